This design comes from an exercise in tuning for small area on the open sky130 flow, not from production work.
Where RTL was checked, it was by simulation tests only, not by an equivalence proof against the original.
Runs are listed by start time; runs that overlapped did not see each other's results, and the first one shown may already differ from the original design.
The series may have gaps, and a smaller design here may also do less where the tests do not look.
Only the layout flow was run in runs 3 to 7; the RTL was not checked for function there.
The clock cells of runs 9 to 16 come from the design's own scripts or RTL, not from TritonCTS.
The flow treats the clock pin as an ideal source. Dropping or thinning the clock tree relies on that and would not hold on a real chip.
Power figures rest on the tool's default switching activity, not on a simulated workload.

<file path="flow/config.mk">
export PLATFORM = sky130hd
export DESIGN_NAME = collision_avoidance_car
export DESIGN_NICKNAME = collision_avoidance_car
export VERILOG_FILES = /design/flow/design.v
export SDC_FILE = /design/flow/constraint.sdc
export NUM_CORES = 4
export LEC_CHECK = 0
export CAP_MARGIN = 20
export CORE_MARGIN = 2
export CORE_UTILIZATION = 40
export SLEW_MARGIN = 20
</file>
<file path="flow/constraint.sdc">
create_clock -name core_clock -period 9.0 [get_ports {clk}]
set_input_delay 1.8000 -clock core_clock [delete_from_list [all_inputs] [get_ports {clk}]]
set_output_delay 1.8000 -clock core_clock [all_outputs]
set_load 0.01 [all_outputs]
</file>
<file path="flow/design.v">
module collision_avoidance_car (
    input wire clk,
    input wire rst,
    input wire front_obstacle_detected,
    input wire left_obstacle_detected,
    input wire right_obstacle_detected,
    input wire front_obstacle_slow,
    input wire lane_clear_left,
    input wire lane_clear_right,
    input wire destination_reached,
    input wire [1:0] speed_limit_zone,
    output reg [1:0] acceleration,
    output reg [1:0] steering,
    output reg [1:0] indicators,
    output reg [7:0] current_speed_out,
    output reg [31:0] distance_travelled_out,
    output reg [31:0] total_power_consumed_out
);
    reg [1:0] next_acceleration;
    reg [1:0] next_steering;
    reg [1:0] next_indicators;
    reg front_obstacle_slow_reg;
    reg lane_clear_left_reg;
    reg lane_clear_right_reg;
    reg destination_reached_reg;
    reg [1:0] speed_limit_zone_reg;
    always @(posedge clk or posedge rst) begin
        if (rst) begin
            front_obstacle_slow_reg <= 1'b0;
            lane_clear_left_reg     <= 1'b0;
            lane_clear_right_reg    <= 1'b0;
            destination_reached_reg <= 1'b0;
            speed_limit_zone_reg    <= 2'b0;
        end else begin
            front_obstacle_slow_reg <= front_obstacle_slow;
            lane_clear_left_reg     <= lane_clear_left;
            lane_clear_right_reg    <= lane_clear_right;
            destination_reached_reg <= destination_reached;
            speed_limit_zone_reg    <= speed_limit_zone;
        end
    end
    parameter STATE_WIDTH = 11;
    parameter IDLE                      = 11'b00000000001;
    parameter ACCELERATE_FWD            = 11'b00000000010;
    parameter CRUISE                    = 11'b00000000100;
    parameter DECELERATE                = 11'b00000001000;
    parameter PREPARE_LANE_CHANGE_LEFT  = 11'b00000010000;
    parameter LANE_CHANGE_LEFT          = 11'b00000100000;
    parameter PREPARE_LANE_CHANGE_RIGHT = 11'b00001000000;
    parameter LANE_CHANGE_RIGHT         = 11'b00010000000;
    parameter AVOID_OBSTACLE_STOP       = 11'b00100000000;
    parameter REVERSE                   = 11'b01000000000;
    parameter STOPPED                   = 11'b10000000000;
    reg [STATE_WIDTH-1:0] current_state, next_state;
    reg [2:0] front_obstacle_history, left_obstacle_history, right_obstacle_history;
    wire persistent_front_obstacle, persistent_left_obstacle, persistent_right_obstacle;
    always @(posedge clk or posedge rst) begin
        if (rst) begin
            front_obstacle_history <= 3'b0;
            left_obstacle_history  <= 3'b0;
            right_obstacle_history <= 3'b0;
        end else begin
            front_obstacle_history <= {front_obstacle_history[1:0], front_obstacle_detected};
            left_obstacle_history  <= {left_obstacle_history[1:0], left_obstacle_detected};
            right_obstacle_history <= {right_obstacle_history[1:0], right_obstacle_detected};
        end
    end
    assign persistent_front_obstacle = &front_obstacle_history;
    assign persistent_left_obstacle  = &left_obstacle_history;
    assign persistent_right_obstacle = &right_obstacle_history;
    reg [7:0] current_speed;
    wire [7:0] target_speed;
    reg [31:0] distance_travelled;
    wire [7:0] speed_limit;
    wire [7:0] speed_error;
    wire signed [8:0] signed_speed_error;
    wire [7:0] throttle_value;
    wire speed_is_zero;
    wire target_speed_reached;
    reg signed [15:0] integral_error_accumulator;
    wire [15:0] instantaneous_power;
    reg [31:0] total_power_consumed;
    assign speed_limit = (speed_limit_zone_reg == 2'b00) ? 8'd30 :
                         (speed_limit_zone_reg == 2'b01) ? 8'd60 :
                         (speed_limit_zone_reg == 2'b10) ? 8'd100:
                         8'd0;
    assign speed_error = (target_speed > current_speed) ? (target_speed - current_speed) : 8'd0;
    assign signed_speed_error = target_speed - current_speed;
    assign throttle_value = (acceleration == 2'b10 && speed_error > 20) ? 8'd150:
                            (acceleration == 2'b10 && speed_error > 5)  ? 8'd100:
                            (acceleration == 2'b10)                     ? 8'd50 :
                            8'd0;
    assign instantaneous_power = current_speed * throttle_value;
    always @(posedge clk or posedge rst) begin
        if (rst) begin
            current_speed <= 8'd0;
            distance_travelled <= 32'd0;
            total_power_consumed <= 32'd0;
            integral_error_accumulator <= 16'd0;
        end else begin
            if (acceleration[1]) begin
                current_speed <= current_speed + (throttle_value >> 4) + (integral_error_accumulator >> 8);
            end else if (!acceleration[1] && !acceleration[0] && current_speed > 0) begin
                current_speed <= (current_speed > 8'd1) ? current_speed - 8'd2 : 8'd0;
            end
            distance_travelled <= distance_travelled + current_speed;
            total_power_consumed <= total_power_consumed + instantaneous_power;
            if (current_state == CRUISE) begin
                integral_error_accumulator <= integral_error_accumulator + signed_speed_error;
            end else begin
                integral_error_accumulator <= 16'd0;
            end
        end
    end
    assign speed_is_zero = (current_speed == 8'd0);
    assign target_speed_reached = (current_speed >= target_speed);
    always @(posedge clk or posedge rst) begin
        if (rst) current_state <= IDLE;
        else     current_state <= next_state;
    end
    always @(*) begin
        next_state = current_state;
        case (current_state)
            IDLE:           if (destination_reached_reg) next_state = STOPPED; else if (!persistent_front_obstacle) next_state = ACCELERATE_FWD;
            ACCELERATE_FWD: if (persistent_front_obstacle) next_state = AVOID_OBSTACLE_STOP; else if (front_obstacle_slow_reg) next_state = DECELERATE; else if (destination_reached_reg) next_state = STOPPED; else if (target_speed_reached) next_state = CRUISE;
            CRUISE:         if (persistent_front_obstacle) next_state = AVOID_OBSTACLE_STOP; else if (front_obstacle_slow_reg) next_state = DECELERATE; else if (destination_reached_reg) next_state = STOPPED; else if (!target_speed_reached) next_state = ACCELERATE_FWD;
            DECELERATE:     if (persistent_front_obstacle) next_state = AVOID_OBSTACLE_STOP; else if (lane_clear_left_reg && !persistent_left_obstacle) next_state = PREPARE_LANE_CHANGE_LEFT; else if (lane_clear_right_reg && !persistent_right_obstacle) next_state = PREPARE_LANE_CHANGE_RIGHT; else if (!front_obstacle_slow_reg) next_state = ACCELERATE_FWD;
            PREPARE_LANE_CHANGE_LEFT:  next_state = LANE_CHANGE_LEFT;
            LANE_CHANGE_LEFT:          next_state = ACCELERATE_FWD;
            PREPARE_LANE_CHANGE_RIGHT: next_state = LANE_CHANGE_RIGHT;
            LANE_CHANGE_RIGHT:         next_state = ACCELERATE_FWD;
            AVOID_OBSTACLE_STOP:       if (speed_is_zero && !persistent_front_obstacle) next_state = IDLE;
            STOPPED:                   next_state = STOPPED;
            default: next_state = IDLE;
        endcase
    end
    assign target_speed = 
        (current_state == ACCELERATE_FWD || current_state == LANE_CHANGE_LEFT || current_state == LANE_CHANGE_RIGHT) ? speed_limit :
        (current_state == PREPARE_LANE_CHANGE_LEFT || current_state == PREPARE_LANE_CHANGE_RIGHT) ? current_speed :
        8'd0;
    always @(*) begin
        next_acceleration = 2'b01;
        next_steering = 2'b00;
        next_indicators = 2'b00;
        case (current_state)
            ACCELERATE_FWD: next_acceleration = 2'b10;
            CRUISE:         next_acceleration = 2'b01;
            DECELERATE:     next_acceleration = 2'b00;
            PREPARE_LANE_CHANGE_LEFT:  next_indicators = 2'b01;
            LANE_CHANGE_LEFT:          begin next_acceleration = 2'b10; next_steering = 2'b01; next_indicators = 2'b01; end
            PREPARE_LANE_CHANGE_RIGHT: next_indicators = 2'b10;
            LANE_CHANGE_RIGHT:         begin next_acceleration = 2'b10; next_steering = 2'b10; next_indicators = 2'b10; end
            AVOID_OBSTACLE_STOP:       next_acceleration = 2'b00;
            STOPPED:                   next_acceleration = 2'b00;
        endcase
    end
    always @(posedge clk or posedge rst) begin
        if (rst) begin
            acceleration <= 2'b01;
            steering     <= 2'b00;
            indicators   <= 2'b00;
            current_speed_out <= 8'd0;
            distance_travelled_out <= 32'd0;
            total_power_consumed_out <= 32'd0;
        end else begin
            acceleration <= next_acceleration;
            steering     <= next_steering;
            indicators   <= next_indicators;
            current_speed_out <= current_speed;
            distance_travelled_out <= distance_travelled;
            total_power_consumed_out <= total_power_consumed;
        end
    end
endmodule
</file>
<file path="flow/run.sh">
#!/bin/bash
# synth_recipe.tcl (not shown) runs the flow's synth.tcl, then flattens the netlist and writes it again
# the make line also repeats each setting of config.mk as NAME=value (left out here)
make -C /OpenROAD-flow-scripts/flow DESIGN_CONFIG=/design/flow/config.mk WORK_HOME=/design/flow/orfs CLKGATE_MAP_FILE= SYNTH_SCRIPT=/design/flow/synth_recipe.tcl finish
</file>
==> PnR_summary.wiki, run 1 <==
{| class="wikitable"
! Metric !! Value
|-
| Setup repair after global routing missed its margin || no
|-
| Buffers on Ports || 87
|-
| Net count reported at finish || 1243
|-
| Total via count in the routed design || 7293
|-
| Detailed-placement wirelength estimate || 15.5 mm
|-
| Die X || 167 µm
|-
| Number of buffers created by CTS || 17
|-
| Register bit total from synthesis || 189
|-
| Max-cap check violation count || 0
|-
| Combined flip-flop and latch cell area || 4730 µm²
|-
| Pre-antenna DRT Iters || 18
|-
| Total global routing overflow || 0
|-
| Final routed DRC violation total || 0
|-
| Share of post-route cells with drive strength above 1 || 5.62%
|-
| Post-CTS setup buffers || 0
|-
| Routability-driven placement congestion ratio || 0.821
|-
| Worst slew pin tran || 922 ps
|-
| Global-route wire length before repair || 36.6 mm
|-
| Final critical delay including setup and external delays || 8380 ps
|-
| Antenna Diode Count || 0
|-
| Critical-path top delay cell || or4_4
|-
| Vias in the first global route || 7270
|-
| Layout-stage area growth over the synthesis result || 17.8%
|-
| Final antenna-violating net count || 0
|-
| Clock tree root driver cell || clkbuf_16
|-
| Net count after synthesis || 1154
|-
| Core box area || 26100 µm²
|-
| Netlist cell types || 74
|-
| Mean number of vias per cell || 5.07
|-
| Count of clock tree sinks || 189
|-
| Req. time, crit path || 9300 ps
|-
| CTS clk-pin slew, worst paths || 80 ps
|-
| Type of element launching the critical path || register
|-
| Synthesized instance count || 1002
|-
| Max stage delay on crit path || 600 ps
|-
| Minimum setup slack in the final design || 617 ps
|-
| Dominant cell type by count on the critical path || fa_1
|-
| Minimum setup slack after placement || 331 ps
|-
| Leakage Power || 6.29 nW
|-
| Kind of end point of the critical path || register
|-
| Number of antenna violations at the first check in global routing || 0
|-
| Status || timing/DRC/antenna clean
|-
| CP arrival || 8690 ps
|-
| Buffers from clock root to sink, at most || 2
|-
| Starting density of the core || 40.8%
|-
| Die footprint || 28000 µm²
|-
| Commonest non-fill, non-tap cell in the layout || dfrtp_1
|-
| Most frequent cells in the layout || 187 x dfrtp_1, 108 x inv_1, 98 x ha_1, 87 x clkdlybuf4s50_1, 84 x nor2_1
|-
| Number of flops mapped to enable cells by yosys || 0
|-
| Dominant delay contributor by cell family on the critical path || simple AND/OR/NAND/NOR gates
|-
| Path category of the worst min-delay check || reg -> reg
|-
| Count of cells resized by post-cts repair || 0
|-
| Die height || 167 µm
|-
| Number of setup violations in the final report || 0
|-
| Std-Cell Rows || 59
|-
| Buffer and inverter count on the worst path || 4
|-
| Most instantiated flip-flop cell in the synthesis netlist || dfrtp_1
|-
| Max Freq || 119 MHz
|-
| Register area share after synthesis || 44.3%
|-
| Clock skew || 11.1 ps
|-
| Count of hold-fix buffers inserted at cts || 0
|-
| Clock tree from TritonCTS || yes
|-
| DRC violation total after the first TritonRoute iteration || 539
|-
| Area of combinational cells with multiple inputs || 5460 µm²
|-
| Source-to-sink clock delay at the later pin of the worst-skew pair || 430 ps
|-
| Wirelength, routed || 21.0 mm
|-
| Cell Pwr Density || 254 nW/µm²
|-
| Deepest level of the CTS H-tree || 4
|-
| Post-route fraction of the period consumed by the critical path || 93.1%
|-
| Number of top-level pins || 89
|-
| Total number of yosys warnings || 1
|-
| Final Hold Viols || 0
|-
| Largest registers || distance_travelled (32), distance_travelled_out (32)
|-
| Share of synthesized registers carrying an async set or reset || 100%
|-
| Total global routing track utilization || 16.0%
|-
| Fillers || 2428
|-
| Tot Pwr || 0.00320 W
|-
| Critical setup path kind || reg -> reg
|-
| Post-Route Setup TNS || 0 ps
|-
| Wire per inst || 14.6 µm
|-
| Relative slew slack || 38.6%
|-
| Syn_area_per_cell || 10.7 µm²
|-
| Number of slew-limit violations in the final report || 0
|-
| Maximum number of pins on one net before global-route repair || 117
|-
| Maximum net fanout on the critical path || 10
|-
| Synth Cell Area || 10700 µm²
|-
| Worst IR drop on VDD || 0.000120 V
|}
-- routing by layer --
layer	up-vias	track usage, %	wire length (µm)
met2	134	26.1	9930
met4	0	3.36	157
li1	3596	-	-
met3	12	2.74	904
met5	-	0	0
met1	3551	22.7	10000
-- power by group --
| part | internal [W] | switching (W) |
|---|---|---|
| clock network | 0.000386 | 0.000397 |
| registers | 0.00101 | 0.000167 |
| logic | 0.000571 | 0.000673 |
| total | 0.00196 | 0.00124 |
-- cell usage after synthesis (4+ instances only) --
library cell / instances / area, µm²
o2111ai_1: 4 / 35.0
xnor2_1: 51 / 447
nor2_1: 85 / 319
ha_1: 98 / 1230
fa_1: 43 / 861
nor2b_1: 16 / 100
and2_1: 9 / 56.3
a21oi_1: 36 / 180
nand4_1: 7 / 43.8
a22o_1: 4 / 35.0
o21bai_1: 6 / 45.0
nand2b_1: 16 / 100
xor2_1: 29 / 254
o21a_1: 7 / 52.6
a21o_1: 17 / 128
or2_2: 4 / 25.0
o21ai_1: 5 / 25.0
a31oi_1: 6 / 37.5
nand3_1: 38 / 190
nor4_1: 9 / 56.3
a211oi_1: 9 / 67.6
inv_1: 109 / 409
clkbuf_1: 17 / 63.8
dfrtp_1: 187 / 4680
and3_1: 19 / 119
or3_1: 5 / 31.3
nor3_1: 19 / 95.1
and4_1: 5 / 43.8
nand2_1: 51 / 191
o21ai_0: 26 / 130
-- through the flow --
step	instances	util, %	hold slack [ps]	area [µm²]
2_1_floorplan	1002	-	346	10700
3_3_place_gp	1407	45.6	352	11900
3_5_place_dp	1407	45.6	362	11900
4_1_cts	1439	48.0	379	12500
5_1_grt	1439	48.1	392	12600
6_report	1439	48.1	380	12600
-- logic make-up after synthesis --
kind of cell / Yosys count / share of synthesized area (%)
simple gates: 299 / 14.3
flops: 189 / 44.3
compound gates: 159 / 10.3
fa+ha+maj: 141 / 19.6
buf+inv: 132 / 4.82
xor+xnor: 80 / 6.56
other cells: 1 / 0.0351
mux: 1 / 0.0938
-- area by class of cell --
cell class	instances	area share, %
clock buffer	17	3.38
clock inverter	15	1.64
inverter	109	3.31
multi-input combinational	681	43.4
sequential	189	37.6
tap	335	3.33
timing repair buffer	93	7.28
-- path summary, 6_finish.rpt --
path,startpoint,end,slack (ps),depth (start not counted)
min in group asynchronous,rst,total_power_consumed_out[23],1920,2
max in group asynchronous,rst,speed_limit_zone_reg[0],5660,3
min,front_obstacle_history[0],front_obstacle_history[1],380,0
max,current_state[5],total_power_consumed[29],620,28
max reg2reg,current_state[5],total_power_consumed[29],620,28
min reg2reg,front_obstacle_history[0],front_obstacle_history[1],380,0
==> inputs of run 2 (changes only) <==
==> flow/design.v (replaced) <==
module collision_avoidance_car (
    input wire clk,
    input wire rst,
    input wire front_obstacle_detected,
    input wire left_obstacle_detected,
    input wire right_obstacle_detected,
    input wire front_obstacle_slow,
    input wire lane_clear_left,
    input wire lane_clear_right,
    input wire destination_reached,
    input wire [1:0] speed_limit_zone,
    output wire [1:0] acceleration,
    output wire [1:0] steering,
    output wire [1:0] indicators,
    output reg  [7:0] current_speed_out,
    output reg  [31:0] distance_travelled_out,
    output wire [31:0] total_power_consumed_out
);
    reg [1:0] front_cnt;
    reg       left_h1, left_h2;      
    reg       right_h1, right_h2;
    reg       lcl_ok, lcr_ok;
    reg       slow_r, dest_r;
    reg [1:0] zone_r;
    always @(posedge clk or posedge rst) begin
        if (rst) begin
            front_cnt <= 2'd0;
            left_h1   <= 1'b0;
            left_h2   <= 1'b0;
            right_h1  <= 1'b0;
            right_h2  <= 1'b0;
            lcl_ok    <= 1'b0;
            lcr_ok    <= 1'b0;
            slow_r    <= 1'b0;
            dest_r    <= 1'b0;
            zone_r    <= 2'd0;
        end else begin
            front_cnt[1] <= front_obstacle_detected & (front_cnt[1] | front_cnt[0]);
            front_cnt[0] <= front_obstacle_detected & (front_cnt[1] | ~front_cnt[0]);
            left_h1   <= left_obstacle_detected;
            left_h2   <= left_obstacle_detected & left_h1;
            right_h1  <= right_obstacle_detected;
            right_h2  <= right_obstacle_detected & right_h1;
            lcl_ok    <= lane_clear_left  & ~(left_obstacle_detected  & left_h2);
            lcr_ok    <= lane_clear_right & ~(right_obstacle_detected & right_h2);
            slow_r    <= front_obstacle_slow;
            dest_r    <= destination_reached;
            zone_r    <= speed_limit_zone;
        end
    end
    wire pf = front_cnt[1] & front_cnt[0];
    localparam [3:0] S_IDLE  = 4'd0,
                     S_ACC   = 4'd1,
                     S_CRU   = 4'd2,
                     S_DEC   = 4'd3,
                     S_PLL   = 4'd4,
                     S_LL    = 4'd5,
                     S_PLR   = 4'd6,
                     S_LR    = 4'd7,
                     S_AVOID = 4'd8,
                     S_STOP  = 4'd9;
    reg [3:0] st, st_n;
    reg a1, a0, s1, s0;
    assign acceleration = {a1, a0};
    assign indicators   = {s1, s0};
    assign steering     = {s1 & a1, s0 & a1};
    reg [1:0] k_d;       
    reg       brake_d;   
    wire [7:0] S = current_speed_out;
    wire [7:0] sp_b = {{4{brake_d}},
                       brake_d | (k_d[1] & k_d[0]),
                       brake_d | (k_d[1] & ~k_d[0]),
                       brake_d | (k_d[1] ^ k_d[0]),
                       k_d[0]};
    wire [7:0] sp_sum;
    cac_rca #(8) u_sp (.a(S), .b(sp_b), .s(sp_sum));
    wire [7:0] speed = (brake_d & (S[7:1] == 7'd0)) ? 8'd0 : sp_sum;
    reg hi, mid, reached;
    always @(*) begin
        case (zone_r)
            2'd0: begin hi = speed < 8'd10; mid = speed < 8'd25; reached = speed >= 8'd30;  end
            2'd1: begin hi = speed < 8'd40; mid = speed < 8'd55; reached = speed >= 8'd60;  end
            2'd2: begin hi = speed < 8'd80; mid = speed < 8'd95; reached = speed >= 8'd100; end
            default: begin hi = 1'b0; mid = 1'b0; reached = 1'b1; end
        endcase
    end
    wire in_acc = (st == S_ACC);
    wire [1:0] k = !a1 ? 2'd0 :
                   (in_acc & hi)  ? 2'd3 :
                   (in_acc & mid) ? 2'd2 : 2'd1;
    always @(*) begin
        st_n = st;
        case (st)
            S_IDLE:  if (dest_r) st_n = S_STOP; else if (!pf) st_n = S_ACC;
            S_ACC:   if (pf) st_n = S_AVOID; else if (slow_r) st_n = S_DEC; else if (dest_r) st_n = S_STOP; else if (reached) st_n = S_CRU;
            S_CRU:   if (pf) st_n = S_AVOID; else if (slow_r) st_n = S_DEC; else if (dest_r) st_n = S_STOP;
            S_DEC:   if (pf) st_n = S_AVOID; else if (lcl_ok) st_n = S_PLL; else if (lcr_ok) st_n = S_PLR; else if (!slow_r) st_n = S_ACC;
            S_PLL:   st_n = S_LL;
            S_LL:    st_n = S_ACC;
            S_PLR:   st_n = S_LR;
            S_LR:    st_n = S_ACC;
            S_AVOID: if (speed == 8'd0 && !pf) st_n = S_IDLE;
            S_STOP:  st_n = S_STOP;
            default: st_n = S_IDLE;
        endcase
    end
    wire a1_n = (st == S_ACC) | (st == S_LL) | (st == S_LR);
    wire a0_n = (st == S_IDLE) | (st == S_CRU) | (st == S_PLL) | (st == S_PLR);
    wire s0_n = (st == S_PLL) | (st == S_LL);
    wire s1_n = (st == S_PLR) | (st == S_LR);
    reg [30:0] pw;
    assign total_power_consumed_out = {pw, 1'b0};
    wire [9:0] m;
    cac_rca #(10) u_m (.a({2'b00, S & {8{k_d[0]}}}), .b({1'b0, S & {8{k_d[1]}}, 1'b0}), .s(m));
    wire [30:0] c1s, c1c, c2s, c2c, pw_n;
    cac_csa #(31) u_c1 (.a({21'd0, m}), .b({18'd0, m, 3'd0}), .c({17'd0, m, 4'd0}), .s(c1s), .co(c1c));
    cac_csa #(31) u_c2 (.a(c1s), .b(c1c), .c(pw), .s(c2s), .co(c2c));
    cac_rca #(31) u_pw (.a(c2s), .b(c2c), .s(pw_n));
    wire [31:0] dist_n;
    cac_rca #(32) u_d (.a(distance_travelled_out), .b({24'd0, S}), .s(dist_n));
    always @(posedge clk or posedge rst) begin
        if (rst) begin
            st <= S_IDLE;
            a1 <= 1'b0; a0 <= 1'b1; s1 <= 1'b0; s0 <= 1'b0;
            k_d <= 2'd0;
            brake_d <= 1'b0;
            current_speed_out <= 8'd0;
            distance_travelled_out <= 32'd0;
            pw <= 31'd0;
        end else begin
            st <= st_n;
            a1 <= a1_n; a0 <= a0_n; s1 <= s1_n; s0 <= s0_n;
            k_d <= k;
            brake_d <= ~a1 & ~a0;
            current_speed_out <= speed;
            distance_travelled_out <= dist_n;
            pw <= pw_n;
        end
    end
endmodule
module cac_rca #(parameter W = 8) (
    input  wire [W-1:0] a,
    input  wire [W-1:0] b,
    output wire [W-1:0] s
);
    wire [W:0] c;
    assign c[0] = 1'b0;
    genvar i;
    generate for (i = 0; i < W; i = i + 1) begin : g
        assign s[i]   = a[i] ^ b[i] ^ c[i];
        assign c[i+1] = (a[i] & b[i]) | (c[i] & (a[i] ^ b[i]));
    end endgenerate
endmodule
module cac_csa #(parameter W = 8) (
    input  wire [W-1:0] a,
    input  wire [W-1:0] b,
    input  wire [W-1:0] c,
    output wire [W-1:0] s,
    output wire [W-1:0] co
);
    wire [W-1:0] mj = (a & b) | (c & (a ^ b));
    assign s  = a ^ b ^ c;
    assign co = {mj[W-2:0], 1'b0};
endmodule
==> run 2 against run 1 <==
  * Now fails the layout checks on negative setup slack
  * Total power decreased by 27%
  * Critical endpoint is now pw[30]
  * Highest routed layer unchanged
  * First-iteration DRC count decreased by 77%
  * Synthesized area decreased by 51%
  * Non-clock buffer count is 14 higher
  * Global-route usage decreased by 1.1 points
  * Sequential cell count shrank 95
  * Clock skew fell by 6.5 ps
  * Synthesized cell count down 59%
  * Worst hold slack improved by 41 ps
==> PnR_summary.wiki, run 2 <==
{| class="wikitable"
! Metric !! Value
|-
| Critical-path top delay cell || fa_2
|-
| Clock tree root driver cell || clkbuf_16
|-
| Combined flip-flop and latch cell area || 2350 µm² (-50%)
|-
| Buffers from clock root to sink, at most || 2 (unchanged)
|-
| Count of placed standard cells in the final layout, fillers left out || 682 (-53%)
|-
| Count of hold-fix buffers inserted at cts || 0 (unchanged)
|-
| Post-route fraction of the period consumed by the critical path || 103% (+9.8 points)
|-
| Cell Pwr Density || 344 nW/µm² (+35%)
|-
| Clock skew || 4.52 ps (-6.54 ps)
|-
| Maximum net fanout on the critical path || 2 (-8)
|-
| Total global routing overflow || 0 (unchanged)
|-
| Max stage delay on crit path || 550 ps (-50 ps)
|-
| Status || complete, but fails checks
|-
| Max Freq || 108 MHz (-9.6%)
|-
| Antenna Diode Count || 0 (unchanged)
|-
| Worst slew pin tran || 693 ps (-228 ps)
|-
| Maximum number of pins on one net before global-route repair || 56 (-52%)
|-
| Largest registers || distance_travelled_out (32), pw (31), current_speed_out (8)
|-
| Final critical delay including setup and external delays || 9270 ps (+885 ps)
|-
| Die footprint || 13900 µm² (-50%)
|-
| Type of element launching the critical path || register
|-
| Path category of the worst min-delay check || reg -> reg
|-
| Count of clock tree sinks || 94 (-50%)
|-
| Total global routing track utilization || 15.0% (-1.1 points)
|-
| Syn_area_per_cell || 12.5 µm² (+18%)
|-
| Clock tree from TritonCTS || yes
|-
| Fillers || 1129 (-54%)
|-
| Detailed route wirelength on metal2 || 4.65 mm (-53%)
|-
| Final core area utilization || 53.4% (+5.3 points)
|-
| Pre-antenna DRT Iters || 4 (-14)
|-
| Deepest level of the CTS H-tree || 3 (-1)
|-
| Leading cell types by total area after synthesis || dfrtp_1 45%, fa_1 18%, ha_1 13%
|-
| Post-synth top area cell || dfrtp_1
|-
| Failed Checks || negative setup slack
|-
| Total met3 wirelength after detailed routing || 588 µm (-35%)
|-
| Number of antenna violations at the first check in global routing || 0 (unchanged)
|-
| Final antenna-violating net count || 0 (unchanged)
|-
| Vias in the first global route || 3475 (-52%)
|-
| Most instantiated flip-flop cell in the synthesis netlist || dfrtp_1
|-
| Buffers on Ports || 87 (unchanged)
|-
| Relative slew slack || 53.8% (+15 points)
|-
| Netlist cell types || 49 (-34%)
|-
| Detailed-placement wirelength estimate || 7.41 mm (-52%)
|-
| Std-Cell Rows || 41 (-31%)
|-
| CP arrival || 9500 ps (+810 ps)
|-
| Final routed DRC violation total || 0 (unchanged)
|-
| Share of post-route cells with drive strength above 1 || 17.8% (+12 points)
|-
| Kind of end point of the critical path || register
|-
| Number of slew-limit violations in the final report || 0 (unchanged)
|-
| Core box area || 12700 µm² (-52%)
|-
| Share of synthesized registers carrying an async set or reset || 100% (unchanged)
|-
| Proportion of netlist area held by the largest area contributor || 44.7% (+0.88 points)
|-
| Global-route wire length before repair || 16.5 mm (-55%)
|-
| Mean number of vias per cell || 4.69 (-7.4%)
|-
| Net count after synthesis || 529 (-54%)
|-
| Max-cap check violation count || 0 (unchanged)
|-
| Register area share after synthesis || 45.2% (+0.89 points)
|-
| Die X || 118 µm (-29%)
|-
| DRC violation total after the first TritonRoute iteration || 123 (-77%)
|-
| Number of top-level pins || 89 (unchanged)
|-
| Total via count in the routed design || 3201 (-56%)
|-
| Max reg flops || 32
|-
| Dominant cell type by count on the critical path || ha_4
|-
| Req. time, crit path || 9230 ps (-70 ps)
|-
| Layout-stage area growth over the synthesis result || 30.0%
|-
| Top-count cell post-synth || dfrtp_1
|-
| WL met1 || 3.89 mm (-61%)
|-
| Critical setup path kind || reg -> reg
|-
| Most numerous cell types in the synthesized netlist || 93 x dfrtp_1, 61 x inv_1, 55 x ha_1
|-
| Wire per inst || 13.7 µm (-6.4%)
|-
| Number of setup violations in the final report || 3 (+3)
|-
| Routability-driven placement congestion ratio || 0.852 (+3.8%)
|-
| Source-to-sink clock delay at the later pin of the worst-skew pair || 350 ps (-80 ps)
|-
| Minimum setup slack after placement || -423 ps (-754 ps)
|-
| Die height || 118 µm (-29%)
|-
| Total number of yosys warnings || 1 (unchanged)
|-
| CTS clk-pin slew, worst paths || 60 ps (-20 ps)
|-
| Synth Cell Area || 5200 µm² (-51%)
|-
| Total placed cells including tap cells || 664 (-53%)
|-
| Setup repair after global routing missed its margin || yes
|-
| Final Hold Viols || 0 (unchanged)
|-
| Largest reg by FF count || distance_travelled_out
|-
| Synthesized instance count || 415 (-59%)
|-
| Top sig layer || met4
|-
| Net count reported at finish || 619 (-50%)
|-
| Worst IR drop on VDD || 0.000161 V (+35%)
|-
| Number of flops mapped to enable cells by yosys || 0 (unchanged)
|-
| Number of buffers created by CTS || 9 (-8)
|-
| Minimum setup slack in the final design || -268 ps (-885 ps)
|-
| Commonest non-fill, non-tap cell in the layout || dfrtp_1
|-
| Most frequent cells in the layout || 92 x dfrtp_1, 87 x clkdlybuf4s50_1, 51 x inv_1, 39 x ha_1, 32 x fa_1
|-
| Wirelength, routed || 9.32 mm (-56%)
|-
| Register bit total from synthesis || 94 (-50%)
|-
| Starting density of the core || 41.1% (+0.22 points)
|-
| Leakage Power || 3.19 nW (-49%)
|-
| Area of combinational cells with multiple inputs || 2660 µm² (-51%)
|}
-- run 2: kinds of logic (layout without fill, tap and decap cells) --
| group | after synthesis | count (layout) | synth area share [%] |
|---|---|---|---|
| fa+ha+maj | 103 | 103 | 31.7 |
| flops | 94 | 94 | 45.2 |
| buf+inv | 89 | 184 | 8.15 |
| simple gates | 78 | 78 | 7.91 |
| compound gates | 47 | 47 | 6.08 |
| xor+xnor | 3 | 3 | 0.866 |
| other cells | 1 | 1 | 0.0721 |
-- run 2: power breakdown --
part / internal (W) / switching (W)
clock: 0.000202 / 0.000158
combinational: 0.000640 / 0.000655
sequential: 0.000560 / 0.000111
total: 0.00140 / 0.000924
-- run 2: per-layer routing --
layer,vias up,GRT usage (%)
li1,1500,-
met1,1593,17.8
met2,94,24.8
met3,14,5.72
met4,0,5.27
met5,-,0
-- run 2: path summary, 6_finish.rpt --
check                                              to  startpoint  cells past startpoint  slack [ps]
min in group asynchronous  distance_travelled_out[19]         rst                      2        1820
hold reg to reg                                lcl_ok     left_h2                      1         420
setup reg to reg                               pw[30]      k_d[0]                     39        -270
max in group asynchronous                      k_d[0]         rst                      3        6070
setup / recovery                               pw[30]      k_d[0]                     39        -270
hold / removal                                 lcl_ok     left_h2                      1         420
-- run 2: area by class of cell --
cell class	count	share of cell area (%)
sequential	94	34.8
timing repair buffer	107	15.1
clock buffer	11	3.74
tap	172	3.18
multi-input combinational	232	39.3
inverter	61	3.42
clock inverter	5	0.462
-- run 2: through the flow --
step | power [W] | setup TNS [ps] | instance area (µm²) | hold WS, ps
2_1_floorplan | 0.00151 | -522 | 5410 | 404
3_3_place_gp | 0.00193 | -592 | 6440 | 417
3_5_place_dp | 0.00199 | -915 | 6440 | 425
4_1_cts | 0.00237 | -599 | 6770 | 428
5_1_grt | 0.00257 | -1360 | 6770 | 444
6_report | 0.00233 | -433 | 6770 | 421
-- run 2: what timing repair did --
item | 4_1_cts | 5_1_grt
endpoints found under the setup margin | 3 | 4
buffers inserted | 2 | 0
resized for setup | 5 | 0
pin swaps | 3 | 0
-- run 2: critical path, delay by kind of cell, from the launching register on --
| family | cells | cell delay, ps |
|---|---|---|
| buf+inv | 5 | 230 |
| xor+xnor | 1 | 150 |
| simple gates | 1 | 90 |
| fa+ha+maj | 32 | 8260 |
| flops | 1 | 370 |
==> inputs of run 3 (changes only) <==
==> flow/design.v (replaced) <==
module collision_avoidance_car (
    input wire clk,
    input wire rst,
    input wire front_obstacle_detected,
    input wire left_obstacle_detected,
    input wire right_obstacle_detected,
    input wire front_obstacle_slow,
    input wire lane_clear_left,
    input wire lane_clear_right,
    input wire destination_reached,
    input wire [1:0] speed_limit_zone,
    output wire [1:0] acceleration,
    output wire [1:0] steering,
    output wire [1:0] indicators,
    output reg  [7:0] current_speed_out,
    output reg  [31:0] distance_travelled_out,
    output wire [31:0] total_power_consumed_out
);
    reg [1:0] front_cnt;
    reg       left_h1, left_h2;      
    reg       right_h1, right_h2;
    reg       lcl_ok, lcr_ok;
    reg       slow_r, dest_r;
    reg [1:0] zone_r;
    always @(posedge clk or posedge rst) begin
        if (rst) begin
            front_cnt <= 2'd0;
            left_h1   <= 1'b0;
            left_h2   <= 1'b0;
            right_h1  <= 1'b0;
            right_h2  <= 1'b0;
            lcl_ok    <= 1'b0;
            lcr_ok    <= 1'b0;
            slow_r    <= 1'b0;
            dest_r    <= 1'b0;
            zone_r    <= 2'd0;
        end else begin
            front_cnt[1] <= front_obstacle_detected & (front_cnt[1] | front_cnt[0]);
            front_cnt[0] <= front_obstacle_detected & (front_cnt[1] | ~front_cnt[0]);
            left_h1   <= left_obstacle_detected;
            left_h2   <= left_obstacle_detected & left_h1;
            right_h1  <= right_obstacle_detected;
            right_h2  <= right_obstacle_detected & right_h1;
            lcl_ok    <= lane_clear_left  & ~(left_obstacle_detected  & left_h2);
            lcr_ok    <= lane_clear_right & ~(right_obstacle_detected & right_h2);
            slow_r    <= front_obstacle_slow;
            dest_r    <= destination_reached;
            zone_r    <= speed_limit_zone;
        end
    end
    wire pf = front_cnt[1] & front_cnt[0];
    localparam [2:0] X_IDLE  = 3'd0,
                     X_ACC   = 3'd1,
                     X_CRU   = 3'd2,
                     X_DEC   = 3'd3,
                     X_AVOID = 3'd4,
                     X_STOP  = 3'd5,
                     X_LEFT  = 3'd6,
                     X_RIGHT = 3'd7;
    reg a1, a0;
    reg [2:0] x;
    assign acceleration = {a1, a0};
    wire sd      = x[2] & x[1];
    wire ind_on  = sd & (a1 | a0);
    assign indicators = {ind_on & x[0], ind_on & ~x[0]};
    assign steering   = {sd & a1 & x[0], sd & a1 & ~x[0]};
    wire in_idle  = (x == X_IDLE);
    wire in_acc   = (x == X_ACC) | (sd & a1);
    wire in_cru   = (x == X_CRU);
    wire in_dec   = (x == X_DEC);
    wire in_avoid = (x == X_AVOID);
    wire in_prep  = sd & ~a1 & ~a0;
    wire in_lane  = sd & a0;
    reg [1:0] k_d;       
    reg       brake_d;   
    wire [7:0] S = current_speed_out;
    wire spb1 = brake_d | (k_d[1] ^ k_d[0]);
    wire spb2 = brake_d | (k_d[1] & ~k_d[0]);
    wire spb3 = brake_d | (k_d[1] & k_d[0]);
    wire [7:0] sp_sum;
    wire [7:0] speed = (brake_d & (S[7:1] == 7'd0)) ? 8'd0 : sp_sum;
    reg hi, mid, reached;
    always @(*) begin
        case (zone_r)
            2'd0: begin hi = speed < 8'd10; mid = speed < 8'd25; reached = speed >= 8'd30;  end
            2'd1: begin hi = speed < 8'd40; mid = speed < 8'd55; reached = speed >= 8'd60;  end
            2'd2: begin hi = speed < 8'd80; mid = speed < 8'd95; reached = speed >= 8'd100; end
            default: begin hi = 1'b0; mid = 1'b0; reached = 1'b1; end
        endcase
    end
    wire [1:0] k = !a1 ? 2'd0 :
                   (in_acc & hi)  ? 2'd3 :
                   (in_acc & mid) ? 2'd2 : 2'd1;
    reg [2:0] x_n;
    always @(*) begin
        x_n = x;
        if (in_idle) begin
            if (dest_r) x_n = X_STOP; else if (!pf) x_n = X_ACC;
        end else if (in_acc) begin
            if (pf) x_n = X_AVOID; else if (slow_r) x_n = X_DEC; else if (dest_r) x_n = X_STOP;
            else if (reached) x_n = X_CRU; else x_n = X_ACC;
        end else if (in_cru) begin
            if (pf) x_n = X_AVOID; else if (slow_r) x_n = X_DEC; else if (dest_r) x_n = X_STOP;
        end else if (in_dec) begin
            if (pf) x_n = X_AVOID; else if (lcl_ok) x_n = X_LEFT; else if (lcr_ok) x_n = X_RIGHT;
            else if (!slow_r) x_n = X_ACC;
        end else if (in_avoid) begin
            if (speed == 8'd0 && !pf) x_n = X_IDLE;
        end
    end
    wire a1_n = in_acc | in_lane;
    wire a0_n = in_idle | in_cru | in_prep;
    reg [30:0] pw;
    assign total_power_consumed_out = {pw, 1'b0};
    wire [7:0] ma = S & {8{k_d[0]}};
    wire [7:0] mb = S & {8{k_d[1]}};
    wire [30:0] pw_n;
    wire [31:0] dist_n;
    wire hs1, hc2, fs3, fc4, fs5, fc6, fs7, fc8, fs9, fc10, fs11, fc12, fs13, fc14, w15, hs16, hc17, fs18, fc19, fs20, fc21, fs22, fc23, fs24, fc25, fs26, fc27, fs28, fc29, hs30, hc31, fs32, fc33, fs34, fc35, fs36, fc37, fs38, fc39, fs40, fc41, fs42, fc43, fs44, fc45, fs46, fc47, fs48, fc49, fs50, fc51, fs52, fc53, fs54, fc55, fs56, fc57, fs58, fc59, fs60, fc61, fs62, fc63, fs64, fc65, fs66, fc67, fs68, fc69, fs70, fc71, hs72, hc73, fs74, fc75, fs76, fc77, hs78, hc79, hs80, hc81, fs82, fc83, fs84, fc85, fs86, fc87, fs88, fc89, fs90, fc91, hs92, hc93, hs94, hc95, hs96, hc97, fs98, fc99, fs100, fc101, hs102, hc103, hs104, hc105, hs106, hc107, w108, cb109, hs110, hc111, hs112, hc113, hs114, hc115, w116, cb117, hs118, hc119, hs120, hc121, hs122, hc123, w124, cb125, hs126, hc127, hs128, hc129, hs130, hc131, w132, hs133, hc134, fs135, fc136, fs137, fc138, fs139, fc140, fs141, fc142, fs143, fc144, fs145, fc146, fs147, fc148, hs149, hc150, hs151, hc152, hs153, hc154, hs155, hc156, hs157, hc158, hs159, hc160, hs161, hc162, hs163, hc164, hs165, hc166, hs167, hc168, hs169, hc170, w171, cb172, hs173, hc174, hs175, hc176, hs177, hc178, hs179, hc180, hs181, hc182, hs183, hc184, hs185, hc186, hs187, hc188, hs189, hc190, hs191, hc192, hs193, hc194, w195;
    cac_ha u_hs1 (.a(S[0]), .b(k_d[0]), .s(hs1), .co(hc2));
    cac_fa u_fs3 (.a(S[1]), .b(spb1), .c(hc2), .s(fs3), .co(fc4));
    cac_fa u_fs5 (.a(S[2]), .b(spb2), .c(fc4), .s(fs5), .co(fc6));
    cac_fa u_fs7 (.a(S[3]), .b(spb3), .c(fc6), .s(fs7), .co(fc8));
    cac_fa u_fs9 (.a(S[4]), .b(brake_d), .c(fc8), .s(fs9), .co(fc10));
    cac_fa u_fs11 (.a(S[5]), .b(brake_d), .c(fc10), .s(fs11), .co(fc12));
    cac_fa u_fs13 (.a(S[6]), .b(brake_d), .c(fc12), .s(fs13), .co(fc14));
    assign w15 = S[7] ^ brake_d ^ fc14;
    assign sp_sum = {w15, fs13, fs11, fs9, fs7, fs5, fs3, hs1};
    cac_ha u_hs16 (.a(ma[1]), .b(mb[0]), .s(hs16), .co(hc17));
    cac_fa u_fs18 (.a(ma[2]), .b(mb[1]), .c(hc17), .s(fs18), .co(fc19));
    cac_fa u_fs20 (.a(ma[3]), .b(mb[2]), .c(fc19), .s(fs20), .co(fc21));
    cac_fa u_fs22 (.a(ma[4]), .b(mb[3]), .c(fc21), .s(fs22), .co(fc23));
    cac_fa u_fs24 (.a(ma[5]), .b(mb[4]), .c(fc23), .s(fs24), .co(fc25));
    cac_fa u_fs26 (.a(ma[6]), .b(mb[5]), .c(fc25), .s(fs26), .co(fc27));
    cac_fa u_fs28 (.a(ma[7]), .b(mb[6]), .c(fc27), .s(fs28), .co(fc29));
    cac_ha u_hs30 (.a(mb[7]), .b(fc29), .s(hs30), .co(hc31));
    cac_fa u_fs32 (.a(pw[3]), .b(fs20), .c(ma[0]), .s(fs32), .co(fc33));
    cac_fa u_fs34 (.a(pw[4]), .b(fs22), .c(hs16), .s(fs34), .co(fc35));
    cac_fa u_fs36 (.a(pw[5]), .b(fs24), .c(fs18), .s(fs36), .co(fc37));
    cac_fa u_fs38 (.a(pw[6]), .b(fs26), .c(fs20), .s(fs38), .co(fc39));
    cac_fa u_fs40 (.a(pw[7]), .b(fs28), .c(fs22), .s(fs40), .co(fc41));
    cac_fa u_fs42 (.a(pw[8]), .b(hs30), .c(fs24), .s(fs42), .co(fc43));
    cac_fa u_fs44 (.a(pw[9]), .b(hc31), .c(fs26), .s(fs44), .co(fc45));
    cac_fa u_fs46 (.a(pw[10]), .b(fs28), .c(fs26), .s(fs46), .co(fc47));
    cac_fa u_fs48 (.a(pw[11]), .b(hs30), .c(fs28), .s(fs48), .co(fc49));
    cac_fa u_fs50 (.a(pw[12]), .b(hc31), .c(hs30), .s(fs50), .co(fc51));
    cac_fa u_fs52 (.a(fc33), .b(fs34), .c(ma[0]), .s(fs52), .co(fc53));
    cac_fa u_fs54 (.a(fc35), .b(fs36), .c(hs16), .s(fs54), .co(fc55));
    cac_fa u_fs56 (.a(fc37), .b(fs38), .c(fs18), .s(fs56), .co(fc57));
    cac_fa u_fs58 (.a(fc39), .b(fs40), .c(fs20), .s(fs58), .co(fc59));
    cac_fa u_fs60 (.a(fc41), .b(fs42), .c(fs22), .s(fs60), .co(fc61));
    cac_fa u_fs62 (.a(fc43), .b(fs44), .c(fs24), .s(fs62), .co(fc63));
    cac_fa u_fs64 (.a(fc51), .b(pw[13]), .c(hc31), .s(fs64), .co(fc65));
    cac_fa u_fs66 (.a(fc63), .b(fc45), .c(fs46), .s(fs66), .co(fc67));
    cac_fa u_fs68 (.a(fc67), .b(fc47), .c(fs48), .s(fs68), .co(fc69));
    cac_fa u_fs70 (.a(fc69), .b(fc49), .c(fs50), .s(fs70), .co(fc71));
    cac_ha u_hs72 (.a(pw[0]), .b(ma[0]), .s(hs72), .co(hc73));
    cac_fa u_fs74 (.a(pw[1]), .b(hs16), .c(hc73), .s(fs74), .co(fc75));
    cac_fa u_fs76 (.a(pw[2]), .b(fs18), .c(fc75), .s(fs76), .co(fc77));
    cac_ha u_hs78 (.a(fs32), .b(fc77), .s(hs78), .co(hc79));
    cac_ha u_hs80 (.a(fs52), .b(hc79), .s(hs80), .co(hc81));
    cac_fa u_fs82 (.a(fc53), .b(fs54), .c(hc81), .s(fs82), .co(fc83));
    cac_fa u_fs84 (.a(fc55), .b(fs56), .c(fc83), .s(fs84), .co(fc85));
    cac_fa u_fs86 (.a(fc57), .b(fs58), .c(fc85), .s(fs86), .co(fc87));
    cac_fa u_fs88 (.a(fc59), .b(fs60), .c(fc87), .s(fs88), .co(fc89));
    cac_fa u_fs90 (.a(fc61), .b(fs62), .c(fc89), .s(fs90), .co(fc91));
    cac_ha u_hs92 (.a(fs66), .b(fc91), .s(hs92), .co(hc93));
    cac_ha u_hs94 (.a(fs68), .b(hc93), .s(hs94), .co(hc95));
    cac_ha u_hs96 (.a(fs70), .b(hc95), .s(hs96), .co(hc97));
    cac_fa u_fs98 (.a(fc71), .b(fs64), .c(hc97), .s(fs98), .co(fc99));
    cac_fa u_fs100 (.a(fc65), .b(pw[14]), .c(fc99), .s(fs100), .co(fc101));
    cac_ha u_hs102 (.a(pw[15]), .b(fc101), .s(hs102), .co(hc103));
    cac_ha u_hs104 (.a(pw[16]), .b(hc103), .s(hs104), .co(hc105));
    cac_ha u_hs106 (.a(pw[17]), .b(hc105), .s(hs106), .co(hc107));
    assign w108 = pw[18] ^ hc107;
    assign cb109 = fc101 & pw[15] & pw[16] & pw[17] & pw[18];
    cac_ha u_hs110 (.a(pw[19]), .b(cb109), .s(hs110), .co(hc111));
    cac_ha u_hs112 (.a(pw[20]), .b(hc111), .s(hs112), .co(hc113));
    cac_ha u_hs114 (.a(pw[21]), .b(hc113), .s(hs114), .co(hc115));
    assign w116 = pw[22] ^ hc115;
    assign cb117 = fc101 & pw[15] & pw[16] & pw[17] & pw[18] & pw[19] & pw[20] & pw[21] & pw[22];
    cac_ha u_hs118 (.a(pw[23]), .b(cb117), .s(hs118), .co(hc119));
    cac_ha u_hs120 (.a(pw[24]), .b(hc119), .s(hs120), .co(hc121));
    cac_ha u_hs122 (.a(pw[25]), .b(hc121), .s(hs122), .co(hc123));
    assign w124 = pw[26] ^ hc123;
    assign cb125 = fc101 & pw[15] & pw[16] & pw[17] & pw[18] & pw[19] & pw[20] & pw[21] & pw[22] & pw[23] & pw[24] & pw[25] & pw[26];
    cac_ha u_hs126 (.a(pw[27]), .b(cb125), .s(hs126), .co(hc127));
    cac_ha u_hs128 (.a(pw[28]), .b(hc127), .s(hs128), .co(hc129));
    cac_ha u_hs130 (.a(pw[29]), .b(hc129), .s(hs130), .co(hc131));
    assign w132 = pw[30] ^ hc131;
    assign pw_n = {w132, hs130, hs128, hs126, w124, hs122, hs120, hs118, w116, hs114, hs112, hs110, w108, hs106, hs104, hs102, fs100, fs98, hs96, hs94, hs92, fs90, fs88, fs86, fs84, fs82, hs80, hs78, fs76, fs74, hs72};
    cac_ha u_hs133 (.a(distance_travelled_out[0]), .b(S[0]), .s(hs133), .co(hc134));
    cac_fa u_fs135 (.a(distance_travelled_out[1]), .b(S[1]), .c(hc134), .s(fs135), .co(fc136));
    cac_fa u_fs137 (.a(distance_travelled_out[2]), .b(S[2]), .c(fc136), .s(fs137), .co(fc138));
    cac_fa u_fs139 (.a(distance_travelled_out[3]), .b(S[3]), .c(fc138), .s(fs139), .co(fc140));
    cac_fa u_fs141 (.a(distance_travelled_out[4]), .b(S[4]), .c(fc140), .s(fs141), .co(fc142));
    cac_fa u_fs143 (.a(distance_travelled_out[5]), .b(S[5]), .c(fc142), .s(fs143), .co(fc144));
    cac_fa u_fs145 (.a(distance_travelled_out[6]), .b(S[6]), .c(fc144), .s(fs145), .co(fc146));
    cac_fa u_fs147 (.a(distance_travelled_out[7]), .b(S[7]), .c(fc146), .s(fs147), .co(fc148));
    cac_ha u_hs149 (.a(distance_travelled_out[8]), .b(fc148), .s(hs149), .co(hc150));
    cac_ha u_hs151 (.a(distance_travelled_out[9]), .b(hc150), .s(hs151), .co(hc152));
    cac_ha u_hs153 (.a(distance_travelled_out[10]), .b(hc152), .s(hs153), .co(hc154));
    cac_ha u_hs155 (.a(distance_travelled_out[11]), .b(hc154), .s(hs155), .co(hc156));
    cac_ha u_hs157 (.a(distance_travelled_out[12]), .b(hc156), .s(hs157), .co(hc158));
    cac_ha u_hs159 (.a(distance_travelled_out[13]), .b(hc158), .s(hs159), .co(hc160));
    cac_ha u_hs161 (.a(distance_travelled_out[14]), .b(hc160), .s(hs161), .co(hc162));
    cac_ha u_hs163 (.a(distance_travelled_out[15]), .b(hc162), .s(hs163), .co(hc164));
    cac_ha u_hs165 (.a(distance_travelled_out[16]), .b(hc164), .s(hs165), .co(hc166));
    cac_ha u_hs167 (.a(distance_travelled_out[17]), .b(hc166), .s(hs167), .co(hc168));
    cac_ha u_hs169 (.a(distance_travelled_out[18]), .b(hc168), .s(hs169), .co(hc170));
    assign w171 = distance_travelled_out[19] ^ hc170;
    assign cb172 = fc148 & distance_travelled_out[8] & distance_travelled_out[9] & distance_travelled_out[10] & distance_travelled_out[11] & distance_travelled_out[12] & distance_travelled_out[13] & distance_travelled_out[14] & distance_travelled_out[15] & distance_travelled_out[16] & distance_travelled_out[17] & distance_travelled_out[18] & distance_travelled_out[19];
    cac_ha u_hs173 (.a(distance_travelled_out[20]), .b(cb172), .s(hs173), .co(hc174));
    cac_ha u_hs175 (.a(distance_travelled_out[21]), .b(hc174), .s(hs175), .co(hc176));
    cac_ha u_hs177 (.a(distance_travelled_out[22]), .b(hc176), .s(hs177), .co(hc178));
    cac_ha u_hs179 (.a(distance_travelled_out[23]), .b(hc178), .s(hs179), .co(hc180));
    cac_ha u_hs181 (.a(distance_travelled_out[24]), .b(hc180), .s(hs181), .co(hc182));
    cac_ha u_hs183 (.a(distance_travelled_out[25]), .b(hc182), .s(hs183), .co(hc184));
    cac_ha u_hs185 (.a(distance_travelled_out[26]), .b(hc184), .s(hs185), .co(hc186));
    cac_ha u_hs187 (.a(distance_travelled_out[27]), .b(hc186), .s(hs187), .co(hc188));
    cac_ha u_hs189 (.a(distance_travelled_out[28]), .b(hc188), .s(hs189), .co(hc190));
    cac_ha u_hs191 (.a(distance_travelled_out[29]), .b(hc190), .s(hs191), .co(hc192));
    cac_ha u_hs193 (.a(distance_travelled_out[30]), .b(hc192), .s(hs193), .co(hc194));
    assign w195 = distance_travelled_out[31] ^ hc194;
    assign dist_n = {w195, hs193, hs191, hs189, hs187, hs185, hs183, hs181, hs179, hs177, hs175, hs173, w171, hs169, hs167, hs165, hs163, hs161, hs159, hs157, hs155, hs153, hs151, hs149, fs147, fs145, fs143, fs141, fs139, fs137, fs135, hs133};
    always @(posedge clk or posedge rst) begin
        if (rst) begin
            x <= X_IDLE;
            a1 <= 1'b0; a0 <= 1'b1;
            k_d <= 2'd0;
            brake_d <= 1'b0;
            current_speed_out <= 8'd0;
            distance_travelled_out <= 32'd0;
            pw <= 31'd0;
        end else begin
            x <= x_n;
            a1 <= a1_n; a0 <= a0_n;
            k_d <= k;
            brake_d <= ~a1 & ~a0;
            current_speed_out <= speed;
            distance_travelled_out <= dist_n;
            pw <= pw_n;
        end
    end
endmodule
module cac_fa (input wire a, input wire b, input wire c, output wire s, output wire co);
    assign s  = a ^ b ^ c;
    assign co = (a & b) | (c & (a ^ b));
endmodule
module cac_ha (input wire a, input wire b, output wire s, output wire co);
    assign s  = a ^ b;
    assign co = a & b;
endmodule
--- a/flow/config.mk
+++ b/flow/config.mk
@@ -9,3 +9,4 @@
 export CORE_MARGIN = 2
 export CORE_UTILIZATION = 40
 export SLEW_MARGIN = 20
+export SYNTH_HIERARCHICAL = 1
==> run 3 against run 2 <==
  * The run now finishes clean
  * Utilization down 1.9 points
  * First-iteration DRC count decreased by 20%
  * Cell area fell by 9.3%
  * Non-clock buffer count fell by 19
  * Sequential cell count shrank 3
  * Global-route usage is 0.92 points higher
  * Via count decreased by 8.1%
  * Clock power rose by 14%
  * Combinational power shrank 3%
  * Register-to-register slack improved by 1200 ps
  * Critical endpoint unchanged
==> PnR_summary.wiki, run 3 <==
{| class="wikitable"
! Metric !! Value
|-
| Status || timing/DRC/antenna clean
|-
| Worst slew pin tran || 711 ps (+17.6 ps)
|-
| Count of cells along the worst register-to-register path || 25 (-36%)
|-
| Layout-stage area growth over the synthesis result || 27.1%
|-
| R2R Setup Slk || 930 ps (+1190 ps)
|-
| Maximum net fanout on the critical path || 11 (+9)
|-
| Cell Pwr Density || 385 nW/µm² (+12%)
|-
| Most numerous cell types in the synthesized netlist || 90 x dfrtp_1, 48 x fa_1, 46 x ha_1
|-
| Wirelength, routed || 9.08 mm (-2.7%)
|-
| Die height || 114 µm (-3.6%)
|-
| Hold Path Stages || 1 (unchanged)
|-
| Max reg flops || 32 (unchanged)
|-
| Critical setup path kind || reg -> reg
|-
| Antenna Diode Count || 0 (unchanged)
|-
| Buffers on Ports || 87 (unchanged)
|-
| Number of flops mapped to enable cells by yosys || 0 (unchanged)
|-
| Vias in the first global route || 3093 (-11%)
|-
| Maximum number of pins on one net before global-route repair || 57 (+1.8%)
|-
| CP arrival || 8300 ps (-1200 ps)
|-
| Pre-antenna DRT Iters || 4 (unchanged)
|-
| Clock tree root driver cell || clkbuf_16
|-
| Mean number of vias per cell || 5.08 (+8.3%)
|-
| Register area share after synthesis || 47.2% (+2.0 points)
|-
| Netlist cell types || 52 (+6.1%)
|-
| Routability-driven placement congestion ratio || 0.876 (+2.7%)
|-
| Leakage Power || 2.93 nW (-8.2%)
|-
| Setup repair after global routing missed its margin || no
|-
| Max Freq || 124 MHz (+15%)
|-
| Final critical delay including setup and external delays || 8070 ps (-1190 ps)
|-
| Deepest level of the CTS H-tree || 3 (unchanged)
|-
| Number of buffers created by CTS || 9 (unchanged)
|-
| Most frequent cells in the layout || 90 x dfrtp_1, 87 x clkdlybuf4s50_1, 48 x fa_1, 46 x ha_1, 24 x and2_1
|-
| Std-Cell Rows || 40 (-2.4%)
|-
| Count of clock tree sinks || 91 (-3.2%)
|-
| Path category of the worst min-delay check || reg -> reg
|-
| Count of hold-fix buffers inserted at cts || 0 (unchanged)
|-
| Total via count in the routed design || 2943 (-8.1%)
|-
| Clock tree from TritonCTS || yes
|-
| Net count after synthesis || 443 (-16%)
|-
| Total number of yosys warnings || 7 (+6)
|-
| Commonest non-fill, non-tap cell in the layout || dfrtp_1
|-
| Kind of end point of the critical path || register
|-
| RR Startpoint || k_d[0]
|-
| Top-count cell post-synth || dfrtp_1
|-
| CTS clk-pin slew, worst paths || 60 ps (about the same)
|-
| Proportion of netlist area held by the largest area contributor || 46.6% (+1.9 points)
|-
| Final Hold Viols || 0 (unchanged)
|-
| Source-to-sink clock delay at the later pin of the worst-skew pair || 340 ps (about the same)
|-
| Hold Crit Start || right_h2
|-
| Share of post-route cells with drive strength above 1 || 8.33% (-9.5 points)
|-
| Leading cell types by total area after synthesis || dfrtp_1 47%, fa_1 20%, ha_1 12%
|-
| Post-Route Setup TNS || 0 ps (+433 ps)
|-
| Req. time, crit path || 9230 ps (about the same)
|-
| Die footprint || 13000 µm² (-7.0%)
|-
| Number of slew-limit violations in the final report || 0 (unchanged)
|-
| Post-synth top area cell || dfrtp_1
|-
| Largest registers || distance_travelled_out (32), pw (31), current_speed_out (8)
|-
| Worst IR drop on VDD || 0.000124 V (-23%)
|-
| Fillers || 1067 (-5.5%)
|-
| Synthesized instance count || 338 (-19%)
|-
| Total global routing overflow || 0 (unchanged)
|-
| Syn_area_per_cell || 14.3 µm² (+14%)
|-
| Most instantiated flip-flop cell in the synthesis netlist || dfrtp_1
|-
| Clock skew || 7.41 ps (+2.89 ps)
|-
| Max-cap check violation count || 0 (unchanged)
|-
| Type of element launching the critical path || register
|-
| Net count reported at finish || 533 (-14%)
|-
| Hold Path End || lcr_ok
|-
| Number of top-level pins || 89 (unchanged)
|-
| Detailed-placement wirelength estimate || 7.05 mm (-5.0%)
|-
| Number of antenna violations at the first check in global routing || 0 (unchanged)
|-
| Post-CTS setup buffers || 0 (-2)
|-
| Buffers from clock root to sink, at most || 2 (unchanged)
|-
| Largest reg by FF count || distance_travelled_out
|-
| Share of synthesized registers carrying an async set or reset || 100% (unchanged)
|-
| DRC violation total after the first TritonRoute iteration || 98 (-20%)
|-
| Final routed DRC violation total || 0 (unchanged)
|-
| Count of cells resized by post-cts repair || 0 (-5)
|-
| Relative slew slack || 52.6% (-1.2 points)
|-
| Number of setup violations in the final report || 0 (-3)
|-
| Synth Cell Area || 4830 µm² (-7.2%)
|-
| Post-route fraction of the period consumed by the critical path || 89.7% (-13 points)
|-
| Core box area || 11900 µm² (-6.0%)
|-
| Wire per inst || 15.7 µm (+15%)
|-
| Die X || 114 µm (-3.6%)
|-
| Final antenna-violating net count || 0 (unchanged)
|-
| Global-route wire length before repair || 15.8 mm (-4.2%)
|-
| Total global routing track utilization || 15.9% (+0.92 points)
|-
| Starting density of the core || 40.5% (-0.53 points)
|-
| Capturing point of the worst reg2reg path || pw[30]
|-
| Register bit total from synthesis || 91 (-3.2%)
|-
| Minimum hold slack || 427 ps (+5.35 ps)
|}
## run 3: cell families after synthesis
group	share of synthesized area, %
buf+inv	2.12
mux	0.233
simple gates	9.95
xor+xnor	1.76
flops	47.2
fa+ha+maj	31.8
compound gates	6.84
other cells	0.0777
## run 3: worst max-delay path: stages, from the launching register on
cell     delay [ps]
dfrtp_1         470
and2_1          210
ha_1            200
fa_1            370
fa_1            380
fa_1            390
fa_1            390
fa_1            380
fa_1            610
fa_1            480
fa_1            500
fa_1            420
fa_1            380
fa_1            370
ha_1            190
ha_1            190
ha_1            190
fa_1            370
fa_1            400
and3_1          180
nand3_1         120
nor3_1           70
ha_1            180
ha_1            180
ha_1            180
xor2_1          150
## run 3: power breakdown
part | switching [W] | internal (W) | leakage [nW]
clock | 0.000152 | 0.000257 | 0.162
combinational | 0.000616 | 0.000634 | 1.62
sequential | 0.000155 | 0.000551 | 1.15
## run 3: worst max path at each step
stage                    startpoint     end
3_3_place_gp   current_speed_out[1]  pw[30]
5_1_grt        current_speed_out[1]  pw[30]
3_5_place_dp   current_speed_out[1]  pw[30]
4_1_cts        current_speed_out[1]  pw[30]
2_1_floorplan  current_speed_out[1]  pw[30]
6_report                     k_d[0]  pw[30]
## run 3: routing by layer
metal  GRT usage (%)  vias up  wire (µm)
li1                -     1365          -
met4            4.96        0        108
met3            5.74       10        484
met5               0        -          0
met1            20.7     1497       3980
met2            25.0       71       4510
## run 3: stage by stage
stage          area (µm²)  worst slack, ps  std cells  util, %  power [W]
2_1_floorplan        4830             1170        338        -    0.00157
3_3_place_gp         5810              980        564     48.8    0.00196
3_5_place_dp         5810              858        564     48.8    0.00199
4_1_cts              6140              869        579     51.5    0.00242
5_1_grt              6140              610        579     51.5    0.00262
6_report             6140              926        579     51.5    0.00237
## run 3: area by class of cell
cell class	instances	area (µm²)	area share, %
clock buffers	11	253	4.12
clock inverters	4	73.8	1.20
inverters	6	23.8	0.387
multi-input cells	232	2450	39.9
flip-flops and latches	91	2280	37.1
well taps	147	184	3.00
repair buffers	88	878	14.3
## run 3: modules after synthesis (local to each module, per instance)
module	copies in the design	flip-flops and latches	cell area [µm²]	cells
collision_avoidance_car	1	91	3320	246
cac_fa	48	0	20.0	1
cac_ha	44	0	12.5	1
==> inputs of run 4 (changes only) <==
==> flow/flow/run.sh (new file) <==
#!/bin/bash
# The standard layout, with small port buffers and a clock tree without dummy loads.
set -euo pipefail
bash standard.sh \
  "BUFFER_PORTS_ARGS=-buffer_cell sky130_fd_sc_hd__buf_1" \
  "CTS_ARGS=-sink_clustering_enable -repair_clock_nets -dont_use_dummy_load" \
  finish > standard.log 2>&1
==> flow/standard.sh (new file) <==
#!/bin/bash
# synth_recipe.tcl (not shown) runs the flow's synth.tcl, then flattens the netlist and writes it again
# the make line also repeats each setting of config.mk as NAME=value (left out here)
make -C /OpenROAD-flow-scripts/flow DESIGN_CONFIG=/design/flow/config.mk WORK_HOME=/design/flow/orfs CLKGATE_MAP_FILE= SYNTH_SCRIPT=/design/flow/synth_recipe.tcl "${@:-finish}"
removed: flow/run.sh
==> run 4 against run 3 <==
  * Cell count is 1.0% lower
  * Die area is the same
  * Non-clock buffer count unchanged
  * Clock-buffer cell count decreased by 2
  * Highest routed layer unchanged
  * Sequential cell count stayed put
==> PnR_summary.wiki, run 4 <==
{| class="wikitable"
! Metric !! Value
|-
| Proportion of netlist area held by the largest area contributor || 46.6% (unchanged)
|-
| Count of cells along the worst register-to-register path || 25 (unchanged)
|-
| Maximum number of pins on one net before global-route repair || 66 (+16%)
|-
| Critical setup path kind || reg -> reg
|-
| Wirelength, routed || 8.78 mm (-3.3%)
|-
| Path category of the worst min-delay check || reg -> reg
|-
| Synth Cell Area || 4830 µm² (unchanged)
|-
| Total via count in the routed design || 2943 (unchanged)
|-
| Top-count cell post-synth || dfrtp_1
|-
| Total global routing track utilization || 15.2% (-0.66 points)
|-
| R2R Setup Slk || 900 ps (-30 ps)
|-
| Capturing point of the worst reg2reg path || pw[30]
|-
| Commonest non-fill, non-tap cell in the layout || dfrtp_1
|-
| Fillers || 1127 (+5.6%)
|-
| Layout-stage area growth over the synthesis result || 13.8%
|-
| Buffers on Ports || 87 (unchanged)
|-
| CTS clk-pin slew, worst paths || 60 ps (about the same)
|-
| CP arrival || 8330 ps (+30 ps)
|-
| Final Hold Viols || 0 (unchanged)
|-
| Final critical delay including setup and external delays || 8100 ps (+30.4 ps)
|-
| Register bit total from synthesis || 91 (unchanged)
|-
| Total global routing overflow || 0 (unchanged)
|-
| RR Startpoint || k_d[0]
|-
| Number of antenna violations at the first check in global routing || 0 (unchanged)
|-
| Critical path startpoint || k_d[0]
|-
| Global-route wire length before repair || 15.3 mm (-2.9%)
|-
| Combined flip-flop and latch cell area || 2280 µm² (unchanged)
|-
| Share of post-route cells with drive strength above 1 || 7.04% (-1.3 points)
|-
| Final routed DRC violation total || 0 (unchanged)
|-
| Starting density of the core || 40.5% (unchanged)
|-
| Std-Cell Rows || 40 (unchanged)
|-
| Number of buffers created by CTS || 9 (unchanged)
|-
| Count of placed standard cells in the final layout, fillers left out || 573 (-1.0%)
|-
| Req. time, crit path || 9230 ps (about the same)
|-
| Final antenna-violating net count || 0 (unchanged)
|-
| Post-CTS setup buffers || 0 (unchanged)
|-
| Kind of end point of the critical path || register
|-
| Syn_area_per_cell || 14.3 µm² (unchanged)
|-
| Net count reported at finish || 533 (unchanged)
|-
| Worst slew pin tran || 842 ps (+131 ps)
|-
| Largest registers || distance_travelled_out (32), pw (31), current_speed_out (8)
|-
| Status || timing/DRC/antenna clean
|-
| Post-synth top area cell || dfrtp_1
|-
| Die height || 114 µm (unchanged)
|-
| Count of hold-fix buffers inserted at cts || 0 (unchanged)
|-
| Number of setup violations in the final report || 0 (unchanged)
|-
| Register area share after synthesis || 47.2% (unchanged)
|-
| Core box area || 11900 µm² (unchanged)
|-
| Antenna Diode Count || 0 (unchanged)
|-
| Pre-antenna DRT Iters || 4 (unchanged)
|-
| Buffers from clock root to sink, at most || 2 (unchanged)
|-
| Clock skew || 15.6 ps (+8.19 ps)
|-
| Vias in the first global route || 3156 (+2.0%)
|-
| Post-Route Setup TNS || 0 ps (unchanged)
|-
| Wire per inst || 15.3 µm (-2.2%)
|-
| Maximum net fanout on the critical path || 11 (unchanged)
|-
| Hold Path End || lcl_ok
|-
| Deepest level of the CTS H-tree || 3 (unchanged)
|-
| Area of combinational cells with multiple inputs || 2450 µm² (unchanged)
|-
| Minimum setup slack after placement || 829 ps (-28.8 ps)
|-
| Number of flops mapped to enable cells by yosys || 0 (unchanged)
|-
| Mean number of vias per cell || 5.14 (+1.0%)
|-
| Largest reg by FF count || distance_travelled_out
|-
| Relative slew slack || 43.9% (-8.7 points)
|-
| Type of element launching the critical path || register
|-
| Total number of yosys warnings || 7 (unchanged)
|-
| Max reg flops || 32 (unchanged)
|-
| Number of top-level pins || 89 (unchanged)
|-
| Number of slew-limit violations in the final report || 0 (unchanged)
|-
| Minimum setup slack in the final design || 896 ps (-30.4 ps)
|-
| Count of cells resized by post-cts repair || 0 (unchanged)
|-
| Synthesized instance count || 338 (unchanged)
|-
| Max-cap check violation count || 0 (unchanged)
|-
| Setup repair after global routing missed its margin || no
|-
| Leading cell types by total area after synthesis || dfrtp_1 47%, fa_1 20%, ha_1 12%
|-
| Count of clock tree sinks || 91 (unchanged)
|-
| Max Freq || 123 MHz (-0.38%)
|-
| Most numerous cell types in the synthesized netlist || 90 x dfrtp_1, 48 x fa_1, 46 x ha_1
|-
| Total placed cells including tap cells || 564 (unchanged)
|-
| Source-to-sink clock delay at the later pin of the worst-skew pair || 350 ps (about the same)
|-
| Net count after synthesis || 443 (unchanged)
|-
| Share of synthesized registers carrying an async set or reset || 100% (unchanged)
|-
| DRC violation total after the first TritonRoute iteration || 78 (-20%)
|-
| Most frequent cells in the layout || 90 x dfrtp_1, 87 x buf_1, 48 x fa_1, 46 x ha_1, 24 x and2_1
|-
| Routability-driven placement congestion ratio || 0.879 (+0.32%)
|-
| Most instantiated flip-flop cell in the synthesis netlist || dfrtp_1
|-
| Hold Crit Start || left_h2
|-
| Hold Path Stages || 1 (unchanged)
|-
| Netlist cell types || 52 (unchanged)
|-
| Clock tree root driver cell || clkbuf_16
|-
| Die footprint || 13000 µm² (unchanged)
|-
| Detailed-placement wirelength estimate || 6.88 mm (-2.4%)
|-
| Die X || 114 µm (unchanged)
|-
| Clock tree from TritonCTS || yes
|-
| Post-route fraction of the period consumed by the critical path || 90.0% (+0.34 points)
|}
[run 4: how the worst max path moves through the flow]
stage / endpoint / depth (start not counted)
final: pw[30] / 25
after global routing: pw[26] / 25
after CTS: pw[30] / 25
after detailed placement: pw[30] / 25
after global placement: pw[30] / 25
after floorplan: pw[30] / 25
[run 4: logic make-up after synthesis]
group | count (synthesis) | share of synthesized area (%)
buf+inv | 15 | 2.12
fa+ha+maj | 94 | 31.8
mux | 1 | 0.233
flops | 91 | 47.2
xor+xnor | 8 | 1.76
other cells | 1 | 0.0777
compound gates | 46 | 6.84
simple gates | 82 | 9.95
[run 4: per-layer routing]
layer | track usage [%] | part of all wire [%] | vias to the layer above
met3 | 3.72 | 5.0 | 16
met2 | 24.2 | 50 | 67
met4 | 7.07 | 2.1 | 0
met1 | 19.8 | 43 | 1506
li1 | - | - | 1354
met5 | 0 | 0 | -
[run 4: cell type report]
type	instances	share of cell area [%]
clock buffers	9	4.10
well taps	147	3.35
repair buffers	88	6.08
multi-input cells	232	44.6
flip-flops and latches	91	41.5
inverters	6	0.433
[run 4: critical path, cell delays in order, from the launching register on]
cell	delay [ps]
dfrtp_1	460
and2_1	200
ha_1	200
fa_1	380
fa_1	400
fa_1	400
fa_1	610
fa_1	470
fa_1	490
fa_1	420
fa_1	390
fa_1	390
fa_1	400
fa_1	380
ha_1	200
ha_1	180
ha_1	190
fa_1	380
fa_1	400
and3_1	180
nand3_1	110
nor3_1	80
ha_1	180
ha_1	170
ha_1	190
xor2_1	160
[run 4: metrics by stage]
stage	util, %	instance area (µm²)	hold WS [ps]
finish	46.1	5490	431
global route	46.1	5490	445
detailed placement	44.2	5270	431
floorplan	-	4830	406
CTS	46.1	5490	438
global placement	44.2	5270	417
[run 4: modules after synthesis (local to each module, per instance)]
module,copies in the design,cells inside,flops+latches,cell area [µm²]
cac_fa,48,1,0,20.0
cac_ha,44,1,0,12.5
collision_avoidance_car,1,246,91,3320
Power of run 4 is not shown: the default activity estimate is doubtful for this run.
==> inputs of run 5 (changes only) <==
==> flow/flow/run.sh (replaced) <==
#!/bin/bash
# The standard layout, with small port buffers and a small clock tree without dummy loads.
set -euo pipefail
bash standard.sh \
  "BUFFER_PORTS_ARGS=-buffer_cell sky130_fd_sc_hd__buf_1" \
  "CTS_ARGS=-sink_clustering_enable -repair_clock_nets -dont_use_dummy_load -buf_list sky130_fd_sc_hd__clkbuf_8 -sink_clustering_size 40 -sink_clustering_max_diameter 200" \
  finish > standard.log 2>&1
==> run 5 against run 4 <==
  * Critical path type unchanged
  * Worst setup slack barely moved
  * Sequential share of layout area grew 0.78 points
  * Synthesized cell count unchanged
  * Worst hold slack improved by 3.3 ps
  * Clock-buffer cell count stayed put
==> PnR_summary.wiki, run 5 <==
{| class="wikitable"
! Metric !! Value
|-
| Most frequent cells in the layout || 90 x dfrtp_1, 87 x buf_1, 48 x fa_1, 46 x ha_1, 24 x and2_1
|-
| Path category of the worst min-delay check || reg -> reg
|-
| Netlist cell types || 52 (unchanged)
|-
| Leading cell types by total area after synthesis || dfrtp_1 47%, fa_1 20%, ha_1 12%
|-
| Max-cap check violation count || 0 (unchanged)
|-
| Number of slew-limit violations in the final report || 0 (unchanged)
|-
| Largest registers || distance_travelled_out (32), pw (31), current_speed_out (8)
|-
| Count of placed standard cells in the final layout, fillers left out || 573 (unchanged)
|-
| Clock tree root driver cell || clkbuf_8
|-
| Net count reported at finish || 533 (unchanged)
|-
| Mean number of vias per cell || 5.20 (+1.2%)
|-
| Number of buffers created by CTS || 9 (unchanged)
|-
| Post-route fraction of the period consumed by the critical path || 90.1% (about the same)
|-
| Most instantiated flip-flop cell in the synthesis netlist || dfrtp_1
|-
| Register area share after synthesis || 47.2% (unchanged)
|-
| Clock skew || 26.3 ps (+10.7 ps)
|-
| Relative slew slack || 45.0% (+1.1 points)
|-
| Fillers || 1145 (+1.6%)
|-
| Total number of yosys warnings || 7 (unchanged)
|-
| Syn_area_per_cell || 14.3 µm² (unchanged)
|-
| Worst slew pin tran || 825 ps (-16.9 ps)
|-
| Die footprint || 13000 µm² (unchanged)
|-
| Req. time, crit path || 9260 ps (+30 ps)
|-
| Share of post-route cells with drive strength above 1 || 7.04% (unchanged)
|-
| CTS clk-pin slew, worst paths || 80 ps (+20 ps)
|-
| Count of hold-fix buffers inserted at cts || 0 (unchanged)
|-
| Total global routing track utilization || 15.2% (-0.021 points)
|-
| Post-CTS setup buffers || 0 (unchanged)
|-
| Status || timing/DRC/antenna clean
|-
| Maximum number of pins on one net before global-route repair || 66 (unchanged)
|-
| Share of synthesized registers carrying an async set or reset || 100% (unchanged)
|-
| DRC violation total after the first TritonRoute iteration || 95 (+22%)
|-
| CP arrival || 8360 ps (+30 ps)
|-
| Wirelength, routed || 8.82 mm (+0.42%)
|-
| Starting density of the core || 40.5% (unchanged)
|-
| Buffers on Ports || 87 (unchanged)
|-
| Commonest non-fill, non-tap cell in the layout || dfrtp_1
|-
| Max reg flops || 32 (unchanged)
|-
| Final critical delay including setup and external delays || 8100 ps (+0.328 ps)
|-
| Setup repair after global routing missed its margin || no
|-
| Total placed cells including tap cells || 564 (unchanged)
|-
| Source-to-sink clock delay at the later pin of the worst-skew pair || 370 ps (+20 ps)
|-
| Vias in the first global route || 3173 (+0.54%)
|-
| Number of antenna violations at the first check in global routing || 0 (unchanged)
|-
| Final routed DRC violation total || 0 (unchanged)
|-
| Std-Cell Rows || 40 (unchanged)
|-
| Critical setup path kind || reg -> reg
|-
| Buffers from clock root to sink, at most || 2 (unchanged)
|-
| Maximum net fanout on the critical path || 11 (unchanged)
|-
| Net count after synthesis || 443 (unchanged)
|-
| Count of clock tree sinks || 91 (unchanged)
|-
| Total via count in the routed design || 2979 (+1.2%)
|-
| Number of flops mapped to enable cells by yosys || 0 (unchanged)
|-
| Clock tree from TritonCTS || yes
|-
| Die X || 114 µm (unchanged)
|-
| Synthesized instance count || 338 (unchanged)
|-
| Wire per inst || 15.4 µm (+0.42%)
|-
| Largest reg by FF count || distance_travelled_out
|-
| Register bit total from synthesis || 91 (unchanged)
|-
| Antenna Diode Count || 0 (unchanged)
|-
| Final antenna-violating net count || 0 (unchanged)
|-
| Most numerous cell types in the synthesized netlist || 90 x dfrtp_1, 48 x fa_1, 46 x ha_1
|-
| Post-synth top area cell || dfrtp_1
|-
| Number of setup violations in the final report || 0 (unchanged)
|-
| Global-route wire length before repair || 15.3 mm (-0.13%)
|-
| Type of element launching the critical path || register
|-
| Detailed-placement wirelength estimate || 6.88 mm (unchanged)
|-
| Core box area || 11900 µm² (unchanged)
|-
| Layout-stage area growth over the synthesis result || 11.7%
|-
| Deepest level of the CTS H-tree || 3 (unchanged)
|-
| Die height || 114 µm (unchanged)
|-
| Top-count cell post-synth || dfrtp_1
|-
| Total global routing overflow || 0 (unchanged)
|-
| Kind of end point of the critical path || register
|-
| Area of combinational cells with multiple inputs || 2450 µm² (unchanged)
|-
| Synth Cell Area || 4830 µm² (unchanged)
|-
| Final Hold Viols || 0 (unchanged)
|-
| Proportion of netlist area held by the largest area contributor || 46.6% (unchanged)
|-
| Number of top-level pins || 89 (unchanged)
|-
| Count of cells resized by post-cts repair || 0 (unchanged)
|-
| Combined flip-flop and latch cell area || 2280 µm² (unchanged)
|-
| Max Freq || 123 MHz (about the same)
|-
| Post-Route Setup TNS || 0 ps (unchanged)
|-
| Pre-antenna DRT Iters || 4 (unchanged)
|-
| Routability-driven placement congestion ratio || 0.879 (unchanged)
|}
run 5: cell counts after synthesis:
Identical to the previous run, type by type.
run 5: logic make-up (layout without fill, tap and decap cells):
family                     count (synthesis)  after routing  synth area share, %
DFF                                       91             91                 47.2
xor gates and xnor gates                   8              8                 1.76
muxes                                      1              1                0.233
adders and majority gates                 94             94                 31.8
and+or+nand+nor                           82             82                 9.95
other                                      1              1               0.0777
buffers and inverters                     15            103                 2.12
AOI/OAI and AO/OA                         46             46                 6.84
run 5: worst max-delay path, stage by stage (launching register included):
cell and delay [ps]:
dfrtp_1 470, and2_1 200, ha_1 200, fa_1 380
fa_1 400, fa_1 400, fa_1 610, fa_1 470
fa_1 490, fa_1 420, fa_1 390, fa_1 390
fa_1 400, fa_1 380, ha_1 200, ha_1 180
ha_1 190, fa_1 380, fa_1 400, and3_1 180
nand3_1 110, nor3_1 80, ha_1 180, ha_1 170
ha_1 190, xor2_1 160
run 5: worst paths after layout:
check	startpoint	end	slack (ps)	cells after the start
max	k_d[0]	pw[30]	900	25
max in group asynchronous	rst	pw[3]	6390	3
min in group asynchronous	rst	distance_travelled_out[19]	1390	2
min reg2reg	left_h2	lcl_ok	430	1
max reg2reg	k_d[0]	pw[30]	900	25
min	left_h2	lcl_ok	430	1
run 5: stage by stage:
step                area, µm²  worst slack [ps]  utilization, %  hold slack, ps
floorplan                4830              1170               -             406
global placement         5270               976            44.2             417
detailed placement       5270               829            44.2             431
CTS                      5390               836            45.3             441
global route             5390               529            45.3             449
finish                   5390               895            45.3             435
run 5: cell type report:
| cell class | instances | area share [%] |
|---|---|---|
| inverter | 6 | 0.441 |
| timing repair buffer | 88 | 6.20 |
| multi-input combinational | 232 | 45.4 |
| clock buffer | 9 | 2.30 |
| tap | 147 | 3.41 |
| sequential | 91 | 42.3 |
run 5: metal layers:
layer / wire length (µm) / vias to the layer above / share of wire (%) / global-route usage, %
li1: - / 1350 / - / -
met4: 194 / 0 / 2.2 / 6.83
met2: 4410 / 78 / 50 / 24.5
met5: 0 / - / 0 / 0
met1: 3790 / 1538 / 43 / 19.6
met3: 424 / 13 / 4.8 / 3.72
run 5: per-module statistics from Yosys, one instance, submodules excluded:
module | flops+latches | times used | area [µm²] | cells inside
cac_fa | 0 | 48 | 20.0 | 1
cac_ha | 0 | 44 | 12.5 | 1
collision_avoidance_car | 91 | 1 | 3320 | 246
Power of run 5 is not shown: the default activity estimate is doubtful for this run.
==> inputs of run 6 (changes only) <==
==> flow/flow/run.sh (replaced) <==
#!/bin/bash
# The standard layout, with small port buffers and a small clock tree without dummy loads.
set -euo pipefail
bash standard.sh \
  "BUFFER_PORTS_ARGS=-buffer_cell sky130_fd_sc_hd__buf_1" \
  "CTS_ARGS=-sink_clustering_enable -repair_clock_nets -dont_use_dummy_load -buf_list sky130_fd_sc_hd__clkbuf_16 -sink_clustering_size 100 -sink_clustering_max_diameter 500" \
  finish > standard.log 2>&1
==> run 6 against run 5 <==
  * Cell area rose by 1.9%
  * Non-clock buffer count did not move
  * Synthesized area did not move
  * Worst hold slack got worse by 3.3 ps
  * Global-route usage barely moved
  * Worst setup slack barely moved
  * Sequential cell count did not move
  * Sequential share of layout area fell by 0.78 points
  * Cell count did not move
  * Clock-buffer cell count did not move
  * First-iteration DRC count fell by 18%
  * Register-to-register slack barely moved
  * Critical endpoint unchanged
  * Largest cell class unchanged
==> PnR_summary.wiki, run 6 <==
{| class="wikitable"
! Metric !! Value
|-
| Dominant delay contributor by cell family on the critical path || adder cells
|-
| Maximum net fanout on the critical path || 11 (unchanged)
|-
| Clock tree from TritonCTS || yes
|-
| Die footprint || 13000 µm² (unchanged)
|-
| Number of buffers created by CTS || 9 (unchanged)
|-
| Kind of end point of the critical path || register
|-
| Maximum number of pins on one net before global-route repair || 66 (unchanged)
|-
| Total global routing overflow || 0 (unchanged)
|-
| Max reg flops || 32 (unchanged)
|-
| Total global routing track utilization || 15.2% (+0.021 points)
|-
| R2R Setup Slk || 900 ps (about the same)
|-
| Antenna Diode Count || 0 (unchanged)
|-
| Net count after synthesis || 443 (unchanged)
|-
| Number of top-level pins || 89 (unchanged)
|-
| Final critical delay including setup and external delays || 8100 ps (-0.328 ps)
|-
| Wire per inst || 15.3 µm (-0.42%)
|-
| Synth Cell Area || 4830 µm² (unchanged)
|-
| Mean number of vias per cell || 5.14 (-1.2%)
|-
| Final Hold Viols || 0 (unchanged)
|-
| Critical setup path kind || reg -> reg
|-
| Path category of the worst min-delay check || reg -> reg
|-
| Clock tree root driver cell || clkbuf_16
|-
| Post-synth top area cell || dfrtp_1
|-
| Layout-stage area growth over the synthesis result || 13.8%
|-
| Post-Route Setup TNS || 0 ps (unchanged)
|-
| Status || timing/DRC/antenna clean
|-
| Total number of yosys warnings || 7 (unchanged)
|-
| Buffers from clock root to sink, at most || 2 (unchanged)
|-
| Req. time, crit path || 9230 ps (-30 ps)
|-
| Buffer and inverter count on the worst path || 0 (unchanged)
|-
| Count of cells resized by post-cts repair || 0 (unchanged)
|-
| Max stage delay on crit path || 610 ps (about the same)
|-
| Largest reg by FF count || distance_travelled_out
|-
| Post-CTS setup buffers || 0 (unchanged)
|-
| Std-Cell Rows || 40 (unchanged)
|-
| RR Startpoint || k_d[0]
|-
| Syn_area_per_cell || 14.3 µm² (unchanged)
|-
| Number of antenna violations at the first check in global routing || 0 (unchanged)
|-
| Most numerous cell types in the synthesized netlist || 90 x dfrtp_1, 48 x fa_1, 46 x ha_1
|-
| Hold Crit Start || left_h2
|-
| Setup repair after global routing missed its margin || no
|-
| Global-route wire length before repair || 15.3 mm (+0.13%)
|-
| Commonest non-fill, non-tap cell in the layout || dfrtp_1
|-
| Starting density of the core || 40.5% (unchanged)
|-
| Max Freq || 123 MHz (about the same)
|-
| Count of clock tree sinks || 91 (unchanged)
|-
| Pre-antenna DRT Iters || 4 (unchanged)
|-
| Final routed DRC violation total || 0 (unchanged)
|-
| Proportion of netlist area held by the largest area contributor || 46.6% (unchanged)
|-
| Detailed-placement wirelength estimate || 6.88 mm (unchanged)
|-
| Die X || 114 µm (unchanged)
|-
| Relative slew slack || 43.9% (-1.1 points)
|-
| Hold Path End || lcl_ok
|-
| Final antenna-violating net count || 0 (unchanged)
|-
| Largest registers || distance_travelled_out (32), pw (31), current_speed_out (8)
|-
| Routability-driven placement congestion ratio || 0.879 (unchanged)
|-
| Top-count cell post-synth || dfrtp_1
|-
| Netlist cell types || 52 (unchanged)
|-
| Core box area || 11900 µm² (unchanged)
|-
| Number of slew-limit violations in the final report || 0 (unchanged)
|-
| Number of flops mapped to enable cells by yosys || 0 (unchanged)
|-
| Source-to-sink clock delay at the later pin of the worst-skew pair || 350 ps (-20 ps)
|-
| Share of post-route cells with drive strength above 1 || 7.04% (unchanged)
|-
| DRC violation total after the first TritonRoute iteration || 78 (-18%)
|-
| Register bit total from synthesis || 91 (unchanged)
|-
| Type of element launching the critical path || register
|-
| Critical-path top delay cell || fa_1
|-
| Hold Path Stages || 1 (unchanged)
|-
| Dominant cell type by count on the critical path || fa_1
|-
| Max-cap check violation count || 0 (unchanged)
|-
| CP arrival || 8330 ps (-30 ps)
|-
| Leading cell types by total area after synthesis || dfrtp_1 47%, fa_1 20%, ha_1 12%
|-
| Worst slew pin tran || 842 ps (+16.9 ps)
|-
| Die height || 114 µm (unchanged)
|-
| Post-route fraction of the period consumed by the critical path || 90.0% (about the same)
|-
| Count of cells along the worst register-to-register path || 25 (unchanged)
|-
| Register area share after synthesis || 47.2% (unchanged)
|-
| Clock skew || 15.6 ps (-10.7 ps)
|-
| Share of synthesized registers carrying an async set or reset || 100% (unchanged)
|-
| CTS clk-pin slew, worst paths || 60 ps (-20 ps)
|-
| Buffers on Ports || 87 (unchanged)
|-
| Deepest level of the CTS H-tree || 3 (unchanged)
|-
| Synthesized instance count || 338 (unchanged)
|-
| Count of hold-fix buffers inserted at cts || 0 (unchanged)
|-
| Capturing point of the worst reg2reg path || pw[30]
|-
| Number of setup violations in the final report || 0 (unchanged)
|-
| Most instantiated flip-flop cell in the synthesis netlist || dfrtp_1
|-
| Vias in the first global route || 3156 (-0.54%)
|-
| Most frequent cells in the layout || 90 x dfrtp_1, 87 x buf_1, 48 x fa_1, 46 x ha_1, 24 x and2_1
|-
| Net count reported at finish || 533 (unchanged)
|-
| Wirelength, routed || 8.78 mm (-0.42%)
|-
| Total via count in the routed design || 2943 (-1.2%)
|}
==> run 6: cell counts after synthesis <==
Identical to the previous run, type by type.
==> run 6: per-stage QoR <==
| step | area (µm²) | cells | util (%) | setup slack [ps] | hold WS, ps |
|---|---|---|---|---|---|
| after floorplan | 4830 | 338 | - | 1170 | 406 |
| after global placement | 5270 | 564 | 44.2 | 976 | 417 |
| after detailed placement | 5270 | 564 | 44.2 | 829 | 431 |
| after CTS | 5490 | 573 | 46.1 | 827 | 438 |
| after global routing | 5490 | 573 | 46.1 | 526 | 445 |
| final | 5490 | 573 | 46.1 | 896 | 431 |
==> run 6: area by class of cell <==
cell class                 instances  area [µm²]
sequential                        91        2280
timing repair buffer              88         334
inverter                           6        23.8
multi-input combinational        232        2450
clock buffer                       9         225
fill                            1127        6420
tap                              147         184
==> run 6: kinds of logic after synthesis <==
logic type	share of synthesized area (%)
multiplexers	0.233
XOR/XNOR	1.76
AND/OR/NAND/NOR	9.95
adder cells (fa/ha/maj)	31.8
flip-flops	47.2
buffers and inverters	2.12
AO/OA/AOI/OAI	6.84
other	0.0777
==> run 6: metal layers <==
layer / global-route usage (%) / up-vias / share of wire, %
met2: 24.2 / 67 / 50
li1: - / 1354 / -
met5: 0 / - / 0
met4: 7.07 / 0 / 2.1
met1: 19.8 / 1506 / 43
met3: 3.72 / 16 / 5.0
==> run 6: worst max-delay path by stage <==
stage / depth (start not counted) / endpoint / startpoint
floorplan: 25 / pw[30] / current_speed_out[1]
global placement: 25 / pw[30] / current_speed_out[1]
detailed placement: 25 / pw[30] / k_d[0]
CTS: 25 / pw[30] / k_d[0]
global route: 25 / pw[26] / k_d[0]
finish: 25 / pw[30] / k_d[0]
==> run 6: per-module statistics from Yosys (local to each module, per instance) <==
module,times used,cell area [µm²],flops+latches
collision_avoidance_car,1,3320,91
cac_ha,44,12.5,0
cac_fa,48,20.0,0
Power of run 6 is not shown: the default activity estimate is doubtful for this run.
==> inputs of run 7 (changes only) <==
==> flow/flow/run.sh (replaced) <==
#!/bin/bash
# The standard layout, with small port buffers and a small clock tree without dummy loads.
set -euo pipefail
bash standard.sh \
  "BUFFER_PORTS_ARGS=-buffer_cell sky130_fd_sc_hd__buf_1" \
  "CTS_ARGS=-repair_clock_nets -dont_use_dummy_load -buf_list sky130_fd_sc_hd__clkbuf_8 -root_buf sky130_fd_sc_hd__clkbuf_16" \
  finish > standard.log 2>&1
==> run 7 against run 6 <==
  * Clock skew did not move
  * Die area did not move
  * Maximum frequency did not move
  * Sequential share of layout area did not move
  * Global-route usage did not move
  * Critical path type unchanged
==> PnR_summary.wiki, run 7 <==
{| class="wikitable"
! Metric !! Value
|-
| Status || timing/DRC/antenna clean
|-
| Net count after synthesis || 443 (unchanged)
|-
| Final Hold Viols || 0 (unchanged)
|-
| Post-CTS setup buffers || 0 (unchanged)
|-
| Req. time, crit path || 9230 ps (about the same)
|-
| Buffer and inverter count on the worst path || 0 (unchanged)
|-
| Final antenna-violating net count || 0 (unchanged)
|-
| Number of flops mapped to enable cells by yosys || 0 (unchanged)
|-
| Deepest level of the CTS H-tree || 3 (unchanged)
|-
| Maximum net fanout on the critical path || 11 (unchanged)
|-
| Dominant delay contributor by cell family on the critical path || adder cells
|-
| Die height || 114 µm (unchanged)
|-
| Buffers on Ports || 87 (unchanged)
|-
| Net count reported at finish || 533 (unchanged)
|-
| Core box area || 11900 µm² (unchanged)
|-
| Share of post-route cells with drive strength above 1 || 7.04% (unchanged)
|-
| Share of synthesized registers carrying an async set or reset || 100% (unchanged)
|-
| Total met3 wirelength after detailed routing || 436 µm (unchanged)
|-
| Synth Cell Area || 4830 µm² (unchanged)
|-
| Clock tree root driver cell || clkbuf_16
|-
| Largest reg by FF count || distance_travelled_out
|-
| Most instantiated flip-flop cell in the synthesis netlist || dfrtp_1
|-
| Type of element launching the critical path || register
|-
| Synthesized instance count || 338 (unchanged)
|-
| Global-route wire length before repair || 15.3 mm (unchanged)
|-
| Antenna Diode Count || 0 (unchanged)
|-
| Max Freq || 123 MHz (unchanged)
|-
| Critical setup path kind || reg -> reg
|-
| Top-count cell post-synth || dfrtp_1
|-
| Clock skew || 15.6 ps (unchanged)
|-
| Most frequent cells in the layout || 90 x dfrtp_1, 87 x buf_1, 48 x fa_1, 46 x ha_1, 24 x and2_1
|-
| Number of top-level pins || 89 (unchanged)
|-
| Max-cap check violation count || 0 (unchanged)
|-
| Fillers || 1127 (unchanged)
|-
| Number of buffers created by CTS || 9 (unchanged)
|-
| Kind of end point of the critical path || register
|-
| Critical-path top delay cell || fa_1
|-
| Final critical delay including setup and external delays || 8100 ps (unchanged)
|-
| Number of slew-limit violations in the final report || 0 (unchanged)
|-
| Number of antenna violations at the first check in global routing || 0 (unchanged)
|-
| Wirelength, routed || 8.78 mm (unchanged)
|-
| Largest registers || distance_travelled_out (32), pw (31), current_speed_out (8)
|-
| Source-to-sink clock delay at the later pin of the worst-skew pair || 350 ps (about the same)
|-
| Vias in the first global route || 3156 (unchanged)
|-
| Number of setup violations in the final report || 0 (unchanged)
|-
| WL met1 || 3.79 mm (unchanged)
|-
| Dominant cell type by count on the critical path || fa_1
|-
| Post-synth top area cell || dfrtp_1
|-
| CP arrival || 8330 ps (about the same)
|-
| Std-Cell Rows || 40 (unchanged)
|-
| Syn_area_per_cell || 14.3 µm² (unchanged)
|-
| Total global routing overflow || 0 (unchanged)
|-
| Setup repair after global routing missed its margin || no
|-
| Total global routing track utilization || 15.2% (unchanged)
|-
| Clock tree from TritonCTS || yes
|-
| Count of hold-fix buffers inserted at cts || 0 (unchanged)
|-
| Register area share after synthesis || 47.2% (unchanged)
|-
| Pre-antenna DRT Iters || 4 (unchanged)
|-
| Post-Route Setup TNS || 0 ps (unchanged)
|-
| Die footprint || 13000 µm² (unchanged)
|-
| Relative slew slack || 43.9% (unchanged)
|-
| Starting density of the core || 40.5% (unchanged)
|-
| Total placed cells including tap cells || 564 (unchanged)
|-
| Buffers from clock root to sink, at most || 2 (unchanged)
|-
| Detailed-placement wirelength estimate || 6.88 mm (unchanged)
|-
| Leading cell types by total area after synthesis || dfrtp_1 47%, fa_1 20%, ha_1 12%
|-
| Top sig layer || met4
|-
| Total number of yosys warnings || 7 (unchanged)
|-
| Post-route fraction of the period consumed by the critical path || 90.0% (unchanged)
|-
| Proportion of netlist area held by the largest area contributor || 46.6% (unchanged)
|-
| Wire per inst || 15.3 µm (unchanged)
|-
| Max stage delay on crit path || 610 ps (about the same)
|-
| Netlist cell types || 52 (unchanged)
|-
| DRC violation total after the first TritonRoute iteration || 78 (unchanged)
|-
| Layout-stage area growth over the synthesis result || 13.8% (unchanged)
|-
| CTS clk-pin slew, worst paths || 60 ps (about the same)
|-
| Max reg flops || 32 (unchanged)
|-
| Maximum number of pins on one net before global-route repair || 66 (unchanged)
|-
| Final routed DRC violation total || 0 (unchanged)
|-
| Register bit total from synthesis || 91 (unchanged)
|-
| Routability-driven placement congestion ratio || 0.879 (unchanged)
|-
| Mean number of vias per cell || 5.14 (unchanged)
|-
| Die X || 114 µm (unchanged)
|-
| Commonest non-fill, non-tap cell in the layout || dfrtp_1
|-
| Most numerous cell types in the synthesized netlist || 90 x dfrtp_1, 48 x fa_1, 46 x ha_1
|-
| Worst slew pin tran || 842 ps (unchanged)
|-
| Detailed route wirelength on metal2 || 4.37 mm (unchanged)
|-
| Count of placed standard cells in the final layout, fillers left out || 573 (unchanged)
|-
| Total via count in the routed design || 2943 (unchanged)
|-
| Count of clock tree sinks || 91 (unchanged)
|-
| Path category of the worst min-delay check || reg -> reg
|-
| Count of cells resized by post-cts repair || 0 (unchanged)
|}
[run 7: path summary, 6_finish.rpt]
| path | slack (ps) | from | endpoint | cells past startpoint |
|---|---|---|---|---|
| setup / recovery | 900 | k_d[0] | pw[30] | 25 |
| setup reg to reg | 900 | k_d[0] | pw[30] | 25 |
| min in group asynchronous | 1430 | rst | pw[19] | 2 |
| hold reg to reg | 430 | left_h2 | lcl_ok | 1 |
| max in group asynchronous | 6360 | rst | pw[3] | 3 |
| hold / removal | 430 | left_h2 | lcl_ok | 1 |
[run 7: worst register-to-register path, cell delays in order (launching register included)]
cell and delay, ps:
dfrtp_1 460, and2_1 200, ha_1 200, fa_1 380
fa_1 400, fa_1 400, fa_1 610, fa_1 470
fa_1 490, fa_1 420, fa_1 390, fa_1 390
fa_1 400, fa_1 380, ha_1 200, ha_1 180
ha_1 190, fa_1 380, fa_1 400, and3_1 180
nand3_1 110, nor3_1 80, ha_1 180, ha_1 170
ha_1 190, xor2_1 160
[run 7: cell type report]
cell class / instances / area [µm²] / area share (%)
clock buffer: 9 / 225 / 4.10
sequential: 91 / 2280 / 41.5
tap: 147 / 184 / 3.35
multi-input combinational: 232 / 2450 / 44.6
timing repair buffer: 88 / 334 / 6.08
inverter: 6 / 23.8 / 0.433
[run 7: metrics by stage]
stage | area [µm²] | utilization, % | hold slack [ps] | setup slack, ps
2_1_floorplan | 4830 | - | 406 | 1170
3_3_place_gp | 5270 | 44.2 | 417 | 976
5_1_grt | 5490 | 46.1 | 445 | 526
3_5_place_dp | 5270 | 44.2 | 431 | 829
4_1_cts | 5490 | 46.1 | 438 | 827
6_report | 5490 | 46.1 | 431 | 896
[run 7: layer usage]
metal,up-vias,track usage [%]
met3,16,3.72
met2,67,24.2
li1,1354,-
met1,1506,19.8
met4,0,7.07
met5,-,0
[run 7: cell families (layout without fill, tap and decap cells)]
logic type      count (synthesis)  count (layout)  share of synthesized area [%]
fa+ha+maj                      94              94                           31.8
buf+inv                        15             103                           2.12
compound gates                 46              46                           6.84
flops                          91              91                           47.2
mux                             1               1                          0.233
other cells                     1               1                         0.0777
simple gates                   82              82                           9.95
xor+xnor                        8               8                           1.76
[run 7: per-module statistics from Yosys (local to each module, per instance)]
module / cells inside / copies in the design / cell area (µm²) / flops+latches
collision_avoidance_car: 246 / 1 / 3320 / 91
cac_ha: 1 / 44 / 12.5 / 0
cac_fa: 1 / 48 / 20.0 / 0
Power of run 7 is not shown: the default activity estimate is doubtful for this run.
==> inputs of run 8 (changes only) <==
==> flow/design.v (replaced) <==
module collision_avoidance_car (
    input wire clk,
    input wire rst,
    input wire front_obstacle_detected,
    input wire left_obstacle_detected,
    input wire right_obstacle_detected,
    input wire front_obstacle_slow,
    input wire lane_clear_left,
    input wire lane_clear_right,
    input wire destination_reached,
    input wire [1:0] speed_limit_zone,
    output wire [1:0] acceleration,
    output wire [1:0] steering,
    output wire [1:0] indicators,
    output reg  [7:0] current_speed_out,
    output reg  [31:0] distance_travelled_out,
    output wire [31:0] total_power_consumed_out
);
    reg [1:0] front_cnt;
    reg       left_h1, left_h2;      
    reg       right_h1, right_h2;
    reg       lcl_ok, lcr_ok;
    reg       slow_r, dest_r;
    reg [1:0] zone_r;
    always @(posedge clk or posedge rst) begin
        if (rst) begin
            front_cnt <= 2'd0;
            left_h1   <= 1'b0;
            left_h2   <= 1'b0;
            right_h1  <= 1'b0;
            right_h2  <= 1'b0;
            dest_r    <= 1'b0;
        end else begin
            front_cnt[1] <= front_obstacle_detected & (front_cnt[1] | front_cnt[0]);
            front_cnt[0] <= front_obstacle_detected & (front_cnt[1] | ~front_cnt[0]);
            left_h1   <= left_obstacle_detected;
            left_h2   <= left_obstacle_detected & left_h1;
            right_h1  <= right_obstacle_detected;
            right_h2  <= right_obstacle_detected & right_h1;
            dest_r    <= destination_reached;
        end
    end
    always @(posedge clk) begin
        lcl_ok    <= lane_clear_left  & ~(left_obstacle_detected  & left_h2);
        lcr_ok    <= lane_clear_right & ~(right_obstacle_detected & right_h2);
        slow_r    <= front_obstacle_slow;
        zone_r    <= speed_limit_zone;
    end
    wire pf = front_cnt[1] & front_cnt[0];
    localparam [2:0] X_IDLE  = 3'd0,
                     X_ACC   = 3'd1,
                     X_CRU   = 3'd2,
                     X_DEC   = 3'd3,
                     X_AVOID = 3'd4,
                     X_STOP  = 3'd5,
                     X_LEFT  = 3'd6,
                     X_RIGHT = 3'd7;
    reg a1, a0;
    reg [2:0] x;
    assign acceleration = {a1, a0};
    wire xl      = (x == X_LEFT);
    wire xr      = (x == X_RIGHT);
    wire sd      = xl | xr;
    wire ind_on  = a1 | a0;
    assign indicators = {ind_on & xr, ind_on & xl};
    assign steering   = {a1 & xr, a1 & xl};
    wire in_idle  = (x == X_IDLE);
    wire in_acc   = (x == X_ACC) | (sd & a1);
    wire in_cru   = (x == X_CRU);
    wire in_dec   = (x == X_DEC);
    wire in_avoid = (x == X_AVOID);
    wire in_prep  = sd & ~a1 & ~a0;
    wire in_lane  = sd & a0;
    reg [1:0] k_d;       
    reg       brake_d;   
    wire [7:0] S = current_speed_out;
    wire sat  = (S[7:1] == 7'd0);
    wire spbe = brake_d & (~sat | S[0]);
    wire spb0 = k_d[0] | (brake_d & sat & S[0]);
    wire spb1 = spbe | (k_d[1] ^ k_d[0]);
    wire spb2 = spbe | (k_d[1] & ~k_d[0]);
    wire spb3 = spbe | (k_d[1] & k_d[0]);
    wire [7:0] sp_sum;
    wire [7:0] speed = sp_sum;
    reg hi, mid, reached;
    always @(*) begin
        case (zone_r)
            2'd0: begin hi = speed < 8'd10; mid = speed < 8'd25; reached = speed >= 8'd30;  end
            2'd1: begin hi = speed < 8'd40; mid = speed < 8'd55; reached = speed >= 8'd60;  end
            2'd2: begin hi = speed < 8'd80; mid = speed < 8'd95; reached = speed >= 8'd100; end
            default: begin hi = 1'b0; mid = 1'b0; reached = 1'b1; end
        endcase
    end
    wire [1:0] k = !a1 ? 2'd0 :
                   (in_acc & hi)  ? 2'd3 :
                   (in_acc & mid) ? 2'd2 : 2'd1;
    reg [2:0] x_n;
    always @(*) begin
        x_n = x;
        if (in_idle) begin
            if (dest_r) x_n = X_STOP; else if (!pf) x_n = X_ACC;
        end else if (in_acc) begin
            if (pf) x_n = X_AVOID; else if (slow_r) x_n = X_DEC; else if (dest_r) x_n = X_STOP;
            else if (reached) x_n = X_CRU; else x_n = X_ACC;
        end else if (in_cru) begin
            if (pf) x_n = X_AVOID; else if (slow_r) x_n = X_DEC; else if (dest_r) x_n = X_STOP;
        end else if (in_dec) begin
            if (pf) x_n = X_AVOID; else if (lcl_ok) x_n = X_LEFT; else if (lcr_ok) x_n = X_RIGHT;
            else if (!slow_r) x_n = X_ACC;
        end else if (in_avoid) begin
            if (speed == 8'd0 && !pf) x_n = X_IDLE;
        end
    end
    wire a1_n = in_acc | in_lane;
    wire a0_n = in_idle | in_cru | in_prep;
    reg [30:0] pw;
    assign total_power_consumed_out = {pw, 1'b0};
    wire [7:0] ma = S & {8{k_d[0]}};
    wire [7:0] mb = S & {8{k_d[1]}};
    wire [30:0] pw_n;
    wire [31:0] dist_n;
    wire hs1, hc2, fs3, fc4, fs5, fc6, fs7, fc8, fs9, fc10, fs11, fc12, fs13, fc14, fs15, fc16, hs17, hc18, fs19, fc20, fs21, fc22, fs23, fc24, fs25, fc26, fs27, fc28, fs29, fc30, hs31, hc32, fs33, fc34, fs35, fc36, fs37, fc38, fs39, fc40, fs41, fc42, fs43, fc44, fs45, fc46, fs47, fc48, fs49, fc50, fs51, fc52, fs53, fc54, fs55, fc56, fs57, fc58, fs59, fc60, fs61, fc62, fs63, fc64, fs65, fc66, fs67, fc68, fs69, fc70, fs71, fc72, hs73, hc74, fs75, fc76, fs77, fc78, hs79, hc80, hs81, hc82, fs83, fc84, fs85, fc86, fs87, fc88, fs89, fc90, fs91, fc92, hs93, hc94, hs95, hc96, hs97, hc98, fs99, fc100, fs101, fc102, hs103, hc104, hs105, hc106, hs107, hc108, w109, cb110, hs111, hc112, hs113, hc114, hs115, hc116, w117, cb118, hs119, hc120, hs121, hc122, hs123, hc124, w125, cb126, hs127, hc128, hs129, hc130, hs131, hc132, w133, hs134, hc135, fs136, fc137, fs138, fc139, fs140, fc141, fs142, fc143, fs144, fc145, fs146, fc147, fs148, fc149, hs150, hc151, hs152, hc153, hs154, hc155, hs156, hc157, hs158, hc159, hs160, hc161, hs162, hc163, hs164, hc165, hs166, hc167, hs168, hc169, hs170, hc171, w172, cb173, hs174, hc175, hs176, hc177, hs178, hc179, hs180, hc181, hs182, hc183, hs184, hc185, hs186, hc187, hs188, hc189, hs190, hc191, hs192, hc193, hs194, hc195, w196;
    cac_ha u_hs1 (.a(S[0]), .b(spb0), .s(hs1), .co(hc2));
    cac_fa u_fs3 (.a(S[1]), .b(spb1), .c(hc2), .s(fs3), .co(fc4));
    cac_fa u_fs5 (.a(S[2]), .b(spb2), .c(fc4), .s(fs5), .co(fc6));
    cac_fa u_fs7 (.a(S[3]), .b(spb3), .c(fc6), .s(fs7), .co(fc8));
    cac_fa u_fs9 (.a(S[4]), .b(spbe), .c(fc8), .s(fs9), .co(fc10));
    cac_fa u_fs11 (.a(S[5]), .b(spbe), .c(fc10), .s(fs11), .co(fc12));
    cac_fa u_fs13 (.a(S[6]), .b(spbe), .c(fc12), .s(fs13), .co(fc14));
    cac_fa u_fs15 (.a(S[7]), .b(spbe), .c(fc14), .s(fs15), .co(fc16));
    assign sp_sum = {fs15, fs13, fs11, fs9, fs7, fs5, fs3, hs1};
    cac_ha u_hs17 (.a(ma[1]), .b(mb[0]), .s(hs17), .co(hc18));
    cac_fa u_fs19 (.a(ma[2]), .b(mb[1]), .c(hc18), .s(fs19), .co(fc20));
    cac_fa u_fs21 (.a(ma[3]), .b(mb[2]), .c(fc20), .s(fs21), .co(fc22));
    cac_fa u_fs23 (.a(ma[4]), .b(mb[3]), .c(fc22), .s(fs23), .co(fc24));
    cac_fa u_fs25 (.a(ma[5]), .b(mb[4]), .c(fc24), .s(fs25), .co(fc26));
    cac_fa u_fs27 (.a(ma[6]), .b(mb[5]), .c(fc26), .s(fs27), .co(fc28));
    cac_fa u_fs29 (.a(ma[7]), .b(mb[6]), .c(fc28), .s(fs29), .co(fc30));
    cac_ha u_hs31 (.a(mb[7]), .b(fc30), .s(hs31), .co(hc32));
    cac_fa u_fs33 (.a(pw[3]), .b(fs21), .c(ma[0]), .s(fs33), .co(fc34));
    cac_fa u_fs35 (.a(pw[4]), .b(fs23), .c(hs17), .s(fs35), .co(fc36));
    cac_fa u_fs37 (.a(pw[5]), .b(fs25), .c(fs19), .s(fs37), .co(fc38));
    cac_fa u_fs39 (.a(pw[6]), .b(fs27), .c(fs21), .s(fs39), .co(fc40));
    cac_fa u_fs41 (.a(pw[7]), .b(fs29), .c(fs23), .s(fs41), .co(fc42));
    cac_fa u_fs43 (.a(pw[8]), .b(hs31), .c(fs25), .s(fs43), .co(fc44));
    cac_fa u_fs45 (.a(pw[9]), .b(hc32), .c(fs27), .s(fs45), .co(fc46));
    cac_fa u_fs47 (.a(pw[10]), .b(fs29), .c(fs27), .s(fs47), .co(fc48));
    cac_fa u_fs49 (.a(pw[11]), .b(hs31), .c(fs29), .s(fs49), .co(fc50));
    cac_fa u_fs51 (.a(pw[12]), .b(hc32), .c(hs31), .s(fs51), .co(fc52));
    cac_fa u_fs53 (.a(fc34), .b(fs35), .c(ma[0]), .s(fs53), .co(fc54));
    cac_fa u_fs55 (.a(fc36), .b(fs37), .c(hs17), .s(fs55), .co(fc56));
    cac_fa u_fs57 (.a(fc38), .b(fs39), .c(fs19), .s(fs57), .co(fc58));
    cac_fa u_fs59 (.a(fc40), .b(fs41), .c(fs21), .s(fs59), .co(fc60));
    cac_fa u_fs61 (.a(fc42), .b(fs43), .c(fs23), .s(fs61), .co(fc62));
    cac_fa u_fs63 (.a(fc44), .b(fs45), .c(fs25), .s(fs63), .co(fc64));
    cac_fa u_fs65 (.a(fc52), .b(pw[13]), .c(hc32), .s(fs65), .co(fc66));
    cac_fa u_fs67 (.a(fc64), .b(fc46), .c(fs47), .s(fs67), .co(fc68));
    cac_fa u_fs69 (.a(fc68), .b(fc48), .c(fs49), .s(fs69), .co(fc70));
    cac_fa u_fs71 (.a(fc70), .b(fc50), .c(fs51), .s(fs71), .co(fc72));
    cac_ha u_hs73 (.a(pw[0]), .b(ma[0]), .s(hs73), .co(hc74));
    cac_fa u_fs75 (.a(pw[1]), .b(hs17), .c(hc74), .s(fs75), .co(fc76));
    cac_fa u_fs77 (.a(pw[2]), .b(fs19), .c(fc76), .s(fs77), .co(fc78));
    cac_ha u_hs79 (.a(fs33), .b(fc78), .s(hs79), .co(hc80));
    cac_ha u_hs81 (.a(fs53), .b(hc80), .s(hs81), .co(hc82));
    cac_fa u_fs83 (.a(fc54), .b(fs55), .c(hc82), .s(fs83), .co(fc84));
    cac_fa u_fs85 (.a(fc56), .b(fs57), .c(fc84), .s(fs85), .co(fc86));
    cac_fa u_fs87 (.a(fc58), .b(fs59), .c(fc86), .s(fs87), .co(fc88));
    cac_fa u_fs89 (.a(fc60), .b(fs61), .c(fc88), .s(fs89), .co(fc90));
    cac_fa u_fs91 (.a(fc62), .b(fs63), .c(fc90), .s(fs91), .co(fc92));
    cac_ha u_hs93 (.a(fs67), .b(fc92), .s(hs93), .co(hc94));
    cac_ha u_hs95 (.a(fs69), .b(hc94), .s(hs95), .co(hc96));
    cac_ha u_hs97 (.a(fs71), .b(hc96), .s(hs97), .co(hc98));
    cac_fa u_fs99 (.a(fc72), .b(fs65), .c(hc98), .s(fs99), .co(fc100));
    cac_fa u_fs101 (.a(fc66), .b(pw[14]), .c(fc100), .s(fs101), .co(fc102));
    cac_ha u_hs103 (.a(pw[15]), .b(fc102), .s(hs103), .co(hc104));
    cac_ha u_hs105 (.a(pw[16]), .b(hc104), .s(hs105), .co(hc106));
    cac_ha u_hs107 (.a(pw[17]), .b(hc106), .s(hs107), .co(hc108));
    assign w109 = pw[18] ^ hc108;
    assign cb110 = fc102 & pw[15] & pw[16] & pw[17] & pw[18];
    cac_ha u_hs111 (.a(pw[19]), .b(cb110), .s(hs111), .co(hc112));
    cac_ha u_hs113 (.a(pw[20]), .b(hc112), .s(hs113), .co(hc114));
    cac_ha u_hs115 (.a(pw[21]), .b(hc114), .s(hs115), .co(hc116));
    assign w117 = pw[22] ^ hc116;
    assign cb118 = fc102 & pw[15] & pw[16] & pw[17] & pw[18] & pw[19] & pw[20] & pw[21] & pw[22];
    cac_ha u_hs119 (.a(pw[23]), .b(cb118), .s(hs119), .co(hc120));
    cac_ha u_hs121 (.a(pw[24]), .b(hc120), .s(hs121), .co(hc122));
    cac_ha u_hs123 (.a(pw[25]), .b(hc122), .s(hs123), .co(hc124));
    assign w125 = pw[26] ^ hc124;
    assign cb126 = fc102 & pw[15] & pw[16] & pw[17] & pw[18] & pw[19] & pw[20] & pw[21] & pw[22] & pw[23] & pw[24] & pw[25] & pw[26];
    cac_ha u_hs127 (.a(pw[27]), .b(cb126), .s(hs127), .co(hc128));
    cac_ha u_hs129 (.a(pw[28]), .b(hc128), .s(hs129), .co(hc130));
    cac_ha u_hs131 (.a(pw[29]), .b(hc130), .s(hs131), .co(hc132));
    assign w133 = pw[30] ^ hc132;
    assign pw_n = {w133, hs131, hs129, hs127, w125, hs123, hs121, hs119, w117, hs115, hs113, hs111, w109, hs107, hs105, hs103, fs101, fs99, hs97, hs95, hs93, fs91, fs89, fs87, fs85, fs83, hs81, hs79, fs77, fs75, hs73};
    cac_ha u_hs134 (.a(distance_travelled_out[0]), .b(S[0]), .s(hs134), .co(hc135));
    cac_fa u_fs136 (.a(distance_travelled_out[1]), .b(S[1]), .c(hc135), .s(fs136), .co(fc137));
    cac_fa u_fs138 (.a(distance_travelled_out[2]), .b(S[2]), .c(fc137), .s(fs138), .co(fc139));
    cac_fa u_fs140 (.a(distance_travelled_out[3]), .b(S[3]), .c(fc139), .s(fs140), .co(fc141));
    cac_fa u_fs142 (.a(distance_travelled_out[4]), .b(S[4]), .c(fc141), .s(fs142), .co(fc143));
    cac_fa u_fs144 (.a(distance_travelled_out[5]), .b(S[5]), .c(fc143), .s(fs144), .co(fc145));
    cac_fa u_fs146 (.a(distance_travelled_out[6]), .b(S[6]), .c(fc145), .s(fs146), .co(fc147));
    cac_fa u_fs148 (.a(distance_travelled_out[7]), .b(S[7]), .c(fc147), .s(fs148), .co(fc149));
    cac_ha u_hs150 (.a(distance_travelled_out[8]), .b(fc149), .s(hs150), .co(hc151));
    cac_ha u_hs152 (.a(distance_travelled_out[9]), .b(hc151), .s(hs152), .co(hc153));
    cac_ha u_hs154 (.a(distance_travelled_out[10]), .b(hc153), .s(hs154), .co(hc155));
    cac_ha u_hs156 (.a(distance_travelled_out[11]), .b(hc155), .s(hs156), .co(hc157));
    cac_ha u_hs158 (.a(distance_travelled_out[12]), .b(hc157), .s(hs158), .co(hc159));
    cac_ha u_hs160 (.a(distance_travelled_out[13]), .b(hc159), .s(hs160), .co(hc161));
    cac_ha u_hs162 (.a(distance_travelled_out[14]), .b(hc161), .s(hs162), .co(hc163));
    cac_ha u_hs164 (.a(distance_travelled_out[15]), .b(hc163), .s(hs164), .co(hc165));
    cac_ha u_hs166 (.a(distance_travelled_out[16]), .b(hc165), .s(hs166), .co(hc167));
    cac_ha u_hs168 (.a(distance_travelled_out[17]), .b(hc167), .s(hs168), .co(hc169));
    cac_ha u_hs170 (.a(distance_travelled_out[18]), .b(hc169), .s(hs170), .co(hc171));
    assign w172 = distance_travelled_out[19] ^ hc171;
    assign cb173 = fc149 & distance_travelled_out[8] & distance_travelled_out[9] & distance_travelled_out[10] & distance_travelled_out[11] & distance_travelled_out[12] & distance_travelled_out[13] & distance_travelled_out[14] & distance_travelled_out[15] & distance_travelled_out[16] & distance_travelled_out[17] & distance_travelled_out[18] & distance_travelled_out[19];
    cac_ha u_hs174 (.a(distance_travelled_out[20]), .b(cb173), .s(hs174), .co(hc175));
    cac_ha u_hs176 (.a(distance_travelled_out[21]), .b(hc175), .s(hs176), .co(hc177));
    cac_ha u_hs178 (.a(distance_travelled_out[22]), .b(hc177), .s(hs178), .co(hc179));
    cac_ha u_hs180 (.a(distance_travelled_out[23]), .b(hc179), .s(hs180), .co(hc181));
    cac_ha u_hs182 (.a(distance_travelled_out[24]), .b(hc181), .s(hs182), .co(hc183));
    cac_ha u_hs184 (.a(distance_travelled_out[25]), .b(hc183), .s(hs184), .co(hc185));
    cac_ha u_hs186 (.a(distance_travelled_out[26]), .b(hc185), .s(hs186), .co(hc187));
    cac_ha u_hs188 (.a(distance_travelled_out[27]), .b(hc187), .s(hs188), .co(hc189));
    cac_ha u_hs190 (.a(distance_travelled_out[28]), .b(hc189), .s(hs190), .co(hc191));
    cac_ha u_hs192 (.a(distance_travelled_out[29]), .b(hc191), .s(hs192), .co(hc193));
    cac_ha u_hs194 (.a(distance_travelled_out[30]), .b(hc193), .s(hs194), .co(hc195));
    assign w196 = distance_travelled_out[31] ^ hc195;
    assign dist_n = {w196, hs194, hs192, hs190, hs188, hs186, hs184, hs182, hs180, hs178, hs176, hs174, w172, hs170, hs168, hs166, hs164, hs162, hs160, hs158, hs156, hs154, hs152, hs150, fs148, fs146, fs144, fs142, fs140, fs138, fs136, hs134};
    always @(posedge clk or posedge rst) begin
        if (rst) begin
            x <= X_IDLE;
            a1 <= 1'b0; a0 <= 1'b1;
            k_d <= 2'd0;
            brake_d <= 1'b0;
            current_speed_out <= 8'd0;
            distance_travelled_out <= 32'd0;
            pw <= 31'd0;
        end else begin
            x <= x_n;
            a1 <= a1_n; a0 <= a0_n;
            k_d <= k;
            brake_d <= ~a1 & ~a0;
            current_speed_out <= speed;
            distance_travelled_out <= dist_n;
            pw <= pw_n;
        end
    end
endmodule
module cac_fa (input wire a, input wire b, input wire c, output wire s, output wire co);
    assign s  = a ^ b ^ c;
    assign co = (a & b) | (c & (a ^ b));
endmodule
module cac_ha (input wire a, input wire b, output wire s, output wire co);
    assign s  = a ^ b;
    assign co = a & b;
endmodule
==> flow/flow/run.sh (replaced) <==
#!/bin/bash
# The standard layout (standard synthesis unchanged), with buf_1 port buffers and a
# clock tree of clkbuf_8 without dummy loads. Each tool's output is in orfs/logs; make's
# own output is in standard.log.
set -euo pipefail
bash standard.sh \
  "BUFFER_PORTS_ARGS=-buffer_cell sky130_fd_sc_hd__buf_1" \
  "CTS_ARGS=-sink_clustering_enable -repair_clock_nets -dont_use_dummy_load -buf_list sky130_fd_sc_hd__clkbuf_8 -sink_clustering_size 40 -sink_clustering_max_diameter 200" \
  finish > standard.log 2>&1
==> run 8 against run 7 <==
  * Still clean on timing, DRC and antenna
  * Worst setup slack worse by 9.7 ps
  * Synthesized cell count is 2.1% lower
  * Sequential share of layout area is 1.1 points higher
  * Via count is 2.9% lower
  * Synthesized area is 2.7% lower
  * Non-clock buffer count stayed put
  * Maximum frequency is 0.12% lower
  * Sequential cell count stayed put
  * Clock skew is 3.3 ps lower
  * Global-route usage is 0.52 points lower
==> PnR_summary.wiki, run 8 <==
{| class="wikitable"
! Metric !! Value
|-
| Count of cells resized by post-cts repair || 0 (unchanged)
|-
| CTS clk-pin slew, worst paths || 80 ps (+20 ps)
|-
| Share of post-route cells with drive strength above 1 || 4.52% (-2.5 points)
|-
| Proportion of netlist area held by the largest area contributor || 45.3% (-1.4 points)
|-
| Wire per inst || 15.2 µm (-0.63%)
|-
| Total global routing track utilization || 14.7% (-0.52 points)
|-
| Hold Path End || lcl_ok
|-
| Req. time, crit path || 9250 ps (+20 ps)
|-
| RR Startpoint || k_d[0]
|-
| Post-synth top area cell || dfrtp_1
|-
| Post-CTS setup buffers || 0 (unchanged)
|-
| Capturing point of the worst reg2reg path || pw[26]
|-
| Detailed-placement wirelength estimate || 6.59 mm (-4.3%)
|-
| Number of top-level pins || 89 (unchanged)
|-
| Total number of yosys warnings || 7 (unchanged)
|-
| Hold Path Stages || 1 (unchanged)
|-
| Netlist cell types || 46 (-12%)
|-
| Net count reported at finish || 528 (-0.94%)
|-
| Leakage Power || 2.60 nW
|-
| Final routed DRC violation total || 0 (unchanged)
|-
| Count of clock tree sinks || 91 (unchanged)
|-
| Fillers || 1043 (-7.5%)
|-
| Leading cell types by total area after synthesis || dfrtp_1 45%, fa_1 21%, ha_1 12%
|-
| Deepest level of the CTS H-tree || 3 (unchanged)
|-
| Cell Pwr Density || 352 nW/µm²
|-
| Die height || 112 µm (-1.3%)
|-
| Top sig layer || met4
|-
| Minimum setup slack in the final design || 886 ps (-9.74 ps)
|-
| Most frequent cells in the layout || 87 x buf_1, 85 x dfrtp_1, 49 x fa_1, 46 x ha_1, 18 x and2_1
|-
| Clock tree from TritonCTS || yes
|-
| Syn_area_per_cell || 14.2 µm² (-0.64%)
|-
| Wirelength, routed || 8.57 mm (-2.4%)
|-
| Critical setup path kind || reg -> reg
|-
| Status || timing/DRC/antenna clean
|-
| Critical-path top delay cell || fa_1
|-
| Number of setup violations in the final report || 0 (unchanged)
|-
| Synthesized instance count || 331 (-2.1%)
|-
| Number of antenna violations at the first check in global routing || 0 (unchanged)
|-
| Path category of the worst min-delay check || reg -> reg
|-
| Most instantiated flip-flop cell in the synthesis netlist || dfrtp_1
|-
| Share of synthesized registers carrying an async set or reset || 94.5% (-5.5 points)
|-
| Maximum number of pins on one net before global-route repair || 87 (+32%)
|-
| Max Freq || 123 MHz (-0.12%)
|-
| CP arrival || 8360 ps (+30 ps)
|-
| Count of hold-fix buffers inserted at cts || 0 (unchanged)
|-
| Kind of end point of the critical path || register
|-
| Starting density of the core || 41.1% (+0.61 points)
|-
| Top-count cell post-synth || dfrtp_1
|-
| DRC violation total after the first TritonRoute iteration || 172 (+120%)
|-
| Die X || 112 µm (-1.3%)
|-
| Dominant cell type by count on the critical path || fa_1
|-
| Register bit total from synthesis || 91 (unchanged)
|-
| Count of cells along the worst register-to-register path || 25 (unchanged)
|-
| R2R Setup Slk || 890 ps (about the same)
|-
| Vias in the first global route || 2944 (-6.7%)
|-
| Clock tree root driver cell || clkbuf_8
|-
| Register area share after synthesis || 48.0% (+0.77 points)
|-
| Post-layout instance area || 5290 µm² (-3.7%)
|-
| Largest reg by FF count || distance_travelled_out
|-
| Relative slew slack || 48.0% (+4.2 points)
|-
| Global-route wire length before repair || 14.4 mm (-6.0%)
|-
| Layout-stage area growth over the synthesis result || 12.5%
|-
| Max stage delay on crit path || 610 ps (about the same)
|-
| Std-Cell Rows || 39 (-2.5%)
|-
| Final antenna-violating net count || 0 (unchanged)
|-
| Total met3 wirelength after detailed routing || 522 µm (+20%)
|-
| Final critical delay including setup and external delays || 8110 ps (+9.74 ps)
|-
| Post-route fraction of the period consumed by the critical path || 90.2% (+0.11 points)
|-
| Type of element launching the critical path || register
|-
| Number of flops mapped to enable cells by yosys || 0 (unchanged)
|-
| Worst slew pin tran || 780 ps (-62.4 ps)
|-
| Detailed route wirelength on metal2 || 4.11 mm (-6.0%)
|-
| Cell area reported after detailed placement || 5160 µm² (-2.0%)
|-
| Hold Crit Start || left_h2
|-
| Pre-antenna DRT Iters || 4 (unchanged)
|-
| Post-Route Setup TNS || 0 ps (unchanged)
|-
| Minimum setup slack after placement || 842 ps (+12.3 ps)
|-
| Total via count in the routed design || 2859 (-2.9%)
|-
| Number of buffers created by CTS || 9 (unchanged)
|-
| Worst IR drop on VDD || 0.000174 V
|-
| Synth Cell Area || 4700 µm² (-2.7%)
|-
| Commonest non-fill, non-tap cell in the layout || buf_1
|-
| Core box area || 11400 µm² (-4.1%)
|-
| Most numerous cell types in the synthesized netlist || 85 x dfrtp_1, 49 x fa_1, 46 x ha_1
|-
| WL met1 || 3.80 mm (about the same)
|-
| Maximum net fanout on the critical path || 10 (-1)
|-
| Largest registers || distance_travelled_out (32), pw (31), current_speed_out (8)
|-
| Max reg flops || 32 (unchanged)
|-
| Die footprint || 12600 µm² (-2.6%)
|-
| Source-to-sink clock delay at the later pin of the worst-skew pair || 370 ps (+20 ps)
|-
| Total global routing overflow || 0 (unchanged)
|-
| Net count after synthesis || 437 (-1.4%)
|-
| Final Hold Viols || 0 (unchanged)
|-
| Routability-driven placement congestion ratio || 0.787 (-10%)
|-
| Buffers from clock root to sink, at most || 2 (unchanged)
|-
| Mean number of vias per cell || 5.08 (-1.1%)
|-
| Buffers on Ports || 87 (unchanged)
|-
| Number of slew-limit violations in the final report || 0 (unchanged)
|-
| Max-cap check violation count || 0 (unchanged)
|-
| Setup repair after global routing missed its margin || no
|-
| Clock skew || 12.3 ps (-3.32 ps)
|-
| Antenna Diode Count || 0 (unchanged)
|}
-- run 8: worst max path at each step --
stage	end	startpoint	cells past startpoint
after global routing	pw[26]	k_d[0]	25
after CTS	pw[26]	k_d[0]	25
after detailed placement	pw[26]	k_d[0]	25
after global placement	pw[30]	k_d[0]	25
final	pw[26]	k_d[0]	25
after floorplan	pw[30]	current_speed_out[1]	25
-- run 8: kinds of logic after synthesis --
group                    Yosys count  share of synthesized area [%]
adder cells (fa/ha/maj)           95                           33.1
flip-flops                        91                           48.0
AND/OR/NAND/NOR                   77                           9.13
AO/OA/AOI/OAI                     39                           6.10
buffers and inverters             20                           2.08
XOR/XNOR                           7                           1.30
other                              1                         0.0798
multiplexers                       1                          0.213
-- run 8: power by group --
group | internal, W | total, W | switching, W
combinational | 0.000394 | 0.000959 | 0.000565
sequential | 0.000539 | 0.000688 | 0.000149
clock | 0.0000896 | 0.000215 | 0.000125
total | 0.00102 | 0.00186 | 0.000840
-- run 8: stage by stage --
stage	cells	power, W	hold slack [ps]	utilization (%)
final	563	0.00186	432	46.3
after floorplan	331	0.00138	411	-
after global placement	554	0.00163	425	45.2
after detailed placement	554	0.00167	424	45.2
after CTS	563	0.00190	440	46.3
after global routing	563	0.00207	454	46.3
-- run 8: final cells by class --
type	count	area, µm²	area share (%)
flip-flops and latches	91	2250	42.6
inverters	12	46.3	0.876
clock buffers	9	124	2.34
multi-input cells	220	2350	44.4
well taps	143	179	3.38
repair buffers	88	338	6.39
-- run 8: worst max-delay path, delay by kind of cell, from the launching register on --
kind / cells / cell delay, ps
fa+ha+maj: 20 / 6790
simple gates: 4 / 580
flops: 1 / 470
xor+xnor: 1 / 150
-- run 8: Yosys stat by module, one instance, submodules excluded --
module,cell area (µm²),times used,cells inside,flip-flops and latches
collision_avoidance_car,3170,1,238,91
cac_fa,20.0,49,1,0
cac_ha,12.5,44,1,0
-- run 8: per-layer routing --
metal  global-route usage (%)  vias up
li1                         -     1323
met1                     20.4     1451
met2                     21.7       75
met3                     4.81       10
met4                     5.61        0
met5                        0        -
==> inputs of run 9 (changes only) <==
==> flow/flow/run.sh (replaced) <==
#!/bin/bash
# The standard layout (standard synthesis unchanged) with buf_1 port buffers, and a
# clock tree built by flow/mycts.tcl in place of ORFS's cts step: the clock port drives
# 4 sky130_fd_sc_hd__clkbuf_16 buffer(s), each at the centre of its group of flip-flops.
# Logs: standard_*.log, mycts.log, and each tool's log in orfs/logs.
set -euo pipefail
here=$(pwd)
B="BUFFER_PORTS_ARGS=-buffer_cell sky130_fd_sc_hd__buf_1"
bash standard.sh "$B" place > standard_place.log 2>&1
bash standard.sh "$B" run RUN_SCRIPT=$here/flow/mycts.tcl RUN_LOG_NAME_STEM=4_1_cts \
  MY_CTS_BUF=sky130_fd_sc_hd__clkbuf_16 MY_CTS_GROUPS=4 > mycts.log 2>&1
bash standard.sh "$B" finish > standard_finish.log 2>&1
==> flow/flow/mycts.tcl (new file) <==
# Clock tree: the clock port drives CTS_ROOT_BUF buffers placed at the centroids of
# groups of flip-flops (k-means on their placement). Then the rest of ORFS's cts step.
utl::set_metrics_stage "cts__{}"
source $::env(SCRIPTS_DIR)/load.tcl
erase_non_stage_variables cts
load_design 3_place.odb 3_place.sdc

set buf_cell $::env(MY_CTS_BUF)
set ngroups $::env(MY_CTS_GROUPS)
set block [ord::get_db_block]
set clk_net [$block findNet clk]
set sinks {}
foreach it [$clk_net getITerms] {
  set inst [$it getInst]
  lappend sinks [list $it [$inst getLocation]]
}
puts "clock sinks: [llength $sinks]"
# k-means on sink locations
set pts {}
foreach s $sinks { lappend pts [lindex $s 1] }
set n [llength $pts]
set cent {}
for {set g 0} {$g < $ngroups} {incr g} {
  lappend cent [lindex $pts [expr {int(($g + 0.5) * $n / $ngroups)}]]
}
# sort points by x for an initial guess
set pts_sorted [lsort -integer -index 0 $pts]
set cent {}
for {set g 0} {$g < $ngroups} {incr g} {
  lappend cent [lindex $pts_sorted [expr {int(($g + 0.5) * $n / $ngroups)}]]
}
for {set iter 0} {$iter < 30} {incr iter} {
  set assign {}
  foreach p $pts {
    set best 0; set bd 1e30
    for {set g 0} {$g < $ngroups} {incr g} {
      set c [lindex $cent $g]
      set d [expr {abs([lindex $p 0]-[lindex $c 0]) + abs([lindex $p 1]-[lindex $c 1])}]
      if {$d < $bd} { set bd $d; set best $g }
    }
    lappend assign $best
  }
  set newc {}
  for {set g 0} {$g < $ngroups} {incr g} {
    set sx 0; set sy 0; set k 0
    foreach p $pts a $assign { if {$a == $g} { incr sx [lindex $p 0]; incr sy [lindex $p 1]; incr k } }
    if {$k == 0} { lappend newc [lindex $cent $g] } else { lappend newc [list [expr {$sx / $k}] [expr {$sy / $k}]] }
  }
  set cent $newc
}
set dbu [$block getDbUnitsPerMicron]
for {set g 0} {$g < $ngroups} {incr g} {
  set pins {}
  foreach s $sinks a $assign {
    if {$a == $g} {
      set it [lindex $s 0]
      lappend pins [get_pins -of_objects [get_cells [[$it getInst] getName]] -filter "direction == input && is_clock"]
    }
  }
  set c [lindex $cent $g]
  set x [expr {double([lindex $c 0]) / $dbu}]
  set y [expr {double([lindex $c 1]) / $dbu}]
  puts "group $g: [llength $pins] sinks at $x $y"
  insert_buffer -buffer_cell $buf_cell -net clk -load_pins $pins -location [list $x $y] \
    -buffer_name clkbuf_my_$g -net_name clknet_my_$g
}
foreach net [list clk] { [$block findNet $net] setSigType CLOCK }
foreach inst [$block getInsts] {
  if {[string match "clkbuf_my_*" [$inst getName]]} {
    foreach it [$inst getITerms] {
      set net [$it getNet]
      if {$net != "NULL"} { if {[$net getName] ne "VDD" && [$net getName] ne "VSS"} { $net setSigType CLOCK } }
    }
    puts "inserted [$inst getName] [[$inst getMaster] getName]"
  }
}
set_propagated_clock [all_clocks]

estimate_parasitics -placement
set_placement_padding -global \
  -left $::env(CELL_PAD_IN_SITES_DETAIL_PLACEMENT) \
  -right $::env(CELL_PAD_IN_SITES_DETAIL_PLACEMENT)
detailed_placement
estimate_parasitics -placement
repair_timing_helper
detailed_placement
check_placement -verbose
report_clock_min_period
report_checks -path_delay min_max
report_check_types -max_slew -max_capacitance -violators
foreach g [lsort [array names ::env MY_CTS*]] { puts "$g=$::env($g)" }
report_metrics 4 "cts final"
orfs_write_db $::env(RESULTS_DIR)/4_1_cts.odb
orfs_write_sdc $::env(RESULTS_DIR)/4_cts.sdc
==> run 9 against run 8 <==
  * Still clean
  * Sequential power barely moved
  * Synthesized cell count unchanged
  * Register-to-register slack about the same
  * Largest power group unchanged
  * Highest routed layer unchanged
==> PnR_summary.wiki, run 9 <==
{| class="wikitable"
! Metric !! Value
|-
| Number of antenna violations at the first check in global routing || 0 (unchanged)
|-
| Netlist cell types || 46 (unchanged)
|-
| Maximum net fanout on the critical path || 10 (unchanged)
|-
| Net count after synthesis || 437 (unchanged)
|-
| Tot Pwr || 0.00183 W (-1.9%)
|-
| Largest registers || distance_travelled_out (32), pw (31), current_speed_out (8)
|-
| Final Hold Viols || 0 (unchanged)
|-
| Most frequent cells in the layout || 87 x buf_1, 85 x dfrtp_1, 49 x fa_1, 46 x ha_1, 18 x and2_1
|-
| CTS clk-pin slew, worst paths || 90 ps (about the same)
|-
| Layout-stage area growth over the synthesis result || 12.0%
|-
| Max-cap check violation count || 0 (unchanged)
|-
| Total via count in the routed design || 2813 (-1.6%)
|-
| Net count reported at finish || 523 (-0.95%)
|-
| Status || timing/DRC/antenna clean
|-
| Most numerous cell types in the synthesized netlist || 85 x dfrtp_1, 49 x fa_1, 46 x ha_1
|-
| Synthesized instance count || 331 (unchanged)
|-
| Std-Cell Rows || 39 (unchanged)
|-
| Antenna Diode Count || 0 (unchanged)
|-
| Register area share after synthesis || 48.0% (unchanged)
|-
| Type of element launching the critical path || register
|-
| Capturing point of the worst reg2reg path || pw[26]
|-
| Max Freq || 123 MHz (-0.18%)
|-
| Post-CTS setup buffers || 0 (unchanged)
|-
| Final antenna-violating net count || 0 (unchanged)
|-
| Post-Route Setup TNS || 0 ps (unchanged)
|-
| Global-route wire length before repair || 14.4 mm (-0.34%)
|-
| RR Startpoint || k_d[0]
|-
| Commonest non-fill, non-tap cell in the layout || buf_1
|-
| Wirelength, routed || 8.42 mm (-1.8%)
|-
| Final routed DRC violation total || 0 (unchanged)
|-
| Mean number of vias per cell || 5.04 (-0.73%)
|-
| R2R Setup Slk || 870 ps (about the same)
|-
| Most instantiated flip-flop cell in the synthesis netlist || dfrtp_1
|-
| Buffers on Ports || 87 (unchanged)
|-
| Source-to-sink clock delay at the later pin of the worst-skew pair || 150 ps (-220 ps)
|-
| Register bit total from synthesis || 91 (unchanged)
|-
| Hold Path End || lcl_ok
|-
| Syn_area_per_cell || 14.2 µm² (unchanged)
|-
| Die footprint || 12600 µm² (unchanged)
|-
| Die height || 112 µm (unchanged)
|-
| Vias in the first global route || 2912 (-1.1%)
|-
| Total number of yosys warnings || 7 (unchanged)
|-
| Total global routing overflow || 0 (unchanged)
|-
| Maximum number of pins on one net before global-route repair || 87 (unchanged)
|-
| Detailed-placement wirelength estimate || 6.59 mm (unchanged)
|-
| Total placed cells including tap cells || 554 (unchanged)
|-
| Number of top-level pins || 89 (unchanged)
|-
| Top-count cell post-synth || dfrtp_1
|-
| Starting density of the core || 41.1% (unchanged)
|-
| Post-route fraction of the period consumed by the critical path || 90.3% (+0.16 points)
|-
| Number of slew-limit violations in the final report || 0 (unchanged)
|-
| Number of flops mapped to enable cells by yosys || 0 (unchanged)
|-
| Leakage Power || 2.58 nW (-0.59%)
|-
| Minimum setup slack after placement || 842 ps (unchanged)
|-
| Path category of the worst min-delay check || reg -> reg
|-
| CP arrival || 8170 ps (-190 ps)
|-
| Largest reg by FF count || distance_travelled_out
|-
| Die X || 112 µm (unchanged)
|-
| Count of cells along the worst register-to-register path || 25 (unchanged)
|-
| Core box area || 11400 µm² (unchanged)
|-
| Number of setup violations in the final report || 0 (unchanged)
|-
| Share of synthesized registers carrying an async set or reset || 94.5% (unchanged)
|-
| DRC violation total after the first TritonRoute iteration || 149 (-13%)
|-
| Clock skew || 5.10 ps (-7.19 ps)
|-
| Count of placed standard cells in the final layout, fillers left out || 558 (-0.89%)
|-
| Leading cell types by total area after synthesis || dfrtp_1 45%, fa_1 21%, ha_1 12%
|-
| Worst IR drop on VDD || 0.000182 V (+4.5%)
|-
| Pre-antenna DRT Iters || 6 (+2)
|-
| Relative slew slack || 48.2% (+0.13 points)
|-
| Max reg flops || 32 (unchanged)
|-
| Hold Path Stages || 1 (unchanged)
|-
| Count of hold-fix buffers inserted at cts || 0 (unchanged)
|-
| Setup repair after global routing missed its margin || no
|-
| Total global routing track utilization || 13.5% (-1.2 points)
|-
| Worst slew pin tran || 778 ps (-2.02 ps)
|-
| Post-synth top area cell || dfrtp_1
|-
| Minimum setup slack in the final design || 871 ps (-14.7 ps)
|-
| Synth Cell Area || 4700 µm² (unchanged)
|-
| Wire per inst || 15.1 µm (-0.88%)
|-
| Share of post-route cells with drive strength above 1 || 3.37% (-1.2 points)
|-
| Kind of end point of the critical path || register
|-
| Count of cells resized by post-cts repair || 0 (unchanged)
|-
| Req. time, crit path || 9040 ps (-210 ps)
|-
| Hold Crit Start || left_h2
|-
| Critical setup path kind || reg -> reg
|-
| Final critical delay including setup and external delays || 8130 ps (+14.7 ps)
|-
| Routability-driven placement congestion ratio || 0.787 (unchanged)
|-
| Cell Pwr Density || 347 nW/µm² (-1.5%)
|-
| Proportion of netlist area held by the largest area contributor || 45.3% (unchanged)
|}
## run 9: changes by cell type in the layout (fill, tap and decap cells not counted)
cell / change
clkbuf_8: -9
clkbuf_16: +4
## run 9: area by class of cell
cell class / instances / area [µm²]
multi-input cells: 220 / 2350
inverters: 12 / 46.3
repair buffers: 88 / 338
fillers: 1047 / 6150
flip-flops and latches: 91 / 2250
well taps: 143 / 179
clock buffers: 4 / 100
## run 9: cells by family after synthesis
kind of cell,synth area share [%]
mux,0.213
fa+ha+maj,33.1
xor+xnor,1.30
buf+inv,2.08
simple gates,9.13
other cells,0.0798
flops,48.0
compound gates,6.10
## run 9: critical path, cell delays in order, from the launching register on
cell and delay, ps:
dfrtp_1 480, and2_1 220, ha_1 210, fa_1 380, fa_1 380, fa_1 380, fa_1 390, fa_1 390
fa_1 610, fa_1 480, fa_1 500, fa_1 420, fa_1 380, fa_1 380, ha_1 200, ha_1 180
ha_1 190, fa_1 380, fa_1 390, and3_1 180, nand3_1 120, nor2_1 70, ha_1 190, ha_1 180
ha_1 180, xor2_1 150
## run 9: power breakdown
group / switching, W / leakage (nW) / internal [W]
logic: 0.000564 / 1.40 / 0.000394
registers: 0.000150 / 1.13 / 0.000538
clock network: 0.0000988 / 0.0493 / 0.0000812
## run 9: layer usage
metal  part of all wire [%]  track usage, %  wire [µm]
met1                     44            20.2       3740
met3                    5.1            1.73        431
met4                    1.7            1.87        146
met2                     49            22.0       4100
met5                      0               0          0
## run 9: worst max-delay path by stage
| stage | startpoint | end | slack (ps) | cells past startpoint |
|---|---|---|---|---|
| 6_report | k_d[0] | pw[26] | 870 | 25 |
| 5_1_grt | k_d[0] | pw[26] | 470 | 25 |
| 4_1_cts | k_d[0] | pw[26] | 820 | 25 |
| 3_5_place_dp | k_d[0] | pw[26] | 840 | 25 |
| 3_3_place_gp | k_d[0] | pw[30] | 1030 | 25 |
| 2_1_floorplan | current_speed_out[1] | pw[30] | 1190 | 25 |
## run 9: modules after synthesis (local to each module, per instance)
module / area (µm²) / flip-flops and latches
cac_ha: 12.5 / 0
collision_avoidance_car: 3170 / 91
cac_fa: 20.0 / 0
## run 9: metrics by stage
step | utilization (%) | hold WS [ps] | area [µm²]
2_1_floorplan | - | 411 | 4700
5_1_grt | 46.1 | 456 | 5260
3_5_place_dp | 45.2 | 424 | 5160
6_report | 46.1 | 435 | 5260
3_3_place_gp | 45.2 | 425 | 5160
==> inputs of run 10 (changes only) <==
==> flow/flow/run.sh (replaced) <==
#!/bin/bash
# The standard layout with three changes:
#  1. after the standard synthesis (unchanged), flow/reabc.sh re-maps the combinational
#     logic for area; registers and full adders keep their instances, names and cells;
#  2. port buffers are buf_1;
#  3. the clock tree is built by flow/mycts.tcl in place of ORFS's cts step: the clock
#     port drives 4 clkbuf_16, each at the centre of its group of flip-flops.
# Logs: standard_*.log, reabc.log, mycts.log here, and each tool's log in orfs/logs.
set -euo pipefail
here=$(pwd)
B="BUFFER_PORTS_ARGS=-buffer_cell sky130_fd_sc_hd__buf_1"
R=orfs/results/sky130hd/collision_avoidance_car/base
bash standard.sh "$B" synth > standard_synth.log 2>&1
cp $R/1_2_yosys.v $R/1_2_yosys_standard.v
bash flow/reabc.sh $here/$R/1_2_yosys_standard.v $here/$R/1_2_yosys.v > reabc.log 2>&1
rm -f $R/1_synth.odb $R/1_synth.sdc
bash standard.sh "$B" place > standard_place.log 2>&1
bash standard.sh "$B" run RUN_SCRIPT=$here/flow/mycts.tcl RUN_LOG_NAME_STEM=4_1_cts \
  MY_CTS_BUF=sky130_fd_sc_hd__clkbuf_16 MY_CTS_GROUPS=4 > mycts.log 2>&1
bash standard.sh "$B" finish > standard_finish.log 2>&1
==> flow/flow/reabc.sh (new file) <==
#!/bin/bash
# Re-maps the combinational logic of the standard synthesis netlist for area.
# Flip-flops and full adders are kept as they are (same instances, names and cells);
# everything else is flattened to gates, optimised with ABC (&deepsyn) and mapped
# again with an area-oriented mapper. Usage: reabc.sh in.v out.v
set -euo pipefail
in=$1; out=$2
here=$(cd "$(dirname "$0")" && pwd)
LIB=$FLOW_HOME/platforms/sky130hd/lib/sky130_fd_sc_hd__tt_025C_1v80.lib
YOSYS=${YOSYS_EXE:-$FLOW_HOME/../tools/install/yosys/bin/yosys}
[[ -x $YOSYS ]] || YOSYS=yosys
work=$(dirname "$out")
cat > "$work/reabc.abc" <<EOS
strash
&get -n
&deepsyn -T ${REABC_T:-20}
&put
dch -f
amap
EOS
cat > "$work/reabc.ys" <<EOS
read_liberty -ignore_miss_func $LIB
blackbox sky130_fd_sc_hd__df* sky130_fd_sc_hd__fa_* sky130_fd_sc_hd__conb_1
read_verilog $in
hierarchy -check -top collision_avoidance_car
flatten
rename -hide w:*.*
opt -purge
abc -liberty $LIB -dont_use sky130_fd_sc_hd__probe_p_8 -dont_use sky130_fd_sc_hd__probec_p_8 -dont_use sky130_fd_sc_hd__lpflow_* -script $work/reabc.abc
setundef -zero
splitnets
opt_clean -purge
hilomap -singleton -hicell sky130_fd_sc_hd__conb_1 HI -locell sky130_fd_sc_hd__conb_1 LO
opt_clean -purge
write_verilog -noattr -nohex -nodec $work/reabc_raw.v
design -reset
read_liberty -lib $LIB
read_verilog $work/reabc_raw.v
hierarchy -check -top collision_avoidance_car
insbuf -buf sky130_fd_sc_hd__buf_4 A X
opt_clean -purge
check -assert -mapped
tee -o $work/reabc_stat.txt stat -liberty $LIB
write_verilog -noattr -nohex -nodec $out
EOS
"$YOSYS" -s "$work/reabc.ys"
==> run 10 against run 9 <==
  * Worst hold slack gained 22 ps
  * Register-to-register slack got worse by 220 ps
  * Critical path depth increased by 3
  * Synthesized area is 5.5% lower
  * Via count up 5.6%
  * Cell count increased by 12%
  * Non-clock buffer count stayed put
  * First-iteration DRC count is 11% lower
  * Synthesized cell count rose by 19%
  * Global-route usage is 0.87 points higher
  * Maximum frequency is 2.6% lower
==> PnR_summary.wiki, run 10 <==
{| class="wikitable"
! Metric !! Value
|-
| Kind of end point of the critical path || register
|-
| Count of hold-fix buffers inserted at cts || 0 (unchanged)
|-
| Largest reg by FF count || distance_travelled_out
|-
| Number of top-level pins || 89 (unchanged)
|-
| Clock skew || 18.6 ps (+13.5 ps)
|-
| Worst slew pin tran || 667 ps (-111 ps)
|-
| Mean number of vias per cell || 4.76 (-5.6%)
|-
| Post-Route Setup TNS || 0 ps (unchanged)
|-
| Max Freq || 120 MHz (-2.6%)
|-
| Relative slew slack || 55.6% (+7.4 points)
|-
| Most frequent cells in the layout || 112 x nor2_1, 87 x buf_1, 85 x dfrtp_1, 49 x fa_1, 34 x and3_1
|-
| Worst setup path endpoint || pw[30]
|-
| Starting density of the core || 41.0% (-0.17 points)
|-
| Maximum number of pins on one net before global-route repair || 54 (-38%)
|-
| Vias in the first global route || 2991 (+2.7%)
|-
| Layout-stage area growth over the synthesis result || 13.2%
|-
| Status || timing/DRC/antenna clean
|-
| Antenna Diode Count || 0 (unchanged)
|-
| Detailed-placement wirelength estimate || 6.74 mm (+2.4%)
|-
| Total number of yosys warnings || 7 (unchanged)
|-
| Count of cells along the worst register-to-register path || 28 (+12%)
|-
| CP arrival || 8430 ps (+260 ps)
|-
| Syn_area_per_cell || 11.2 µm² (-21%)
|-
| Number of slew-limit violations in the final report || 0 (unchanged)
|-
| Net count reported at finish || 546 (+4.4%)
|-
| Synth Cell Area || 4440 µm² (-5.5%)
|-
| Commonest non-fill, non-tap cell in the layout || nor2_1
|-
| Net count after synthesis || 455 (+4.1%)
|-
| Post-CTS setup buffers || 0 (unchanged)
|-
| Post-route fraction of the period consumed by the critical path || 92.7% (+2.4 points)
|-
| Final routed DRC violation total || 0 (unchanged)
|-
| Path category of the worst min-delay check || reg -> reg
|-
| Critical-path top delay cell || fa_1
|-
| Largest registers || distance_travelled_out (32), pw (31), current_speed_out (8)
|-
| Type of element launching the critical path || register
|-
| Die footprint || 12000 µm² (-5.3%)
|-
| Die height || 109 µm (-2.7%)
|-
| Total via count in the routed design || 2970 (+5.6%)
|-
| Wire per inst || 13.3 µm (-12%)
|-
| Dominant cell type by count on the critical path || fa_1
|-
| Die X || 109 µm (-2.7%)
|-
| Req. time, crit path || 9090 ps (+50 ps)
|-
| Wirelength, routed || 8.28 mm (-1.6%)
|-
| Share of post-route cells with drive strength above 1 || 1.45% (-1.9 points)
|-
| Total global routing overflow || 0 (unchanged)
|-
| Critical path startpoint || current_speed_out[1]
|-
| Buffers on Ports || 87 (unchanged)
|-
| R2R Setup Slk || 660 ps (-220 ps)
|-
| Core box area || 10800 µm² (-5.1%)
|-
| Pre-antenna DRT Iters || 4 (-2)
|-
| RR Startpoint || current_speed_out[1]
|-
| Global-route wire length before repair || 14.1 mm (-2.0%)
|-
| Number of setup violations in the final report || 0 (unchanged)
|-
| Maximum net fanout on the critical path || 6 (-4)
|-
| CTS clk-pin slew, worst paths || 100 ps (about the same)
|-
| Max stage delay on crit path || 610 ps (about the same)
|-
| Number of antenna violations at the first check in global routing || 0 (unchanged)
|-
| Std-Cell Rows || 38 (-2.6%)
|-
| Final critical delay including setup and external delays || 8340 ps (+216 ps)
|-
| Total global routing track utilization || 14.4% (+0.87 points)
|-
| Setup repair after global routing missed its margin || no
|-
| Max-cap check violation count || 0 (unchanged)
|-
| Final Hold Viols || 0 (unchanged)
|-
| DRC violation total after the first TritonRoute iteration || 132 (-11%)
|-
| Final antenna-violating net count || 0 (unchanged)
|-
| Routability-driven placement congestion ratio || 0.872 (+11%)
|-
| Capturing point of the worst reg2reg path || pw[30]
|-
| Synthesized instance count || 395 (+19%)
|-
| Count of cells resized by post-cts repair || 0 (unchanged)
|-
| Source-to-sink clock delay at the later pin of the worst-skew pair || 160 ps (about the same)
|-
| Critical setup path kind || reg -> reg
|-
| Max reg flops || 32 (unchanged)
|}
run 10: how the worst min path moves through the flow:
stage               cells past startpoint  startpoint      to  slack (ps)
global route                            1    right_h2  lcr_ok         470
CTS                                     1    right_h2  lcr_ok         460
detailed placement                      1     left_h2  lcl_ok         440
global placement                        1     left_h2  lcl_ok         430
finish                                  1     left_h2  lcl_ok         460
floorplan                               1     left_h2  lcl_ok         410
run 10: critical path, delay by kind of cell (launching register included):
kind	cells	cell delay, ps
adder cells (fa/ha/maj)	13	5530
AND/OR/NAND/NOR	14	2250
flip-flops	1	470
AO/OA/AOI/OAI	1	60
run 10: per-layer routing:
layer	global-route usage, %	routed length (µm)	vias up
met5	0	0	-
met4	0.904	59	0
li1	-	-	1452
met1	20.9	3740	1449
met2	24.3	3990	64
met3	2.07	496	5
run 10: layout make-up:
cell class / instances / area [µm²]
Sequential cell: 91 / 2250
Inverter: 29 / 110
Tap cell: 140 / 175
Clock buffer: 4 / 100
Fill cell: 1030 / 5810
Timing Repair Buffer: 88 / 334
Multi-Input combinational cell: 272 / 2060
run 10: metrics by stage:
stage / worst slack (ps) / cell area [µm²] / cells / util, % / hold slack, ps
6_report: 655 / 5030 / 624 / 46.4 / 457
5_1_grt: 209 / 5030 / 624 / 46.4 / 468
3_5_place_dp: 596 / 4930 / 620 / 45.5 / 442
3_3_place_gp: 753 / 4930 / 620 / 45.5 / 426
2_1_floorplan: 953 / 4440 / 395 / - / 409
Power of run 10 is not shown: the default activity estimate is doubtful for this run.
==> inputs of run 11 (changes only) <==
--- a/flow/flow/run.sh
+++ b/flow/flow/run.sh
@@ -4,7 +4,7 @@
 #     logic for area; registers and full adders keep their instances, names and cells;
 #  2. port buffers are buf_1;
 #  3. the clock tree is built by flow/mycts.tcl in place of ORFS's cts step: the clock
-#     port drives 4 clkbuf_16, each at the centre of its group of flip-flops.
+#     port drives 3 clkbuf_16, each at the centre of its group of flip-flops.
 # Logs: standard_*.log, reabc.log, mycts.log here, and each tool's log in orfs/logs.
 set -euo pipefail
 here=$(pwd)
@@ -16,5 +16,5 @@
 rm -f $R/1_synth.odb $R/1_synth.sdc
 bash standard.sh "$B" place > standard_place.log 2>&1
 bash standard.sh "$B" run RUN_SCRIPT=$here/flow/mycts.tcl RUN_LOG_NAME_STEM=4_1_cts \
-  MY_CTS_BUF=sky130_fd_sc_hd__clkbuf_16 MY_CTS_GROUPS=4 > mycts.log 2>&1
+  MY_CTS_BUF=sky130_fd_sc_hd__clkbuf_16 MY_CTS_GROUPS=3 > mycts.log 2>&1
 bash standard.sh "$B" finish > standard_finish.log 2>&1
--- a/flow/flow/mycts.tcl
+++ b/flow/flow/mycts.tcl
@@ -29,16 +29,29 @@
 for {set g 0} {$g < $ngroups} {incr g} {
   lappend cent [lindex $pts_sorted [expr {int(($g + 0.5) * $n / $ngroups)}]]
 }
-for {set iter 0} {$iter < 30} {incr iter} {
-  set assign {}
+# balanced k-means: each group takes at most ceil(n / ngroups) sinks
+set cap [expr {($n + $ngroups - 1) / $ngroups}]
+for {set iter 0} {$iter < 40} {incr iter} {
+  set pairs {}
+  set i 0
   foreach p $pts {
-    set best 0; set bd 1e30
     for {set g 0} {$g < $ngroups} {incr g} {
       set c [lindex $cent $g]
-      set d [expr {abs([lindex $p 0]-[lindex $c 0]) + abs([lindex $p 1]-[lindex $c 1])}]
-      if {$d < $bd} { set bd $d; set best $g }
+      set dx [expr {double([lindex $p 0]-[lindex $c 0])}]
+      set dy [expr {double([lindex $p 1]-[lindex $c 1])}]
+      lappend pairs [list [expr {$dx*$dx + $dy*$dy}] $i $g]
     }
-    lappend assign $best
+    incr i
+  }
+  set pairs [lsort -real -index 0 $pairs]
+  set assign [lrepeat $n -1]
+  set count [lrepeat $ngroups 0]
+  foreach pr $pairs {
+    lassign $pr d i g
+    if {[lindex $assign $i] >= 0} continue
+    if {[lindex $count $g] >= $cap} continue
+    lset assign $i $g
+    lset count $g [expr {[lindex $count $g] + 1}]
   }
   set newc {}
   for {set g 0} {$g < $ngroups} {incr g} {
==> run 11 against run 10 <==
  * Still clean on timing, DRC and antenna
  * Non-clock buffer count did not move
  * Worst setup slack worse by 31 ps
  * Synthesized cell count unchanged
  * Cell count down 0.16%
  * Die area unchanged
  * Register-to-register slack got worse by 30 ps
  * Maximum frequency fell by 0.37%
  * First-iteration DRC count increased by 1.5%
  * Critical path type unchanged
  * Highest routed layer unchanged
==> PnR_summary.wiki, run 11 <==
{| class="wikitable"
! Metric !! Value
|-
| Pre-antenna DRT Iters || 4 (unchanged)
|-
| Commonest non-fill, non-tap cell in the layout || nor2_1
|-
| Number of antenna violations at the first check in global routing || 0 (unchanged)
|-
| Core box area || 10800 µm² (unchanged)
|-
| Source-to-sink clock delay at the later pin of the worst-skew pair || 170 ps (about the same)
|-
| Post-layout instance area || 5000 µm² (-0.50%)
|-
| Die X || 109 µm (unchanged)
|-
| Count of cells along the worst register-to-register path || 28 (unchanged)
|-
| Die footprint || 12000 µm² (unchanged)
|-
| Routability-driven placement congestion ratio || 0.872 (unchanged)
|-
| Largest reg by FF count || distance_travelled_out
|-
| Final critical delay including setup and external delays || 8380 ps (+31.3 ps)
|-
| Max stage delay on crit path || 610 ps (about the same)
|-
| Layout-stage area growth over the synthesis result || 12.7%
|-
| Max Freq || 119 MHz (-0.37%)
|-
| Net count after synthesis || 455 (unchanged)
|-
| Die height || 109 µm (unchanged)
|-
| Worst slew pin tran || 672 ps (+5.17 ps)
|-
| Max-cap check violation count || 0 (unchanged)
|-
| Largest registers || distance_travelled_out (32), pw (31), current_speed_out (8)
|-
| Number of setup violations in the final report || 0 (unchanged)
|-
| Maximum net fanout on the critical path || 6 (unchanged)
|-
| Total global routing track utilization || 14.3% (-0.082 points)
|-
| Post-Route Setup TNS || 0 ps (unchanged)
|-
| Syn_area_per_cell || 11.2 µm² (unchanged)
|-
| Synth Cell Area || 4440 µm² (unchanged)
|-
| Post-CTS setup buffers || 0 (unchanged)
|-
| Total global routing overflow || 0 (unchanged)
|-
| CTS clk-pin slew, worst paths || 110 ps (about the same)
|-
| Most frequent cells in the layout || 112 x nor2_1, 87 x buf_1, 85 x dfrtp_1, 49 x fa_1, 34 x and3_1
|-
| Kind of end point of the critical path || register
|-
| Dominant cell type by count on the critical path || fa_1
|-
| Total number of yosys warnings || 7 (unchanged)
|-
| Share of post-route cells with drive strength above 1 || 1.24% (-0.20 points)
|-
| Std-Cell Rows || 38 (unchanged)
|-
| Clock skew || 9.99 ps (-8.61 ps)
|-
| Hold Path Stages || 1 (unchanged)
|-
| Final antenna-violating net count || 0 (unchanged)
|-
| Count of cells resized by post-cts repair || 0 (unchanged)
|-
| Cell area reported after detailed placement || 4930 µm² (unchanged)
|-
| Critical setup path kind || reg -> reg
|-
| Detailed-placement wirelength estimate || 6.74 mm (unchanged)
|-
| Buffers on Ports || 87 (unchanged)
|-
| Count of hold-fix buffers inserted at cts || 0 (unchanged)
|-
| Max reg flops || 32 (unchanged)
|-
| Post-route fraction of the period consumed by the critical path || 93.1% (+0.35 points)
|-
| Antenna Diode Count || 0 (unchanged)
|-
| Total via count in the routed design || 2973 (+0.10%)
|-
| Number of top-level pins || 89 (unchanged)
|-
| CP arrival || 8470 ps (+40 ps)
|-
| Number of slew-limit violations in the final report || 0 (unchanged)
|-
| Mean number of vias per cell || 4.77 (+0.26%)
|-
| Net count reported at finish || 545 (-0.18%)
|-
| Type of element launching the critical path || register
|-
| Path category of the worst min-delay check || reg -> reg
|-
| Maximum number of pins on one net before global-route repair || 54 (unchanged)
|-
| Critical-path top delay cell || fa_1
|-
| Setup repair after global routing missed its margin || no
|-
| Final Hold Viols || 0 (unchanged)
|-
| Final routed DRC violation total || 0 (unchanged)
|-
| Final core area utilization || 46.2% (-0.23 points)
|-
| DRC violation total after the first TritonRoute iteration || 134 (+1.5%)
|-
| Req. time, crit path || 9100 ps (about the same)
|-
| Wirelength, routed || 8.24 mm (-0.51%)
|-
| Starting density of the core || 41.0% (unchanged)
|-
| Status || timing/DRC/antenna clean
|-
| Wire per inst || 13.2 µm (-0.35%)
|-
| Synthesized instance count || 395 (unchanged)
|-
| Global-route wire length before repair || 14.1 mm (-0.19%)
|-
| Vias in the first global route || 2975 (-0.53%)
|-
| Relative slew slack || 55.2% (-0.34 points)
|}
run 11: cell count changes in the layout (fill, tap and decap cells not counted), sizes merged:
cell and delta:
clkbuf -1
run 11: cell type report:
class,instances,area (µm²)
fillers,1033,5840
flip-flops and latches,91,2250
multi-input cells,272,2060
repair buffers,88,334
well taps,140,175
inverters,29,110
clock buffers,3,75.1
run 11: per-layer routing:
metal / share of wire [%] / vias up / global-route usage (%)
li1: - / 1451 / -
met1: 46 / 1462 / 20.8
met2: 48 / 55 / 24.3
met3: 5.0 / 5 / 1.72
met4: 0.85 / 0 / 0.995
met5: 0 / - / 0
run 11: worst max-delay path: cells and delay by family (launching register included):
kind            cells  cell delay [ps]
fa+ha+maj          13             5510
simple gates       14             2250
flops               1              480
compound gates      1               60
run 11: path summary, 6_finish.rpt:
path | from | end | slack (ps)
worst max-delay path | current_speed_out[1] | pw[30] | 620
worst min-delay path | left_h2 | lcl_ok | 460
worst max register to register | current_speed_out[1] | pw[30] | 620
min in group asynchronous | rst | distance_travelled_out[24] | 1640
worst min register to register | left_h2 | lcl_ok | 460
max in group asynchronous | rst | pw[18] | 6280
run 11: metrics by stage:
step	setup slack [ps]	instances	hold WS, ps
floorplan	953	395	409
global placement	753	620	426
global route	173	623	472
detailed placement	596	620	442
finish	624	623	465
Power of run 11 is not shown: the default activity estimate is doubtful for this run.
==> inputs of run 12 (changes only) <==
--- a/flow/design.v
+++ b/flow/design.v
@@ -26,21 +26,19 @@
         if (rst) begin
             front_cnt <= 2'd0;
             left_h1   <= 1'b0;
-            left_h2   <= 1'b0;
             right_h1  <= 1'b0;
-            right_h2  <= 1'b0;
             dest_r    <= 1'b0;
         end else begin
             front_cnt[1] <= front_obstacle_detected & (front_cnt[1] | front_cnt[0]);
             front_cnt[0] <= front_obstacle_detected & (front_cnt[1] | ~front_cnt[0]);
             left_h1   <= left_obstacle_detected;
-            left_h2   <= left_obstacle_detected & left_h1;
             right_h1  <= right_obstacle_detected;
-            right_h2  <= right_obstacle_detected & right_h1;
             dest_r    <= destination_reached;
         end
     end
     always @(posedge clk) begin
+        left_h2   <= left_obstacle_detected & left_h1;
+        right_h2  <= right_obstacle_detected & right_h1;
         lcl_ok    <= lane_clear_left  & ~(left_obstacle_detected  & left_h2);
         lcr_ok    <= lane_clear_right & ~(right_obstacle_detected & right_h2);
         slow_r    <= front_obstacle_slow;
--- a/flow/flow/run.sh
+++ b/flow/flow/run.sh
@@ -4,7 +4,7 @@
 #     logic for area; registers and full adders keep their instances, names and cells;
 #  2. port buffers are buf_1;
 #  3. the clock tree is built by flow/mycts.tcl in place of ORFS's cts step: the clock
-#     port drives 3 clkbuf_16, each at the centre of its group of flip-flops.
+#     port drives 3 clkbuf_16, each at the centre of its group of flip-flops (balanced k-means groups).
 # Logs: standard_*.log, reabc.log, mycts.log here, and each tool's log in orfs/logs.
 set -euo pipefail
 here=$(pwd)
==> run 12 against run 11 <==
  * Via count shrank 1.1%
  * Routed wire length shrank 2.0%
  * Synthesized area shrank 0.23%
  * Global-route usage shrank 0.38 points
  * Worst hold slack lost 28 ps
  * Cell count is the same
  * Highest routed layer unchanged
==> PnR_summary.wiki, run 12 <==
{| class="wikitable"
! Metric !! Value
|-
| Post-Route Setup TNS || 0 ps (unchanged)
|-
| Vias in the first global route || 2887 (-3.0%)
|-
| Status || timing/DRC/antenna clean
|-
| Setup repair after global routing missed its margin || no
|-
| Maximum number of pins on one net before global-route repair || 85 (+57%)
|-
| Net count reported at finish || 545 (unchanged)
|-
| Number of top-level pins || 89 (unchanged)
|-
| Dominant cell type by count on the critical path || fa_1
|-
| GRT met2 Usage || 22.8% (-1.5 points)
|-
| Commonest non-fill, non-tap cell in the layout || nor2_1
|-
| Max stage delay on crit path || 600 ps (about the same)
|-
| Path category of the worst min-delay check || reg -> reg
|-
| Post-layout instance area || 5000 µm² (-0.13%)
|-
| Core box area || 10800 µm² (unchanged)
|-
| Synthesized instance count || 395 (unchanged)
|-
| Count of cells resized by post-cts repair || 0 (unchanged)
|-
| Met3 Usage GRT || 1.85% (+0.13 points)
|-
| Source-to-sink clock delay at the later pin of the worst-skew pair || 170 ps (about the same)
|-
| Final antenna-violating net count || 0 (unchanged)
|-
| Critical-path top delay cell || fa_1
|-
| Wirelength, routed || 8.07 mm (-2.0%)
|-
| Largest registers || distance_travelled_out (32), pw (31), current_speed_out (8)
|-
| Number of slew-limit violations in the final report || 0 (unchanged)
|-
| Worst slew pin tran || 768 ps (+96.2 ps)
|-
| Max reg flops || 32 (unchanged)
|-
| Share of post-route cells with drive strength above 1 || 1.24% (unchanged)
|-
| Buffers on Ports || 87 (unchanged)
|-
| Total via count in the routed design || 2941 (-1.1%)
|-
| Kind of end point of the critical path || register
|-
| Detailed-placement wirelength estimate || 6.53 mm (-3.1%)
|-
| Pre-antenna DRT Iters || 4 (unchanged)
|-
| Max-cap check violation count || 0 (unchanged)
|-
| Syn_area_per_cell || 11.2 µm² (-0.23%)
|-
| Most crowded layer after global routing || met2
|-
| Clock skew || 9.46 ps (-0.531 ps)
|-
| Post-route fraction of the period consumed by the critical path || 92.7% (-0.33 points)
|-
| CTS clk-pin slew, worst paths || 110 ps (about the same)
|-
| Met1 routing resource usage after global routing || 20.6% (-0.18 points)
|-
| Req. time, crit path || 9100 ps (about the same)
|-
| Largest reg by FF count || distance_travelled_out
|-
| Type of element launching the critical path || register
|-
| Die footprint || 11900 µm² (-0.21%)
|-
| Final Hold Viols || 0 (unchanged)
|-
| Die X || 109 µm (-0.11%)
|-
| Critical setup path kind || reg -> reg
|-
| Mean number of vias per cell || 4.72 (-1.1%)
|-
| Number of antenna violations at the first check in global routing || 0 (unchanged)
|-
| CP arrival || 8440 ps (-30 ps)
|-
| Std-Cell Rows || 38 (unchanged)
|-
| Die height || 109 µm (-0.11%)
|-
| Total global routing track utilization || 13.9% (-0.38 points)
|-
| Global-route wire length before repair || 13.7 mm (-2.6%)
|-
| Antenna Diode Count || 0 (unchanged)
|-
| Maximum net fanout on the critical path || 6 (unchanged)
|-
| Number of setup violations in the final report || 0 (unchanged)
|-
| Max Freq || 120 MHz (+0.35%)
|-
| Wire per inst || 13.0 µm (-2.0%)
|-
| Count of hold-fix buffers inserted at cts || 0 (unchanged)
|-
| Layout-stage area growth over the synthesis result || 12.8%
|-
| Net count after synthesis || 455 (unchanged)
|-
| Cell area reported after detailed placement || 4920 µm² (-0.20%)
|-
| Total number of yosys warnings || 7 (unchanged)
|-
| Final routed DRC violation total || 0 (unchanged)
|-
| Final critical delay including setup and external delays || 8350 ps (-29.4 ps)
|-
| Routability-driven placement congestion ratio || 0.831 (-4.7%)
|-
| Post-CTS setup buffers || 0 (unchanged)
|-
| Synth Cell Area || 4430 µm² (-0.23%)
|-
| DRC violation total after the first TritonRoute iteration || 144 (+7.5%)
|-
| Starting density of the core || 40.9% (-0.092 points)
|-
| Most frequent cells in the layout || 112 x nor2_1, 87 x buf_1, 83 x dfrtp_1, 49 x fa_1, 34 x and3_1
|-
| Total global routing overflow || 0 (unchanged)
|-
| Relative slew slack || 48.8% (-6.4 points)
|}
-- run 12: worst max-delay path, delay by kind of cell, from the launching register on --
kind / cells / cell delay (ps)
adders and majority gates: 13 / 5490
and+or+nand+nor: 14 / 2250
DFF: 1 / 480
AOI/OAI and AO/OA: 1 / 60
-- run 12: worst paths after layout --
| kind | startpoint | to | slack [ps] | cells past startpoint |
|---|---|---|---|---|
| worst min-delay path | left_h2 | lcl_ok | 440 | 1 |
| max in group asynchronous | rst | k_d[0] | 6680 | 3 |
| worst max-delay path | current_speed_out[1] | pw[30] | 650 | 28 |
| min in group asynchronous | rst | distance_travelled_out[23] | 1790 | 3 |
| worst min register to register | left_h2 | lcl_ok | 440 | 1 |
| worst max register to register | current_speed_out[1] | pw[30] | 650 | 28 |
-- run 12: layout make-up --
cell class / instances / area [µm²]
multi-input combinational: 272 / 2060
fill: 1071 / 5840
clock buffer: 3 / 75.1
timing repair buffer: 88 / 338
tap: 140 / 175
inverter: 29 / 110
sequential: 91 / 2240
-- run 12: stage by stage --
| step | worst slack, ps | instances | util [%] | hold slack [ps] |
|---|---|---|---|---|
| 2_1_floorplan | 953 | 395 | - | 393 |
| 3_3_place_gp | 752 | 620 | 45.4 | 411 |
| 3_5_place_dp | 619 | 620 | 45.4 | 428 |
| 5_1_grt | 97.5 | 623 | 46.1 | 466 |
| 6_report | 653 | 623 | 46.1 | 437 |
-- run 12: per-layer routing --
layer,part of all wire [%],vias up
met1,47,1426
met2,47,60
li1,-,1448
met5,0,-
met4,1.3,0
met3,5.1,7
Power of run 12 is not shown: the default activity estimate is doubtful for this run.
==> inputs of run 13 (changes only) <==
--- a/flow/config.mk
+++ b/flow/config.mk
@@ -7,6 +7,6 @@
 export LEC_CHECK = 0
 export CAP_MARGIN = 20
 export CORE_MARGIN = 2
-export CORE_UTILIZATION = 40
+export CORE_UTILIZATION = 70
 export SLEW_MARGIN = 20
 export SYNTH_HIERARCHICAL = 1
==> run 13 against run 12 <==
  * Global-route usage is 10 points higher
  * Sequential cell count stayed put
  * Clock-buffer cell count stayed put
  * Synthesized cell count stayed put
  * Still clean
  * Maximum frequency is 2.2% lower
  * Register-to-register slack worse by 180 ps
  * First-iteration DRC count is 22% lower
  * Cell count is 10% lower
  * Critical endpoint unchanged
==> PnR_summary.wiki, run 13 <==
{| class="wikitable"
! Metric !! Value
|-
| Status || timing/DRC/antenna clean
|-
| Max-cap check violation count || 0 (unchanged)
|-
| Layout-stage area growth over the synthesis result || 11.0%
|-
| CP arrival || 8620 ps (+180 ps)
|-
| Mean number of vias per cell || 5.47 (+16%)
|-
| Count of placed standard cells in the final layout, fillers left out || 558 (-10%)
|-
| Final antenna-violating net count || 0 (unchanged)
|-
| Net count after synthesis || 455 (unchanged)
|-
| RR Startpoint || k_d[1]
|-
| Maximum number of pins on one net before global-route repair || 85 (unchanged)
|-
| Synth Cell Area || 4430 µm² (unchanged)
|-
| Minimum hold slack || 424 ps (-13.3 ps)
|-
| Number of setup violations in the final report || 0 (unchanged)
|-
| Post-route fraction of the period consumed by the critical path || 94.8% (+2.0 points)
|-
| Starting density of the core || 73.5% (+33 points)
|-
| Clock skew || 10.2 ps (+0.698 ps)
|-
| Pre-antenna DRT Iters || 5 (+1)
|-
| Number of antenna violations at the first check in global routing || 0 (unchanged)
|-
| Count of hold-fix buffers inserted at cts || 0 (unchanged)
|-
| Std-Cell Rows || 28 (-26%)
|-
| Path category of the worst min-delay check || reg -> reg
|-
| Total global routing track utilization || 24.3% (+10 points)
|-
| Share of post-route cells with drive strength above 1 || 1.24% (unchanged)
|-
| Largest registers || distance_travelled_out (32), pw (31), current_speed_out (8)
|-
| Final routed DRC violation total || 0 (unchanged)
|-
| Wire per inst || 14.4 µm (+11%)
|-
| Met1 routing resource usage after global routing || 34.7% (+14 points)
|-
| Critical-path top delay cell || fa_1
|-
| DRC violation total after the first TritonRoute iteration || 112 (-22%)
|-
| Count of cells along the worst register-to-register path || 29 (+3.6%)
|-
| Type of element launching the critical path || register
|-
| CTS clk-pin slew, worst paths || 110 ps (about the same)
|-
| Synthesized instance count || 395 (unchanged)
|-
| Hold Crit Start || left_h2
|-
| Final critical delay including setup and external delays || 8530 ps (+184 ps)
|-
| Post-Route Setup TNS || 0 ps (unchanged)
|-
| Number of slew-limit violations in the final report || 0 (unchanged)
|-
| R2R Setup Slk || 470 ps (-180 ps)
|-
| Die height || 83.6 µm (-24%)
|-
| Count of cells resized by post-cts repair || 0 (unchanged)
|-
| Final Hold Viols || 0 (unchanged)
|-
| Largest reg by FF count || distance_travelled_out
|-
| Max reg flops || 32 (unchanged)
|-
| Global-route wire length before repair || 14.2 mm (+3.6%)
|-
| Number of top-level pins || 89 (unchanged)
|-
| Die X || 83.6 µm (-24%)
|-
| Met3 Usage GRT || 2.18% (+0.32 points)
|-
| Kind of end point of the critical path || register
|-
| Critical setup path kind || reg -> reg
|-
| Post-CTS setup buffers || 0 (unchanged)
|-
| Wirelength, routed || 8.06 mm (-0.16%)
|-
| Total global routing overflow || 0 (unchanged)
|-
| Capturing point of the worst reg2reg path || pw[30]
|-
| Relative slew slack || 51.4% (+2.6 points)
|-
| Total placed cells including tap cells || 555 (-10%)
|-
| Setup repair after global routing missed its margin || no
|-
| Source-to-sink clock delay at the later pin of the worst-skew pair || 170 ps (about the same)
|-
| Commonest non-fill, non-tap cell in the layout || nor2_1
|-
| Dominant cell type by count on the critical path || fa_1
|-
| GRT met2 Usage || 42.4% (+20 points)
|-
| Req. time, crit path || 9090 ps (about the same)
|-
| Max stage delay on crit path || 600 ps (about the same)
|-
| Syn_area_per_cell || 11.2 µm² (unchanged)
|-
| Routability-driven placement congestion ratio || 0.842 (+1.3%)
|-
| Die footprint || 6980 µm² (-41%)
|-
| Hold Path Stages || 1 (unchanged)
|-
| Most frequent cells in the layout || 112 x nor2_1, 87 x buf_1, 83 x dfrtp_1, 49 x fa_1, 34 x and3_1
|-
| Max Freq || 117 MHz (-2.2%)
|-
| Total via count in the routed design || 3052 (+3.8%)
|-
| Worst slew pin tran || 729 ps (-38.9 ps)
|-
| Antenna Diode Count || 0 (unchanged)
|-
| Hold Path End || lcl_ok
|-
| Vias in the first global route || 3134 (+8.6%)
|-
| Most crowded layer after global routing || met2
|-
| Detailed-placement wirelength estimate || 6.29 mm (-3.6%)
|-
| Core box area || 6030 µm² (-44%)
|-
| Maximum net fanout on the critical path || 8 (+2)
|-
| Net count reported at finish || 545 (unchanged)
|-
| Buffers on Ports || 87 (unchanged)
|-
| Total number of yosys warnings || 7 (unchanged)
|}
## run 13: worst max path at each step
stage	slack, ps	end	cells after the start	startpoint
floorplan	950	pw[30]	27	current_speed_out[1]
global placement	800	pw[30]	27	current_speed_out[1]
detailed placement	530	pw[30]	31	k_d[1]
CTS	460	pw[30]	29	k_d[1]
global route	6	pw[30]	31	k_d[1]
finish	470	pw[30]	29	k_d[1]
## run 13: stage by stage
stage / worst slack, ps / area, µm² / util [%]
global placement: 801 / 4840 / 80.3
detailed placement: 532 / 4840 / 80.3
floorplan: 953 / 4430 / -
finish: 470 / 4920 / 81.6
global route: 6.49 / 4920 / 81.6
## run 13: cell type report
class	instances	area (µm²)
inverters	29	110
well taps	75	93.8
repair buffers	88	338
multi-input cells	272	2060
fillers	384	1110
flip-flops and latches	91	2240
clock buffers	3	75.1
## run 13: worst max-delay path, delay by kind of cell (launching register included)
family	cells	cell delay [ps]
adder cells (fa/ha/maj)	13	5530
AND/OR/NAND/NOR	14	2240
flip-flops	1	450
buffers and inverters	1	160
AO/OA/AOI/OAI	1	60
## run 13: per-layer routing
metal	wire length [µm]	share of wire [%]
met1	3450	43
met2	4170	52
met3	330	4.1
met4	109	1.4
met5	0	0
Power of run 13 is not shown: the default activity estimate is doubtful for this run.
==> inputs of run 14 (changes only) <==
--- a/flow/design.v
+++ b/flow/design.v
@@ -26,23 +26,27 @@
         if (rst) begin
             front_cnt <= 2'd0;
             left_h1   <= 1'b0;
+            left_h2   <= 1'b0;
             right_h1  <= 1'b0;
+            right_h2  <= 1'b0;
+            lcl_ok    <= 1'b0;
+            lcr_ok    <= 1'b0;
+            slow_r    <= 1'b0;
             dest_r    <= 1'b0;
+            zone_r    <= 2'd0;
         end else begin
             front_cnt[1] <= front_obstacle_detected & (front_cnt[1] | front_cnt[0]);
             front_cnt[0] <= front_obstacle_detected & (front_cnt[1] | ~front_cnt[0]);
             left_h1   <= left_obstacle_detected;
+            left_h2   <= left_obstacle_detected & left_h1;
             right_h1  <= right_obstacle_detected;
+            right_h2  <= right_obstacle_detected & right_h1;
+            lcl_ok    <= lane_clear_left  & ~(left_obstacle_detected  & left_h2);
+            lcr_ok    <= lane_clear_right & ~(right_obstacle_detected & right_h2);
+            slow_r    <= front_obstacle_slow;
             dest_r    <= destination_reached;
+            zone_r    <= speed_limit_zone;
         end
-    end
-    always @(posedge clk) begin
-        left_h2   <= left_obstacle_detected & left_h1;
-        right_h2  <= right_obstacle_detected & right_h1;
-        lcl_ok    <= lane_clear_left  & ~(left_obstacle_detected  & left_h2);
-        lcr_ok    <= lane_clear_right & ~(right_obstacle_detected & right_h2);
-        slow_r    <= front_obstacle_slow;
-        zone_r    <= speed_limit_zone;
     end
     wire pf = front_cnt[1] & front_cnt[0];
     localparam [2:0] X_IDLE  = 3'd0,
--- a/flow/config.mk
+++ b/flow/config.mk
@@ -7,6 +7,6 @@
 export LEC_CHECK = 0
 export CAP_MARGIN = 20
 export CORE_MARGIN = 2
-export CORE_UTILIZATION = 70
+export CORE_UTILIZATION = 40
 export SLEW_MARGIN = 20
 export SYNTH_HIERARCHICAL = 1
==> run 14 against run 13 <==
  * Sequential share of layout area fell by 0.32 points
  * Synthesized area rose by 0.79%
  * Utilization fell by 35 points
  * Critical path depth fell by 1
  * Via count is 3.2% lower
  * Maximum frequency increased by 1.5%
  * Worst hold slack better by 21 ps
  * Global-route usage down 10 points
  * Register-to-register slack better by 120 ps
  * Clock-buffer cell count unchanged
  * Die area grew 72%
==> PnR_summary.wiki, run 14 <==
{| class="wikitable"
! Metric !! Value
|-
| Wirelength, routed || 8.11 mm (+0.57%)
|-
| Detailed-placement wirelength estimate || 6.60 mm (+4.9%)
|-
| Largest registers || distance_travelled_out (32), pw (31), current_speed_out (8)
|-
| Count of hold-fix buffers inserted at cts || 0 (unchanged)
|-
| Max Freq || 119 MHz (+1.5%)
|-
| Max stage delay on crit path || 610 ps (about the same)
|-
| Maximum net fanout on the critical path || 6 (-2)
|-
| Final Hold Viols || 0 (unchanged)
|-
| Post-Route Setup TNS || 0 ps (unchanged)
|-
| Final critical delay including setup and external delays || 8410 ps (-122 ps)
|-
| Source-to-sink clock delay at the later pin of the worst-skew pair || 180 ps (about the same)
|-
| Number of setup violations in the final report || 0 (unchanged)
|-
| Std-Cell Rows || 38 (+36%)
|-
| Total via count in the routed design || 2953 (-3.2%)
|-
| Dominant cell type by count on the critical path || fa_1
|-
| Worst slew pin tran || 669 ps (-60.5 ps)
|-
| Clock skew || 12.2 ps (+2.05 ps)
|-
| Total number of yosys warnings || 7 (unchanged)
|-
| Most frequent cells in the layout || 112 x nor2_1, 90 x dfrtp_1, 87 x buf_1, 49 x fa_1, 34 x and3_1
|-
| Type of element launching the critical path || register
|-
| Largest reg by FF count || distance_travelled_out
|-
| Final antenna-violating net count || 0 (unchanged)
|-
| Number of slew-limit violations in the final report || 0 (unchanged)
|-
| Antenna Diode Count || 0 (unchanged)
|-
| Total global routing overflow || 0 (unchanged)
|-
| Max-cap check violation count || 0 (unchanged)
|-
| Path category of the worst min-delay check || reg -> reg
|-
| Layout-stage area growth over the synthesis result || 12.6%
|-
| Synthesized instance count || 395 (unchanged)
|-
| Core box area || 10900 µm² (+81%)
|-
| Critical setup path kind || reg -> reg
|-
| Buffers on Ports || 87 (unchanged)
|-
| Total global routing track utilization || 14.2% (-10 points)
|-
| Commonest non-fill, non-tap cell in the layout || nor2_1
|-
| Final routed DRC violation total || 0 (unchanged)
|-
| CTS clk-pin slew, worst paths || 120 ps (about the same)
|-
| Max reg flops || 32 (unchanged)
|-
| Critical-path top delay cell || fa_1
|-
| Net count after synthesis || 455 (unchanged)
|-
| Setup repair after global routing missed its margin || no
|-
| Global-route wire length before repair || 14.0 mm (-1.7%)
|-
| Syn_area_per_cell || 11.3 µm² (+0.79%)
|-
| Number of antenna violations at the first check in global routing || 0 (unchanged)
|-
| Starting density of the core || 41.0% (-33 points)
|-
| Pre-antenna DRT Iters || 6 (+1)
|-
| Maximum number of pins on one net before global-route repair || 53 (-38%)
|-
| Share of post-route cells with drive strength above 1 || 1.24% (unchanged)
|-
| Die footprint || 12000 µm² (+72%)
|-
| Relative slew slack || 55.4% (+4.0 points)
|-
| Post-route fraction of the period consumed by the critical path || 93.4% (-1.4 points)
|-
| CP arrival || 8500 ps (-120 ps)
|-
| Count of cells resized by post-cts repair || 0 (unchanged)
|-
| Wire per inst || 13.0 µm (-9.9%)
|-
| Kind of end point of the critical path || register
|-
| DRC violation total after the first TritonRoute iteration || 150 (+34%)
|-
| Mean number of vias per cell || 4.74 (-13%)
|-
| Die height || 110 µm (+31%)
|-
| Synth Cell Area || 4470 µm² (+0.79%)
|-
| Number of top-level pins || 89 (unchanged)
|-
| Routability-driven placement congestion ratio || 0.818 (-2.8%)
|-
| Net count reported at finish || 545 (unchanged)
|-
| Req. time, crit path || 9100 ps (about the same)
|-
| Vias in the first global route || 2875 (-8.3%)
|-
| Die X || 110 µm (+31%)
|-
| Status || timing/DRC/antenna clean
|-
| Post-CTS setup buffers || 0 (unchanged)
|}
run 14: cell count changes in the layout (fill, tap and decap cells not counted):
cell / before / now
dfxtp_1: 7 / 0
buf_6: 1 / 0
buf_4: 0 / 1
dfrtp_1: 83 / 90
run 14: final timing paths:
kind | from | end | slack, ps | cells after the start
worst max-delay path | current_speed_out[1] | pw[30] | 590 | 28
worst min-delay path | right_h2 | lcr_ok | 440 | 1
worst max register to register | current_speed_out[1] | pw[30] | 590 | 28
worst min register to register | right_h2 | lcr_ok | 440 | 1
max in group asynchronous | rst | pw[2] | 6250 | 3
min in group asynchronous | rst | distance_travelled_out[15] | 1670 | 2
run 14: layer usage:
metal  up-vias  global-route usage (%)  wire length, µm  share of wire [%]
met4         0                    1.36               95                1.2
met2        55                    22.9             3800                 47
met5         -                       0                0                  0
met3         7                    1.36              379                4.7
li1       1454                       -                -                  -
met1      1437                    21.8             3830                 47
run 14: stage by stage:
step | area (µm²) | std cells | utilization (%) | setup slack (ps) | hold slack, ps
3_3_place_gp | 4950 | 620 | 45.5 | 746 | 420
3_5_place_dp | 4950 | 620 | 45.5 | 591 | 430
5_1_grt | 5030 | 623 | 46.2 | 128 | 473
6_report | 5030 | 623 | 46.2 | 592 | 445
2_1_floorplan | 4470 | 395 | - | 953 | 404
run 14: area by class of cell:
| type | instances | area, µm² |
|---|---|---|
| Fill cell | 1041 | 5860 |
| Sequential cell | 91 | 2280 |
| Multi-Input combinational cell | 272 | 2060 |
| Timing Repair Buffer | 88 | 334 |
| Tap cell | 140 | 175 |
| Inverter | 29 | 110 |
| Clock buffer | 3 | 75.1 |
run 14: critical path, delay by kind of cell, from the launching register on:
family | cells | cell delay [ps]
fa+ha+maj | 13 | 5500
simple gates | 14 | 2250
flops | 1 | 480
compound gates | 1 | 70
Power of run 14 is not shown: the default activity estimate is doubtful for this run.
==> inputs of run 15 (changes only) <==
--- a/flow/design.v
+++ b/flow/design.v
@@ -26,27 +26,23 @@
         if (rst) begin
             front_cnt <= 2'd0;
             left_h1   <= 1'b0;
-            left_h2   <= 1'b0;
             right_h1  <= 1'b0;
-            right_h2  <= 1'b0;
-            lcl_ok    <= 1'b0;
-            lcr_ok    <= 1'b0;
-            slow_r    <= 1'b0;
             dest_r    <= 1'b0;
-            zone_r    <= 2'd0;
         end else begin
             front_cnt[1] <= front_obstacle_detected & (front_cnt[1] | front_cnt[0]);
             front_cnt[0] <= front_obstacle_detected & (front_cnt[1] | ~front_cnt[0]);
             left_h1   <= left_obstacle_detected;
-            left_h2   <= left_obstacle_detected & left_h1;
             right_h1  <= right_obstacle_detected;
-            right_h2  <= right_obstacle_detected & right_h1;
-            lcl_ok    <= lane_clear_left  & ~(left_obstacle_detected  & left_h2);
-            lcr_ok    <= lane_clear_right & ~(right_obstacle_detected & right_h2);
-            slow_r    <= front_obstacle_slow;
             dest_r    <= destination_reached;
-            zone_r    <= speed_limit_zone;
         end
+    end
+    always @(posedge clk) begin
+        left_h2   <= left_obstacle_detected & left_h1;
+        right_h2  <= right_obstacle_detected & right_h1;
+        lcl_ok    <= lane_clear_left  & ~(left_obstacle_detected  & left_h2);
+        lcr_ok    <= lane_clear_right & ~(right_obstacle_detected & right_h2);
+        slow_r    <= front_obstacle_slow;
+        zone_r    <= speed_limit_zone;
     end
     wire pf = front_cnt[1] & front_cnt[0];
     localparam [2:0] X_IDLE  = 3'd0,
@@ -121,7 +117,7 @@
     wire [7:0] mb = S & {8{k_d[1]}};
     wire [30:0] pw_n;
     wire [31:0] dist_n;
-    wire hs1, hc2, fs3, fc4, fs5, fc6, fs7, fc8, fs9, fc10, fs11, fc12, fs13, fc14, fs15, fc16, hs17, hc18, fs19, fc20, fs21, fc22, fs23, fc24, fs25, fc26, fs27, fc28, fs29, fc30, hs31, hc32, fs33, fc34, fs35, fc36, fs37, fc38, fs39, fc40, fs41, fc42, fs43, fc44, fs45, fc46, fs47, fc48, fs49, fc50, fs51, fc52, fs53, fc54, fs55, fc56, fs57, fc58, fs59, fc60, fs61, fc62, fs63, fc64, fs65, fc66, fs67, fc68, fs69, fc70, fs71, fc72, hs73, hc74, fs75, fc76, fs77, fc78, hs79, hc80, hs81, hc82, fs83, fc84, fs85, fc86, fs87, fc88, fs89, fc90, fs91, fc92, hs93, hc94, hs95, hc96, hs97, hc98, fs99, fc100, fs101, fc102, hs103, hc104, hs105, hc106, hs107, hc108, w109, cb110, hs111, hc112, hs113, hc114, hs115, hc116, w117, cb118, hs119, hc120, hs121, hc122, hs123, hc124, w125, cb126, hs127, hc128, hs129, hc130, hs131, hc132, w133, hs134, hc135, fs136, fc137, fs138, fc139, fs140, fc141, fs142, fc143, fs144, fc145, fs146, fc147, fs148, fc149, hs150, hc151, hs152, hc153, hs154, hc155, hs156, hc157, hs158, hc159, hs160, hc161, hs162, hc163, hs164, hc165, hs166, hc167, hs168, hc169, hs170, hc171, w172, cb173, hs174, hc175, hs176, hc177, hs178, hc179, hs180, hc181, hs182, hc183, hs184, hc185, hs186, hc187, hs188, hc189, hs190, hc191, hs192, hc193, hs194, hc195, w196;
+    wire hs1, hc2, fs3, fc4, fs5, fc6, fs7, fc8, fs9, fc10, fs11, fc12, fs13, fc14, fs15, fc16, hs17, hc18, fs19, fc20, fs21, fc22, fs23, fc24, fs25, fc26, fs27, fc28, fs29, fc30, hs31, hc32, fs33, fc34, fs35, fc36, fs37, fc38, fs39, fc40, fs41, fc42, fs43, fc44, fs45, fc46, fs47, fc48, fs49, fc50, fs51, fc52, fs53, fc54, fs55, fc56, fs57, fc58, fs59, fc60, fs61, fc62, fs63, fc64, fs65, fc66, fs67, fc68, fs69, fc70, fs71, fc72, hs73, hc74, fs75, fc76, fs77, fc78, hs79, hc80, hs81, hc82, fs83, fc84, fs85, fc86, fs87, fc88, fs89, fc90, fs91, fc92, hs93, hc94, hs95, hc96, hs97, hc98, fs99, fc100, fs101, fc102, hs103, hc104, hs105, hc106, hs107, hc108, w109, cb110, hs111, hc112, hs113, hc114, hs115, hc116, w117, cb118, hs119, hc120, hs121, hc122, hs123, hc124, w125, cb126, hs127, hc128, hs129, hc130, hs131, hc132, w133, hs134, hc135, fs136, fc137, fs138, fc139, fs140, fc141, fs142, fc143, fs144, fc145, fs146, fc147, fs148, fc149, is150, ic151, is152, ic153, is154, ic155, is156, ic157, is158, ic159, is160, ic161, is162, ic163, is164, ic165, is166, ic167, is168, ic169, is170, ic171, is172, ic173, is174, ic175, is176, ic177, is178, ic179, is180, ic181, is182, ic183, is184, ic185, is186, ic187, is188, ic189, is190, ic191, is192, ic193, is194, ic195, w196;
     cac_ha u_hs1 (.a(S[0]), .b(spb0), .s(hs1), .co(hc2));
     cac_fa u_fs3 (.a(S[1]), .b(spb1), .c(hc2), .s(fs3), .co(fc4));
     cac_fa u_fs5 (.a(S[2]), .b(spb2), .c(fc4), .s(fs5), .co(fc6));
@@ -202,32 +198,31 @@
     cac_fa u_fs144 (.a(distance_travelled_out[5]), .b(S[5]), .c(fc143), .s(fs144), .co(fc145));
     cac_fa u_fs146 (.a(distance_travelled_out[6]), .b(S[6]), .c(fc145), .s(fs146), .co(fc147));
     cac_fa u_fs148 (.a(distance_travelled_out[7]), .b(S[7]), .c(fc147), .s(fs148), .co(fc149));
-    cac_ha u_hs150 (.a(distance_travelled_out[8]), .b(fc149), .s(hs150), .co(hc151));
-    cac_ha u_hs152 (.a(distance_travelled_out[9]), .b(hc151), .s(hs152), .co(hc153));
-    cac_ha u_hs154 (.a(distance_travelled_out[10]), .b(hc153), .s(hs154), .co(hc155));
-    cac_ha u_hs156 (.a(distance_travelled_out[11]), .b(hc155), .s(hs156), .co(hc157));
-    cac_ha u_hs158 (.a(distance_travelled_out[12]), .b(hc157), .s(hs158), .co(hc159));
-    cac_ha u_hs160 (.a(distance_travelled_out[13]), .b(hc159), .s(hs160), .co(hc161));
-    cac_ha u_hs162 (.a(distance_travelled_out[14]), .b(hc161), .s(hs162), .co(hc163));
-    cac_ha u_hs164 (.a(distance_travelled_out[15]), .b(hc163), .s(hs164), .co(hc165));
-    cac_ha u_hs166 (.a(distance_travelled_out[16]), .b(hc165), .s(hs166), .co(hc167));
-    cac_ha u_hs168 (.a(distance_travelled_out[17]), .b(hc167), .s(hs168), .co(hc169));
-    cac_ha u_hs170 (.a(distance_travelled_out[18]), .b(hc169), .s(hs170), .co(hc171));
-    assign w172 = distance_travelled_out[19] ^ hc171;
-    assign cb173 = fc149 & distance_travelled_out[8] & distance_travelled_out[9] & distance_travelled_out[10] & distance_travelled_out[11] & distance_travelled_out[12] & distance_travelled_out[13] & distance_travelled_out[14] & distance_travelled_out[15] & distance_travelled_out[16] & distance_travelled_out[17] & distance_travelled_out[18] & distance_travelled_out[19];
-    cac_ha u_hs174 (.a(distance_travelled_out[20]), .b(cb173), .s(hs174), .co(hc175));
-    cac_ha u_hs176 (.a(distance_travelled_out[21]), .b(hc175), .s(hs176), .co(hc177));
-    cac_ha u_hs178 (.a(distance_travelled_out[22]), .b(hc177), .s(hs178), .co(hc179));
-    cac_ha u_hs180 (.a(distance_travelled_out[23]), .b(hc179), .s(hs180), .co(hc181));
-    cac_ha u_hs182 (.a(distance_travelled_out[24]), .b(hc181), .s(hs182), .co(hc183));
-    cac_ha u_hs184 (.a(distance_travelled_out[25]), .b(hc183), .s(hs184), .co(hc185));
-    cac_ha u_hs186 (.a(distance_travelled_out[26]), .b(hc185), .s(hs186), .co(hc187));
-    cac_ha u_hs188 (.a(distance_travelled_out[27]), .b(hc187), .s(hs188), .co(hc189));
-    cac_ha u_hs190 (.a(distance_travelled_out[28]), .b(hc189), .s(hs190), .co(hc191));
-    cac_ha u_hs192 (.a(distance_travelled_out[29]), .b(hc191), .s(hs192), .co(hc193));
-    cac_ha u_hs194 (.a(distance_travelled_out[30]), .b(hc193), .s(hs194), .co(hc195));
-    assign w196 = distance_travelled_out[31] ^ hc195;
-    assign dist_n = {w196, hs194, hs192, hs190, hs188, hs186, hs184, hs182, hs180, hs178, hs176, hs174, w172, hs170, hs168, hs166, hs164, hs162, hs160, hs158, hs156, hs154, hs152, hs150, fs148, fs146, fs144, fs142, fs140, fs138, fs136, hs134};
+    cac_ha u_is150 (.a(distance_travelled_out[8]), .b(fc149), .s(is150), .co(ic151));
+    cac_ha u_is152 (.a(distance_travelled_out[9]), .b(ic151), .s(is152), .co(ic153));
+    cac_ha u_is154 (.a(distance_travelled_out[10]), .b(ic153), .s(is154), .co(ic155));
+    cac_ha u_is156 (.a(distance_travelled_out[11]), .b(ic155), .s(is156), .co(ic157));
+    cac_ha u_is158 (.a(distance_travelled_out[12]), .b(ic157), .s(is158), .co(ic159));
+    cac_ha u_is160 (.a(distance_travelled_out[13]), .b(ic159), .s(is160), .co(ic161));
+    cac_ha u_is162 (.a(distance_travelled_out[14]), .b(ic161), .s(is162), .co(ic163));
+    cac_ha u_is164 (.a(distance_travelled_out[15]), .b(ic163), .s(is164), .co(ic165));
+    cac_ha u_is166 (.a(distance_travelled_out[16]), .b(ic165), .s(is166), .co(ic167));
+    cac_ha u_is168 (.a(distance_travelled_out[17]), .b(ic167), .s(is168), .co(ic169));
+    cac_ha u_is170 (.a(distance_travelled_out[18]), .b(ic169), .s(is170), .co(ic171));
+    cac_ha u_is172 (.a(distance_travelled_out[19]), .b(ic171), .s(is172), .co(ic173));
+    cac_ha u_is174 (.a(distance_travelled_out[20]), .b(ic173), .s(is174), .co(ic175));
+    cac_ha u_is176 (.a(distance_travelled_out[21]), .b(ic175), .s(is176), .co(ic177));
+    cac_ha u_is178 (.a(distance_travelled_out[22]), .b(ic177), .s(is178), .co(ic179));
+    cac_ha u_is180 (.a(distance_travelled_out[23]), .b(ic179), .s(is180), .co(ic181));
+    cac_ha u_is182 (.a(distance_travelled_out[24]), .b(ic181), .s(is182), .co(ic183));
+    cac_ha u_is184 (.a(distance_travelled_out[25]), .b(ic183), .s(is184), .co(ic185));
+    cac_ha u_is186 (.a(distance_travelled_out[26]), .b(ic185), .s(is186), .co(ic187));
+    cac_ha u_is188 (.a(distance_travelled_out[27]), .b(ic187), .s(is188), .co(ic189));
+    cac_ha u_is190 (.a(distance_travelled_out[28]), .b(ic189), .s(is190), .co(ic191));
+    cac_ha u_is192 (.a(distance_travelled_out[29]), .b(ic191), .s(is192), .co(ic193));
+    cac_ha u_is194 (.a(distance_travelled_out[30]), .b(ic193), .s(is194), .co(ic195));
+    assign w196 = distance_travelled_out[31] ^ ic195;
+    assign dist_n = {w196, is194, is192, is190, is188, is186, is184, is182, is180, is178, is176, is174, is172, is170, is168, is166, is164, is162, is160, is158, is156, is154, is152, is150, fs148, fs146, fs144, fs142, fs140, fs138, fs136, hs134};
     always @(posedge clk or posedge rst) begin
         if (rst) begin
             x <= X_IDLE;
--- a/flow/flow/run.sh
+++ b/flow/flow/run.sh
@@ -1,7 +1,8 @@
 #!/bin/bash
 # The standard layout with three changes:
 #  1. after the standard synthesis (unchanged), flow/reabc.sh re-maps the combinational
-#     logic for area; registers and full adders keep their instances, names and cells;
+#     logic for area; registers, full adders and the half adders of the distance
+#     incrementer keep their instances, names and cells;
 #  2. port buffers are buf_1;
 #  3. the clock tree is built by flow/mycts.tcl in place of ORFS's cts step: the clock
 #     port drives 3 clkbuf_16, each at the centre of its group of flip-flops (balanced k-means groups).
==> flow/flow/reabc.sh (replaced) <==
#!/bin/bash
# Re-maps the combinational logic of the standard synthesis netlist for area.
# Flip-flops, full adders and the half adders of the incrementers (sum nets is<N>) are
# kept as they are (same instances, names and cells); everything else is flattened to
# gates, optimised with ABC (&deepsyn) and mapped again with an area-oriented mapper.
# Usage: reabc.sh in.v out.v
set -euo pipefail
in=$1; out=$2
LIB=$FLOW_HOME/platforms/sky130hd/lib/sky130_fd_sc_hd__tt_025C_1v80.lib
YOSYS=${YOSYS_EXE:-$FLOW_HOME/../tools/install/yosys/bin/yosys}
[[ -x $YOSYS ]] || YOSYS=yosys
work=$(dirname "$out")
echo '(* blackbox *) module KEEPHA(input A, input B, output COUT, output SUM); endmodule' > "$work/reabc_keepha.v"
python3 - "$in" "$work/reabc_in.v" <<'EOP'
import re, sys
t = open(sys.argv[1]).read()
def f(m):
    body = m.group(0)
    if re.search(r'\.SUM\(is\d+\)', body):
        return body.replace('sky130_fd_sc_hd__ha_1', 'KEEPHA', 1)
    return body
open(sys.argv[2], 'w').write(re.sub(r'sky130_fd_sc_hd__ha_1\s+\S+\s*\([^;]*?\);', f, t, flags=re.S))
EOP
cat > "$work/reabc.abc" <<EOS
strash
&get -n
&deepsyn ${REABC_DS:--T 20}
&put
dch -f
amap
EOS
cat > "$work/reabc1.ys" <<EOS
read_liberty -ignore_miss_func $LIB
blackbox sky130_fd_sc_hd__df* sky130_fd_sc_hd__fa_* sky130_fd_sc_hd__conb_1
read_verilog -lib $work/reabc_keepha.v
read_verilog $work/reabc_in.v
hierarchy -check -top collision_avoidance_car
flatten
rename -hide w:*.*
opt -purge
abc -liberty $LIB -dont_use sky130_fd_sc_hd__probe_p_8 -dont_use sky130_fd_sc_hd__probec_p_8 -dont_use sky130_fd_sc_hd__lpflow_* -script $work/reabc.abc
setundef -zero
splitnets
opt_clean -purge
hilomap -singleton -hicell sky130_fd_sc_hd__conb_1 HI -locell sky130_fd_sc_hd__conb_1 LO
opt_clean -purge
write_verilog -noattr -nohex -nodec $work/reabc_raw.v
EOS
"$YOSYS" -s "$work/reabc1.ys"
sed -i 's/\bKEEPHA\b/sky130_fd_sc_hd__ha_1/' "$work/reabc_raw.v"
cat > "$work/reabc2.ys" <<EOS
read_liberty -lib $LIB
read_verilog $work/reabc_raw.v
hierarchy -check -top collision_avoidance_car
insbuf -buf sky130_fd_sc_hd__buf_4 A X
opt_clean -purge
check -assert -mapped
tee -o $work/reabc_stat.txt stat -liberty $LIB
write_verilog -noattr -nohex -nodec $out
EOS
"$YOSYS" -s "$work/reabc2.ys"
==> run 15 against run 14 <==
  * Critical path type unchanged
  * Still clean on timing, DRC and antenna
  * Worst setup slack got worse by 46 ps
  * Critical endpoint unchanged
  * Critical path depth up 2
  * Cell count shrank 7.4%
  * Non-clock buffer count did not move
==> PnR_summary.wiki, run 15 <==
{| class="wikitable"
! Metric !! Value
|-
| Buffers on Ports || 87 (unchanged)
|-
| Type of element launching the critical path || register
|-
| Source-to-sink clock delay at the later pin of the worst-skew pair || 180 ps (about the same)
|-
| Setup repair after global routing missed its margin || no
|-
| Dominant cell type by count on the critical path || fa_1
|-
| Core box area || 10800 µm² (-0.87%)
|-
| Number of slew-limit violations in the final report || 0 (unchanged)
|-
| Largest reg by FF count || distance_travelled_out
|-
| Status || timing/DRC/antenna clean
|-
| Starting density of the core || 40.9% (-0.11 points)
|-
| Top sig layer || met4
|-
| Req. time, crit path || 9100 ps (about the same)
|-
| Most frequent cells in the layout || 87 x buf_1, 83 x dfrtp_1, 60 x nor2_1, 49 x fa_1, 29 x clkinv_1
|-
| Count of cells along the worst register-to-register path || 30 (+7.1%)
|-
| Final antenna-violating net count || 0 (unchanged)
|-
| Die footprint || 11900 µm² (-1.1%)
|-
| Commonest non-fill, non-tap cell in the layout || buf_1
|-
| Total number of yosys warnings || 7 (unchanged)
|-
| Total via count in the routed design || 2766 (-6.3%)
|-
| Clock skew || 15.6 ps (+3.43 ps)
|-
| Maximum net fanout on the critical path || 10 (+4)
|-
| Die X || 109 µm (-0.56%)
|-
| CP arrival || 8550 ps (+50 ps)
|-
| Relative slew slack || 50.2% (-5.2 points)
|-
| Hold Path Stages || 1 (unchanged)
|-
| WL met1 || 3.41 mm (-11%)
|-
| Global-route wire length before repair || 13.4 mm (-3.8%)
|-
| Cell area reported after detailed placement || 4900 µm² (-1.0%)
|-
| Largest registers || distance_travelled_out (32), pw (31), current_speed_out (8)
|-
| Combined flip-flop and latch cell area || 2240 µm² (-1.5%)
|-
| Detailed-placement wirelength estimate || 6.34 mm (-4.0%)
|-
| DRC violation total after the first TritonRoute iteration || 99 (-34%)
|-
| Mean number of vias per cell || 4.79 (+1.1%)
|-
| Total global routing overflow || 0 (unchanged)
|-
| Worst slew pin tran || 747 ps (+78.2 ps)
|-
| Pre-antenna DRT Iters || 4 (-2)
|-
| Synthesized instance count || 349 (-12%)
|-
| Layout-stage area growth over the synthesis result || 12.8%
|-
| CTS clk-pin slew, worst paths || 110 ps (about the same)
|-
| Total global routing track utilization || 13.9% (-0.33 points)
|-
| Count of hold-fix buffers inserted at cts || 0 (unchanged)
|-
| Wirelength, routed || 7.75 mm (-4.5%)
|-
| Net count reported at finish || 522 (-4.2%)
|-
| Antenna Diode Count || 0 (unchanged)
|-
| Path category of the worst min-delay check || reg -> reg
|-
| Synth Cell Area || 4420 µm² (-1.1%)
|-
| Post-Route Setup TNS || 0 ps (unchanged)
|-
| Area of combinational cells with multiple inputs || 2040 µm² (-0.97%)
|-
| Routability-driven placement congestion ratio || 0.809 (-1.2%)
|-
| Minimum hold slack || 421 ps (-24.1 ps)
|-
| Maximum number of pins on one net before global-route repair || 85 (+60%)
|-
| Kind of end point of the critical path || register
|-
| Max reg flops || 32 (unchanged)
|-
| Total met3 wirelength after detailed routing || 324 µm (-15%)
|-
| Fillers || 1004 (-3.6%)
|-
| Detailed route wirelength on metal2 || 3.91 mm (+2.8%)
|-
| Post-CTS setup buffers || 0 (unchanged)
|-
| Max-cap check violation count || 0 (unchanged)
|-
| Count of cells resized by post-cts repair || 0 (unchanged)
|-
| Syn_area_per_cell || 12.7 µm² (+12%)
|-
| Std-Cell Rows || 38 (unchanged)
|-
| Final routed DRC violation total || 0 (unchanged)
|-
| Net count after synthesis || 432 (-5.1%)
|-
| Number of antenna violations at the first check in global routing || 0 (unchanged)
|-
| Final critical delay including setup and external delays || 8450 ps (+45.7 ps)
|-
| Critical-path top delay cell || fa_1
|-
| Wire per inst || 13.4 µm (+3.2%)
|-
| Max Freq || 118 MHz (-0.54%)
|-
| Share of post-route cells with drive strength above 1 || 1.37% (+0.13 points)
|-
| Number of top-level pins || 89 (unchanged)
|-
| Max stage delay on crit path || 620 ps (about the same)
|-
| Number of setup violations in the final report || 0 (unchanged)
|-
| Die height || 109 µm (-0.56%)
|-
| Critical setup path kind || reg -> reg
|-
| Post-route fraction of the period consumed by the critical path || 93.9% (+0.51 points)
|-
| Final Hold Viols || 0 (unchanged)
|-
| Post-layout instance area || 4980 µm² (-0.95%)
|-
| Vias in the first global route || 2798 (-2.7%)
|}
run 15: worst paths after layout:
kind	startpoint	to	slack (ps)
hold / removal	left_h2	lcl_ok	420
max in group asynchronous	rst	front_cnt[1]	6710
min in group asynchronous	rst	distance_travelled_out[24]	1800
setup / recovery	k_d[0]	pw[30]	550
setup reg to reg	k_d[0]	pw[30]	550
hold reg to reg	left_h2	lcl_ok	420
run 15: cell type report:
class                           count  area share (%)
Clock buffer                        3            1.51
Inverter                           30            2.29
Multi-Input combinational cell    225            40.9
Sequential cell                    91            45.0
Tap cell                          140            3.52
Timing Repair Buffer               88            6.78
run 15: critical path: cells and delay by family (launching register included):
kind,cells,cell delay (ps)
buf+inv,2,260
simple gates,14,2120
fa+ha+maj,13,5520
flops,1,420
compound gates,1,60
run 15: metal layers:
metal | vias to the layer above | GRT usage (%)
li1 | 1327 | -
met1 | 1378 | 20.5
met2 | 54 | 23.2
met3 | 7 | 1.20
met4 | 0 | 1.56
met5 | - | 0
run 15: stage by stage:
step / setup WS [ps] / util, % / std cells
2_1_floorplan: 1050 / - / 349
3_3_place_gp: 785 / 45.4 / 574
3_5_place_dp: 526 / 45.4 / 574
5_1_grt: 108 / 46.2 / 577
6_report: 546 / 46.2 / 577
Power of run 15 is not shown: the default activity estimate is doubtful for this run.
==> inputs of run 16 (changes only) <==
--- a/flow/flow/run.sh
+++ b/flow/flow/run.sh
@@ -1,12 +1,14 @@
 #!/bin/bash
 # The standard layout with three changes:
 #  1. after the standard synthesis (unchanged), flow/reabc.sh re-maps the combinational
-#     logic for area; registers, full adders and the half adders of the distance
-#     incrementer keep their instances, names and cells;
+#     logic for area (ABC &deepsyn from 8 fixed seeds, smallest result kept); registers,
+#     full adders and the half adders of the distance incrementer keep their instances,
+#     names and cells;
 #  2. port buffers are buf_1;
 #  3. the clock tree is built by flow/mycts.tcl in place of ORFS's cts step: the clock
 #     port drives 3 clkbuf_16, each at the centre of its group of flip-flops (balanced k-means groups).
-# Logs: standard_*.log, reabc.log, mycts.log here, and each tool's log in orfs/logs.
+# Logs: standard_*.log, reabc.log, mycts.log here, each yosys run of reabc.sh in
+# orfs/results/sky130hd/collision_avoidance_car/base/reabc_*.log, and each ORFS tool's log in orfs/logs.
 set -euo pipefail
 here=$(pwd)
 B="BUFFER_PORTS_ARGS=-buffer_cell sky130_fd_sc_hd__buf_1"
==> flow/flow/reabc.sh (replaced) <==
#!/bin/bash
# Re-maps the combinational logic of the standard synthesis netlist for area.
# Flip-flops, full adders and the half adders of the distance incrementer (sum nets
# is<N>) are kept as they are (same instances, names and cells); everything else is
# flattened to gates, optimised with ABC (&deepsyn, deterministic, several seeds) and
# mapped again with an area-oriented mapper; the smallest result is kept.
# Usage: reabc.sh in.v out.v   (each yosys run logs to reabc_*.log next to out.v)
set -euo pipefail
in=$1; out=$2
LIB=$FLOW_HOME/platforms/sky130hd/lib/sky130_fd_sc_hd__tt_025C_1v80.lib
YOSYS=${YOSYS_EXE:-$FLOW_HOME/../tools/install/yosys/bin/yosys}
[[ -x $YOSYS ]] || YOSYS=yosys
work=$(dirname "$out")
seeds=${REABC_SEEDS:-"0 1 2 3 4 5 6 7"}
jobs=${NUM_CORES:-4}
echo '(* blackbox *) module KEEPHA(input A, input B, output COUT, output SUM); endmodule' > "$work/reabc_keepha.v"
python3 - "$in" "$work/reabc_in.v" <<'EOP'
import re, sys
t = open(sys.argv[1]).read()
def f(m):
    body = m.group(0)
    if re.search(r'\.SUM\(is\d+\)', body):
        return body.replace('sky130_fd_sc_hd__ha_1', 'KEEPHA', 1)
    return body
open(sys.argv[2], 'w').write(re.sub(r'sky130_fd_sc_hd__ha_1\s+\S+\s*\([^;]*?\);', f, t, flags=re.S))
EOP
run_seed() {
  s=$1
  cat > "$work/reabc_s$s.abc" <<EOS
strash
&get -n
&deepsyn -J 200 -T 300 -S $s
&put
dch -f
amap
EOS
  cat > "$work/reabc_s$s.ys" <<EOS
read_liberty -ignore_miss_func $LIB
blackbox sky130_fd_sc_hd__df* sky130_fd_sc_hd__fa_* sky130_fd_sc_hd__conb_1
read_verilog -lib $work/reabc_keepha.v
read_verilog $work/reabc_in.v
hierarchy -check -top collision_avoidance_car
flatten
rename -hide w:*.*
opt -purge
abc -liberty $LIB -dont_use sky130_fd_sc_hd__probe_p_8 -dont_use sky130_fd_sc_hd__probec_p_8 -dont_use sky130_fd_sc_hd__lpflow_* -script $work/reabc_s$s.abc
setundef -zero
splitnets
opt_clean -purge
hilomap -singleton -hicell sky130_fd_sc_hd__conb_1 HI -locell sky130_fd_sc_hd__conb_1 LO
opt_clean -purge
tee -o $work/reabc_s$s.stat stat -liberty $LIB
write_verilog -noattr -nohex -nodec $work/reabc_s$s.v
EOS
  "$YOSYS" -l "$work/reabc_s$s.log" -q -s "$work/reabc_s$s.ys" > /dev/null
}
pids=()
n=0
for s in $seeds; do
  run_seed $s &
  pids+=($!)
  n=$((n + 1))
  if (( n % jobs == 0 )); then wait "${pids[@]}"; pids=(); fi
done
wait "${pids[@]}" 2>/dev/null || true
best=""; best_area=""
for s in $seeds; do
  [[ -f $work/reabc_s$s.stat ]] || continue
  a=$(grep 'Chip area' "$work/reabc_s$s.stat" | tail -1 | awk '{print $NF}')
  echo "seed $s: area $a"
  if [[ -z $best ]] || python3 -c "import sys; sys.exit(0 if $a < $best_area else 1)"; then best=$s; best_area=$a; fi
done
echo "kept seed $best (area $best_area)"
sed 's/\bKEEPHA\b/sky130_fd_sc_hd__ha_1/' "$work/reabc_s$best.v" > "$work/reabc_raw.v"
cat > "$work/reabc2.ys" <<EOS
read_liberty -lib $LIB
read_verilog $work/reabc_raw.v
hierarchy -check -top collision_avoidance_car
insbuf -buf sky130_fd_sc_hd__buf_4 A X
opt_clean -purge
check -assert -mapped
tee -o $work/reabc_stat.txt stat -liberty $LIB
write_verilog -noattr -nohex -nodec $out
EOS
"$YOSYS" -l "$work/reabc2.log" -q -s "$work/reabc2.ys" > /dev/null
==> run 16 against run 15 <==
  * Worst hold slack better by 14 ps
  * Utilization down 0.15 points
  * Register-to-register slack about the same
  * Sequential cell count unchanged
  * Highest routed layer unchanged
==> PnR_summary.wiki, run 16 <==
{| class="wikitable"
! Metric !! Value
|-
| Max reg flops || 32 (unchanged)
|-
| Critical path startpoint || k_d[0]
|-
| Capturing point of the worst reg2reg path || pw[30]
|-
| DRC violation total after the first TritonRoute iteration || 65 (-34%)
|-
| Detailed-placement wirelength estimate || 6.21 mm (-2.0%)
|-
| Path category of the worst min-delay check || reg -> reg
|-
| Die footprint || 11900 µm² (-0.36%)
|-
| Largest registers || distance_travelled_out (32), pw (31), current_speed_out (8)
|-
| Number of slew-limit violations in the final report || 0 (unchanged)
|-
| Layout-stage area growth over the synthesis result || 12.9% (about the same)
|-
| Number of top-level pins || 89 (unchanged)
|-
| Global-route wire length before repair || 13.3 mm (-0.72%)
|-
| Total global routing track utilization || 13.8% (-0.13 points)
|-
| Total via count in the routed design || 2726 (-1.4%)
|-
| Kind of end point of the critical path || register
|-
| Final Hold Viols || 0 (unchanged)
|-
| Total number of yosys warnings || 7 (unchanged)
|-
| Net count reported at finish || 515 (-1.3%)
|-
| Syn_area_per_cell || 12.9 µm² (+1.7%)
|-
| Clock skew || 12.0 ps (-3.65 ps)
|-
| CP arrival || 8550 ps (about the same)
|-
| Critical-path top delay cell || fa_1
|-
| Pre-antenna DRT Iters || 4 (unchanged)
|-
| CTS clk-pin slew, worst paths || 110 ps (about the same)
|-
| Post-layout instance area || 4970 µm² (-0.33%)
|-
| Routability-driven placement congestion ratio || 0.823 (+1.7%)
|-
| Maximum net fanout on the critical path || 10 (unchanged)
|-
| Final critical delay including setup and external delays || 8450 ps (-5.75 ps)
|-
| Final routed DRC violation total || 0 (unchanged)
|-
| Wire per inst || 13.3 µm (-1.0%)
|-
| Largest reg by FF count || distance_travelled_out
|-
| Cell area reported after detailed placement || 4890 µm² (-0.33%)
|-
| Count of cells along the worst register-to-register path || 30 (unchanged)
|-
| Hold Crit Start || right_h2
|-
| Max-cap check violation count || 0 (unchanged)
|-
| Max Freq || 118 MHz (about the same)
|-
| Total global routing overflow || 0 (unchanged)
|-
| Share of post-route cells with drive strength above 1 || 1.40% (+0.022 points)
|-
| Number of antenna violations at the first check in global routing || 0 (unchanged)
|-
| Net count after synthesis || 425 (-1.6%)
|-
| Setup repair after global routing missed its margin || no
|-
| Commonest non-fill, non-tap cell in the layout || buf_1
|-
| Die height || 109 µm (-0.18%)
|-
| RR Startpoint || k_d[0]
|-
| Synthesized instance count || 342 (-2.0%)
|-
| Worst slew pin tran || 749 ps (+2.16 ps)
|-
| Core box area || 10800 µm² (unchanged)
|-
| Starting density of the core || 40.8% (-0.15 points)
|-
| Maximum number of pins on one net before global-route repair || 85 (unchanged)
|-
| Vias in the first global route || 2750 (-1.7%)
|-
| Hold Path End || lcr_ok
|-
| Wirelength, routed || 7.57 mm (-2.2%)
|-
| Count of hold-fix buffers inserted at cts || 0 (unchanged)
|-
| Number of setup violations in the final report || 0 (unchanged)
|-
| Req. time, crit path || 9100 ps (about the same)
|-
| Antenna Diode Count || 0 (unchanged)
|-
| Max stage delay on crit path || 610 ps (about the same)
|-
| Status || timing/DRC/antenna clean
|-
| Final core area utilization || 46.0% (-0.15 points)
|-
| Buffers on Ports || 87 (unchanged)
|-
| Std-Cell Rows || 38 (unchanged)
|-
| Post-route fraction of the period consumed by the critical path || 93.9% (about the same)
|-
| R2R Setup Slk || 550 ps (about the same)
|-
| Post-Route Setup TNS || 0 ps (unchanged)
|-
| Most frequent cells in the layout || 87 x buf_1, 83 x dfrtp_1, 62 x nor2_1, 49 x fa_1, 25 x clkinv_1
|-
| Count of cells resized by post-cts repair || 0 (unchanged)
|-
| Type of element launching the critical path || register
|-
| Post-CTS setup buffers || 0 (unchanged)
|-
| Mean number of vias per cell || 4.78 (-0.24%)
|-
| Relative slew slack || 50.1% (-0.14 points)
|-
| Synth Cell Area || 4400 µm² (-0.37%)
|-
| Hold Path Stages || 1 (unchanged)
|-
| Final antenna-violating net count || 0 (unchanged)
|-
| Dominant cell type by count on the critical path || fa_1
|-
| Die X || 109 µm (-0.18%)
|-
| Critical setup path kind || reg -> reg
|-
| Source-to-sink clock delay at the later pin of the worst-skew pair || 170 ps (about the same)
|}
[run 16: worst max-delay path by stage]
| stage | to | slack (ps) | depth (start not counted) |
|---|---|---|---|
| finish | pw[30] | 550 | 30 |
| global route | pw[30] | 20 | 32 |
| CTS | pw[30] | 530 | 30 |
| detailed placement | pw[30] | 550 | 31 |
| global placement | pw[30] | 780 | 29 |
| floorplan | pw[30] | 1050 | 29 |
[run 16: layout make-up]
cell class | count | area, µm²
clock buffer | 3 | 75.1
fill | 1015 | 5830
inverter | 26 | 98.8
multi-input combinational | 222 | 2040
sequential | 91 | 2240
tap | 140 | 175
timing repair buffer | 88 | 338
[run 16: worst max-delay path: cells and delay by family (launching register included)]
kind | cells | cell delay [ps]
buffers and inverters | 2 | 270
adder cells (fa/ha/maj) | 13 | 5530
AO/OA/AOI/OAI | 1 | 60
AND/OR/NAND/NOR | 14 | 2100
flip-flops | 1 | 410
[run 16: stage by stage]
step                instances  hold slack [ps]  worst slack, ps
floorplan                 342              393             1050
global placement          567              409              779
detailed placement        567              410              546
global route              570              472             15.9
finish                    570              435              552
[run 16: layer usage]
metal | GRT usage, % | share of wire (%) | vias up
met5 | 0 | 0 | -
met4 | 1.01 | 0.92 | 0
met3 | 0.897 | 4.3 | 5
met2 | 23.1 | 49 | 51
met1 | 20.7 | 46 | 1363
li1 | - | - | 1307
Power of run 16 is not shown: the default activity estimate is doubtful for this run.

[afterwards: timing with drivers on the ports]
No port has a modelled driver above. Below, the same layouts with a new extraction and two added sets of constraints. Step 1 (the two cells are an assumption about what drives the block):
set clk [get_ports {clk}]
set_driving_cell -lib_cell sky130_fd_sc_hd__clkbuf_16 $clk
set_driving_cell -lib_cell sky130_fd_sc_hd__buf_2 [delete_from_list [all_inputs] $clk]
Step 2, shift: input delay + t, output delay - t, t = (earliest + latest rising clock arrival at the registers) / 2. This alone moves slack from input paths to output paths. Slacks: ideal ports / drivers / drivers and shift; pairs: ideal ports / drivers.
run	shift t [ns]	setup slack, ns	worst register clock-pin slew, ns	worst slew at a driven data input, ns	pins driven straight from the clock port
run 1	0.473	0.617 / 0.617 / 0.617	0.08 / 0.08	0.03	1
run 2	0.382	-0.268 / -0.268 / -0.268	0.06 / 0.06	0.04	1
run 3	0.376	0.926 / 0.926 / 0.926	0.06 / 0.06	0.04	1
run 4	0.375	0.896 / 0.896 / 0.896	0.07 / 0.07	0.05	1
run 5	0.393	0.895 / 0.895 / 0.895	0.09 / 0.09	0.04	1
run 6	0.375	0.896 / 0.896 / 0.896	0.07 / 0.07	0.05	1
run 7	0.375	0.896 / 0.896 / 0.896	0.07 / 0.07	0.05	1
run 8	0.394	0.886 / 0.886 / 0.886	0.08 / 0.08	0.04	1
run 9	0.237	0.871 / 0.871 / 0.871	0.09 / 0.09	0.04	4
run 10	0.231	0.655 / 0.655 / 0.655	0.10 / 0.10	0.04	4
run 11	0.234	0.624 / 0.624 / 0.624	0.11 / 0.11	0.04	3
run 12	0.229	0.653 / 0.653 / 0.653	0.11 / 0.11	0.04	3
run 13	0.229	0.470 / 0.470 / 0.470	0.11 / 0.11	0.04	3
run 14	0.235	0.592 / 0.592 / 0.592	0.12 / 0.12	0.03	3
run 15	0.234	0.546 / 0.546 / 0.546	0.12 / 0.12	0.03	3
run 16	0.229	0.552 / 0.552 / 0.552	0.11 / 0.11	0.03	3
